Context: an optimization exercise on an open-source flow, tuned for small area. The choices shown serve that exercise and are no tape-out recipe. At most, simulation tests tie the RTL to the original design; equivalence was not proved. Order is by start time. A run may have started before the one above it ended, and the first run may already hold edits. Some runs may be left out. An edit can pass the tests and still lose a function that they never use. For runs 3 to 13 and 16, only the layout was checked, not whether the RTL still works.

`design/flow/config.mk`:
```
export PLATFORM = sky130hd
export DESIGN_NAME = StepCalculatorDataflow
export DESIGN_NICKNAME = StepCalculatorDataflow
export VERILOG_FILES = /design/flow/design.v
export SDC_FILE = /design/flow/constraint.sdc
export NUM_CORES = 4
export LEC_CHECK = 0
export CAP_MARGIN = 20
export CORE_MARGIN = 2
export CORE_UTILIZATION = 40
export SLEW_MARGIN = 20
```
`design/flow/constraint.sdc`:
```
create_clock -name core_clock -period 90.0 [get_ports {clk}]
set_input_delay 18.0000 -clock core_clock [delete_from_list [all_inputs] [get_ports {clk}]]
set_output_delay 18.0000 -clock core_clock [all_outputs]
set_load 0.01 [all_outputs]
```
`design/flow/design.v`:
```
module HeartRateComparatorDataflow (
    input [7:0] hr_input,
    output [1:0] hr_classification
);
    assign hr_classification = (hr_input <= 150) ? 2'b00 : 
                               (hr_input <= 180) ? 2'b01 : 2'b10;   
endmodule
module WorkoutIntensityComparatorDataflow (
    input [31:0] avg_heart_rate,
    output [1:0] workout_intensity
);
    assign workout_intensity = (avg_heart_rate < 120) ? 2'b00 :    
                               (avg_heart_rate <= 160) ? 2'b01 :   
                               2'b10;   
endmodule
module StepCalculatorDataflow (
    input wire clk,
    input wire rst,
    input wire [7:0] hr_input,
    input wire [2:0] steps_per_second,
    input wire [7:0] stride_length,
    input wire valid_input,
    output reg [15:0] total_steps,
    output reg [31:0] total_distance,
    output reg [31:0] distance_per_second,
    output reg [7:0] time_elapsed,
    output wire [1:0] heart_rate_classification,
    output reg [7:0] max_heart_rate,
    output reg [31:0] total_calories,
    output reg [31:0] average_heart_rate,
    output wire [1:0] workout_intensity,
    output reg [15:0] speed
);
    reg [31:0] heart_rate_sum;
    reg [7:0] heart_rate_count;
    reg [7:0] time_counter;
    wire [31:0] distance_this_second;
    wire [31:0] calories_this_second;
    assign distance_this_second = steps_per_second * stride_length;
    assign calories_this_second = (15 * time_elapsed * average_heart_rate) / 8000;   
    HeartRateComparatorDataflow hr_comparator (
        .hr_input(hr_input),
        .hr_classification(heart_rate_classification)
    );
    WorkoutIntensityComparatorDataflow workout_intensity_comparator (
        .avg_heart_rate(average_heart_rate),
        .workout_intensity(workout_intensity)
    );
    always @(posedge clk or posedge rst) begin
        if (rst) begin
            total_steps <= 0;
            total_distance <= 0;
            distance_per_second <= 0;
            time_counter <= 0;
            time_elapsed <= 0;
            max_heart_rate <= 0;
            total_calories <= 0;
            average_heart_rate <= 0;
            heart_rate_sum <= 0;
            heart_rate_count <= 0;
            speed <= 0;
        end else if (valid_input) begin
            total_steps <= total_steps + steps_per_second;   
            total_distance <= total_distance + distance_this_second;   
            total_calories <= calories_this_second;   
            if (hr_input > max_heart_rate)
                max_heart_rate <= hr_input;
            heart_rate_sum <= heart_rate_sum + hr_input;
            heart_rate_count <= heart_rate_count + 1;
            average_heart_rate <= (heart_rate_count == 0) ? 32'd0 : heart_rate_sum / heart_rate_count;
            time_counter <= time_counter + 1;
            time_elapsed <= time_counter;
            if (time_elapsed > 0)
                speed <= total_distance / time_elapsed;
            else
                speed <= 0;
        end
    end
endmodule
```
`design/flow/run.sh`:
```
#!/bin/bash
# synth_recipe.tcl (not shown) runs the flow's synth.tcl, then flattens the netlist and writes it again
# the make line also repeats each setting of config.mk as NAME=value (left out here)
make -C /OpenROAD-flow-scripts/flow DESIGN_CONFIG=/design/flow/config.mk WORK_HOME=/design/flow/orfs CLKGATE_MAP_FILE= SYNTH_SCRIPT=/design/flow/synth_recipe.tcl finish
```
==> results.sh, run 1 <==
export IMPL_result_of_the_run="complete, no violations"
export IMPL_tritoncts="yes"
export IMPL_detail_route_first_pass_iterations=6
export IMPL_slowest_delay_ns=0.67
export IMPL_syn2layout_area_growth_pct=9.74
export IMPL_report_final_slew_viol_count=0
export IMPL_hold_violations=0
export IMPL_floorplan_die_area_um2=156000
export IMPL_yosys_area_share_simple_pct=28.0
export IMPL_multiInputGateArea_um2=54400
export IMPL_final_common_cell="nand2_1"
export IMPL_cts_sink_count=180
export IMPL_synth_seq_cells=180
export IMPL_first_global_vias=60500
export IMPL_fp_row_count=143
export IMPL_critPathRequiredTime_ns=90.43
export IMPL_synth_xor_xnor_area_share_pct=6.78
export IMPL_post_drt_wl_per_cell_um=20.0
export IMPL_drive_gt1_share_pct=10.6
export IMPL_grt_pass1_wl_um=330000
export IMPL_design_area_um2=67200
export IMPL_final_setup_skew_ns=0.0208
export IMPL_dominant_combinational_cell_family_by_area_after_synthesis="compound AO/OA/AOI/OAI gates"
export IMPL_clock_tree_root_cell="clkbuf_16"
export IMPL_cts_made_buffers=17
export IMPL_synthArstFlopShare_pct=100
export IMPL_die_width_um=395
export IMPL_bufs_and_invs_on_worst_path=17
export IMPL_critical_path_endpoint_category="flip-flop"
export IMPL_die_h_um=395
export IMPL_share_of_the_clock_period_used_by_the_worst_path_after_layout_pct=93.7
export IMPL_clk_transition_reported_paths_ns=0.08
export IMPL_synth_cell_types=160
export IMPL_worstMarginPinSlew_ns=1.25
export IMPL_top_level_ports=202
export IMPL_synth_area_um2=61300
export IMPL_yosys_warnings=1
export IMPL_most_frequent_cells_in_the_layout="nand2_1, nor2_1, ha_1"
export IMPL_synth_largest_type_area_fraction_pct=11.6
export IMPL_critPathLaunchType="flip-flop"
export IMPL_total_wirelength_of_the_detailed_routed_design_um=208000
export IMPL_grt_max_degree=67
export IMPL_post_dp_cell_area_um2=65400
export IMPL_cp_data_arrival_time_ns=84.73
export IMPL_synth_top_flop_cell="dfrtp_1"
export IMPL_critPathKind="flip-flop to flip-flop"
export IMPL_post_synth_fa_ha_maj_area_fraction_pct=20.5
export IMPL_achievable_frequency_ghz=0.0119
export IMPL_total_of_fill_cells_in_the_finished_design=15500
export IMPL_critPathSlowestCell="or4_4"
export IMPL_net_count_of_the_finished_layout=9214
export IMPL_placeable_core_region_um2=152000
export IMPL_syn_inst=8215
export IMPL_crit_family="compound AO/OA/AOI/OAI gates"
export IMPL_setup_viol=0
export IMPL_routabilityCongestion=0.932
export IMPL_synth_area_per_cell_um2=7.46
export IMPL_viasPerCell=6.11
export IMPL_grt_use_total_pct=25.7
export IMPL_post_route_drc_count=0
export IMPL_insertion_delay_ns=0.56
export IMPL_cts_hold_repair_buffers=0
export IMPL_slew_headroom_pct=16.1
export IMPL_grt_antenna_before_repair=5
export IMPL_critPathMostFrequentCell="o21a_1"
export IMPL_ys_seq_area_share_pct=7.35
export IMPL_htreeDepth=4
export IMPL_dp_final_hpwl_um=167000
export IMPL_cts_max_path_buffers=2
export IMPL_io_buffers=157
export IMPL_drt_iter0_drc=4945
export IMPL_maxCapViolations=0
export IMPL_synthMuxAreaShare_pct=3.90
export IMPL_timing_critical_path_fanout_max=19
export IMPL_setup_slack_reg_to_reg_ns=5.70
export IMPL_grt_overflow_total=0
export IMPL_final_period_minus_worst_setup_slack_ns=84.30
export IMPL_synth_area_leader_cell="ha_1"
export IMPL_edff_count_synth=0
export IMPL_start_util_pct=40.3
export IMPL_synth_compound_area_share_pct=28.2
export IMPL_seqCellArea_um2=4510
export IMPL_holdCritPathClass="flip-flop to flip-flop"
export IMPL_num_vias=63600
export IMPL_postRouteAntennaNets=0
export IMPL_synth_top_cells_by_area="ha_1, fa_1, dfrtp_1"
area by class of cell:
cell class | instances | area share (%)
Inverter | 394 | 2.21
Sequential cell | 180 | 6.70
Tap cell | 2030 | 3.78
Clock buffer | 21 | 0.700
Multi-Input combinational cell | 7327 | 80.9
Clock inverter | 11 | 0.277
Timing Repair Buffer | 437 | 5.47
Antenna cell | 1 | 0.00372
kinds of logic after synthesis:
family | after synthesis
multiplexers | 220
AO/OA/AOI/OAI | 2415
XOR/XNOR | 467
buffers and inverters | 751
other | 1
flip-flops | 180
adder cells (fa/ha/maj) | 846
AND/OR/NAND/NOR | 3335
per-stage QoR:
stage	worst slack, ns	instances	TNS [ns]	utilization (%)	hold slack [ns]
2_1_floorplan	5.80	8258	0	-	0.446
3_3_place_gp	0.973	10300	0	43.0	0.460
3_5_place_dp	-2.08	10300	-2.08	43.0	0.463
4_1_cts	0.00382	10300	0	43.5	0.478
5_1_grt	-0.231	10400	-0.329	44.2	0.484
6_report	5.70	10400	0	44.2	0.469
sequential cells by signal (all words and copies together), names as in the netlist:
register / cells
average_heart_rate: 32
heart_rate_count: 8
heart_rate_sum: 32
max_heart_rate: 8
speed: 16
time_counter: 8
time_elapsed: 8
total_calories: 20
total_distance: 32
total_steps: 16
final timing paths:
check                                              startpoint                           endpoint  cells after the start
min in group asynchronous                                 rst  average_heart_rate[0]$_DFFE_PP0P_                      2
worst max register to register  total_distance[1]$_DFFE_PP0P_               speed[0]$_DFFE_PP0P_                    394
worst max-delay path            total_distance[1]$_DFFE_PP0P_               speed[0]$_DFFE_PP0P_                    394
worst min-delay path              total_steps[15]$_DFFE_PP0P_        total_steps[15]$_DFFE_PP0P_                      1
worst min register to register    total_steps[15]$_DFFE_PP0P_        total_steps[15]$_DFFE_PP0P_                      1
max in group asynchronous                                 rst     total_calories[13]$_DFFE_PP0P_                      3
Yosys cell counts, types with 37 or more instances:
| cell type | instances |
|---|---|
| nor4_1 | 95 |
| or4_1 | 44 |
| a211o_1 | 37 |
| or2_2 | 102 |
| o31ai_1 | 172 |
| o21ai_1 | 37 |
| and2_1 | 175 |
| nor3_1 | 467 |
| a211oi_1 | 82 |
| dfrtp_1 | 180 |
| and3_1 | 84 |
| a22o_1 | 50 |
| a21oi_1 | 457 |
| nand4_1 | 113 |
| mux2_2 | 125 |
| or3_1 | 80 |
| xnor2_1 | 329 |
| inv_1 | 394 |
| nand2_1 | 879 |
| o211ai_1 | 78 |
| clkbuf_1 | 222 |
| o22ai_1 | 50 |
| o21a_1 | 350 |
| o21bai_1 | 49 |
| buf_4 | 89 |
| nand2b_1 | 74 |
| and4_1 | 37 |
| o21ai_0 | 310 |
| xor2_1 | 129 |
| fa_1 | 269 |
| nor2b_1 | 62 |
| a31oi_1 | 89 |
| mux2i_1 | 83 |
| o31a_1 | 41 |
| nor2_1 | 672 |
| ha_1 | 566 |
| a21o_1 | 137 |
| nand3_1 | 198 |
layer usage:
metal | up-vias | part of all wire [%] | global-route usage (%)
li1 | 30700 | - | -
met1 | 30700 | 45 | 35.1
met2 | 1824 | 46 | 42.6
met3 | 291 | 5.6 | 2.57
met4 | 2 | 3.1 | 7.98
met5 | - | 0.0063 | 0
what timing repair did:
action                     CTS  global route
gates resized for setup     13           153
setup endpoints to repair    1             6
buffers inserted             1            68
pin swaps                    1            28
Power of run 1 is not shown: default switching activity piles up to over one toggle a cycle in this logic, so the estimate is an artifact.
==> inputs of run 2 (changes only) <==
==> design/flow/design.v (replaced) <==
module StepCalculatorDataflow (
    input wire clk,
    input wire rst,
    input wire [7:0] hr_input,
    input wire [2:0] steps_per_second,
    input wire [7:0] stride_length,
    input wire valid_input,
    output wire [15:0] total_steps,
    output wire [31:0] total_distance,
    output wire [31:0] distance_per_second,
    output wire [7:0] time_elapsed,
    output wire [1:0] heart_rate_classification,
    output wire [7:0] max_heart_rate,
    output wire [31:0] total_calories,
    output wire [31:0] average_heart_rate,
    output wire [1:0] workout_intensity,
    output wire [15:0] speed
);
    reg [6:0] k;         
    reg z;               
    reg flag;            
    reg clr;             
    wire start = valid_input | z;
    always @(posedge clk or posedge rst) begin
        if (rst) begin
            k <= 7'd0;
            z <= 1'b1;
            flag <= 1'b0;
        end else begin
            if (start) begin
                k <= 7'd1;
                z <= 1'b0;
            end else if (k != 7'd0) begin
                k <= (k == 7'd122) ? 7'd0 : k + 7'd1;
                if (k == 7'd122 && !clr)
                    flag <= 1'b1;
            end
        end
    end
    always @(posedge clk)
        if (start) clr <= ~valid_input;
    wire ph_a  = (k >= 7'd1)  && (k <= 7'd32);
    wire ph_ts = (k >= 7'd1)  && (k <= 7'd16);
    wire ph_b  = (k >= 7'd33) && (k <= 7'd64);
    wire ph_b6 = (k >= 7'd33) && (k <= 7'd58);
    wire ph_c  = (k >= 7'd59) && (k <= 7'd90);
    wire ph_d  = (k >= 7'd91) && (k <= 7'd122);
    wire ph_te = (k >= 7'd91) && (k <= 7'd98);
    wire [6:0] ka = k - 7'd1;     
    wire [6:0] kb = k - 7'd33;    
    wire [6:0] kc = k - 7'd59;    
    wire [6:0] kd = k - 7'd91;    
    reg [7:0] h;         
    reg [7:0] w;         
    reg [2:0] s;         
    always @(posedge clk) begin
        if (valid_input) begin
            h <= hr_input;
            w <= stride_length;
        end else begin
            h <= {h[0], h[7:1]};
            w <= {w[0], w[7:1]};
        end
        if (valid_input) s <= steps_per_second;
    end
    wire [2:0] s_e = clr ? 3'd0 : s;
    reg [7:0] mx;
    always @(posedge clk or posedge rst) begin
        if (rst) mx <= 8'd0;
        else if (valid_input && hr_input > mx) mx <= hr_input;
    end
    reg [15:0] ts;
    reg [31:0] td;
    reg [31:0] sum;
    reg [31:0] avg;
    reg [19:0] cal;
    reg [15:0] spd;
    reg [7:0] te;
    reg [7:0] r;
    wire div_first = (k == 7'd1) || (k == 7'd33) || (k == 7'd59);
    wire td_rd  = td[{~ka[3:0], 1'b1}];
    wire sum_rd = sum[{~kc[3:0], 1'b1}];
    wire n_in = ph_a ? td_rd : (ph_c ? sum_rd : avg[31]);
    wire [7:0] dv = ph_b6 ? 8'd125 : te;
    wire [8:0] x9 = {(div_first ? 8'd0 : r), n_in};
    wire [9:0] df = {1'b0, x9} - {2'b0, dv} - {9'd0, ph_c};
    wire q = ~df[9];
    always @(posedge clk)
        r <= q ? df[7:0] : x9[7:0];
    wire spd_ok = flag & (te != 8'd0);
    wire avg_ok = flag & (te != 8'd255);
    reg [7:0] acc;
    reg [3:0] xd;
    reg pb;
    wire a_in = avg[0] & flag;
    wire [8:0] msum = {1'b0, (ka == 7'd0) ? 8'd0 : acc} + {1'b0, a_in ? te : 8'd0};
    wire x_t = msum[0];
    wire x_d = (ka >= 7'd4) ? xd[3] : 1'b0;
    wire b_e = (ka == 7'd0) ? 1'b0 : pb;
    wire p_t = x_d ^ x_t ^ b_e;
    wire b_n = (~x_d & (x_t | b_e)) | (x_t & b_e);
    always @(posedge clk) begin
        if (ph_a) begin
            acc <= msum[8:1];
            xd <= {xd[2:0], x_t};
            pb <= b_n;
        end
    end
    reg cts;
    wire s_bit = (ka == 7'd0) ? s_e[0] : (ka == 7'd1) ? s_e[1] : (ka == 7'd2) ? s_e[2] : 1'b0;
    wire cts_e = (ka == 7'd0) ? 1'b0 : cts;
    wire [1:0] ts_add = (ts[0] & flag) + s_bit + cts_e;
    always @(posedge clk) begin
        if (ph_ts) begin
            ts <= {ts_add[0], ts[15:1]};
            cts <= ts_add[1];
        end
    end
    reg [1:0] ctd;
    wire a0 = s_e[0] & w[0] & (kb < 7'd8);
    wire a1 = s_e[1] & w[7] & (kb >= 7'd1) & (kb <= 7'd8);
    wire a2 = s_e[2] & w[6] & (kb >= 7'd2) & (kb <= 7'd9);
    wire [1:0] ctd_e = (kb == 7'd0) ? 2'd0 : ctd;
    wire [2:0] td_add = (td[0] & flag) + a0 + a1 + a2 + ctd_e;
    always @(posedge clk) begin
        if (ph_a)
            td <= {td[0], td[31:1]};
        else if (ph_b)
            td <= {td_add[0], td[31:1]};
        if (ph_b) ctd <= td_add[2:1];
    end
    always @(posedge clk)
        if (ph_a) spd <= {spd[14:0], q & spd_ok};
    always @(posedge clk) begin
        if (ph_a)
            avg <= {p_t, avg[31:1]};
        else if (ph_b6 || ph_c)
            avg <= {avg[30:0], q & avg_ok};
    end
    always @(posedge clk)
        if (ph_b6) cal <= {cal[18:0], q};
    reg csum;
    wire h_bit = h[6] & (kd < 7'd8) & ~clr;
    wire csum_e = (kd == 7'd0) ? 1'b0 : csum;
    wire [1:0] sum_add = (sum[0] & flag) + h_bit + csum_e;
    always @(posedge clk) begin
        if (ph_c)
            sum <= {sum[0], sum[31:1]};
        else if (ph_d)
            sum <= {sum_add[0], sum[31:1]};
        if (ph_d) csum <= sum_add[1];
    end
    reg cte;
    wire cte_e = (kd == 7'd0) ? 1'b1 : cte;
    always @(posedge clk) begin
        if (ph_te) begin
            te <= {flag & (te[0] ^ cte_e), te[7:1]};
            cte <= te[0] & cte_e;
        end
    end
    assign total_steps = ts;
    assign total_distance = td;
    assign distance_per_second = 32'd0;
    assign time_elapsed = te;
    assign max_heart_rate = mx;
    assign total_calories = {12'd0, cal};
    assign average_heart_rate = avg;
    assign speed = spd;
    assign heart_rate_classification = (hr_input <= 8'd150) ? 2'b00 :
                                       (hr_input <= 8'd180) ? 2'b01 : 2'b10;
    assign workout_intensity = (avg < 32'd120) ? 2'b00 :
                               (avg <= 32'd160) ? 2'b01 : 2'b10;
endmodule
==> run 2 against run 1 <==
  * First-iteration DRC count down 93%
  * Fmax up 120%
  * Worst setup slack better by 46 ns
  * Still clean
  * Critical path depth down 388
  * Synthesized area down 84%
==> results.sh, run 2 <==
export IMPL_synth_largest_type_area_fraction_pct=53.5
export IMPL_finalSetupTns_ns=0
export IMPL_cts_hold_repair_buffers=0
export IMPL_clock_tree_root_cell="clkbuf_16"
export IMPL_n_antenna_cell=0
export IMPL_synthArstFlopShare_pct=7.76
export IMPL_bufs_and_invs_on_worst_path=2
export IMPL_fp_row_count=57
export IMPL_synth_cell_types=68
export IMPL_critPathLaunchType="input port"
export IMPL_syn_inst=704
export IMPL_worstMarginPinSlew_ns=0.824
export IMPL_total_wirelength_of_the_detailed_routed_design_um=19800
export IMPL_routabilityCongestion=0.758
export IMPL_cp_cell_sequence="clkdlybuf4s50_1 -> nor4bb_1 -> nand4_1 -> a21oi_1 -> o21a_1 -> clkdlybuf4s50_1"
export IMPL_grt_pass1_wl_um=31600
export IMPL_floorplan_die_area_um2=26300
export IMPL_die_width_um=162
export IMPL_grt_overflow_total=0
export IMPL_detail_route_first_pass_iterations=4
export IMPL_net_count_of_the_finished_layout=940
export IMPL_syn2layout_area_growth_pct=25.4
export IMPL_cp_data_arrival_time_ns=19.97
export IMPL_synth_top_cells_by_area="edfxtp_1, mux2_2, dfxtp_1"
export IMPL_slew_headroom_pct=45.1
export IMPL_design_area_um2=12500
export IMPL_slowest_delay_ns=0.56
export IMPL_cts_made_buffers=25
export IMPL_htreeDepth=1
export IMPL_post_drt_wl_per_cell_um=16.3
export IMPL_layout_top_registers="avg (32), sum (32), td (32)"
export IMPL_final_setup_skew_ns=0.0173
export IMPL_drt_iter0_drc=365
export IMPL_drive_gt1_share_pct=13.3
export IMPL_hold_worst_slack_ns=0.419
export IMPL_post_route_drc_count=0
export IMPL_ys_seq_area_share_pct=62.5
export IMPL_critPathMostFrequentCell="clkdlybuf4s50_1"
export IMPL_cts_max_path_buffers=3
export IMPL_top_level_ports=202
export IMPL_cts_sink_count=219
export IMPL_critPathRequiredTime_ns=72.00
export IMPL_final_common_cell="edfxtp_1"
export IMPL_placeable_core_region_um2=24500
export IMPL_grt_max_degree=38
export IMPL_hold_violations=0
export IMPL_num_vias=6017
export IMPL_critPathKind="input port to output port"
export IMPL_synth_area_leader_cell="edfxtp_1"
export IMPL_tritoncts="yes"
export IMPL_cts_resized=0
export IMPL_grt_antenna_before_repair=1
export IMPL_dp_final_hpwl_um=13500
export IMPL_achievable_frequency_ghz=0.0263
export IMPL_share_of_the_clock_period_used_by_the_worst_path_after_layout_pct=42.2
export IMPL_viasPerCell=4.95
export IMPL_critPathSlowestCell="clkdlybuf4s50_1"
export IMPL_edff_count_synth=178
export IMPL_start_util_pct=40.9
export IMPL_grt_setup_unrepaired="no"
export IMPL_maxCapViolations=0
export IMPL_io_buffers=157
export IMPL_holdCritPathClass="flip-flop to flip-flop"
export IMPL_die_h_um=162
export IMPL_most_frequent_cells_in_the_layout="edfxtp_1, clkdlybuf4s50_1, mux2_2"
export IMPL_cts_post_setup_buffers_inserted=0
export IMPL_insertion_delay_ns=0.51
export IMPL_clk_transition_reported_paths_ns=0.06
export IMPL_yosys_top_cells_count="edfxtp_1, mux2_2, buf_4, ha_1"
export IMPL_result_of_the_run="complete, no violations"
export IMPL_timing_critical_path_fanout_max=6
export IMPL_synth_area_um2=10000
export IMPL_first_global_vias=5735
export IMPL_crit_family="buffers and inverters"
export IMPL_synth_top_flop_cell="edfxtp_1"
export IMPL_final_cell_count_no_fill=1216
export IMPL_critical_path_endpoint_category="output port"
export IMPL_setup_viol=0
export IMPL_final_period_minus_worst_setup_slack_ns=37.97
export IMPL_report_final_slew_viol_count=0
export IMPL_postRouteAntennaNets=0
export IMPL_yosys_warnings=1
export IMPL_place_inst=1170
export IMPL_synth_area_per_cell_um2=14.2
export IMPL_grt_use_total_pct=15.0
export IMPL_synth_most_common_cell="edfxtp_1"
export IMPL_post_dp_cell_area_um2=11800
export IMPL_synth_seq_cells=219
## run 2: logic make-up after synthesis
kind of cell,synth area share [%]
flip-flops,62.5
AND/OR/NAND/NOR,9.07
buffers and inverters,5.69
AO/OA/AOI/OAI,5.88
multiplexers,8.80
adder cells (fa/ha/maj),6.31
XOR/XNOR,1.66
other,0.0375
## run 2: worst paths after layout
kind                                   start                            to  slack, ns  cells after the start
hold / removal             sum[28]$_DFFE_PP_             sum[27]$_DFFE_PP_       0.42                      0
hold reg to reg            sum[28]$_DFFE_PP_             sum[27]$_DFFE_PP_       0.42                      0
setup reg to reg            k[0]$_DFFE_PP0P_              avg[0]$_DFFE_PP_      85.00                     14
min in group asynchronous                rst             mx[5]$_DFFE_PP0P_      17.92                      2
setup / recovery                 hr_input[7]  heart_rate_classification[0]      52.03                      6
max in group asynchronous                rst             mx[7]$_DFFE_PP0P_      71.59                      2
## run 2: through the flow
step	utilization, %	worst slack (ns)
final	51.2	52.03
after global routing	51.2	51.87
after CTS	51.2	52.01
after detailed placement	48.1	52.03
after global placement	48.1	52.13
after floorplan	-	53.21
## run 2: layout make-up
| class | count | area [µm²] |
|---|---|---|
| clock inverters | 11 | 103 |
| flip-flops and latches | 219 | 6250 |
| fillers | 2124 | 11900 |
| inverters | 35 | 131 |
| well taps | 324 | 405 |
| clock buffers | 35 | 663 |
| repair buffers | 165 | 1630 |
| multi-input cells | 427 | 3350 |
## run 2: metal layers
metal / vias up / share of wire (%) / wire (µm) / track usage, %
met3: 31 / 5.5 / 1100 / 2.86
met1: 2962 / 45 / 8910 / 20.7
met5: - / 0.081 / 16 / 0
li1: 2846 / - / - / -
met4: 2 / 2.1 / 408 / 4.75
met2: 176 / 47 / 9380 / 24.2
Power of run 2 is not shown: the default activity estimate is doubtful for this run.
==> inputs of run 3 (changes only) <==
==> design/flow/design.v (replaced) <==
module StepCalculatorDataflow (
    input wire clk,
    input wire rst,
    input wire [7:0] hr_input,
    input wire [2:0] steps_per_second,
    input wire [7:0] stride_length,
    input wire valid_input,
    output wire [15:0] total_steps,
    output wire [31:0] total_distance,
    output wire [31:0] distance_per_second,
    output wire [7:0] time_elapsed,
    output wire [1:0] heart_rate_classification,
    output wire [7:0] max_heart_rate,
    output wire [31:0] total_calories,
    output wire [31:0] average_heart_rate,
    output wire [1:0] workout_intensity,
    output wire [15:0] speed
);
    reg [6:0] k;         
    reg z;               
    reg flag;            
    reg clr;             
    wire start = valid_input | z;
    always @(posedge clk or posedge rst) begin
        if (rst) begin
            k <= 7'd127;
            z <= 1'b1;
            flag <= 1'b0;
        end else begin
            if (start) begin
                k <= 7'd0;
                z <= 1'b0;
            end else if (k != 7'd127) begin
                k <= k + 7'd1;
            end
            if (k == 7'd122 && !clr)
                flag <= 1'b1;
        end
    end
    always @(posedge clk)
        if (start) clr <= ~valid_input;
    localparam [127:0] M_A  = 128'h000000000000000000000000ffffffff;
    localparam [127:0] M_TS = 128'h0000000000000000000000000000ffff;
    localparam [127:0] M_B  = 128'h0000000000000000ffffffff00000000;
    localparam [127:0] M_B6 = 128'h000000000000000003ffffff00000000;
    localparam [127:0] M_C  = 128'h0000000003fffffffc00000000000000;
    localparam [127:0] M_D  = 128'h03fffffffc0000000000000000000000;
    localparam [127:0] M_TE = 128'h00000003fc0000000000000000000000;
    localparam [127:0] M_W0 = 128'h0000000000000000000000ff00000000;
    localparam [127:0] M_W1 = 128'h0000000000000000000001fe00000000;
    localparam [127:0] M_W2 = 128'h0000000000000000000003fc00000000;
    wire ph_a  = M_A[k];
    wire ph_ts = M_TS[k];
    wire ph_b  = M_B[k];
    wire ph_b6 = M_B6[k];
    wire ph_c  = M_C[k];
    wire ph_d  = M_D[k];
    wire ph_te = M_TE[k];
    wire k0  = (k == 7'd0);
    wire k32 = (k == 7'd32);
    wire k58 = (k == 7'd58);
    wire k90 = (k == 7'd90);
    reg [7:0] h;         
    reg [7:0] w;         
    reg [2:0] s;         
    always @(posedge clk) begin
        if (valid_input) begin
            h <= hr_input;
            w <= stride_length;
        end else begin
            h <= {h[0], h[7:1]};
            w <= {w[0], w[7:1]};
        end
        if (valid_input) s <= steps_per_second;
    end
    wire [2:0] s_e = clr ? 3'd0 : s;
    reg [7:0] mx;
    reg hr_gt;
    integer gi;
    always @(*) begin
        hr_gt = 1'b0;
        for (gi = 0; gi < 8; gi = gi + 1)
            hr_gt = (hr_input[gi] & ~mx[gi]) | (~(hr_input[gi] ^ mx[gi]) & hr_gt);
    end
    always @(posedge clk or posedge rst) begin
        if (rst) mx <= 8'd0;
        else if (valid_input && hr_gt) mx <= hr_input;
    end
    reg [15:0] ts;
    reg [31:0] td;
    reg [31:0] sum;
    reg [31:0] avg;
    reg [19:0] cal;
    reg [15:0] spd;
    reg [7:0] te;
    reg [7:0] r;
    wire div_first = k0 | k32 | k58;
    wire td_rd = td[{~k[3:0], 1'b1}];
    reg sum_rd;
    always @(*) begin
        case (k[3:0])
            4'd0: sum_rd = sum[19];
            4'd1: sum_rd = sum[17];
            4'd2: sum_rd = sum[15];
            4'd3: sum_rd = sum[13];
            4'd4: sum_rd = sum[11];
            4'd5: sum_rd = sum[9];
            4'd6: sum_rd = sum[7];
            4'd7: sum_rd = sum[5];
            4'd8: sum_rd = sum[3];
            4'd9: sum_rd = sum[1];
            4'd10: sum_rd = sum[31];
            4'd11: sum_rd = sum[29];
            4'd12: sum_rd = sum[27];
            4'd13: sum_rd = sum[25];
            4'd14: sum_rd = sum[23];
            4'd15: sum_rd = sum[21];
        endcase
    end
    wire n_in = ph_a ? td_rd : (ph_c ? sum_rd : avg[31]);
    wire [7:0] dv = ph_b6 ? 8'd125 : te;
    wire [8:0] x9 = {(div_first ? 8'd0 : r), n_in};
    wire [10:0] df = {1'b0, x9, 1'b1} + {1'b0, 1'b1, ~dv, ~ph_c};
    wire q = df[10];
    always @(posedge clk)
        r <= q ? df[8:1] : x9[7:0];
    wire spd_ok = flag & (te != 8'd0);
    wire avg_ok = flag & (te != 8'd255);
    reg [7:0] acc;
    reg [3:0] xd;
    reg pb;
    wire a_in = avg[0] & flag;
    wire [8:0] msum = {1'b0, k0 ? 8'd0 : acc} + {1'b0, a_in ? te : 8'd0};
    wire x_t = msum[0];
    wire x_d = (k[6:2] != 5'd0) & xd[3];
    wire b_e = ~k0 & pb;
    wire p_t = x_d ^ x_t ^ b_e;
    wire b_n = (~x_d & (x_t | b_e)) | (x_t & b_e);
    always @(posedge clk) begin
        acc <= msum[8:1];
        xd <= {xd[2:0], x_t};
        pb <= b_n;
    end
    reg cts;
    wire s_bit = (k == 7'd0) ? s_e[0] : (k == 7'd1) ? s_e[1] : (k == 7'd2) ? s_e[2] : 1'b0;
    wire [1:0] ts_add = (ts[0] & flag) + s_bit + (~k0 & cts);
    always @(posedge clk) begin
        if (ph_ts) ts <= {ts_add[0], ts[15:1]};
        cts <= ts_add[1];
    end
    reg [1:0] ctd;
    wire a0 = s_e[0] & w[0] & M_W0[k];
    wire a1 = s_e[1] & w[7] & M_W1[k];
    wire a2 = s_e[2] & w[6] & M_W2[k];
    wire [2:0] td_add = (td[0] & flag) + a0 + a1 + a2 + (k32 ? 2'd0 : ctd);
    always @(posedge clk) begin
        if (ph_a)
            td <= {td[0], td[31:1]};
        else if (ph_b)
            td <= {td_add[0], td[31:1]};
        ctd <= td_add[2:1];
    end
    always @(posedge clk)
        if (ph_a) spd <= {spd[14:0], q & spd_ok};
    always @(posedge clk) begin
        if (ph_a)
            avg <= {p_t, avg[31:1]};
        else if (ph_b6 || ph_c)
            avg <= {avg[30:0], q & avg_ok};
    end
    always @(posedge clk)
        if (ph_b6) cal <= {cal[18:0], q};
    reg csum;
    wire h_bit = h[6] & ph_te & ~clr;
    wire [1:0] sum_add = (sum[0] & flag) + h_bit + (~k90 & csum);
    always @(posedge clk) begin
        if (ph_c)
            sum <= {sum[0], sum[31:1]};
        else if (ph_d)
            sum <= {sum_add[0], sum[31:1]};
        csum <= sum_add[1];
    end
    reg cte;
    wire cte_e = k90 | cte;
    always @(posedge clk) begin
        if (ph_te) te <= {flag & (te[0] ^ cte_e), te[7:1]};
        cte <= te[0] & cte_e;
    end
    assign total_steps = ts;
    assign total_distance = td;
    assign distance_per_second = 32'd0;
    assign time_elapsed = te;
    assign max_heart_rate = mx;
    assign total_calories = {12'd0, cal};
    assign average_heart_rate = avg;
    assign speed = spd;
    localparam [255:0] M_HR1 = 256'hffffffffffffffffffffffffff80000000000000000000000000000000000000;    
    localparam [255:0] M_HR2 = 256'hffffffffffffffffffe000000000000000000000000000000000000000000000;    
    localparam [255:0] M_AV1 = 256'hffffffffffffffffffffffffffffffffff000000000000000000000000000000;    
    localparam [255:0] M_AV2 = 256'hfffffffffffffffffffffffe0000000000000000000000000000000000000000;    
    wire hr1 = M_HR1[hr_input];
    wire hr2 = M_HR2[hr_input];
    assign heart_rate_classification = {hr2, hr1 & ~hr2};
    wire av_hi = |avg[31:8];
    wire av1 = av_hi | M_AV1[avg[7:0]];
    wire av2 = av_hi | M_AV2[avg[7:0]];
    assign workout_intensity = {av2, av1 & ~av2};
endmodule
==> design/flow/flow/run.sh (new file) <==
#!/bin/bash
# Standard layout; keep copies of the inputs for inspection.
cp standard.sh standard_copy.sh.txt
cp config.mk config_copy.mk.txt
bash standard.sh > standard.log 2>&1
==> design/flow/standard.sh (new file) <==
#!/bin/bash
# synth_recipe.tcl (not shown) runs the flow's synth.tcl, then flattens the netlist and writes it again
# the make line also repeats each setting of config.mk as NAME=value (left out here)
make -C /OpenROAD-flow-scripts/flow DESIGN_CONFIG=/design/flow/config.mk WORK_HOME=/design/flow/orfs CLKGATE_MAP_FILE= SYNTH_SCRIPT=/design/flow/synth_recipe.tcl "${@:-finish}"
removed: design/flow/run.sh
==> run 3 against run 2 <==
  * Die area decreased by 6.7%
  * Synthesized area decreased by 6.9%
  * Still clean on timing, DRC and antenna
  * Worst setup slack improved by 0.32 ns
  * Sequential share of layout area increased by 1.3 points
==> results.sh, run 3 <==
export IMPL_synth_largest_type_area_fraction_pct=51.6
export IMPL_tritoncts="yes"
export IMPL_slew_headroom_pct=42.9
export IMPL_grt_overflow_total=0
export IMPL_multiInputGateArea_um2=2870
export IMPL_grt_max_degree=34
export IMPL_first_global_vias=5597
export IMPL_grt_pass1_wl_um=30400
export IMPL_setup_viol=0
export IMPL_result_of_the_run="complete, no violations"
export IMPL_synth_top_flop_cell="edfxtp_1"
export IMPL_synthArstFlopShare_pct=7.76
export IMPL_num_vias=5662
export IMPL_drt_iter0_drc=303
export IMPL_synth_most_common_cell="edfxtp_1"
export IMPL_critical_path_endpoint_category="output port"
export IMPL_net_count_of_the_finished_layout=871
export IMPL_synth_area_per_cell_um2=14.3
export IMPL_bufs_and_invs_on_worst_path=2
export IMPL_detail_route_first_pass_iterations=5
export IMPL_syn_inst=649
export IMPL_htreeDepth=1
export IMPL_hold_violations=0
export IMPL_fp_row_count=55
export IMPL_synth_area_leader_cell="edfxtp_1"
export IMPL_cts_resized=0
export IMPL_critPathSlowestCell="clkdlybuf4s50_1"
export IMPL_crit_family="buffers and inverters"
export IMPL_holdCritPathClass="flip-flop to flip-flop"
export IMPL_die_width_um=157
export IMPL_post_drt_wl_per_cell_um=17.4
export IMPL_share_of_the_clock_period_used_by_the_worst_path_after_layout_pct=41.8
export IMPL_seqCellArea_um2=6080
export IMPL_synth_seq_cells=219
export IMPL_worstMarginPinSlew_ns=0.853
export IMPL_cp_data_arrival_time_ns=19.66
export IMPL_cts_max_path_buffers=3
export IMPL_top_level_ports=202
export IMPL_final_setup_skew_ns=0.00979
export IMPL_io_buffers=157
export IMPL_critPathRequiredTime_ns=72.00
export IMPL_edff_count_synth=160
export IMPL_die_h_um=157
export IMPL_cts_post_setup_buffers_inserted=0
export IMPL_yosys_warnings=1
export IMPL_achievable_frequency_ghz=0.0266
export IMPL_most_frequent_cells_in_the_layout="edfxtp_1, clkdlybuf4s50_1, mux2_2"
export IMPL_clk_transition_reported_paths_ns=0.06
export IMPL_slowest_delay_ns=0.53
export IMPL_report_final_slew_viol_count=0
export IMPL_synth_area_um2=9310
export IMPL_yosys_top_cells_count="edfxtp_1, mux2_2, buf_4, dfxtp_1, nor2_1"
export IMPL_timing_critical_path_fanout_max=5
export IMPL_routabilityCongestion=0.825
export IMPL_synth_cell_types=60
export IMPL_floorplan_die_area_um2=24500
export IMPL_critPathLaunchType="input port"
export IMPL_cts_hold_repair_buffers=0
export IMPL_insertion_delay_ns=0.51
export IMPL_ys_seq_area_share_pct=65.3
export IMPL_final_period_minus_worst_setup_slack_ns=37.66
export IMPL_grt_antenna_before_repair=0
export IMPL_synth_top_cells_by_area="edfxtp_1, dfxtp_1, mux2_2"
export IMPL_cts_sink_count=219
export IMPL_finalSetupTns_ns=0
export IMPL_drive_gt1_share_pct=15.3
export IMPL_viasPerCell=5.07
export IMPL_critPathMostFrequentCell="clkdlybuf4s50_1"
export IMPL_start_util_pct=41.0
export IMPL_design_area_um2=11900
export IMPL_cp_cell_sequence="clkdlybuf4s50_1 -> o21ai_0 -> nand2b_1 -> a31oi_1 -> and3b_1 -> clkdlybuf4s50_1"
export IMPL_total_of_fill_cells_in_the_finished_design=1852
export IMPL_total_wirelength_of_the_detailed_routed_design_um=19400
export IMPL_maxCapViolations=0
export IMPL_postRouteAntennaNets=0
export IMPL_placeable_core_region_um2=22700
export IMPL_cts_made_buffers=24
export IMPL_syn2layout_area_growth_pct=27.6
export IMPL_n_antenna_cell=0
export IMPL_final_common_cell="edfxtp_1"
export IMPL_critPathKind="input port to output port"
export IMPL_dp_final_hpwl_um=13400
export IMPL_setup_slack_reg_to_reg_ns=85.45
export IMPL_grt_use_total_pct=15.5
export IMPL_post_route_drc_count=0
export IMPL_post_dp_cell_area_um2=11000
export IMPL_clock_tree_root_cell="clkbuf_16"
export IMPL_layout_top_registers="avg (32), sum (32), td (32)"
export IMPL_grt_setup_unrepaired="no"
-- run 3: cell count changes in the layout (fill, tap and decap cells not counted), sizes merged, moves of 5 or more --
| cell | delta |
|---|---|
| ha | -8 |
| dfrtp | -7 |
| nand2 | -9 |
| o21a | -6 |
| edfxtp | -18 |
| dfstp | +7 |
| clkbuf | -8 |
| nor2 | +13 |
| inv | -10 |
| nand2b | -14 |
| nor3b | -5 |
| dfxtp | +18 |
| mux2i | -6 |
| a21o | -5 |
-- run 3: per-stage QoR --
| step | hold WS (ns) | setup WS [ns] | util, % | std cells |
|---|---|---|---|---|
| after CTS | 0.329 | 52.33 | 52.3 | 1116 |
| after floorplan | 0.310 | 53.41 | - | 693 |
| final | 0.327 | 52.34 | 52.3 | 1116 |
| after detailed placement | 0.315 | 52.35 | 48.5 | 1072 |
| after global routing | 0.342 | 52.21 | 52.3 | 1116 |
| after global placement | 0.314 | 52.37 | 48.5 | 1072 |
-- run 3: final timing paths --
check	cells after the start	endpoint	start
worst min-delay path	0	xd[3]$_DFF_P_	xd[2]$_DFF_P_
min in group asynchronous	2	mx[5]$_DFFE_PP0P_	rst
max in group asynchronous	2	mx[0]$_DFFE_PP0P_	rst
worst max register to register	14	avg[0]$_DFFE_PP_	k[1]$_DFFE_PP1P_
worst min register to register	0	xd[3]$_DFF_P_	xd[2]$_DFF_P_
worst max-delay path	6	heart_rate_classification[0]	hr_input[1]
-- run 3: metal layers --
layer	GRT usage [%]	vias to the layer above	wire [µm]
met3	4.46	42	1490
met1	21.2	2754	8550
met2	24.1	224	8850
met4	4.76	0	489
li1	-	2642	-
met5	0	-	0
-- run 3: cell type report --
| cell class | count | share of cell area (%) |
|---|---|---|
| inverters | 27 | 0.853 |
| multi-input cells | 379 | 24.2 |
| repair buffers | 162 | 13.5 |
| well taps | 285 | 3.00 |
| flip-flops and latches | 219 | 51.2 |
| clock inverters | 17 | 1.82 |
| clock buffers | 27 | 5.41 |
-- run 3: logic make-up after synthesis --
| logic type | Yosys count | share of synthesized area, % |
|---|---|---|
| AO/OA/AOI/OAI | 80 | 5.73 |
| XOR/XNOR | 17 | 1.60 |
| adder cells (fa/ha/maj) | 36 | 5.48 |
| buffers and inverters | 95 | 5.77 |
| flip-flops | 219 | 65.3 |
| multiplexers | 66 | 8.56 |
| other | 1 | 0.0403 |
| AND/OR/NAND/NOR | 135 | 7.49 |
Power of run 3 is not shown: the default activity estimate is doubtful for this run.
==> inputs of run 4 (changes only) <==
==> design/flow/flow/run.sh (replaced) <==
#!/bin/bash
# Standard ORFS layout (standard.sh) with a few extra ORFS settings
# from flow/extra.mk: smaller port buffers, no CTS dummy loads.
set -euo pipefail
HERE=$(pwd)
{ echo "include $HERE/config.mk"; cat "$HERE/flow/extra.mk"; } > "$HERE/my_config.mk"
sed "s#DESIGN_CONFIG=[^ ]*#DESIGN_CONFIG=$HERE/my_config.mk#" standard.sh > my_standard.sh
bash my_standard.sh > standard.log 2>&1
==> design/flow/flow/extra.mk (new file) <==
export BUFFER_PORTS_ARGS = -buffer_cell sky130_fd_sc_hd__buf_1
export CTS_ARGS = -sink_clustering_enable -repair_clock_nets -dont_use_dummy_load -buf_list sky130_fd_sc_hd__clkbuf_4
==> run 4 against run 3 <==
  * Cell count grew 1.4%
  * Count of clock-buffer cells in the layout grew 31
  * Die area is the same
  * Core utilization shrank 6.2 points
  * Worst setup slack gained 0.75 ns
  * Critical endpoint unchanged
  * Highest routed layer unchanged
==> results.sh, run 4 <==
export IMPL_slowest_delay_ns=0.21
export IMPL_synth_cell_types=60
export IMPL_post_dp_cell_area_um2=10000
export IMPL_grt_use_total_pct=14.9
export IMPL_post_route_drc_count=0
export IMPL_num_vias=5678
export IMPL_dp_final_hpwl_um=12600
export IMPL_placeable_core_region_um2=22700
export IMPL_drt_iter0_drc=291
export IMPL_grt_pass1_wl_um=29000
export IMPL_hold_violations=0
export IMPL_routabilityCongestion=0.789
export IMPL_design_area_um2=10500
export IMPL_ys_seq_area_share_pct=65.3
export IMPL_tritoncts="yes"
export IMPL_setup_viol=0
export IMPL_insertion_delay_ns=0.66
export IMPL_final_common_cell="edfxtp_1"
export IMPL_syn2layout_area_growth_pct=12.6
export IMPL_edff_count_synth=160
export IMPL_critPathLaunchType="input port"
export IMPL_grt_setup_unrepaired="no"
export IMPL_synth_top_cells_by_area="edfxtp_1, dfxtp_1, mux2_2"
export IMPL_die_h_um=157
export IMPL_fp_row_count=55
export IMPL_io_buffers=157
export IMPL_cts_max_path_buffers=3
export IMPL_synth_area_leader_cell="edfxtp_1"
export IMPL_synth_area_um2=9310
export IMPL_start_util_pct=41.0
export IMPL_result_of_the_run="complete, no violations"
export IMPL_grt_max_degree=34
export IMPL_floorplan_die_area_um2=24500
export IMPL_place_inst=1073
export IMPL_htreeDepth=2
export IMPL_syn_inst=649
export IMPL_postRouteAntennaNets=0
export IMPL_grt_antenna_before_repair=1
export IMPL_share_of_the_clock_period_used_by_the_worst_path_after_layout_pct=41.0
export IMPL_final_period_minus_worst_setup_slack_ns=36.91
export IMPL_report_final_slew_viol_count=0
export IMPL_worstMarginPinSlew_ns=0.805
export IMPL_synth_largest_type_area_fraction_pct=51.6
export IMPL_synth_most_common_cell="edfxtp_1"
export IMPL_cts_made_buffers=58
export IMPL_layout_top_registers="avg (32), sum (32), td (32)"
export IMPL_total_wirelength_of_the_detailed_routed_design_um=18500
export IMPL_cts_hold_repair_buffers=0
export IMPL_synth_area_per_cell_um2=14.3
export IMPL_timing_critical_path_fanout_max=5
export IMPL_critPathKind="input port to output port"
export IMPL_cts_sink_count=219
export IMPL_top_level_ports=202
export IMPL_maxCapViolations=0
export IMPL_synth_seq_cells=219
export IMPL_viasPerCell=5.02
export IMPL_critPathSlowestCell="a31oi_1"
export IMPL_drive_gt1_share_pct=17.1
export IMPL_clock_tree_root_cell="clkbuf_4"
export IMPL_achievable_frequency_ghz=0.0271
export IMPL_synthArstFlopShare_pct=7.76
export IMPL_synth_top_flop_cell="edfxtp_1"
export IMPL_cts_post_setup_buffers_inserted=0
export IMPL_hold_worst_slack_ns=0.310
export IMPL_clk_transition_reported_paths_ns=0.06
export IMPL_cp_data_arrival_time_ns=18.91
export IMPL_post_drt_wl_per_cell_um=16.3
export IMPL_detail_route_first_pass_iterations=4
export IMPL_yosys_warnings=1
export IMPL_finalSetupTns_ns=0
export IMPL_net_count_of_the_finished_layout=906
export IMPL_cts_resized=0
export IMPL_most_frequent_cells_in_the_layout="edfxtp_1, buf_1, mux2_2, clkbuf_4, conb_1"
export IMPL_first_global_vias=5529
export IMPL_grt_overflow_total=0
export IMPL_slew_headroom_pct=46.2
export IMPL_critPathRequiredTime_ns=72.00
export IMPL_final_setup_skew_ns=0.101
export IMPL_holdCritPathClass="flip-flop to flip-flop"
export IMPL_critical_path_endpoint_category="output port"
export IMPL_critPathMostFrequentCell="buf_1"
export IMPL_yosys_top_cells_count="edfxtp_1, mux2_2, buf_4, dfxtp_1, nor2_1"
export IMPL_total_of_fill_cells_in_the_finished_design=2094
export IMPL_cp_cell_sequence="buf_1 -> o21ai_0 -> nand2b_1 -> a31oi_1 -> and3b_1 -> buf_1"
export IMPL_die_width_um=157
export IMPL_final_cell_count_no_fill=1132
run 4: changes by cell type in the layout (fill, tap and decap cells not counted), moves of 2 or more:
cell	change
buf_1	+157
clkbuf_16	-25
clkbuf_4	+58
bufinv_16	-5
clkinv_2	-7
clkinv_1	-2
clkinvlp_4	-2
clkdlybuf4s50_1	-157
run 4: worst paths after layout:
check / start / to / slack [ns] / depth (start not counted)
setup / recovery: hr_input[1] / heart_rate_classification[0] / 53.09 / 6
hold / removal: xd[2]$_DFF_P_ / xd[3]$_DFF_P_ / 0.31 / 0
setup reg to reg: k[1]$_DFFE_PP1P_ / avg[0]$_DFFE_PP_ / 85.53 / 14
hold reg to reg: xd[2]$_DFF_P_ / xd[3]$_DFF_P_ / 0.31 / 0
max in group asynchronous: rst / mx[6]$_DFFE_PP0P_ / 72.01 / 2
min in group asynchronous: rst / mx[0]$_DFFE_PP0P_ / 17.43 / 2
run 4: layer usage:
layer  vias up  GRT usage, %  wire, µm
met1      2760          20.5      8570
met4         0          5.33       362
li1       2701             -         -
met3        32          5.07      1370
met2       185          22.1      8150
met5         -             0         0
run 4: through the flow:
step | setup WS (ns) | utilization [%]
finish | 53.09 | 46.1
global route | 52.96 | 46.1
CTS | 53.09 | 46.1
detailed placement | 53.10 | 44.2
global placement | 53.13 | 44.2
floorplan | 53.41 | -
run 4: final cells by class:
| cell class | instances | area [µm²] | area share [%] |
|---|---|---|---|
| Timing Repair Buffer | 163 | 634 | 6.06 |
| Antenna cell | 1 | 2.50 | 0.0239 |
| Tap cell | 285 | 357 | 3.40 |
| Inverter | 27 | 101 | 0.967 |
| Multi-Input combinational cell | 379 | 2870 | 27.3 |
| Sequential cell | 219 | 6080 | 58.0 |
| Clock buffer | 58 | 435 | 4.16 |
run 4: cell families (layout without fill, tap and decap cells):
family                   count (synthesis)  in the layout  synth area share (%)
other                                    1             46                0.0403
adder cells (fa/ha/maj)                 36             36                  5.48
multiplexers                            66             66                  8.56
XOR/XNOR                                17             17                  1.60
buffers and inverters                   95            248                  5.77
AND/OR/NAND/NOR                        135            135                  7.49
AO/OA/AOI/OAI                           80             80                  5.73
flip-flops                             219            219                  65.3
run 4: critical path: cells and delay by family:
family	cells	cell delay, ns
AOI/OAI and AO/OA	2	0.37
buffers and inverters	2	0.28
and+or+nand+nor	2	0.25
Power of run 4 is not shown: the default activity estimate is doubtful for this run.
==> inputs of run 5 (changes only) <==
==> design/flow/flow/extra.mk (replaced) <==
export BUFFER_PORTS_ARGS = -buffer_cell sky130_fd_sc_hd__buf_1
export CTS_ARGS = -sink_clustering_enable -repair_clock_nets -dont_use_dummy_load -buf_list sky130_fd_sc_hd__clkbuf_4
export SKIP_REPAIR_TIE_FANOUT = 1
==> run 5 against run 4 <==
  * Core utilization decreased by 0.72 points
  * Fmax decreased by 0.10%
  * Global-route usage increased by 0.26 points
  * Synthesized area did not move
  * Worst hold slack improved by 0.018 ns
  * Register-to-register slack improved by 0.08 ns
  * Worst setup slack worse by 0.037 ns
  * Synthesized cell count unchanged
  * Critical path type unchanged
==> results.sh, run 5 <==
export IMPL_floorplan_die_area_um2=24500
export IMPL_synth_area_leader_cell="edfxtp_1"
export IMPL_tritoncts="yes"
export IMPL_insertion_delay_ns=0.67
export IMPL_cts_hold_repair_buffers=0
export IMPL_grt_max_degree=46
export IMPL_start_util_pct=41.0
export IMPL_critical_path_endpoint_category="output port"
export IMPL_cts_sink_count=219
export IMPL_final_common_cell="edfxtp_1"
export IMPL_cts_made_buffers=58
export IMPL_synth_seq_cells=219
export IMPL_post_route_drc_count=0
export IMPL_report_final_slew_viol_count=0
export IMPL_synth_area_um2=9310
export IMPL_maxCapViolations=0
export IMPL_synthArstFlopShare_pct=7.76
export IMPL_total_of_fill_cells_in_the_finished_design=2105
export IMPL_io_buffers=157
export IMPL_clock_tree_root_cell="clkbuf_4"
export IMPL_slew_headroom_pct=39.1
export IMPL_critPathRequiredTime_ns=72.00
export IMPL_detail_route_first_pass_iterations=4
export IMPL_yosys_warnings=1
export IMPL_final_setup_skew_ns=0.0724
export IMPL_grt_use_total_pct=15.2
export IMPL_yosys_top_cells_count="edfxtp_1, mux2_2, buf_4, dfxtp_1, nor2_1"
export IMPL_num_vias=5587
export IMPL_finalSetupTns_ns=0
export IMPL_synth_area_per_cell_um2=14.3
export IMPL_setup_viol=0
export IMPL_final_period_minus_worst_setup_slack_ns=36.94
export IMPL_dp_final_hpwl_um=12500
export IMPL_routabilityCongestion=0.769
export IMPL_hold_worst_slack_ns=0.328
export IMPL_cts_resized=0
export IMPL_holdCritPathClass="flip-flop to flip-flop"
export IMPL_achievable_frequency_ghz=0.0271
export IMPL_synth_cell_types=60
export IMPL_placeable_core_region_um2=22700
export IMPL_edff_count_synth=160
export IMPL_die_h_um=157
export IMPL_cp_cell_sequence="buf_1 -> o21ai_0 -> nand2b_1 -> a31oi_1 -> and3b_1 -> buf_1"
export IMPL_die_width_um=157
export IMPL_post_drt_wl_per_cell_um=17.0
export IMPL_share_of_the_clock_period_used_by_the_worst_path_after_layout_pct=41.0
export IMPL_hold_violations=0
export IMPL_postRouteAntennaNets=0
export IMPL_synth_top_cells_by_area="edfxtp_1, dfxtp_1, mux2_2"
export IMPL_fp_row_count=55
export IMPL_grt_setup_unrepaired="no"
export IMPL_cts_post_setup_buffers_inserted=0
export IMPL_syn2layout_area_growth_pct=10.8
export IMPL_ys_seq_area_share_pct=65.3
export IMPL_synth_largest_type_area_fraction_pct=51.6
export IMPL_synth_top_flop_cell="edfxtp_1"
export IMPL_slowest_delay_ns=0.22
export IMPL_grt_antenna_before_repair=1
export IMPL_synth_most_common_cell="edfxtp_1"
export IMPL_grt_overflow_total=0
export IMPL_viasPerCell=5.13
export IMPL_top_level_ports=202
export IMPL_first_global_vias=5622
export IMPL_critPathLaunchType="input port"
export IMPL_net_count_of_the_finished_layout=862
export IMPL_clk_transition_reported_paths_ns=0.06
export IMPL_drive_gt1_share_pct=18.1
export IMPL_timing_critical_path_fanout_max=5
export IMPL_most_frequent_cells_in_the_layout="edfxtp_1, buf_1, mux2_2, clkbuf_4, dfxtp_1"
export IMPL_cp_data_arrival_time_ns=18.94
export IMPL_critPathMostFrequentCell="buf_1"
export IMPL_cts_max_path_buffers=3
export IMPL_critPathSlowestCell="a31oi_1"
export IMPL_htreeDepth=2
export IMPL_syn_inst=649
export IMPL_grt_pass1_wl_um=29500
export IMPL_worstMarginPinSlew_ns=0.910
export IMPL_drt_iter0_drc=306
export IMPL_layout_top_registers="avg (32), sum (32), td (32)"
export IMPL_result_of_the_run="complete, no violations"
export IMPL_critPathKind="input port to output port"
export IMPL_total_wirelength_of_the_detailed_routed_design_um=18500
run 5: cells by family after synthesis:
logic type      share of synthesized area (%)
compound gates                           5.73
xor+xnor                                 1.60
fa+ha+maj                                5.48
buf+inv                                  5.77
flops                                    65.3
mux                                      8.56
other cells                            0.0403
simple gates                             7.49
run 5: layout make-up:
cell class	instances	area [µm²]	share of cell area, %
diodes	2	5.00	0.0485
clock buffers	58	435	4.22
inverters	27	101	0.983
multi-input cells	335	2700	26.2
flip-flops and latches	219	6080	59.0
well taps	285	357	3.46
repair buffers	163	634	6.15
run 5: through the flow:
stage	cell area (µm²)	utilization, %	worst slack, ns	cells
4_1_cts	10300	45.4	53.03	1087
3_3_place_gp	9870	43.5	53.06	1029
3_5_place_dp	9870	43.5	53.04	1029
6_report	10300	45.4	53.06	1089
5_1_grt	10300	45.4	52.95	1088
2_1_floorplan	9310	-	53.41	649
run 5: path summary, 6_finish.rpt:
path                             startpoint                           end  slack, ns  cells after the start
hold reg to reg               xd[0]$_DFF_P_                 xd[1]$_DFF_P_       0.33                      0
setup reg to reg           k[1]$_DFFE_PP1P_                  r[5]$_DFF_P_      85.61                     13
min in group asynchronous               rst             mx[0]$_DFFE_PP0P_      17.45                      2
hold / removal                xd[0]$_DFF_P_                 xd[1]$_DFF_P_       0.33                      0
setup / recovery                hr_input[1]  heart_rate_classification[0]      53.06                      6
max in group asynchronous               rst             mx[6]$_DFFE_PP0P_      72.08                      2
run 5: metal layers:
layer	track usage (%)	vias to the layer above	share of wire (%)
li1	-	2654	-
met2	23.5	226	44
met1	20.5	2666	46
met3	3.93	41	7.7
met4	5.94	0	2.3
met5	0	-	0
run 5: worst max-delay path: cells and delay by family:
family | cells | cell delay [ns]
compound gates | 2 | 0.40
buf+inv | 2 | 0.28
simple gates | 2 | 0.25
Power of run 5 is not shown: the default activity estimate is doubtful for this run.
==> inputs of run 6 (changes only) <==
==> design/flow/flow/extra.mk (replaced) <==
export BUFFER_PORTS_ARGS = -buffer_cell sky130_fd_sc_hd__buf_1
export CTS_ARGS = -sink_clustering_enable -repair_clock_nets -dont_use_dummy_load -buf_list sky130_fd_sc_hd__clkbuf_16 -sink_clustering_size 20 -sink_clustering_max_diameter 60
export SKIP_REPAIR_TIE_FANOUT = 1
==> run 6 against run 5 <==
  * Clock skew fell by 0.024 ns
  * Die area did not move
  * Sequential share of layout area fell by 0.50 points
  * Global-route usage fell by 0.48 points
  * Critical path type unchanged
  * Via count fell by 3.5%
  * Critical path depth did not move
  * Synthesized area did not move
  * Synthesized cell count did not move
  * First-iteration DRC count rose by 12%
  * Core utilization rose by 0.39 points
  * Largest cell class unchanged
  * Register-to-register slack got worse by 0.02 ns
  * Fmax barely moved
==> results.sh, run 6 <==
export IMPL_result_of_the_run="complete, no violations"
export IMPL_met2_demand_to_capacity_share_in_global_routing_pct=23.1
export IMPL_synth_seq_cells=219
export IMPL_insertion_delay_ns=0.51
export IMPL_final_period_minus_worst_setup_slack_ns=36.94
export IMPL_first_global_vias=5283
export IMPL_timing_critical_path_fanout_max=5
export IMPL_achievable_frequency_ghz=0.0271
export IMPL_die_width_um=157
export IMPL_clk_transition_reported_paths_ns=0.06
export IMPL_cts_max_path_buffers=3
export IMPL_io_buffers=157
export IMPL_grt_overflow_total=0
export IMPL_timing_hold_worst_path_depth=0
export IMPL_num_vias=5391
export IMPL_top_level_ports=202
export IMPL_clock_tree_root_cell="clkbuf_16"
export IMPL_grt_util_met3_pct=3.30
export IMPL_report_final_slew_viol_count=0
export IMPL_start_util_pct=41.0
export IMPL_synth_most_common_cell="edfxtp_1"
export IMPL_synth_largest_type_area_fraction_pct=51.6
export IMPL_post_drt_wl_per_cell_um=17.2
export IMPL_grt_pass1_wl_um=28600
export IMPL_htreeDepth=1
export IMPL_cts_hold_repair_buffers=0
export IMPL_dp_final_hpwl_um=12500
export IMPL_die_h_um=157
export IMPL_cts_resized=0
export IMPL_total_wirelength_of_the_detailed_routed_design_um=18100
export IMPL_post_route_drc_count=0
export IMPL_holdCritPathClass="flip-flop to flip-flop"
export IMPL_hold_violations=0
export IMPL_postRouteAntennaNets=0
export IMPL_net_count_of_the_finished_layout=825
export IMPL_detail_route_first_pass_iterations=4
export IMPL_setup_viol=0
export IMPL_syn2layout_area_growth_pct=11.7
export IMPL_share_of_the_clock_period_used_by_the_worst_path_after_layout_pct=41.0
export IMPL_slew_headroom_pct=39.6
export IMPL_final_setup_skew_ns=0.0483
export IMPL_critPathSlowestCell="a31oi_1"
export IMPL_viasPerCell=5.13
export IMPL_fp_row_count=55
export IMPL_grt_max_degree=46
export IMPL_yosys_warnings=1
export IMPL_drive_gt1_share_pct=14.1
export IMPL_crit_reg2reg_launch="k[1]$_DFFE_PP1P_"
export IMPL_r2r_cells=14
export IMPL_busiest_layer="met2"
export IMPL_cts_made_buffers=21
export IMPL_cp_cell_sequence="buf_1 -> o21ai_0 -> nand2b_1 -> a31oi_1 -> and3b_1 -> buf_1"
export IMPL_synth_area_um2=9310
export IMPL_routabilityCongestion=0.769
export IMPL_grt_setup_unrepaired="no"
export IMPL_tritoncts="yes"
export IMPL_placeable_core_region_um2=22700
export IMPL_synth_area_leader_cell="edfxtp_1"
export IMPL_synth_cell_types=60
export IMPL_cp_data_arrival_time_ns=18.94
export IMPL_most_frequent_cells_in_the_layout="edfxtp_1, buf_1, mux2_2"
export IMPL_layout_top_registers="avg (32), sum (32), td (32)"
export IMPL_groute_layer_met1_usage_pct=21.0
export IMPL_worst_setup_path_startpoint="hr_input[1]"
export IMPL_finalSetupTns_ns=0
export IMPL_min_delay_start="xd[0]$_DFF_P_"
export IMPL_critical_path_endpoint_category="output port"
export IMPL_grt_use_total_pct=14.7
export IMPL_critPathKind="input port to output port"
export IMPL_final_common_cell="edfxtp_1"
export IMPL_slowest_delay_ns=0.22
export IMPL_ys_seq_area_share_pct=65.3
export IMPL_synthArstFlopShare_pct=7.76
export IMPL_drt_iter0_drc=344
export IMPL_critPathMostFrequentCell="buf_1"
export IMPL_edff_count_synth=160
export IMPL_syn_inst=649
export IMPL_synth_area_per_cell_um2=14.3
export IMPL_worstMarginPinSlew_ns=0.903
export IMPL_critPathLaunchType="input port"
export IMPL_synth_top_flop_cell="edfxtp_1"
export IMPL_synth_top_cells_by_area="edfxtp_1, dfxtp_1, mux2_2"
export IMPL_yosys_top_cells_count="edfxtp_1, mux2_2, buf_4, dfxtp_1, nor2_1"
export IMPL_cts_sink_count=219
export IMPL_maxCapViolations=0
export IMPL_floorplan_die_area_um2=24500
export IMPL_critPathRequiredTime_ns=72.00
export IMPL_cts_post_setup_buffers_inserted=0
export IMPL_grt_antenna_before_repair=0
[run 6: cell counts after synthesis]
Identical to the previous run, type by type.
[run 6: critical path: cells and delay by family]
family / cells / cell delay [ns]
simple gates: 2 / 0.25
buf+inv: 2 / 0.28
compound gates: 2 / 0.40
[run 6: final cells by class]
cell class	count	area, µm²
fill	2075	12300
sequential	219	6080
multi-input combinational	335	2700
timing repair buffer	163	634
clock buffer	21	526
tap	285	357
inverter	27	101
antenna	1	2.50
[run 6: kinds of logic (layout without fill, tap and decap cells)]
| group | after synthesis | count (layout) | share of synthesized area, % |
|---|---|---|---|
| buffers and inverters | 95 | 211 | 5.77 |
| adder cells (fa/ha/maj) | 36 | 36 | 5.48 |
| multiplexers | 66 | 66 | 8.56 |
| AO/OA/AOI/OAI | 80 | 80 | 5.73 |
| flip-flops | 219 | 219 | 65.3 |
| AND/OR/NAND/NOR | 135 | 135 | 7.49 |
| XOR/XNOR | 17 | 17 | 1.60 |
| other | 1 | 2 | 0.0403 |
[run 6: path summary, 6_finish.rpt]
| kind | slack (ns) | to |
|---|---|---|
| min in group asynchronous | 17.60 | mx[0]$_DFFE_PP0P_ |
| setup / recovery | 53.06 | heart_rate_classification[0] |
| hold / removal | 0.33 | xd[1]$_DFF_P_ |
| max in group asynchronous | 71.92 | mx[4]$_DFFE_PP0P_ |
| hold reg to reg | 0.33 | xd[1]$_DFF_P_ |
| setup reg to reg | 85.59 | avg[0]$_DFFE_PP_ |
[run 6: stage by stage]
step	utilization [%]	std cells	area (µm²)	setup slack (ns)	hold slack, ns
2_1_floorplan	-	649	9310	53.41	0.310
3_3_place_gp	43.5	1029	9870	53.06	0.312
3_5_place_dp	43.5	1029	9870	53.04	0.315
4_1_cts	45.8	1050	10400	53.03	0.330
5_1_grt	45.8	1050	10400	52.95	0.334
6_report	45.8	1051	10400	53.06	0.327
[run 6: metal layers]
metal  vias up  wire length [µm]
li1       2562                 -
met1      2620              8560
met2       192              8060
met3        17              1250
met4         0               210
met5         -                 0
Power of run 6 is not shown: the default activity estimate is doubtful for this run.
==> inputs of run 7 (changes only) <==
==> design/flow/flow/extra.mk (replaced) <==
export BUFFER_PORTS_ARGS = -buffer_cell sky130_fd_sc_hd__buf_1
export CTS_ARGS = -sink_clustering_enable -repair_clock_nets -dont_use_dummy_load -buf_list sky130_fd_sc_hd__clkbuf_8 -sink_clustering_size 10 -sink_clustering_max_diameter 50
export SKIP_REPAIR_TIE_FANOUT = 1
==> run 7 against run 6 <==
  * Non-clock buffer count stayed put
  * Critical path type unchanged
  * Routed wire length up 1.1%
  * Synthesized cell count stayed put
  * Worst hold slack is essentially flat
  * Count of clock-buffer cells in the layout rose by 9
  * Global-route usage is essentially flat
  * Clock skew decreased by 0.016 ns
  * Cell count rose by 0.86%
  * Register-to-register slack gained 0.05 ns
  * Critical endpoint unchanged
  * Critical path depth unchanged
  * Still clean on timing, DRC and antenna
==> results.sh, run 7 <==
export IMPL_slew_headroom_pct=39.0
export IMPL_synth_largest_type_area_fraction_pct=51.6
export IMPL_synth_cell_types=60
export IMPL_routabilityCongestion=0.769
export IMPL_critical_path_endpoint_category="output port"
export IMPL_grt_setup_unrepaired="no"
export IMPL_die_width_um=157
export IMPL_edff_count_synth=160
export IMPL_worstMarginPinSlew_ns=0.912
export IMPL_post_route_drc_count=0
export IMPL_layout_top_registers="avg (32), sum (32), td (32)"
export IMPL_final_period_minus_worst_setup_slack_ns=36.94
export IMPL_cts_sink_count=219
export IMPL_cp_cell_sequence="buf_1 -> o21ai_0 -> nand2b_1 -> a31oi_1 -> and3b_1 -> buf_1"
export IMPL_dp_final_hpwl_um=12500
export IMPL_timing_critical_path_fanout_max=5
export IMPL_critPathSlowestCell="a31oi_1"
export IMPL_report_final_slew_viol_count=0
export IMPL_final_common_cell="edfxtp_1"
export IMPL_num_vias=5460
export IMPL_min_delay_start="xd[2]$_DFF_P_"
export IMPL_post_drt_wl_per_cell_um=17.3
export IMPL_maxCapViolations=0
export IMPL_htreeDepth=1
export IMPL_setup_viol=0
export IMPL_cts_hold_repair_buffers=0
export IMPL_met3WireLength_um=1060
export IMPL_r2r_cells=14
export IMPL_top_level_ports=202
export IMPL_synth_seq_cells=219
export IMPL_synth_most_common_cell="edfxtp_1"
export IMPL_grt_antenna_before_repair=0
export IMPL_final_cell_count_no_fill=1060
export IMPL_timing_hold_worst_path_depth=0
export IMPL_dp_slack_ns=53.04
export IMPL_drt_iter0_drc=307
export IMPL_synth_area_um2=9310
export IMPL_critPathRequiredTime_ns=72.00
export IMPL_net_count_of_the_finished_layout=834
export IMPL_cts_max_path_buffers=3
export IMPL_r2r_end="avg[0]$_DFFE_PP_"
export IMPL_setup_slack_reg_to_reg_ns=85.64
export IMPL_timing_critical_path_depth=6
export IMPL_start_util_pct=41.0
export IMPL_critPathLaunchType="input port"
export IMPL_fp_row_count=55
export IMPL_grt_use_total_pct=14.7
export IMPL_grt_pass1_wl_um=28800
export IMPL_post_route_worst_setup_slack_ns=53.06
export IMPL_bufs_and_invs_on_worst_path=2
export IMPL_syn_inst=649
export IMPL_met2_length_um=8040
export IMPL_die_h_um=157
export IMPL_synthArstFlopShare_pct=7.76
export IMPL_slowest_delay_ns=0.22
export IMPL_insertion_delay_ns=0.56
export IMPL_final_core_util_pct=45.3
export IMPL_critPathKind="input port to output port"
export IMPL_synth_top_flop_cell="edfxtp_1"
export IMPL_syn2layout_area_growth_pct=10.5
export IMPL_placeable_core_region_um2=22700
export IMPL_place_inst=1029
export IMPL_io_buffers=157
export IMPL_viasPerCell=5.15
export IMPL_finalSetupTns_ns=0
export IMPL_yosys_warnings=1
export IMPL_floorplan_die_area_um2=24500
export IMPL_yosys_top_cells_count="edfxtp_1, mux2_2, buf_4, dfxtp_1, nor2_1"
export IMPL_final_setup_skew_ns=0.0326
export IMPL_grt_max_degree=46
export IMPL_share_of_the_clock_period_used_by_the_worst_path_after_layout_pct=41.0
export IMPL_holdCritPathClass="flip-flop to flip-flop"
export IMPL_grt_overflow_total=0
export IMPL_drive_gt1_share_pct=15.1
export IMPL_most_frequent_cells_in_the_layout="edfxtp_1, buf_1, mux2_2"
export IMPL_result_of_the_run="complete, no violations"
export IMPL_synth_top_cells_by_area="edfxtp_1, dfxtp_1, mux2_2"
export IMPL_cp_data_arrival_time_ns=18.94
export IMPL_synth_area_leader_cell="edfxtp_1"
export IMPL_tritoncts="yes"
export IMPL_hold_end="xd[3]$_DFF_P_"
export IMPL_clk_transition_reported_paths_ns=0.06
export IMPL_cts_post_setup_buffers_inserted=0
export IMPL_postRouteAntennaNets=0
export IMPL_highest_signal_layer="met4"
export IMPL_critPathMostFrequentCell="buf_1"
export IMPL_clock_tree_root_cell="clkbuf_8"
export IMPL_ys_seq_area_share_pct=65.3
export IMPL_first_global_vias=5373
export IMPL_crit_family="compound AO/OA/AOI/OAI gates"
export IMPL_synth_area_per_cell_um2=14.3
export IMPL_achievable_frequency_ghz=0.0271
export IMPL_detail_route_first_pass_iterations=4
export IMPL_crit_reg2reg_launch="k[1]$_DFFE_PP1P_"
export IMPL_total_wirelength_of_the_detailed_routed_design_um=18300
export IMPL_cts_resized=0
export IMPL_wirelength_met1_um=8690
export IMPL_hold_violations=0
export IMPL_cts_made_buffers=30
[run 7: cell counts after synthesis]
No cell type changed its count.
[run 7: area by class of cell]
type,instances,area (µm²)
Fill cell,2084,12400
Tap cell,285,357
Multi-Input combinational cell,335,2700
Antenna cell,1,2.50
Timing Repair Buffer,163,634
Clock buffer,30,413
Sequential cell,219,6080
Inverter,27,101
[run 7: worst max-delay path by stage]
stage | start | endpoint | slack (ns)
after floorplan | hr_input[0] | heart_rate_classification[0] | 53.41
after global placement | hr_input[1] | heart_rate_classification[0] | 53.06
after detailed placement | hr_input[0] | heart_rate_classification[0] | 53.04
after CTS | hr_input[1] | heart_rate_classification[0] | 53.03
after global routing | hr_input[1] | heart_rate_classification[0] | 52.95
final | hr_input[1] | heart_rate_classification[0] | 53.06
[run 7: stage by stage]
step                      area, µm²  hold WS (ns)
after floorplan                9310         0.310
after global placement         9870         0.312
after detailed placement       9870         0.315
after CTS                     10300         0.328
after global routing          10300         0.330
final                         10300         0.327
[run 7: kinds of logic after synthesis]
| group | count (synthesis) | share of synthesized area [%] |
|---|---|---|
| adder cells (fa/ha/maj) | 36 | 5.48 |
| AO/OA/AOI/OAI | 80 | 5.73 |
| flip-flops | 219 | 65.3 |
| buffers and inverters | 95 | 5.77 |
| XOR/XNOR | 17 | 1.60 |
| multiplexers | 66 | 8.56 |
| other | 1 | 0.0403 |
| AND/OR/NAND/NOR | 135 | 7.49 |
[run 7: routing by layer]
layer  vias up  track usage [%]
li1       2580                -
met1      2648             21.0
met2       197             22.9
met3        35             2.88
met4         0             4.41
met5         -                0
Power of run 7 is not shown: the default activity estimate is doubtful for this run.
==> inputs of run 8 (changes only) <==
==> design/flow/design.v (replaced) <==
module StepCalculatorDataflow (
    input wire clk,
    input wire rst,
    input wire [7:0] hr_input,
    input wire [2:0] steps_per_second,
    input wire [7:0] stride_length,
    input wire valid_input,
    output wire [15:0] total_steps,
    output wire [31:0] total_distance,
    output wire [31:0] distance_per_second,
    output wire [7:0] time_elapsed,
    output wire [1:0] heart_rate_classification,
    output wire [7:0] max_heart_rate,
    output wire [31:0] total_calories,
    output wire [31:0] average_heart_rate,
    output wire [1:0] workout_intensity,
    output wire [15:0] speed
);
    reg [6:0] k;         
    reg z;               
    reg flag;            
    reg clr;             
    wire start = valid_input | z;    
    wire busy = (k != 7'd0);
    always @(posedge clk or posedge rst) begin
        if (rst) begin
            k <= 7'd0;
            z <= 1'b1;
            flag <= 1'b0;
        end else begin
            if (start) begin
                k <= 7'd1;
                z <= 1'b0;
            end else if (busy) begin
                k <= k + 7'd1;
            end
            if (k == 7'd127 && !clr)
                flag <= 1'b1;
        end
    end
    always @(posedge clk)
        if (start) clr <= ~valid_input;
    wire ph_a  = start | (busy && k[6:5] == 2'd0);
    wire ph_b  = (k[6:5] == 2'd1);
    wire ph_b6 = ph_b && !(k[4:3] == 2'b11 && k[2:1] != 2'b00);    
    wire ph_c  = (k[6:5] == 2'd2);
    wire ph_ts = ph_c && !k[4];
    wire ph_d  = (k[6:5] == 2'd3);
    wire ph_te = ph_d && (k[4:3] == 2'd0);
    wire [4:0] ki = k[4:0];                  
    wire ix0 = (ki == 5'd0);
    reg [7:0] h;         
    reg [2:0] s;         
    always @(posedge clk) begin
        if (valid_input)
            h <= hr_input;
        else
            h <= {h[0], h[7:1]};
        if (valid_input) s <= steps_per_second;
    end
    wire [2:0] s_e = clr ? 3'd0 : s;
    reg [7:0] mx;
    reg hr_gt;
    integer gi;
    always @(*) begin
        hr_gt = 1'b0;
        for (gi = 0; gi < 8; gi = gi + 1)
            hr_gt = (hr_input[gi] & ~mx[gi]) | (~(hr_input[gi] ^ mx[gi]) & hr_gt);
    end
    always @(posedge clk or posedge rst) begin
        if (rst) mx <= 8'd0;
        else if (valid_input && hr_gt) mx <= hr_input;
    end
    reg [15:0] ts;
    reg [31:0] td;
    reg [31:0] sum;
    reg [31:0] avg;
    reg [19:0] cal;
    reg [15:0] spd;
    reg [7:0] te;
    reg [7:0] r;
    wire div_first = start | (ph_b & ix0) | (ph_c & ix0);
    wire td_rd  = start ? td[31] : td[{~k[3:0], 1'b1}];
    wire sum_rd = sum[{~k[3:0], 1'b1}];
    wire n_in = ph_a ? td_rd : (ph_c ? sum_rd : avg[31]);
    wire [7:0] dv = ph_b ? 8'd125 : te;
    wire [8:0] x9 = {(div_first ? 8'd0 : r), n_in};
    wire [10:0] df = {1'b0, x9, 1'b1} + {1'b0, 1'b1, ~dv, ~ph_c};
    wire q = df[10];
    always @(posedge clk)
        r <= q ? df[8:1] : x9[7:0];
    wire spd_ok = flag & (te != 8'd0);
    wire avg_ok = flag & (te != 8'd255);
    reg [7:0] acc;
    reg [3:0] xd;
    reg pb;
    wire a_in = avg[0] & flag;
    wire [8:0] msum = {1'b0, start ? 8'd0 : acc} + {1'b0, a_in ? te : 8'd0};
    wire x_t = msum[0];
    wire x_d = ~start & (k[4:2] != 3'd0) & xd[3];
    wire b_e = ~start & pb;
    wire p_t = x_d ^ x_t ^ b_e;
    wire b_n = (~x_d & (x_t | b_e)) | (x_t & b_e);
    always @(posedge clk) begin
        acc <= msum[8:1];
        xd <= {xd[2:0], x_t};
        pb <= b_n;
    end
    reg cts;
    wire s_bit = (ki == 5'd0) ? s_e[0] : (ki == 5'd1) ? s_e[1] : (ki == 5'd2) ? s_e[2] : 1'b0;
    wire [1:0] ts_add = (ts[0] & flag) + s_bit + (~ix0 & cts);
    always @(posedge clk) begin
        if (ph_ts) ts <= {ts_add[0], ts[15:1]};
        cts <= ts_add[1];
    end
    reg w1, w2;
    always @(posedge clk) begin
        w1 <= cal[19];
        w2 <= w1;
    end
    wire a0 = s_e[0] & cal[19] & (ki[4:3] == 2'd0);
    wire a1 = s_e[1] & w1 & (ki >= 5'd1) & (ki <= 5'd8);
    wire a2 = s_e[2] & w2 & (ki >= 5'd2) & (ki <= 5'd9);
    reg [1:0] ctd;
    wire [2:0] td_add = (td[0] & flag) + a0 + a1 + a2 + (ix0 ? 2'd0 : ctd);
    always @(posedge clk) begin
        if (ph_a)
            td <= {td[0], td[31:1]};
        else if (ph_b)
            td <= {td_add[0], td[31:1]};
        ctd <= td_add[2:1];
    end
    always @(posedge clk)
        if (ph_a) spd <= {spd[14:0], q & spd_ok};
    always @(posedge clk) begin
        if (ph_a)
            avg <= {p_t, avg[31:1]};
        else if (ph_b6 || ph_c)
            avg <= {avg[30:0], q & avg_ok};
    end
    always @(posedge clk) begin
        if (valid_input)
            cal[19:12] <= {stride_length[0], stride_length[1], stride_length[2], stride_length[3],
                           stride_length[4], stride_length[5], stride_length[6], stride_length[7]};
        else if (ph_b6)
            cal <= {cal[18:0], q};
    end
    reg csum;
    wire h_bit = h[1] & ph_te & ~clr;
    wire [1:0] sum_add = (sum[0] & flag) + h_bit + (~ix0 & csum);
    always @(posedge clk) begin
        if (ph_c)
            sum <= {sum[0], sum[31:1]};
        else if (ph_d)
            sum <= {sum_add[0], sum[31:1]};
        csum <= sum_add[1];
    end
    reg cte;
    wire cte_e = ix0 | cte;
    always @(posedge clk) begin
        if (ph_te) te <= {flag & (te[0] ^ cte_e), te[7:1]};
        cte <= te[0] & cte_e;
    end
    assign total_steps = ts;
    assign total_distance = td;
    assign distance_per_second = 32'd0;
    assign time_elapsed = te;
    assign max_heart_rate = mx;
    assign total_calories = {12'd0, cal};
    assign average_heart_rate = avg;
    assign speed = spd;
    localparam [255:0] M_HR1 = 256'hffffffffffffffffffffffffff80000000000000000000000000000000000000;    
    localparam [255:0] M_HR2 = 256'hffffffffffffffffffe000000000000000000000000000000000000000000000;    
    localparam [255:0] M_AV1 = 256'hffffffffffffffffffffffffffffffffff000000000000000000000000000000;    
    localparam [255:0] M_AV2 = 256'hfffffffffffffffffffffffe0000000000000000000000000000000000000000;    
    wire hr1 = M_HR1[hr_input];
    wire hr2 = M_HR2[hr_input];
    assign heart_rate_classification = {hr2, hr1 & ~hr2};
    wire av_hi = |avg[31:8];
    wire av1 = av_hi | M_AV1[avg[7:0]];
    wire av2 = av_hi | M_AV2[avg[7:0]];
    assign workout_intensity = {av2, av1 & ~av2};
endmodule
==> design/flow/flow/extra.mk (replaced) <==
export BUFFER_PORTS_ARGS = -buffer_cell sky130_fd_sc_hd__buf_1
export CTS_ARGS = -sink_clustering_enable -repair_clock_nets -dont_use_dummy_load -buf_list sky130_fd_sc_hd__clkbuf_16 -sink_clustering_size 24 -sink_clustering_max_diameter 80
export SKIP_REPAIR_TIE_FANOUT = 1
==> run 8 against run 7 <==
  * Highest routed layer unchanged
  * Core utilization fell by 0.53 points
  * Cell area shrank 1.2%
  * Die area is 0.39% lower
  * Non-clock buffer count up 3
  * Critical endpoint unchanged
  * Fmax grew 0.14%
  * Worst setup slack gained 0.051 ns
  * Global-route usage down 0.14 points
  * First-iteration DRC count is 6.2% lower
  * Synthesized area down 0.40%
  * Sequential share of layout area down 0.57 points
==> results.sh, run 8 <==
export IMPL_clk_transition_reported_paths_ns=0.10
export IMPL_cts_hold_repair_buffers=0
export IMPL_layout_top_registers="avg (32), sum (32), td (32)"
export IMPL_synth_seq_cells=213
export IMPL_detail_route_first_pass_iterations=6
export IMPL_critPathRequiredTime_ns=72.00
export IMPL_final_period_minus_worst_setup_slack_ns=36.89
export IMPL_grt_overflow_total=0
export IMPL_critPathLaunchType="input port"
export IMPL_ys_seq_area_share_pct=64.2
export IMPL_net_count_of_the_finished_layout=888
export IMPL_cts_sink_count=213
export IMPL_routabilityCongestion=0.789
export IMPL_postRouteAntennaNets=0
export IMPL_hold_worst_slack_ns=0.329
export IMPL_top_level_ports=202
export IMPL_synth_area_leader_cell="edfxtp_1"
export IMPL_cts_post_setup_buffers_inserted=0
export IMPL_clock_tree_root_cell="clkbuf_16"
export IMPL_drive_gt1_share_pct=7.48
export IMPL_cts_max_path_buffers=3
export IMPL_holdCritPathClass="flip-flop to flip-flop"
export IMPL_crit_path_end="heart_rate_classification[0]"
export IMPL_grt_util_met3_pct=3.74
export IMPL_synth_area_um2=9270
export IMPL_floorplan_die_area_um2=24400
export IMPL_edff_count_synth=160
export IMPL_total_wirelength_of_the_detailed_routed_design_um=18100
export IMPL_yosys_warnings=1
export IMPL_worstMarginPinSlew_ns=0.923
export IMPL_most_frequent_cells_in_the_layout="edfxtp_1, buf_1, nand2_1"
export IMPL_synth_top_flop_cell="edfxtp_1"
export IMPL_post_drt_wl_per_cell_um=16.2
export IMPL_syn2layout_area_growth_pct=9.69
export IMPL_finalSetupTns_ns=0
export IMPL_grt_antenna_before_repair=0
export IMPL_critPathKind="input port to output port"
export IMPL_placeable_core_region_um2=22700
export IMPL_busiest_layer="met2"
export IMPL_post_route_drc_count=0
export IMPL_maxCapViolations=0
export IMPL_met2_demand_to_capacity_share_in_global_routing_pct=21.8
export IMPL_critPathMostFrequentCell="buf_1"
export IMPL_synth_cell_types=55
export IMPL_share_of_the_clock_period_used_by_the_worst_path_after_layout_pct=41.0
export IMPL_achievable_frequency_ghz=0.0271
export IMPL_slowest_delay_ns=0.19
export IMPL_r2r_end="avg[0]$_DFFE_PP_"
export IMPL_grt_use_total_pct=14.6
export IMPL_groute_layer_met1_usage_pct=21.6
export IMPL_setup_slack_reg_to_reg_ns=85.36
export IMPL_yosys_top_cells_count="edfxtp_1, nand2_1, buf_4, dfxtp_1, inv_1"
export IMPL_design_area_um2=10200
export IMPL_cp_data_arrival_time_ns=18.89
export IMPL_grt_pass1_wl_um=28400
export IMPL_report_final_slew_viol_count=0
export IMPL_fp_row_count=55
export IMPL_io_buffers=157
export IMPL_start_util_pct=40.8
export IMPL_grt_max_degree=52
export IMPL_cts_made_buffers=14
export IMPL_synth_largest_type_area_fraction_pct=51.8
export IMPL_setup_viol=0
export IMPL_grt_setup_unrepaired="no"
export IMPL_timing_critical_path_fanout_max=5
export IMPL_r2r_cells=14
export IMPL_tritoncts="yes"
export IMPL_result_of_the_run="complete, no violations"
export IMPL_worst_setup_path_startpoint="hr_input[1]"
export IMPL_synthArstFlopShare_pct=7.98
export IMPL_critPathSlowestCell="a31oi_1"
export IMPL_slew_headroom_pct=38.2
export IMPL_htreeDepth=1
export IMPL_post_dp_cell_area_um2=9820
export IMPL_num_vias=5567
export IMPL_cts_resized=0
export IMPL_dp_final_hpwl_um=12500
export IMPL_viasPerCell=4.99
export IMPL_die_width_um=156
export IMPL_syn_inst=719
export IMPL_critical_path_endpoint_category="output port"
export IMPL_insertion_delay_ns=0.49
export IMPL_hold_violations=0
export IMPL_final_common_cell="edfxtp_1"
export IMPL_synth_top_cells_by_area="edfxtp_1, dfxtp_1, nand2_1"
export IMPL_synth_most_common_cell="edfxtp_1"
export IMPL_synth_area_per_cell_um2=12.9
export IMPL_drt_iter0_drc=288
export IMPL_final_setup_skew_ns=0.0527
export IMPL_crit_reg2reg_launch="k[0]$_DFFE_PP0P_"
export IMPL_first_global_vias=5248
export IMPL_die_h_um=156
export IMPL_cp_cell_sequence="buf_1 -> o21ai_0 -> nand2b_1 -> a31oi_1 -> and3b_1 -> buf_1"
run 8: cell types whose count changed in the layout (fill, tap and decap cells not counted), sizes merged, moves of 8 or more:
cell    change
nand2     +102
mux2       -29
mux2i      +17
clkbuf     -16
nor2        -8
run 8: area by class of cell:
cell class / count / area, µm²
multi-input cells: 403 / 2730
fillers: 2129 / 12500
diodes: 1 / 2.50
well taps: 285 / 357
flip-flops and latches: 213 / 5950
repair buffers: 166 / 657
inverters: 33 / 124
clock buffers: 14 / 350
run 8: routing by layer:
layer / vias to the layer above / share of wire [%]
li1: 2693 / -
met5: - / 0
met3: 15 / 8.1
met2: 167 / 42
met1: 2692 / 49
met4: 0 / 1.1
run 8: critical path, delay by kind of cell:
family / cells / cell delay [ns]
AOI/OAI and AO/OA: 2 / 0.36
and+or+nand+nor: 2 / 0.26
buffers and inverters: 2 / 0.26
run 8: kinds of logic after synthesis:
| logic type | share of synthesized area [%] |
|---|---|
| AOI/OAI and AO/OA | 4.40 |
| muxes | 5.90 |
| other | 0.0405 |
| DFF | 64.2 |
| buffers and inverters | 6.38 |
| xor gates and xnor gates | 1.42 |
| adders and majority gates | 5.37 |
| and+or+nand+nor | 12.3 |
run 8: how the worst min path moves through the flow:
stage                              from       endpoint  cells after the start
final                     xd[0]$_DFF_P_  xd[1]$_DFF_P_                      0
after global routing      xd[0]$_DFF_P_  xd[1]$_DFF_P_                      0
after CTS                 xd[2]$_DFF_P_  xd[3]$_DFF_P_                      0
after detailed placement  xd[1]$_DFF_P_  xd[2]$_DFF_P_                      0
after global placement    xd[0]$_DFF_P_  xd[1]$_DFF_P_                      0
after floorplan           xd[0]$_DFF_P_  xd[1]$_DFF_P_                      0
run 8: metrics by stage:
stage / worst slack [ns] / util [%] / cells
2_1_floorplan: 53.41 / - / 719
6_report: 53.11 / 44.8 / 1115
3_5_place_dp: 53.11 / 43.2 / 1100
5_1_grt: 52.99 / 44.8 / 1114
3_3_place_gp: 53.10 / 43.2 / 1100
4_1_cts: 53.10 / 44.8 / 1114
Power of run 8 is not shown: the default activity estimate is doubtful for this run.
==> inputs of run 9 (changes only) <==
==> design/flow/flow/extra.mk (replaced) <==
export BUFFER_PORTS_ARGS = -buffer_cell sky130_fd_sc_hd__buf_1
export CTS_ARGS = -sink_clustering_enable -repair_clock_nets -dont_use_dummy_load -buf_list sky130_fd_sc_hd__clkbuf_8 -sink_clustering_size 16 -sink_clustering_max_diameter 80
export SKIP_REPAIR_TIE_FANOUT = 1
==> run 9 against run 8 <==
  * Core utilization shrank 0.51 points
  * Via count grew 0.56%
  * Non-clock buffer count is the same
  * First-iteration DRC count shrank 17%
  * Largest cell class unchanged
==> results.sh, run 9 <==
export IMPL_start_util_pct=40.8
export IMPL_post_route_worst_setup_slack_ns=53.11
export IMPL_cts_post_setup_buffers_inserted=0
export IMPL_synth_area_per_cell_um2=12.9
export IMPL_synth_compound_area_share_pct=4.40
export IMPL_synth_seq_cells=213
export IMPL_edff_count_synth=160
export IMPL_ys_seq_area_share_pct=64.2
export IMPL_syn2layout_area_growth_pct=8.44
export IMPL_cts_sink_count=213
export IMPL_synth_xor_xnor_area_share_pct=1.42
export IMPL_seqCellArea_um2=5950
export IMPL_drive_gt1_share_pct=7.81
export IMPL_final_common_cell="edfxtp_1"
export IMPL_holdCritPathClass="flip-flop to flip-flop"
export IMPL_grt_use_total_pct=14.7
export IMPL_tritoncts="yes"
export IMPL_yosys_area_share_simple_pct=12.3
export IMPL_synthMuxAreaShare_pct=5.90
export IMPL_synth_area_um2=9270
export IMPL_cts_max_path_buffers=3
export IMPL_report_final_slew_viol_count=0
export IMPL_syn_inst=719
export IMPL_synth_cell_types=55
export IMPL_yosys_warnings=1
export IMPL_drt_iter0_drc=239
export IMPL_bufs_and_invs_on_worst_path=2
export IMPL_htreeDepth=1
export IMPL_critPathMostFrequentCell="buf_1"
export IMPL_timing_critical_path_fanout_max=5
export IMPL_dp_final_hpwl_um=12500
export IMPL_die_h_um=156
export IMPL_post_synth_fa_ha_maj_area_fraction_pct=5.37
export IMPL_insertion_delay_ns=0.52
export IMPL_share_of_the_clock_period_used_by_the_worst_path_after_layout_pct=41.0
export IMPL_cts_hold_repair_buffers=0
export IMPL_place_inst=1100
export IMPL_total_of_fill_cells_in_the_finished_design=2148
export IMPL_die_width_um=156
export IMPL_fp_row_count=55
export IMPL_critPathRequiredTime_ns=72.00
export IMPL_cp_cell_sequence="buf_1 -> o21ai_0 -> nand2b_1 -> a31oi_1 -> and3b_1 -> buf_1"
export IMPL_detail_route_first_pass_iterations=5
export IMPL_viasPerCell=5.01
export IMPL_routabilityCongestion=0.789
export IMPL_post_drt_wl_per_cell_um=16.3
export IMPL_critical_path_endpoint_category="output port"
export IMPL_hold_violations=0
export IMPL_grt_setup_unrepaired="no"
export IMPL_crit_reg2reg_launch="k[0]$_DFFE_PP0P_"
export IMPL_synth_area_leader_cell="edfxtp_1"
export IMPL_worstMarginPinSlew_ns=0.926
export IMPL_slew_headroom_pct=38.0
export IMPL_synth_top_cells_by_area="edfxtp_1, dfxtp_1, nand2_1"
export IMPL_grt_overflow_total=0
export IMPL_dominant_combinational_cell_family_by_area_after_synthesis="simple AND/OR/NAND/NOR gates"
export IMPL_critPathSlowestCell="a31oi_1"
export IMPL_result_of_the_run="complete, no violations"
export IMPL_floorplan_die_area_um2=24400
export IMPL_final_cell_count_no_fill=1118
export IMPL_hold_worst_slack_ns=0.336
export IMPL_synth_most_common_cell="edfxtp_1"
export IMPL_cts_made_buffers=17
export IMPL_placeable_core_region_um2=22700
export IMPL_post_route_drc_count=0
export IMPL_layout_top_registers="avg (32), sum (32), td (32)"
export IMPL_num_vias=5598
export IMPL_io_buffers=157
export IMPL_multiInputGateArea_um2=2730
export IMPL_worst_setup_path_startpoint="hr_input[1]"
export IMPL_critPathLaunchType="input port"
export IMPL_postRouteAntennaNets=0
export IMPL_dp_slack_ns=53.11
export IMPL_net_count_of_the_finished_layout=891
export IMPL_top_level_ports=202
export IMPL_final_period_minus_worst_setup_slack_ns=36.89
export IMPL_achievable_frequency_ghz=0.0271
export IMPL_synth_largest_type_area_fraction_pct=51.8
export IMPL_cts_resized=0
export IMPL_grt_max_degree=52
export IMPL_first_global_vias=5272
export IMPL_crit_family="compound AO/OA/AOI/OAI gates"
export IMPL_final_setup_skew_ns=0.0291
export IMPL_most_frequent_cells_in_the_layout="edfxtp_1, buf_1, nand2_1"
export IMPL_clock_tree_root_cell="clkbuf_8"
export IMPL_cp_data_arrival_time_ns=18.89
export IMPL_critPathKind="input port to output port"
export IMPL_synthArstFlopShare_pct=7.98
export IMPL_total_wirelength_of_the_detailed_routed_design_um=18200
export IMPL_synth_top_flop_cell="edfxtp_1"
export IMPL_grt_pass1_wl_um=28600
export IMPL_maxCapViolations=0
export IMPL_clk_transition_reported_paths_ns=0.10
export IMPL_finalSetupTns_ns=0
export IMPL_setup_viol=0
export IMPL_slowest_delay_ns=0.19
export IMPL_min_delay_start="xd[2]$_DFF_P_"
export IMPL_yosys_top_cells_count="edfxtp_1, nand2_1, buf_4, dfxtp_1, inv_1"
export IMPL_grt_antenna_before_repair=0
## run 9: cell families after synthesis
family | after synthesis
XOR/XNOR | 15
AND/OR/NAND/NOR | 243
buffers and inverters | 103
other | 1
flip-flops | 213
AO/OA/AOI/OAI | 60
adder cells (fa/ha/maj) | 35
multiplexers | 49
## run 9: cell type report
type	count	area share [%]
multi-input combinational	403	27.1
sequential	213	59.2
inverter	33	1.23
clock buffer	17	2.33
timing repair buffer	166	6.53
tap	285	3.55
antenna	1	0.0249
## run 9: path summary, 6_finish.rpt
kind	endpoint	slack, ns	depth (start not counted)
worst max register to register	avg[0]$_DFFE_PP_	85.36	14
max in group asynchronous	mx[3]$_DFFE_PP0P_	72.02	2
worst max-delay path	heart_rate_classification[0]	53.11	6
worst min register to register	xd[3]$_DFF_P_	0.34	0
min in group asynchronous	k[0]$_DFFE_PP0P_	17.54	2
worst min-delay path	xd[3]$_DFF_P_	0.34	0
## run 9: per-stage QoR
stage	util [%]	instance area, µm²
after floorplan	-	9270
after global placement	43.2	9820
after detailed placement	43.2	9820
after CTS	44.3	10000
after global routing	44.3	10000
final	44.3	10100
## run 9: layer usage
metal | routed length, µm | share of wire [%] | vias up | global-route usage (%)
met5 | 0 | 0 | - | 0
met4 | 361 | 2.0 | 0 | 3.41
met3 | 1390 | 7.7 | 20 | 3.68
met2 | 7690 | 42 | 176 | 22.0
met1 | 8730 | 48 | 2697 | 21.7
li1 | - | - | 2705 | -
Power of run 9 is not shown: the default activity estimate is doubtful for this run.
==> inputs of run 10 (changes only) <==
--- a/design/flow/design.v
+++ b/design/flow/design.v
@@ -20,42 +20,54 @@
     reg z;               
     reg flag;            
     reg clr;             
-    wire start = valid_input | z;    
-    wire busy = (k != 7'd0);
+    wire start = valid_input | z;
     always @(posedge clk or posedge rst) begin
         if (rst) begin
-            k <= 7'd0;
+            k <= 7'd127;
             z <= 1'b1;
             flag <= 1'b0;
         end else begin
             if (start) begin
-                k <= 7'd1;
+                k <= 7'd0;
                 z <= 1'b0;
-            end else if (busy) begin
+            end else if (k != 7'd127) begin
                 k <= k + 7'd1;
             end
-            if (k == 7'd127 && !clr)
+            if (k == 7'd122 && !clr)
                 flag <= 1'b1;
         end
     end
     always @(posedge clk)
         if (start) clr <= ~valid_input;
-    wire ph_a  = start | (busy && k[6:5] == 2'd0);
-    wire ph_b  = (k[6:5] == 2'd1);
-    wire ph_b6 = ph_b && !(k[4:3] == 2'b11 && k[2:1] != 2'b00);    
-    wire ph_c  = (k[6:5] == 2'd2);
-    wire ph_ts = ph_c && !k[4];
-    wire ph_d  = (k[6:5] == 2'd3);
-    wire ph_te = ph_d && (k[4:3] == 2'd0);
-    wire [4:0] ki = k[4:0];                  
-    wire ix0 = (ki == 5'd0);
+    localparam [127:0] M_A  = 128'h000000000000000000000000ffffffff;
+    localparam [127:0] M_TS = 128'h0000000000000000000000000000ffff;
+    localparam [127:0] M_B  = 128'h0000000000000000ffffffff00000000;
+    localparam [127:0] M_B6 = 128'h000000000000000003ffffff00000000;
+    localparam [127:0] M_C  = 128'h0000000003fffffffc00000000000000;
+    localparam [127:0] M_D  = 128'h03fffffffc0000000000000000000000;
+    localparam [127:0] M_TE = 128'h00000003fc0000000000000000000000;
+    localparam [127:0] M_W0 = 128'h0000000000000000000000ff00000000;
+    localparam [127:0] M_W1 = 128'h0000000000000000000001fe00000000;
+    localparam [127:0] M_W2 = 128'h0000000000000000000003fc00000000;
+    wire ph_a  = M_A[k];
+    wire ph_ts = M_TS[k];
+    wire ph_b  = M_B[k];
+    wire ph_b6 = M_B6[k];
+    wire ph_c  = M_C[k];
+    wire ph_d  = M_D[k];
+    wire ph_te = M_TE[k];
+    wire k0  = (k == 7'd0);
+    wire k32 = (k == 7'd32);
+    wire k58 = (k == 7'd58);
+    wire k90 = (k == 7'd90);
     reg [7:0] h;         
     reg [2:0] s;         
     always @(posedge clk) begin
-        if (valid_input)
+        if (valid_input) begin
             h <= hr_input;
-        else
+        end else begin
             h <= {h[0], h[7:1]};
+        end
         if (valid_input) s <= steps_per_second;
     end
     wire [2:0] s_e = clr ? 3'd0 : s;
@@ -79,11 +91,31 @@
     reg [15:0] spd;
     reg [7:0] te;
     reg [7:0] r;
-    wire div_first = start | (ph_b & ix0) | (ph_c & ix0);
-    wire td_rd  = start ? td[31] : td[{~k[3:0], 1'b1}];
-    wire sum_rd = sum[{~k[3:0], 1'b1}];
+    wire div_first = k0 | k32 | k58;
+    wire td_rd = td[{~k[3:0], 1'b1}];
+    reg sum_rd;
+    always @(*) begin
+        case (k[3:0])
+            4'd0: sum_rd = sum[19];
+            4'd1: sum_rd = sum[17];
+            4'd2: sum_rd = sum[15];
+            4'd3: sum_rd = sum[13];
+            4'd4: sum_rd = sum[11];
+            4'd5: sum_rd = sum[9];
+            4'd6: sum_rd = sum[7];
+            4'd7: sum_rd = sum[5];
+            4'd8: sum_rd = sum[3];
+            4'd9: sum_rd = sum[1];
+            4'd10: sum_rd = sum[31];
+            4'd11: sum_rd = sum[29];
+            4'd12: sum_rd = sum[27];
+            4'd13: sum_rd = sum[25];
+            4'd14: sum_rd = sum[23];
+            4'd15: sum_rd = sum[21];
+        endcase
+    end
     wire n_in = ph_a ? td_rd : (ph_c ? sum_rd : avg[31]);
-    wire [7:0] dv = ph_b ? 8'd125 : te;
+    wire [7:0] dv = ph_b6 ? 8'd125 : te;
     wire [8:0] x9 = {(div_first ? 8'd0 : r), n_in};
     wire [10:0] df = {1'b0, x9, 1'b1} + {1'b0, 1'b1, ~dv, ~ph_c};
     wire q = df[10];
@@ -95,10 +127,10 @@
     reg [3:0] xd;
     reg pb;
     wire a_in = avg[0] & flag;
-    wire [8:0] msum = {1'b0, start ? 8'd0 : acc} + {1'b0, a_in ? te : 8'd0};
+    wire [8:0] msum = {1'b0, k0 ? 8'd0 : acc} + {1'b0, a_in ? te : 8'd0};
     wire x_t = msum[0];
-    wire x_d = ~start & (k[4:2] != 3'd0) & xd[3];
-    wire b_e = ~start & pb;
+    wire x_d = (k[6:2] != 5'd0) & xd[3];
+    wire b_e = ~k0 & pb;
     wire p_t = x_d ^ x_t ^ b_e;
     wire b_n = (~x_d & (x_t | b_e)) | (x_t & b_e);
     always @(posedge clk) begin
@@ -107,22 +139,22 @@
         pb <= b_n;
     end
     reg cts;
-    wire s_bit = (ki == 5'd0) ? s_e[0] : (ki == 5'd1) ? s_e[1] : (ki == 5'd2) ? s_e[2] : 1'b0;
-    wire [1:0] ts_add = (ts[0] & flag) + s_bit + (~ix0 & cts);
+    wire s_bit = (k == 7'd0) ? s_e[0] : (k == 7'd1) ? s_e[1] : (k == 7'd2) ? s_e[2] : 1'b0;
+    wire [1:0] ts_add = (ts[0] & flag) + s_bit + (~k0 & cts);
     always @(posedge clk) begin
         if (ph_ts) ts <= {ts_add[0], ts[15:1]};
         cts <= ts_add[1];
     end
+    reg [1:0] ctd;
     reg w1, w2;
     always @(posedge clk) begin
         w1 <= cal[19];
         w2 <= w1;
     end
-    wire a0 = s_e[0] & cal[19] & (ki[4:3] == 2'd0);
-    wire a1 = s_e[1] & w1 & (ki >= 5'd1) & (ki <= 5'd8);
-    wire a2 = s_e[2] & w2 & (ki >= 5'd2) & (ki <= 5'd9);
-    reg [1:0] ctd;
-    wire [2:0] td_add = (td[0] & flag) + a0 + a1 + a2 + (ix0 ? 2'd0 : ctd);
+    wire a0 = s_e[0] & cal[19] & M_W0[k];
+    wire a1 = s_e[1] & w1 & M_W1[k];
+    wire a2 = s_e[2] & w2 & M_W2[k];
+    wire [2:0] td_add = (td[0] & flag) + a0 + a1 + a2 + (k32 ? 2'd0 : ctd);
     always @(posedge clk) begin
         if (ph_a)
             td <= {td[0], td[31:1]};
@@ -138,16 +170,15 @@
         else if (ph_b6 || ph_c)
             avg <= {avg[30:0], q & avg_ok};
     end
-    always @(posedge clk) begin
+    always @(posedge clk)
         if (valid_input)
             cal[19:12] <= {stride_length[0], stride_length[1], stride_length[2], stride_length[3],
                            stride_length[4], stride_length[5], stride_length[6], stride_length[7]};
         else if (ph_b6)
             cal <= {cal[18:0], q};
-    end
     reg csum;
-    wire h_bit = h[1] & ph_te & ~clr;
-    wire [1:0] sum_add = (sum[0] & flag) + h_bit + (~ix0 & csum);
+    wire h_bit = h[6] & ph_te & ~clr;
+    wire [1:0] sum_add = (sum[0] & flag) + h_bit + (~k90 & csum);
     always @(posedge clk) begin
         if (ph_c)
             sum <= {sum[0], sum[31:1]};
@@ -156,7 +187,7 @@
         csum <= sum_add[1];
     end
     reg cte;
-    wire cte_e = ix0 | cte;
+    wire cte_e = k90 | cte;
     always @(posedge clk) begin
         if (ph_te) te <= {flag & (te[0] ^ cte_e), te[7:1]};
         cte <= te[0] & cte_e;
==> run 10 against run 9 <==
  * Still clean
  * Register-to-register slack better by 0.31 ns
  * Count of clock-buffer cells in the layout stayed put
  * Worst setup slack better by 0.017 ns
  * Cell area is 0.12% lower
  * Core utilization is 0.055 points lower
  * Synthesized cell count is 10% lower
  * Die area hardly changed
  * Clock skew is 0.021 ns higher
  * Routed wire length is 0.68% lower
  * Synthesized area hardly changed
==> results.sh, run 10 <==
export IMPL_routabilityCongestion=0.784
export IMPL_grt_overflow_total=0
export IMPL_num_vias=5332
export IMPL_holdCritPathClass="flip-flop to flip-flop"
export IMPL_dp_final_hpwl_um=12500
export IMPL_critPathLaunchType="input port"
export IMPL_insertion_delay_ns=0.52
export IMPL_top_level_ports=202
export IMPL_final_cell_count_no_fill=1046
export IMPL_setup_viol=0
export IMPL_die_width_um=156
export IMPL_most_frequent_cells_in_the_layout="edfxtp_1, buf_1, mux2_1"
export IMPL_yosys_warnings=1
export IMPL_io_buffers=157
export IMPL_r2r_cells=13
export IMPL_edff_count_synth=160
export IMPL_share_of_the_clock_period_used_by_the_worst_path_after_layout_pct=41.0
export IMPL_clk_transition_reported_paths_ns=0.10
export IMPL_seqCellArea_um2=5960
export IMPL_worstMarginPinSlew_ns=0.909
export IMPL_tritoncts="yes"
export IMPL_die_h_um=156
export IMPL_grt_antenna_before_repair=1
export IMPL_critPathRequiredTime_ns=72.00
export IMPL_total_wirelength_of_the_detailed_routed_design_um=18000
export IMPL_busiest_layer="met2"
export IMPL_layout_top_registers="avg (32), sum (32), td (32)"
export IMPL_cts_max_path_buffers=3
export IMPL_floorplan_die_area_um2=24400
export IMPL_synth_largest_type_area_fraction_pct=51.9
export IMPL_grt_pass1_wl_um=28500
export IMPL_drt_iter0_drc=316
export IMPL_fp_row_count=55
export IMPL_viasPerCell=5.10
export IMPL_finalSetupTns_ns=0
export IMPL_syn2layout_area_growth_pct=8.37
export IMPL_placeable_core_region_um2=22700
export IMPL_start_util_pct=40.8
export IMPL_final_setup_skew_ns=0.0503
export IMPL_critical_path_endpoint_category="output port"
export IMPL_slew_headroom_pct=39.2
export IMPL_timing_hold_worst_path_depth=0
export IMPL_final_common_cell="edfxtp_1"
export IMPL_post_drt_wl_per_cell_um=17.3
export IMPL_multiInputGateArea_um2=2770
export IMPL_synth_cell_types=66
export IMPL_clock_tree_root_cell="clkbuf_8"
export IMPL_place_inst=1028
export IMPL_first_global_vias=5221
export IMPL_cts_hold_repair_buffers=0
export IMPL_maxCapViolations=0
export IMPL_cts_made_buffers=17
export IMPL_synth_top_cells_by_area="edfxtp_1, dfxtp_1, mux2_1"
export IMPL_synth_area_per_cell_um2=14.3
export IMPL_postRouteAntennaNets=0
export IMPL_result_of_the_run="complete, no violations"
export IMPL_achievable_frequency_ghz=0.0271
export IMPL_post_route_drc_count=0
export IMPL_grt_use_total_pct=14.7
export IMPL_cts_resized=0
export IMPL_synthArstFlopShare_pct=7.98
export IMPL_synth_most_common_cell="edfxtp_1"
export IMPL_cp_data_arrival_time_ns=18.87
export IMPL_synth_area_um2=9260
export IMPL_net_count_of_the_finished_layout=820
export IMPL_met2_demand_to_capacity_share_in_global_routing_pct=23.2
export IMPL_synth_seq_cells=213
export IMPL_grt_setup_unrepaired="no"
export IMPL_cts_sink_count=213
export IMPL_groute_layer_met1_usage_pct=21.0
export IMPL_final_period_minus_worst_setup_slack_ns=36.87
export IMPL_htreeDepth=1
export IMPL_total_of_fill_cells_in_the_finished_design=2107
export IMPL_hold_violations=0
export IMPL_cts_post_setup_buffers_inserted=0
export IMPL_timing_critical_path_fanout_max=5
export IMPL_critPathKind="input port to output port"
export IMPL_detail_route_first_pass_iterations=4
export IMPL_syn_inst=647
export IMPL_synth_top_flop_cell="edfxtp_1"
export IMPL_grt_util_met3_pct=3.28
export IMPL_synth_area_leader_cell="edfxtp_1"
export IMPL_drive_gt1_share_pct=7.24
export IMPL_grt_max_degree=46
export IMPL_ys_seq_area_share_pct=64.3
export IMPL_report_final_slew_viol_count=0
export IMPL_yosys_top_cells_count="edfxtp_1, mux2_1, buf_4, nor2_1, dfxtp_1"
[run 10: cell types whose count changed in the layout (fill, tap and decap cells not counted), moves of 7 or more]
cell     previous run  this run
nand2_1           127        24
mux2_1              0        49
nor2_1             26        42
mux2_2             25        10
mux2i_1            19         4
o21ai_0            13         3
inv_1              32        23
dfrtp_1            16         9
dfstp_2             1         8
[run 10: area by class of cell]
class / count / area share [%]
sequential: 213 / 59.4
antenna: 1 / 0.0249
inverter: 25 / 0.935
tap: 285 / 3.55
clock buffer: 17 / 2.33
multi-input combinational: 344 / 27.6
timing repair buffer: 161 / 6.17
[run 10: through the flow]
step                      utilization (%)  cell area (µm²)  hold WS [ns]  setup WS (ns)
after floorplan                         -             9260         0.310          53.44
after global placement               43.2             9800         0.312          53.15
after detailed placement             43.2             9800         0.316          53.13
after CTS                            44.2            10000         0.323          53.12
after global routing                 44.2            10000         0.347          52.96
final                                44.2            10000         0.324          53.13
[run 10: layer usage]
layer	part of all wire, %	routed length, µm
met1	46	8370
met2	44	7900
met3	8.3	1490
met4	1.6	287
met5	0	0
[run 10: cell families (layout without fill, tap and decap cells)]
kind of cell	after synthesis	in the layout	share of synthesized area, %
multiplexers	68	68	8.74
flip-flops	213	213	64.3
AO/OA/AOI/OAI	71	71	5.39
adder cells (fa/ha/maj)	36	36	5.51
XOR/XNOR	16	16	1.51
AND/OR/NAND/NOR	152	152	8.63
buffers and inverters	90	203	5.83
other	1	2	0.0405
[run 10: final timing paths]
path / from / to / slack [ns]
min: xd[1]$_DFF_P_ / xd[2]$_DFF_P_ / 0.32
max: hr_input[1] / heart_rate_classification[0] / 53.13
min in group asynchronous: rst / flag$_DFFE_PP0P_ / 17.60
min reg2reg: xd[1]$_DFF_P_ / xd[2]$_DFF_P_ / 0.32
max reg2reg: k[0]$_DFFE_PP1P_ / avg[0]$_DFFE_PP_ / 85.67
max in group asynchronous: rst / mx[3]$_DFFE_PP0P_ / 71.86
[run 10: worst max-delay path: stages]
cell and delay, ns:
buf_1 0.13, o21ai_1 0.14, nand2b_1 0.07, a31oi_1 0.20, and3b_1 0.18, buf_1 0.14
Power of run 10 is not shown: the default activity estimate is doubtful for this run.
==> inputs of run 11 (changes only) <==
==> design/flow/design.v (replaced) <==
module StepCalculatorDataflow (
    input wire clk,
    input wire rst,
    input wire [7:0] hr_input,
    input wire [2:0] steps_per_second,
    input wire [7:0] stride_length,
    input wire valid_input,
    output wire [15:0] total_steps,
    output wire [31:0] total_distance,
    output wire [31:0] distance_per_second,
    output wire [7:0] time_elapsed,
    output wire [1:0] heart_rate_classification,
    output wire [7:0] max_heart_rate,
    output wire [31:0] total_calories,
    output wire [31:0] average_heart_rate,
    output wire [1:0] workout_intensity,
    output wire [15:0] speed
);
    reg [6:0] k;         
    reg z;               
    reg flag;            
    reg clr;             
    wire start = valid_input | z;    
    wire busy = (k != 7'd0);
    always @(posedge clk or posedge rst) begin
        if (rst) begin
            k <= 7'd0;
            z <= 1'b1;
            flag <= 1'b0;
        end else begin
            if (start) begin
                k <= 7'd1;
                z <= 1'b0;
            end else if (busy) begin
                k <= k + 7'd1;
            end
            if (k == 7'd127 && !clr)
                flag <= 1'b1;
        end
    end
    always @(posedge clk)
        if (start) clr <= ~valid_input;
    wire ph_a  = start | (busy && k[6:5] == 2'd0);
    wire ph_b  = (k[6:5] == 2'd1);
    wire ph_b6 = ph_b && !(k[4:3] == 2'b11 && k[2:1] != 2'b00);    
    wire ph_c  = (k[6:5] == 2'd2);
    wire ph_ts = ph_c && !k[4];
    wire ph_d  = (k[6:5] == 2'd3);
    wire ph_te = ph_d && (k[4:3] == 2'd0);
    wire [4:0] ki = k[4:0];                  
    wire ix0 = (ki == 5'd0);
    reg [7:0] h;         
    reg [2:0] s;         
    always @(posedge clk) begin
        if (valid_input)
            h <= hr_input;
        else
            h <= {h[0], h[7:1]};
        if (valid_input) s <= steps_per_second;
    end
    wire [2:0] s_e = clr ? 3'd0 : s;
    reg [7:0] mx;
    reg gt;
    wire ph_mx  = (k[6:4] == 3'b100);
    wire ph_cmp = (k[6:3] == 4'b1000);
    wire m_b = mx[0] & flag;
    wire h_b = h[1] & ~clr;
    always @(posedge clk) begin
        if (ph_cmp)
            gt <= (h_b & ~m_b) | (~(h_b ^ m_b) & ~ix0 & gt);
        if (ph_mx)
            mx <= {ph_cmp ? mx[0] : (gt ? h_b : m_b), mx[7:1]};
    end
    reg [15:0] ts;
    reg [31:0] td;
    reg [31:0] sum;
    reg [31:0] avg;
    reg [19:0] cal;
    reg [15:0] spd;
    reg [7:0] te;
    reg [7:0] r;
    wire div_first = start | (ph_b & ix0) | (ph_c & ix0);
    wire td_rd  = start ? td[31] : td[{~k[3:0], 1'b1}];
    wire sum_rd = sum[{~k[3:0], 1'b1}];
    wire n_in = ph_a ? td_rd : (ph_c ? sum_rd : avg[31]);
    wire [7:0] dv = ph_b ? 8'd125 : te;
    wire [8:0] x9 = {(div_first ? 8'd0 : r), n_in};
    wire [10:0] df = {1'b0, x9, 1'b1} + {1'b0, 1'b1, ~dv, ~ph_c};
    wire q = df[10];
    always @(posedge clk)
        r <= q ? df[8:1] : x9[7:0];
    wire spd_ok = flag & (te != 8'd0);
    wire avg_ok = flag & (te != 8'd255);
    reg [7:0] acc;
    reg [3:0] xd;
    reg pb;
    wire a_in = avg[0] & flag;
    wire [8:0] msum = {1'b0, start ? 8'd0 : acc} + {1'b0, a_in ? te : 8'd0};
    wire x_t = msum[0];
    wire x_d = ~start & (k[4:2] != 3'd0) & xd[3];
    wire b_e = ~start & pb;
    wire p_t = x_d ^ x_t ^ b_e;
    wire b_n = (~x_d & (x_t | b_e)) | (x_t & b_e);
    always @(posedge clk) begin
        acc <= msum[8:1];
        xd <= {xd[2:0], x_t};
        pb <= b_n;
    end
    reg cts;
    wire s_bit = (ki == 5'd0) ? s_e[0] : (ki == 5'd1) ? s_e[1] : (ki == 5'd2) ? s_e[2] : 1'b0;
    wire [1:0] ts_add = (ts[0] & flag) + s_bit + (~ix0 & cts);
    always @(posedge clk) begin
        if (ph_ts) ts <= {ts_add[0], ts[15:1]};
        cts <= ts_add[1];
    end
    reg w1, w2;
    always @(posedge clk) begin
        w1 <= cal[19];
        w2 <= w1;
    end
    wire a0 = s_e[0] & cal[19] & (ki[4:3] == 2'd0);
    wire a1 = s_e[1] & w1 & (ki >= 5'd1) & (ki <= 5'd8);
    wire a2 = s_e[2] & w2 & (ki >= 5'd2) & (ki <= 5'd9);
    reg [1:0] ctd;
    wire [2:0] td_add = (td[0] & flag) + a0 + a1 + a2 + (ix0 ? 2'd0 : ctd);
    always @(posedge clk) begin
        if (ph_a)
            td <= {td[0], td[31:1]};
        else if (ph_b)
            td <= {td_add[0], td[31:1]};
        ctd <= td_add[2:1];
    end
    always @(posedge clk)
        if (ph_a) spd <= {spd[14:0], q & spd_ok};
    always @(posedge clk) begin
        if (ph_a)
            avg <= {p_t, avg[31:1]};
        else if (ph_b6 || ph_c)
            avg <= {avg[30:0], q & avg_ok};
    end
    always @(posedge clk) begin
        if (valid_input)
            cal[19:12] <= {stride_length[0], stride_length[1], stride_length[2], stride_length[3],
                           stride_length[4], stride_length[5], stride_length[6], stride_length[7]};
        else if (ph_b6)
            cal <= {cal[18:0], q};
    end
    reg csum;
    wire h_bit = h_b & ph_te;
    wire [1:0] sum_add = (sum[0] & flag) + h_bit + (~ix0 & csum);
    always @(posedge clk) begin
        if (ph_c)
            sum <= {sum[0], sum[31:1]};
        else if (ph_d)
            sum <= {sum_add[0], sum[31:1]};
        csum <= sum_add[1];
    end
    reg cte;
    wire cte_e = ix0 | cte;
    always @(posedge clk) begin
        if (ph_te) te <= {flag & (te[0] ^ cte_e), te[7:1]};
        cte <= te[0] & cte_e;
    end
    assign total_steps = ts;
    assign total_distance = td;
    assign distance_per_second = 32'd0;
    assign time_elapsed = te;
    assign max_heart_rate = mx;
    assign total_calories = {12'd0, cal};
    assign average_heart_rate = avg;
    assign speed = spd;
    localparam [255:0] M_HR1 = 256'hffffffffffffffffffffffffff80000000000000000000000000000000000000;    
    localparam [255:0] M_HR2 = 256'hffffffffffffffffffe000000000000000000000000000000000000000000000;    
    localparam [255:0] M_AV1 = 256'hffffffffffffffffffffffffffffffffff000000000000000000000000000000;    
    localparam [255:0] M_AV2 = 256'hfffffffffffffffffffffffe0000000000000000000000000000000000000000;    
    wire hr1 = M_HR1[hr_input];
    wire hr2 = M_HR2[hr_input];
    assign heart_rate_classification = {hr2, hr1 & ~hr2};
    wire av_hi = |avg[31:8];
    wire av1 = av_hi | M_AV1[avg[7:0]];
    wire av2 = av_hi | M_AV2[avg[7:0]];
    assign workout_intensity = {av2, av1 & ~av2};
endmodule
==> run 11 against run 10 <==
  * Critical path type unchanged
  * Still clean on timing, DRC and antenna
  * Fmax is 0.12% lower
  * Critical endpoint unchanged
  * First-iteration DRC count increased by 9.8%
  * Count of clock-buffer cells in the layout unchanged
  * Core utilization shrank 0.18 points
  * Cell count decreased by 3.1%
  * Synthesized cell count is 5.4% lower
  * Critical path depth is the same
==> results.sh, run 11 <==
export IMPL_result_of_the_run="complete, no violations"
export IMPL_critPathRequiredTime_ns=72.00
export IMPL_most_frequent_cells_in_the_layout="edfxtp_1, buf_1, mux2_1"
export IMPL_io_buffers=157
export IMPL_setup_slack_reg_to_reg_ns=85.67
export IMPL_cts_max_path_buffers=3
export IMPL_syn_inst=612
export IMPL_start_util_pct=40.5
export IMPL_cp_cell_sequence="buf_1 -> o21ai_1 -> nand2b_1 -> a31oi_1 -> and3b_1 -> buf_1"
export IMPL_post_drt_wl_per_cell_um=17.9
export IMPL_yosys_warnings=1
export IMPL_die_h_um=155
export IMPL_crit_reg2reg_launch="k[0]$_DFFE_PP0P_"
export IMPL_hold_end="xd[1]$_DFF_P_"
export IMPL_post_route_drc_count=0
export IMPL_synth_largest_type_area_fraction_pct=55.7
export IMPL_hold_violations=0
export IMPL_dp_final_hpwl_um=12700
export IMPL_r2r_cells=12
export IMPL_final_common_cell="edfxtp_1"
export IMPL_slowest_delay_ns=0.22
export IMPL_synth_cell_types=64
export IMPL_critPathKind="input port to output port"
export IMPL_ys_seq_area_share_pct=66.1
export IMPL_synth_area_um2=9100
export IMPL_grt_use_total_pct=15.0
export IMPL_layout_top_registers="avg (32), sum (32), td (32)"
export IMPL_critPathLaunchType="input port"
export IMPL_report_final_slew_viol_count=0
export IMPL_num_vias=5249
export IMPL_routabilityCongestion=0.790
export IMPL_detail_route_first_pass_iterations=4
export IMPL_tritoncts="yes"
export IMPL_r2r_end="avg[0]$_DFFE_PP_"
export IMPL_cts_resized=0
export IMPL_floorplan_die_area_um2=24000
export IMPL_min_delay_start="xd[0]$_DFF_P_"
export IMPL_placeable_core_region_um2=22500
export IMPL_yosys_top_cells_count="edfxtp_1, buf_4, mux2_1, dfxtp_1, nor2_1"
export IMPL_synth_top_cells_by_area="edfxtp_1, dfxtp_1, mux2_1"
export IMPL_grt_antenna_before_repair=0
export IMPL_synth_area_leader_cell="edfxtp_1"
export IMPL_net_count_of_the_finished_layout=781
export IMPL_clk_transition_reported_paths_ns=0.10
export IMPL_timing_hold_worst_path_depth=0
export IMPL_achievable_frequency_ghz=0.0271
export IMPL_worst_setup_path_startpoint="hr_input[1]"
export IMPL_synth_top_flop_cell="edfxtp_1"
export IMPL_setup_viol=0
export IMPL_finalSetupTns_ns=0
export IMPL_worstMarginPinSlew_ns=0.900
export IMPL_clock_tree_root_cell="clkbuf_8"
export IMPL_die_width_um=155
export IMPL_grt_overflow_total=0
export IMPL_postRouteAntennaNets=0
export IMPL_cts_post_setup_buffers_inserted=0
export IMPL_grt_pass1_wl_um=28900
export IMPL_cts_made_buffers=17
export IMPL_critPathSlowestCell="a31oi_1"
export IMPL_maxCapViolations=0
export IMPL_cp_data_arrival_time_ns=18.91
export IMPL_synth_area_per_cell_um2=14.9
export IMPL_timing_critical_path_fanout_max=3
export IMPL_cts_sink_count=214
export IMPL_edff_count_synth=169
export IMPL_grt_setup_unrepaired="no"
export IMPL_first_global_vias=5407
export IMPL_share_of_the_clock_period_used_by_the_worst_path_after_layout_pct=41.0
export IMPL_critPathMostFrequentCell="buf_1"
export IMPL_htreeDepth=1
export IMPL_grt_max_degree=46
export IMPL_final_period_minus_worst_setup_slack_ns=36.91
export IMPL_total_wirelength_of_the_detailed_routed_design_um=18200
export IMPL_insertion_delay_ns=0.52
export IMPL_slew_headroom_pct=39.8
export IMPL_top_level_ports=202
export IMPL_fp_row_count=55
export IMPL_syn2layout_area_growth_pct=8.82
export IMPL_drive_gt1_share_pct=7.55
export IMPL_drt_iter0_drc=347
export IMPL_synth_seq_cells=214
export IMPL_synth_most_common_cell="edfxtp_1"
export IMPL_synthArstFlopShare_pct=4.21
export IMPL_cts_hold_repair_buffers=0
export IMPL_critical_path_endpoint_category="output port"
export IMPL_holdCritPathClass="flip-flop to flip-flop"
export IMPL_final_setup_skew_ns=0.0461
export IMPL_viasPerCell=5.18
-- run 11: changes by cell type in the layout (fill, tap and decap cells not counted), sizes merged, moves of 6 or more --
cell,change
edfxtp,+9
o21ai,+7
mux2,-7
a211oi,-6
nor2,-16
ha,-7
dfstp,-7
and3,+7
-- run 11: worst max-delay path, delay by kind of cell --
family	cells	cell delay (ns)
AOI/OAI and AO/OA	2	0.36
buffers and inverters	2	0.27
and+or+nand+nor	2	0.28
-- run 11: how the worst max path moves through the flow --
stage / depth (start not counted) / endpoint
6_report: 6 / heart_rate_classification[0]
5_1_grt: 6 / heart_rate_classification[0]
4_1_cts: 6 / heart_rate_classification[0]
3_5_place_dp: 6 / heart_rate_classification[0]
3_3_place_gp: 6 / heart_rate_classification[0]
2_1_floorplan: 4 / heart_rate_classification[0]
-- run 11: cells by family (layout without fill, tap and decap cells) --
logic type	after synthesis	after routing	share of synthesized area [%]
buffers and inverters	91	207	5.87
DFF	214	214	66.1
AOI/OAI and AO/OA	63	63	4.92
adders and majority gates	29	29	4.65
xor gates and xnor gates	14	14	1.35
and+or+nand+nor	136	136	8.00
muxes	64	64	9.03
other	1	2	0.0412
-- run 11: per-layer routing --
layer	vias to the layer above	track usage, %	part of all wire, %
li1	2435	-	-
met1	2640	20.3	45
met2	149	24.9	48
met3	25	2.95	5.0
met4	0	3.75	2.1
met5	-	0	0
-- run 11: layout make-up --
cell class	instances	area, µm²
multi-input combinational	307	2550
clock buffer	17	234
antenna	1	2.50
tap	285	357
sequential	214	6020
fill	2035	12600
inverter	27	103
timing repair buffer	163	634
-- run 11: per-stage QoR --
stage	util [%]	cells	hold slack, ns	cell area [µm²]	setup slack [ns]
2_1_floorplan	-	612	0.310	9100	53.44
3_3_place_gp	42.9	996	0.319	9660	53.21
3_5_place_dp	43.0	996	0.313	9670	53.09
4_1_cts	44.0	1013	0.343	9900	53.09
5_1_grt	44.0	1013	0.353	9900	53.01
6_report	44.0	1014	0.342	9910	53.09
Power of run 11 is not shown: the default activity estimate is doubtful for this run.
==> inputs of run 12 (changes only) <==
--- a/design/flow/design.v
+++ b/design/flow/design.v
@@ -21,6 +21,12 @@
     reg flag;            
     reg clr;             
     wire start = valid_input | z;    
+    wire [6:0] k_inc;
+    assign k_inc[0] = ~k[0];
+    genvar gk;
+    generate for (gk = 1; gk < 7; gk = gk + 1) begin : g_inc
+        assign k_inc[gk] = k[gk] ^ (&k[gk-1:0]);
+    end endgenerate
     wire busy = (k != 7'd0);
     always @(posedge clk or posedge rst) begin
         if (rst) begin
@@ -32,7 +38,7 @@
                 k <= 7'd1;
                 z <= 1'b0;
             end else if (busy) begin
-                k <= k + 7'd1;
+                k <= k_inc;
             end
             if (k == 7'd127 && !clr)
                 flag <= 1'b1;
@@ -85,17 +91,35 @@
     wire n_in = ph_a ? td_rd : (ph_c ? sum_rd : avg[31]);
     wire [7:0] dv = ph_b ? 8'd125 : te;
     wire [8:0] x9 = {(div_first ? 8'd0 : r), n_in};
-    wire [10:0] df = {1'b0, x9, 1'b1} + {1'b0, 1'b1, ~dv, ~ph_c};
-    wire q = df[10];
+    wire [8:0] b9 = {1'b1, ~dv};
+    wire [9:0] dc;
+    wire [8:0] df;
+    assign dc[0] = ~ph_c;
+    genvar gd;
+    generate for (gd = 0; gd < 9; gd = gd + 1) begin : g_div
+        assign df[gd] = x9[gd] ^ b9[gd] ^ dc[gd];
+        assign dc[gd+1] = (x9[gd] & b9[gd]) | (x9[gd] & dc[gd]) | (b9[gd] & dc[gd]);
+    end endgenerate
+    wire q = dc[9];
     always @(posedge clk)
-        r <= q ? df[8:1] : x9[7:0];
+        r <= q ? df[7:0] : x9[7:0];
     wire spd_ok = flag & (te != 8'd0);
     wire avg_ok = flag & (te != 8'd255);
     reg [7:0] acc;
     reg [3:0] xd;
     reg pb;
     wire a_in = avg[0] & flag;
-    wire [8:0] msum = {1'b0, start ? 8'd0 : acc} + {1'b0, a_in ? te : 8'd0};
+    wire [7:0] m_pp = te & {8{a_in}};
+    wire [7:0] m_ac = acc & {8{~start}};
+    wire [8:0] mc;
+    wire [7:0] ms;
+    assign mc[0] = 1'b0;
+    genvar gm;
+    generate for (gm = 0; gm < 8; gm = gm + 1) begin : g_mul
+        assign ms[gm] = m_ac[gm] ^ m_pp[gm] ^ mc[gm];
+        assign mc[gm+1] = (m_ac[gm] & m_pp[gm]) | (m_ac[gm] & mc[gm]) | (m_pp[gm] & mc[gm]);
+    end endgenerate
+    wire [8:0] msum = {mc[8], ms};
     wire x_t = msum[0];
     wire x_d = ~start & (k[4:2] != 3'd0) & xd[3];
     wire b_e = ~start & pb;
@@ -108,7 +132,9 @@
     end
     reg cts;
     wire s_bit = (ki == 5'd0) ? s_e[0] : (ki == 5'd1) ? s_e[1] : (ki == 5'd2) ? s_e[2] : 1'b0;
-    wire [1:0] ts_add = (ts[0] & flag) + s_bit + (~ix0 & cts);
+    wire ts_i = ts[0] & flag;
+    wire cts_e = ~ix0 & cts;
+    wire [1:0] ts_add = {(ts_i & s_bit) | (ts_i & cts_e) | (s_bit & cts_e), ts_i ^ s_bit ^ cts_e};
     always @(posedge clk) begin
         if (ph_ts) ts <= {ts_add[0], ts[15:1]};
         cts <= ts_add[1];
@@ -122,7 +148,12 @@
     wire a1 = s_e[1] & w1 & (ki >= 5'd1) & (ki <= 5'd8);
     wire a2 = s_e[2] & w2 & (ki >= 5'd2) & (ki <= 5'd9);
     reg [1:0] ctd;
-    wire [2:0] td_add = (td[0] & flag) + a0 + a1 + a2 + (ix0 ? 2'd0 : ctd);
+    wire td_i = td[0] & flag;
+    wire [1:0] ctd_e = ix0 ? 2'd0 : ctd;
+    wire sA = td_i ^ a0 ^ a1;
+    wire cA = (td_i & a0) | (td_i & a1) | (a0 & a1);
+    wire cB = (sA & a2) | (sA & ctd_e[0]) | (a2 & ctd_e[0]);
+    wire [2:0] td_add = {(cA & cB) | (cA & ctd_e[1]) | (cB & ctd_e[1]), cA ^ cB ^ ctd_e[1], sA ^ a2 ^ ctd_e[0]};
     always @(posedge clk) begin
         if (ph_a)
             td <= {td[0], td[31:1]};
@@ -147,7 +178,9 @@
     end
     reg csum;
     wire h_bit = h_b & ph_te;
-    wire [1:0] sum_add = (sum[0] & flag) + h_bit + (~ix0 & csum);
+    wire sm_i = sum[0] & flag;
+    wire csum_e = ~ix0 & csum;
+    wire [1:0] sum_add = {(sm_i & h_bit) | (sm_i & csum_e) | (h_bit & csum_e), sm_i ^ h_bit ^ csum_e};
     always @(posedge clk) begin
         if (ph_c)
             sum <= {sum[0], sum[31:1]};
==> run 12 against run 11 <==
  * Global-route usage fell by 0.72 points
  * Fmax about the same
  * Register-to-register slack got worse by 2.2 ns
  * Non-clock buffer count grew 3
  * Synthesized cell count grew 3.8%
  * Flip-flop and latch count unchanged
  * Highest routed layer unchanged
  * Sequential share of layout area grew 1.4 points
==> results.sh, run 12 <==
export IMPL_result_of_the_run="complete, no violations"
export IMPL_htreeDepth=1
export IMPL_maxCapViolations=0
export IMPL_cts_sink_count=214
export IMPL_final_common_cell="edfxtp_1"
export IMPL_drive_gt1_share_pct=9.13
export IMPL_critPathKind="input port to output port"
export IMPL_timing_critical_path_fanout_max=3
export IMPL_detail_route_first_pass_iterations=4
export IMPL_share_of_the_clock_period_used_by_the_worst_path_after_layout_pct=41.0
export IMPL_synth_largest_type_area_fraction_pct=56.9
export IMPL_timing_hold_worst_path_depth=0
export IMPL_syn_inst=635
export IMPL_floorplan_die_area_um2=23500
export IMPL_synth_area_um2=8910
export IMPL_cp_data_arrival_time_ns=18.92
export IMPL_num_vias=5058
export IMPL_finalSetupTns_ns=0
export IMPL_synth_most_common_cell="edfxtp_1"
export IMPL_achievable_frequency_ghz=0.0271
export IMPL_grt_use_total_pct=14.2
export IMPL_final_period_minus_worst_setup_slack_ns=36.92
export IMPL_insertion_delay_ns=0.50
export IMPL_total_wirelength_of_the_detailed_routed_design_um=17100
export IMPL_grt_overflow_total=0
export IMPL_dp_final_hpwl_um=11500
export IMPL_critPathRequiredTime_ns=72.00
export IMPL_drt_iter0_drc=292
export IMPL_grt_pass1_wl_um=27200
export IMPL_post_drt_wl_per_cell_um=16.7
export IMPL_postRouteAntennaNets=0
export IMPL_die_width_um=153
export IMPL_worstMarginPinSlew_ns=0.991
export IMPL_ys_seq_area_share_pct=67.6
export IMPL_clk_transition_reported_paths_ns=0.11
export IMPL_synth_area_leader_cell="edfxtp_1"
export IMPL_most_frequent_cells_in_the_layout="edfxtp_1, buf_1, nand2_1"
export IMPL_viasPerCell=4.93
export IMPL_holdCritPathClass="flip-flop to flip-flop"
export IMPL_top_level_ports=202
export IMPL_post_route_drc_count=0
export IMPL_cts_made_buffers=17
export IMPL_synthArstFlopShare_pct=4.21
export IMPL_io_buffers=157
export IMPL_report_final_slew_viol_count=0
export IMPL_final_setup_skew_ns=0.0348
export IMPL_first_global_vias=4937
export IMPL_cts_hold_repair_buffers=0
export IMPL_edff_count_synth=169
export IMPL_synth_top_flop_cell="edfxtp_1"
export IMPL_critPathLaunchType="input port"
export IMPL_clock_tree_root_cell="clkbuf_8"
export IMPL_total_of_fill_cells_in_the_finished_design=2023
export IMPL_setup_slack_reg_to_reg_ns=83.51
export IMPL_synth_seq_cells=214
export IMPL_min_delay_start="w1$_DFF_P_"
export IMPL_crit_reg2reg_launch="k[1]$_DFFE_PP0P_"
export IMPL_start_util_pct=40.8
export IMPL_critical_path_endpoint_category="output port"
export IMPL_hold_violations=0
export IMPL_slew_headroom_pct=33.7
export IMPL_grt_max_degree=46
export IMPL_grt_setup_unrepaired="no"
export IMPL_yosys_warnings=1
export IMPL_net_count_of_the_finished_layout=798
export IMPL_yosys_top_cells_count="edfxtp_1, nand2_1, buf_4, dfxtp_1"
export IMPL_synth_top_cells_by_area="edfxtp_1, dfxtp_1, nand2_1"
export IMPL_synth_cell_types=57
export IMPL_synth_area_per_cell_um2=14.0
export IMPL_syn2layout_area_growth_pct=8.59
export IMPL_setup_viol=0
export IMPL_r2r_cells=22
export IMPL_tritoncts="yes"
export IMPL_hold_end="w2$_DFF_P_"
export IMPL_cts_resized=0
export IMPL_routabilityCongestion=0.751
export IMPL_cts_max_path_buffers=3
export IMPL_grt_antenna_before_repair=0
export IMPL_cts_post_setup_buffers_inserted=0
export IMPL_fp_row_count=54
export IMPL_placeable_core_region_um2=21800
export IMPL_r2r_end="avg[0]$_DFFE_PP_"
export IMPL_layout_top_registers="avg (32), sum (32), td (32)"
export IMPL_die_h_um=153
==> run 12: kinds of logic (layout without fill, tap and decap cells) <==
| group | Yosys count | count (layout) | synth area share, % |
|---|---|---|---|
| other cells | 1 | 2 | 0.0421 |
| xor+xnor | 3 | 3 | 0.295 |
| flops | 214 | 214 | 67.6 |
| mux | 35 | 35 | 5.05 |
| simple gates | 216 | 216 | 11.4 |
| buf+inv | 96 | 206 | 6.33 |
| compound gates | 41 | 41 | 3.47 |
| fa+ha+maj | 29 | 29 | 5.84 |
==> run 12: worst max-delay path by stage <==
stage,from,endpoint,cells past startpoint
final,hr_input[1],heart_rate_classification[0],6
after floorplan,hr_input[1],heart_rate_classification[0],4
after CTS,hr_input[1],heart_rate_classification[0],6
after detailed placement,hr_input[1],heart_rate_classification[0],6
after global routing,hr_input[1],heart_rate_classification[0],6
after global placement,hr_input[1],heart_rate_classification[0],6
==> run 12: metal layers <==
| layer | GRT usage [%] | vias up | part of all wire, % |
|---|---|---|---|
| met5 | 0 | - | 0 |
| met4 | 3.35 | 0 | 1.8 |
| met3 | 3.52 | 20 | 7.6 |
| met2 | 21.2 | 171 | 43 |
| met1 | 21.1 | 2474 | 47 |
| li1 | - | 2393 | - |
==> run 12: per-stage QoR <==
stage               hold slack, ns  cell area (µm²)  std cells  util (%)  worst slack, ns
detailed placement           0.318             9440       1008      43.3            53.08
finish                       0.317             9680       1026      44.4            53.08
global placement             0.312             9440       1008      43.3            53.08
CTS                          0.312             9680       1025      44.3            53.08
floorplan                    0.310             8910        635         -            53.41
global route                 0.329             9680       1025      44.3            52.93
==> run 12: layout make-up <==
class	count	area [µm²]	share of cell area, %
multi-input combinational	325	2330	24.0
clock buffer	17	234	2.42
tap	280	350	3.62
inverter	23	86.3	0.892
sequential	214	6020	62.2
timing repair buffer	166	657	6.79
antenna	1	2.50	0.0259
==> run 12: critical path, cell delays in order <==
cell	delay (ns)
buf_1	0.10
o21ai_0	0.16
nand2b_1	0.07
a31oi_1	0.19
and3b_1	0.23
buf_1	0.17
Power of run 12 is not shown: the default activity estimate is doubtful for this run.
==> inputs of run 13 (changes only) <==
==> design/flow/flow/extra.mk (replaced) <==
export BUFFER_PORTS_ARGS = -buffer_cell sky130_fd_sc_hd__buf_1
export CTS_ARGS = -sink_clustering_enable -repair_clock_nets -dont_use_dummy_load -buf_list sky130_fd_sc_hd__clkbuf_8 -sink_clustering_size 20 -sink_clustering_max_diameter 70
export SKIP_REPAIR_TIE_FANOUT = 1
--- a/design/flow/config.mk
+++ b/design/flow/config.mk
@@ -7,5 +7,5 @@
 export LEC_CHECK = 0
 export CAP_MARGIN = 20
 export CORE_MARGIN = 2
-export CORE_UTILIZATION = 40
+export CORE_UTILIZATION = 60
 export SLEW_MARGIN = 20
==> run 13 against run 12 <==
  * Clock skew down 0.0019 ns
  * Sequential share of layout area up 1.2 points
  * Synthesized area unchanged
  * Worst setup slack worse by 0.00080 ns
  * Non-clock buffer count down 4
  * Critical endpoint unchanged
  * Register-to-register slack worse by 0.48 ns
  * Global-route usage up 5.6 points
  * Count of clock-buffer cells in the layout down 3
  * Largest cell class unchanged
  * Flip-flop and latch count unchanged
  * Still clean
  * Via count down 0.22%
==> results.sh, run 13 <==
export IMPL_final_period_minus_worst_setup_slack_ns=36.92
export IMPL_share_of_the_clock_period_used_by_the_worst_path_after_layout_pct=41.0
export IMPL_finalSetupTns_ns=0
export IMPL_achievable_frequency_ghz=0.0271
export IMPL_drt_iter0_drc=379
export IMPL_critPathMostFrequentCell="buf_1"
export IMPL_final_common_cell="edfxtp_1"
export IMPL_yosys_top_cells_count="edfxtp_1, nand2_1, buf_4, dfxtp_1"
export IMPL_total_of_fill_cells_in_the_finished_design=1137
export IMPL_first_global_vias=4882
export IMPL_synth_top_flop_cell="edfxtp_1"
export IMPL_yosys_warnings=1
export IMPL_critPathKind="input port to output port"
export IMPL_most_frequent_cells_in_the_layout="edfxtp_1, buf_1, nand2_1"
export IMPL_crit_family="compound AO/OA/AOI/OAI gates"
export IMPL_worstMarginPinSlew_ns=1.07
export IMPL_ys_seq_area_share_pct=67.6
export IMPL_hold_violations=0
export IMPL_maxCapViolations=0
export IMPL_dp_final_hpwl_um=11000
export IMPL_setup_viol=0
export IMPL_timing_critical_path_fanout_max=3
export IMPL_placeable_core_region_um2=14500
export IMPL_critPathRequiredTime_ns=72.00
export IMPL_cts_made_buffers=14
export IMPL_die_h_um=126
export IMPL_grt_use_total_pct=19.8
export IMPL_hold_worst_slack_ns=0.340
export IMPL_cts_hold_repair_buffers=0
export IMPL_cts_resized=0
export IMPL_total_wirelength_of_the_detailed_routed_design_um=16100
export IMPL_layout_top_registers="avg (32), sum (32), td (32)"
export IMPL_synth_seq_cells=214
export IMPL_cp_data_arrival_time_ns=18.92
export IMPL_cts_post_setup_buffers_inserted=0
export IMPL_n_antenna_cell=0
export IMPL_synth_area_leader_cell="edfxtp_1"
export IMPL_holdCritPathClass="flip-flop to flip-flop"
export IMPL_post_drt_wl_per_cell_um=17.5
export IMPL_net_count_of_the_finished_layout=791
export IMPL_synth_area_per_cell_um2=14.0
export IMPL_routabilityCongestion=0.843
export IMPL_result_of_the_run="complete, no violations"
export IMPL_slowest_delay_ns=0.22
export IMPL_final_cell_count_no_fill=922
export IMPL_floorplan_die_area_um2=15800
export IMPL_final_core_util_pct=65.3
export IMPL_synth_largest_type_area_fraction_pct=56.9
export IMPL_bufs_and_invs_on_worst_path=2
export IMPL_syn_inst=635
export IMPL_synth_area_um2=8910
export IMPL_insertion_delay_ns=0.50
export IMPL_detail_route_first_pass_iterations=6
export IMPL_clk_transition_reported_paths_ns=0.11
export IMPL_grt_setup_unrepaired="no"
export IMPL_htreeDepth=1
export IMPL_clock_tree_root_cell="clkbuf_8"
export IMPL_grt_overflow_total=0
export IMPL_synth_most_common_cell="edfxtp_1"
export IMPL_syn2layout_area_growth_pct=6.50
export IMPL_top_level_ports=202
export IMPL_critPathLaunchType="input port"
export IMPL_cts_max_path_buffers=3
export IMPL_start_util_pct=61.3
export IMPL_viasPerCell=5.47
export IMPL_slew_headroom_pct=28.8
export IMPL_grt_antenna_before_repair=0
export IMPL_grt_max_degree=48
export IMPL_cts_sink_count=214
export IMPL_edff_count_synth=169
export IMPL_critPathSlowestCell="o21ai_0"
export IMPL_die_width_um=126
export IMPL_num_vias=5047
export IMPL_synth_top_cells_by_area="edfxtp_1, dfxtp_1, nand2_1"
export IMPL_critical_path_endpoint_category="output port"
export IMPL_cp_cell_sequence="buf_1 -> o21ai_0 -> nand2b_1 -> a31oi_1 -> and3b_1 -> buf_1"
export IMPL_fp_row_count=44
export IMPL_place_inst=908
export IMPL_synth_cell_types=57
export IMPL_final_setup_skew_ns=0.0330
export IMPL_postRouteAntennaNets=0
export IMPL_tritoncts="yes"
export IMPL_synthArstFlopShare_pct=4.21
export IMPL_grt_pass1_wl_um=25600
export IMPL_post_route_drc_count=0
export IMPL_io_buffers=157
export IMPL_report_final_slew_viol_count=0
export IMPL_drive_gt1_share_pct=8.54
-- run 13: cell counts after synthesis --
Identical to the previous run, type by type.
-- run 13: cell families after synthesis --
family          synth area share, %
simple gates                   11.4
flops                          67.6
buf+inv                        6.33
compound gates                 3.47
mux                            5.05
fa+ha+maj                      5.84
xor+xnor                      0.295
other cells                  0.0421
-- run 13: stage by stage --
step | setup WS (ns) | cell area, µm²
6_report | 53.08 | 9490
5_1_grt | 52.96 | 9490
4_1_cts | 53.08 | 9490
3_5_place_dp | 53.09 | 9300
3_3_place_gp | 53.17 | 9290
2_1_floorplan | 53.41 | 8910
-- run 13: worst paths after layout --
check                      cells past startpoint        startpoint  slack (ns)                            to
min in group asynchronous                      2               rst       17.44              k[0]$_DFFE_PP0P_
max in group asynchronous                      2               rst       72.22                 z$_DFFE_PP1P_
hold / removal                                 0     xd[1]$_DFF_P_        0.34                 xd[2]$_DFF_P_
setup / recovery                               6       hr_input[1]       53.08  heart_rate_classification[0]
setup reg to reg                              21  k[1]$_DFFE_PP0P_       83.03              avg[0]$_DFFE_PP_
hold reg to reg                                0     xd[1]$_DFF_P_        0.34                 xd[2]$_DFF_P_
-- run 13: cell type report --
cell class	count	area [µm²]	share of cell area, %
clock buffer	14	193	2.03
inverter	23	86.3	0.909
multi-input combinational	325	2330	24.6
sequential	214	6020	63.4
tap	184	230	2.43
timing repair buffer	162	627	6.60
-- run 13: metal layers --
metal | track usage (%) | wire length (µm) | vias up
met5 | 0 | 0 | -
li1 | - | - | 2377
met4 | 3.30 | 170 | 0
met1 | 30.2 | 7540 | 2487
met2 | 29.9 | 7240 | 171
met3 | 5.14 | 1140 | 12
Power of run 13 is not shown: the default activity estimate is doubtful for this run.
==> inputs of run 14 (changes only) <==
--- a/design/flow/design.v
+++ b/design/flow/design.v
@@ -139,14 +139,11 @@
         if (ph_ts) ts <= {ts_add[0], ts[15:1]};
         cts <= ts_add[1];
     end
-    reg w1, w2;
-    always @(posedge clk) begin
-        w1 <= cal[19];
-        w2 <= w1;
-    end
-    wire a0 = s_e[0] & cal[19] & (ki[4:3] == 2'd0);
-    wire a1 = s_e[1] & w1 & (ki >= 5'd1) & (ki <= 5'd8);
-    wire a2 = s_e[2] & w2 & (ki >= 5'd2) & (ki <= 5'd9);
+    localparam [31:0] W1_MASK = 32'h000001fe;    
+    localparam [31:0] W2_MASK = 32'h000003fc;    
+    wire a0 = s_e[0] & cal[17] & (ki[4:3] == 2'd0);
+    wire a1 = s_e[1] & cal[18] & W1_MASK[ki];
+    wire a2 = s_e[2] & cal[19] & W2_MASK[ki];
     reg [1:0] ctd;
     wire td_i = td[0] & flag;
     wire [1:0] ctd_e = ix0 ? 2'd0 : ctd;
@@ -171,7 +168,7 @@
     end
     always @(posedge clk) begin
         if (valid_input)
-            cal[19:12] <= {stride_length[0], stride_length[1], stride_length[2], stride_length[3],
+            cal[17:10] <= {stride_length[0], stride_length[1], stride_length[2], stride_length[3],
                            stride_length[4], stride_length[5], stride_length[6], stride_length[7]};
         else if (ph_b6)
             cal <= {cal[18:0], q};
==> design/flow/flow/extra.mk (replaced) <==
export BUFFER_PORTS_ARGS = -buffer_cell sky130_fd_sc_hd__buf_1
export CTS_ARGS = -sink_clustering_enable -repair_clock_nets -dont_use_dummy_load -buf_list sky130_fd_sc_hd__clkbuf_8 -sink_clustering_size 16 -sink_clustering_max_diameter 80
export SKIP_REPAIR_TIE_FANOUT = 1
==> run 14 against run 13 <==
  * Non-clock buffer count increased by 3
  * Still clean
  * Clock skew is 0.048 ns higher
  * Critical endpoint unchanged
  * Routed wire length down 3.7%
  * Largest cell class unchanged
==> results.sh, run 14 <==
export IMPL_timing_critical_path_fanout_max=3
export IMPL_grt_max_degree=48
export IMPL_yosys_warnings=1
export IMPL_die_h_um=125
export IMPL_synthArstFlopShare_pct=4.25
export IMPL_critPathKind="input port to output port"
export IMPL_start_util_pct=61.0
export IMPL_final_core_util_pct=65.6
export IMPL_post_drt_wl_per_cell_um=17.9
export IMPL_placeable_core_region_um2=14400
export IMPL_cp_data_arrival_time_ns=18.89
export IMPL_post_dp_cell_area_um2=9220
export IMPL_total_wirelength_of_the_detailed_routed_design_um=15500
export IMPL_maxCapViolations=0
export IMPL_holdCritPathClass="flip-flop to flip-flop"
export IMPL_result_of_the_run="complete, no violations"
export IMPL_synth_area_leader_cell="edfxtp_1"
export IMPL_yosys_top_cells_count="edfxtp_1, mux2_2, buf_4, dfxtp_1"
export IMPL_grt_overflow_total=0
export IMPL_layout_top_registers="avg (32), sum (32), td (32)"
export IMPL_floorplan_die_area_um2=15700
export IMPL_syn2layout_area_growth_pct=7.48
export IMPL_report_final_slew_viol_count=0
export IMPL_synth_area_per_cell_um2=15.6
export IMPL_achievable_frequency_ghz=0.0271
export IMPL_post_route_drc_count=0
export IMPL_drt_iter0_drc=282
export IMPL_die_width_um=125
export IMPL_clock_tree_root_cell="clkbuf_8"
export IMPL_grt_setup_unrepaired="no"
export IMPL_grt_pass1_wl_um=24700
export IMPL_critical_path_endpoint_category="output port"
export IMPL_fp_row_count=44
export IMPL_synth_top_cells_by_area="edfxtp_1, dfxtp_1, mux2_2"
export IMPL_synth_area_um2=8800
export IMPL_dp_final_hpwl_um=10700
export IMPL_worstMarginPinSlew_ns=0.990
export IMPL_tritoncts="yes"
export IMPL_critPathRequiredTime_ns=72.00
export IMPL_synth_seq_cells=212
export IMPL_cts_hold_repair_buffers=0
export IMPL_io_buffers=157
export IMPL_groute_layer_met1_usage_pct=29.4
export IMPL_grt_antenna_before_repair=0
export IMPL_detail_route_first_pass_iterations=4
export IMPL_ys_seq_area_share_pct=68.0
export IMPL_net_count_of_the_finished_layout=733
export IMPL_routabilityCongestion=0.791
export IMPL_cts_sink_count=212
export IMPL_postRouteAntennaNets=0
export IMPL_edff_count_synth=169
export IMPL_final_setup_skew_ns=0.0813
export IMPL_synth_most_common_cell="edfxtp_1"
export IMPL_setup_viol=0
export IMPL_met2_demand_to_capacity_share_in_global_routing_pct=30.0
export IMPL_grt_use_total_pct=19.5
export IMPL_design_area_um2=9460
export IMPL_synth_largest_type_area_fraction_pct=57.7
export IMPL_drive_gt1_share_pct=13.1
export IMPL_cts_max_path_buffers=3
export IMPL_syn_inst=565
export IMPL_viasPerCell=5.47
export IMPL_most_frequent_cells_in_the_layout="edfxtp_1, buf_1, mux2_2"
export IMPL_htreeDepth=1
export IMPL_final_common_cell="edfxtp_1"
export IMPL_grt_util_met3_pct=3.77
export IMPL_finalSetupTns_ns=0
export IMPL_insertion_delay_ns=0.51
export IMPL_synth_cell_types=52
export IMPL_critPathLaunchType="input port"
export IMPL_share_of_the_clock_period_used_by_the_worst_path_after_layout_pct=41.0
export IMPL_final_period_minus_worst_setup_slack_ns=36.89
export IMPL_synth_top_flop_cell="edfxtp_1"
export IMPL_cts_post_setup_buffers_inserted=0
export IMPL_first_global_vias=4659
export IMPL_num_vias=4729
export IMPL_cts_made_buffers=17
export IMPL_clk_transition_reported_paths_ns=0.09
export IMPL_hold_violations=0
export IMPL_slew_headroom_pct=33.7
export IMPL_busiest_layer="met2"
export IMPL_top_level_ports=202
export IMPL_cts_resized=0
-- run 14: worst paths after layout --
path / from / endpoint / slack, ns / cells past startpoint
worst max-delay path: hr_input[1] / heart_rate_classification[0] / 53.11 / 6
max in group asynchronous: rst / z$_DFFE_PP1P_ / 72.28 / 2
worst max register to register: k[1]$_DFFE_PP0P_ / spd[0]$_DFFE_PP_ / 83.98 / 20
min in group asynchronous: rst / k[1]$_DFFE_PP0P_ / 17.41 / 2
worst min-delay path: xd[1]$_DFF_P_ / xd[2]$_DFF_P_ / 0.33 / 0
worst min register to register: xd[1]$_DFF_P_ / xd[2]$_DFF_P_ / 0.33 / 0
-- run 14: logic make-up (layout without fill, tap and decap cells) --
group	count (synthesis)	count (layout)	share of synthesized area [%]
buffers and inverters	88	202	6.06
XOR/XNOR	6	6	0.597
other	1	2	0.0426
AND/OR/NAND/NOR	128	128	7.79
multiplexers	64	64	8.76
flip-flops	212	212	68.0
AO/OA/AOI/OAI	36	36	2.74
adder cells (fa/ha/maj)	30	30	6.06
-- run 14: worst max-delay path, stage by stage --
cell      delay [ns]
buf_1           0.10
o21ai_0         0.17
nand2b_1        0.08
a31oi_1         0.21
and3b_1         0.19
buf_1           0.15
-- run 14: metal layers --
| layer | vias to the layer above | wire [µm] |
|---|---|---|
| met3 | 22 | 1030 |
| met5 | - | 0 |
| met1 | 2336 | 7240 |
| met2 | 157 | 6960 |
| met4 | 0 | 262 |
| li1 | 2214 | - |
-- run 14: through the flow --
| stage | hold WS, ns | setup WS, ns | std cells |
|---|---|---|---|
| 2_1_floorplan | 0.310 | 53.41 | 565 |
| 5_1_grt | 0.348 | 52.99 | 863 |
| 4_1_cts | 0.336 | 53.10 | 863 |
| 3_3_place_gp | 0.313 | 53.15 | 846 |
| 6_report | 0.335 | 53.11 | 864 |
| 3_5_place_dp | 0.312 | 53.10 | 846 |
-- run 14: final cells by class --
type,count,area (µm²)
Fill cell,1093,4960
Clock buffer,17,234
Antenna cell,1,2.50
Inverter,20,75.1
Sequential cell,212,5980
Timing Repair Buffer,165,649
Multi-Input combinational cell,265,2290
Tap cell,184,230
Power of run 14 is not shown: the default activity estimate is doubtful for this run.
==> inputs of run 15 (changes only) <==
==> design/flow/flow/extra.mk (replaced) <==
export BUFFER_PORTS_ARGS = -buffer_cell sky130_fd_sc_hd__buf_1
export CTS_ARGS = -sink_clustering_enable -repair_clock_nets -dont_use_dummy_load -buf_list sky130_fd_sc_hd__clkbuf_16 -sink_clustering_size 32 -sink_clustering_max_diameter 60
export SKIP_REPAIR_TIE_FANOUT = 1
--- a/design/flow/config.mk
+++ b/design/flow/config.mk
@@ -7,5 +7,5 @@
 export LEC_CHECK = 0
 export CAP_MARGIN = 20
 export CORE_MARGIN = 2
-export CORE_UTILIZATION = 60
+export CORE_UTILIZATION = 75
 export SLEW_MARGIN = 20
==> run 15 against run 14 <==
  * Count of clock-buffer cells in the layout is 4 lower
  * Routed wire length up 8.6%
  * Synthesized area unchanged
  * Cell area increased by 0.33%
==> results.sh, run 15 <==
export IMPL_multiInputGateArea_um2=2290
export IMPL_floorplan_die_area_um2=12600
export IMPL_syn_inst=565
export IMPL_htreeDepth=1
export IMPL_grt_util_met3_pct=4.37
export IMPL_timing_critical_path_fanout_max=3
export IMPL_finalSetupTns_ns=0
export IMPL_num_vias=4901
export IMPL_placeable_core_region_um2=11400
export IMPL_final_common_cell="edfxtp_1"
export IMPL_edff_count_synth=169
export IMPL_timing_critical_path_depth=6
export IMPL_total_wirelength_of_the_detailed_routed_design_um=16800
export IMPL_critical_path_endpoint_category="output port"
export IMPL_synth_area_um2=8800
export IMPL_synth_area_leader_cell="edfxtp_1"
export IMPL_net_count_of_the_finished_layout=728
export IMPL_die_h_um=112
export IMPL_cts_resized=0
export IMPL_synthArstFlopShare_pct=4.25
export IMPL_critPathMostFrequentCell="buf_1"
export IMPL_viasPerCell=5.99
export IMPL_layout_top_registers="avg (32), sum (32), td (32)"
export IMPL_share_of_the_clock_period_used_by_the_worst_path_after_layout_pct=41.1
export IMPL_synth_most_common_cell="edfxtp_1"
export IMPL_hold_violations=0
export IMPL_synth_top_flop_cell="edfxtp_1"
export IMPL_cp_cell_sequence="buf_1 -> o21ai_0 -> nand2b_1 -> a31oi_1 -> and3b_1 -> buf_1"
export IMPL_clock_tree_root_cell="clkbuf_16"
export IMPL_detail_route_first_pass_iterations=5
export IMPL_hold_worst_slack_ns=0.337
export IMPL_synth_area_per_cell_um2=15.6
export IMPL_synth_seq_cells=212
export IMPL_crit_family="compound AO/OA/AOI/OAI gates"
export IMPL_groute_layer_met1_usage_pct=37.8
export IMPL_grt_max_degree=48
export IMPL_bufs_and_invs_on_worst_path=2
export IMPL_top_level_ports=202
export IMPL_syn2layout_area_growth_pct=7.83
export IMPL_insertion_delay_ns=0.46
export IMPL_synth_top_cells_by_area="edfxtp_1, dfxtp_1, mux2_2"
export IMPL_start_util_pct=77.1
export IMPL_cts_max_path_buffers=3
export IMPL_cp_data_arrival_time_ns=18.95
export IMPL_ys_seq_area_share_pct=68.0
export IMPL_first_global_vias=4909
export IMPL_result_of_the_run="complete, no violations"
export IMPL_cts_post_setup_buffers_inserted=0
export IMPL_cts_hold_repair_buffers=0
export IMPL_seqCellArea_um2=5980
export IMPL_routabilityCongestion=0.851
export IMPL_fp_row_count=39
export IMPL_final_period_minus_worst_setup_slack_ns=36.95
export IMPL_worstMarginPinSlew_ns=1.03
export IMPL_postRouteAntennaNets=0
export IMPL_critPathKind="input port to output port"
export IMPL_cts_made_buffers=13
export IMPL_synth_largest_type_area_fraction_pct=57.7
export IMPL_timing_hold_worst_path_depth=0
export IMPL_busiest_layer="met2"
export IMPL_grt_pass1_wl_um=26300
export IMPL_most_frequent_cells_in_the_layout="edfxtp_1, buf_1, mux2_2"
export IMPL_holdCritPathClass="flip-flop to flip-flop"
export IMPL_yosys_warnings=1
export IMPL_critPathSlowestCell="o21ai_0"
export IMPL_achievable_frequency_ghz=0.0271
export IMPL_post_drt_wl_per_cell_um=20.6
export IMPL_total_of_fill_cells_in_the_finished_design=629
export IMPL_slew_headroom_pct=30.8
export IMPL_synth_cell_types=52
export IMPL_post_route_drc_count=0
export IMPL_met2_demand_to_capacity_share_in_global_routing_pct=44.7
export IMPL_grt_overflow_total=0
export IMPL_cts_sink_count=212
export IMPL_drt_iter0_drc=477
export IMPL_final_setup_skew_ns=0.0330
export IMPL_slowest_delay_ns=0.20
export IMPL_grt_setup_unrepaired="no"
export IMPL_r2r_cells=20
export IMPL_tritoncts="yes"
export IMPL_dp_final_hpwl_um=11800
export IMPL_report_final_slew_viol_count=0
export IMPL_clk_transition_reported_paths_ns=0.10
export IMPL_drive_gt1_share_pct=12.6
export IMPL_grt_use_total_pct=26.7
export IMPL_die_width_um=112
export IMPL_maxCapViolations=0
export IMPL_yosys_top_cells_count="edfxtp_1, mux2_2, buf_4, dfxtp_1"
export IMPL_setup_viol=0
export IMPL_io_buffers=157
export IMPL_critPathLaunchType="input port"
export IMPL_grt_antenna_before_repair=0
export IMPL_critPathRequiredTime_ns=72.00
run 15: cell counts after synthesis:
No cell type changed its count.
run 15: worst reg2reg max path, delay by kind of cell, from the launching register on:
family / cells / cell delay (ns)
buf+inv: 3 / 0.34
simple gates: 6 / 1.36
compound gates: 2 / 0.38
flops: 1 / 0.57
fa+ha+maj: 9 / 3.10
run 15: cells by family after synthesis:
kind of cell	after synthesis	share of synthesized area, %
DFF	212	68.0
and+or+nand+nor	128	7.79
buffers and inverters	88	6.06
muxes	64	8.76
AOI/OAI and AO/OA	36	2.74
adders and majority gates	30	6.06
xor gates and xnor gates	6	0.597
other	1	0.0426
run 15: routing by layer:
layer | part of all wire, % | up-vias
li1 | - | 2213
met1 | 40 | 2426
met2 | 50 | 236
met3 | 6.9 | 26
met4 | 2.3 | 0
met5 | 0 | -
run 15: cell type report:
| cell class | count | share of cell area [%] |
|---|---|---|
| diodes | 1 | 0.0264 |
| repair buffers | 164 | 6.75 |
| well taps | 143 | 1.89 |
| clock buffers | 13 | 3.43 |
| flip-flops and latches | 212 | 63.0 |
| multi-input cells | 265 | 24.1 |
| inverters | 20 | 0.791 |
run 15: worst paths after layout:
kind	endpoint	slack (ns)	startpoint
max reg2reg	avg[0]$_DFFE_PP_	84.03	k[1]$_DFFE_PP0P_
min	xd[3]$_DFF_P_	0.34	xd[2]$_DFF_P_
max in group asynchronous	k[1]$_DFFE_PP0P_	72.18	rst
max	heart_rate_classification[0]	53.05	hr_input[1]
min in group asynchronous	k[6]$_DFFE_PP0P_	17.48	rst
min reg2reg	xd[3]$_DFF_P_	0.34	xd[2]$_DFF_P_
run 15: stage by stage:
stage	util, %	worst slack (ns)	area [µm²]	std cells
finish	83.1	53.05	9490	818
global route	83.1	52.99	9490	817
detailed placement	80.2	53.06	9160	804
CTS	83.1	53.05	9490	817
global placement	80.2	53.14	9160	803
floorplan	-	53.41	8800	565
Power of run 15 is not shown: the default activity estimate is doubtful for this run.
==> inputs of run 16 (changes only) <==
--- a/design/flow/design.v
+++ b/design/flow/design.v
@@ -28,18 +28,15 @@
         assign k_inc[gk] = k[gk] ^ (&k[gk-1:0]);
     end endgenerate
     wire busy = (k != 7'd0);
+    always @(posedge clk)
+        k <= start ? 7'd1 : (k_inc & {7{busy}});
     always @(posedge clk or posedge rst) begin
         if (rst) begin
-            k <= 7'd0;
             z <= 1'b1;
             flag <= 1'b0;
         end else begin
-            if (start) begin
-                k <= 7'd1;
+            if (start)
                 z <= 1'b0;
-            end else if (busy) begin
-                k <= k_inc;
-            end
             if (k == 7'd127 && !clr)
                 flag <= 1'b1;
         end
==> design/flow/flow/extra.mk (replaced) <==
export BUFFER_PORTS_ARGS = -buffer_cell sky130_fd_sc_hd__buf_1
export CTS_ARGS = -sink_clustering_enable -repair_clock_nets -dont_use_dummy_load -buf_list sky130_fd_sc_hd__clkbuf_8 -sink_clustering_size 16 -sink_clustering_max_diameter 80
export SKIP_REPAIR_TIE_FANOUT = 1
--- a/design/flow/config.mk
+++ b/design/flow/config.mk
@@ -7,5 +7,5 @@
 export LEC_CHECK = 0
 export CAP_MARGIN = 20
 export CORE_MARGIN = 2
-export CORE_UTILIZATION = 75
+export CORE_UTILIZATION = 60
 export SLEW_MARGIN = 20
==> run 16 against run 15 <==
  * Critical path type unchanged
  * Die area up 23%
  * Fmax up 0.19%
  * Critical path depth unchanged
  * Largest cell class unchanged
  * Via count is 3.3% lower
==> results.sh, run 16 <==
export IMPL_num_vias=4737
export IMPL_post_route_drc_count=0
export IMPL_die_width_um=125
export IMPL_synth_most_common_cell="edfxtp_1"
export IMPL_detail_route_first_pass_iterations=5
export IMPL_drt_iter0_drc=303
export IMPL_grt_overflow_total=0
export IMPL_final_common_cell="edfxtp_1"
export IMPL_synth_area_per_cell_um2=15.6
export IMPL_critPathMostFrequentCell="buf_1"
export IMPL_post_drt_wl_per_cell_um=17.9
export IMPL_placeable_core_region_um2=14400
export IMPL_cts_sink_count=212
export IMPL_critical_path_endpoint_category="output port"
export IMPL_cp_cell_sequence="buf_1 -> o21ai_0 -> nand2b_1 -> a31oi_1 -> and3b_1 -> buf_1"
export IMPL_cp_data_arrival_time_ns=18.88
export IMPL_total_wirelength_of_the_detailed_routed_design_um=15300
export IMPL_timing_critical_path_fanout_max=3
export IMPL_final_core_util_pct=65.3
export IMPL_slowest_delay_ns=0.20
export IMPL_most_frequent_cells_in_the_layout="edfxtp_1, buf_1, mux2_2"
export IMPL_grt_pass1_wl_um=24800
export IMPL_maxCapViolations=0
export IMPL_io_buffers=157
export IMPL_clk_transition_reported_paths_ns=0.10
export IMPL_hold_violations=0
export IMPL_finalSetupTns_ns=0
export IMPL_postRouteAntennaNets=0
export IMPL_cts_resized=0
export IMPL_synth_cell_types=50
export IMPL_top_level_ports=202
export IMPL_drive_gt1_share_pct=14.1
export IMPL_final_setup_skew_ns=0.0475
export IMPL_critPathKind="input port to output port"
export IMPL_cts_max_path_buffers=3
export IMPL_crit_family="compound AO/OA/AOI/OAI gates"
export IMPL_routabilityCongestion=0.772
export IMPL_critPathRequiredTime_ns=72.00
export IMPL_grt_use_total_pct=19.6
export IMPL_edff_count_synth=169
export IMPL_critPathSlowestCell="a31oi_1"
export IMPL_ys_seq_area_share_pct=68.2
export IMPL_insertion_delay_ns=0.50
export IMPL_net_count_of_the_finished_layout=726
export IMPL_holdCritPathClass="flip-flop to flip-flop"
export IMPL_final_period_minus_worst_setup_slack_ns=36.88
export IMPL_synth_largest_type_area_fraction_pct=58.2
export IMPL_synth_top_cells_by_area="edfxtp_1, dfxtp_1, mux2_2"
export IMPL_critPathLaunchType="input port"
export IMPL_cts_post_setup_buffers_inserted=0
export IMPL_synth_area_um2=8720
export IMPL_floorplan_die_area_um2=15500
export IMPL_synth_top_flop_cell="edfxtp_1"
export IMPL_yosys_warnings=1
export IMPL_grt_antenna_before_repair=0
export IMPL_cts_hold_repair_buffers=0
export IMPL_grt_setup_unrepaired="no"
export IMPL_synthArstFlopShare_pct=0.943
export IMPL_yosys_top_cells_count="edfxtp_1, mux2_2, buf_4, dfxtp_1, nor2_1"
export IMPL_syn2layout_area_growth_pct=7.65
export IMPL_report_final_slew_viol_count=0
export IMPL_fp_row_count=44
export IMPL_hold_worst_slack_ns=0.336
export IMPL_die_h_um=125
export IMPL_synth_area_leader_cell="edfxtp_1"
export IMPL_clock_tree_root_cell="clkbuf_8"
export IMPL_total_of_fill_cells_in_the_finished_design=1054
export IMPL_slew_headroom_pct=35.1
export IMPL_synth_seq_cells=212
export IMPL_result_of_the_run="complete, no violations"
export IMPL_share_of_the_clock_period_used_by_the_worst_path_after_layout_pct=41.0
export IMPL_dp_final_hpwl_um=10300
export IMPL_htreeDepth=1
export IMPL_grt_max_degree=46
export IMPL_tritoncts="yes"
export IMPL_achievable_frequency_ghz=0.0271
export IMPL_first_global_vias=4704
export IMPL_syn_inst=558
export IMPL_bufs_and_invs_on_worst_path=2
export IMPL_worstMarginPinSlew_ns=0.970
export IMPL_start_util_pct=60.7
export IMPL_layout_top_registers="avg (32), sum (32), td (32)"
export IMPL_setup_viol=0
export IMPL_viasPerCell=5.53
export IMPL_cts_made_buffers=17
[run 16: final cells by class]
| type | count | area, µm² | area share (%) |
|---|---|---|---|
| Antenna cell | 1 | 2.50 | 0.0267 |
| Clock buffer | 17 | 234 | 2.49 |
| Inverter | 21 | 78.8 | 0.840 |
| Multi-Input combinational cell | 258 | 2250 | 24.0 |
| Sequential cell | 212 | 5950 | 63.3 |
| Tap cell | 184 | 230 | 2.45 |
| Timing Repair Buffer | 164 | 642 | 6.84 |
[run 16: worst paths after layout]
check	endpoint	cells after the start	slack [ns]	startpoint
worst min register to register	xd[3]$_DFF_P_	0	0.34	xd[2]$_DFF_P_
min in group asynchronous	flag$_DFFE_PP0P_	2	17.30	rst
worst min-delay path	xd[3]$_DFF_P_	0	0.34	xd[2]$_DFF_P_
worst max-delay path	heart_rate_classification[0]	6	53.12	hr_input[0]
max in group asynchronous	z$_DFFE_PP1P_	2	72.49	rst
worst max register to register	avg[0]$_DFFE_PP_	18	84.11	k[0]$_SDFF_PP1_
[run 16: logic make-up (layout without fill, tap and decap cells)]
family                     Yosys count  after routing  share of synthesized area, %
xor gates and xnor gates             6              6                         0.603
buffers and inverters               88            202                          6.13
and+or+nand+nor                    115            115                          6.93
other                                1              2                        0.0430
DFF                                212            212                          68.2
AOI/OAI and AO/OA                   43             43                          3.34
adders and majority gates           30             30                          6.11
muxes                               63             63                          8.65
[run 16: routing by layer]
metal | GRT usage [%] | vias up | part of all wire [%]
met2 | 30.4 | 166 | 46
met4 | 4.43 | 0 | 1.7
met3 | 4.12 | 22 | 6.2
li1 | - | 2193 | -
met1 | 29.2 | 2356 | 46
met5 | 0 | - | 0
[run 16: worst reg2reg max path, delay by kind of cell, from the launching register on]
| family | cells | cell delay, ns |
|---|---|---|
| fa+ha+maj | 8 | 2.83 |
| compound gates | 6 | 0.98 |
| flops | 1 | 0.88 |
| mux | 1 | 0.62 |
| simple gates | 1 | 0.21 |
| buf+inv | 2 | 0.15 |
[run 16: through the flow]
step / setup slack (ns) / std cells / area, µm²
final: 53.12 / 857 / 9390
after CTS: 53.13 / 856 / 9380
after floorplan: 53.41 / 558 / 8720
after global routing: 53.00 / 856 / 9390
after global placement: 53.18 / 839 / 9150
after detailed placement: 53.13 / 839 / 9150
Power of run 16 is not shown: the default activity estimate is doubtful for this run.
==> inputs of run 17 (changes only) <==
--- a/design/flow/design.v
+++ b/design/flow/design.v
@@ -105,9 +105,9 @@
     reg [7:0] acc;
     reg [3:0] xd;
     reg pb;
-    wire a_in = avg[0] & flag;
+    wire a_in = avg[0] & flag & ph_a;
     wire [7:0] m_pp = te & {8{a_in}};
-    wire [7:0] m_ac = acc & {8{~start}};
+    wire [7:0] m_ac = acc;
     wire [8:0] mc;
     wire [7:0] ms;
     assign mc[0] = 1'b0;
@@ -118,8 +118,8 @@
     end endgenerate
     wire [8:0] msum = {mc[8], ms};
     wire x_t = msum[0];
-    wire x_d = ~start & (k[4:2] != 3'd0) & xd[3];
-    wire b_e = ~start & pb;
+    wire x_d = xd[3];
+    wire b_e = ~start & pb;      
     wire p_t = x_d ^ x_t ^ b_e;
     wire b_n = (~x_d & (x_t | b_e)) | (x_t & b_e);
     always @(posedge clk) begin
@@ -168,7 +168,7 @@
             cal[17:10] <= {stride_length[0], stride_length[1], stride_length[2], stride_length[3],
                            stride_length[4], stride_length[5], stride_length[6], stride_length[7]};
         else if (ph_b6)
-            cal <= {cal[18:0], q};
+            cal <= {cal[18:0], q & flag};
     end
     reg csum;
     wire h_bit = h_b & ph_te;
==> design/flow/flow/extra.mk (replaced) <==
export BUFFER_PORTS_ARGS = -buffer_cell sky130_fd_sc_hd__buf_1
export CTS_ARGS = -sink_clustering_enable -repair_clock_nets -dont_use_dummy_load -buf_list sky130_fd_sc_hd__clkbuf_8 -sink_clustering_size 20 -sink_clustering_max_diameter 60
export SKIP_REPAIR_TIE_FANOUT = 1
--- a/design/flow/config.mk
+++ b/design/flow/config.mk
@@ -7,5 +7,5 @@
 export LEC_CHECK = 0
 export CAP_MARGIN = 20
 export CORE_MARGIN = 2
-export CORE_UTILIZATION = 60
+export CORE_UTILIZATION = 75
 export SLEW_MARGIN = 20
==> run 17 against run 16 <==
  * Global-route usage is 5.9 points higher
  * Synthesized area fell by 0.39%
  * Sequential share of layout area increased by 0.96 points
  * Fmax is essentially flat
  * Largest cell class unchanged
  * Highest routed layer unchanged
==> results.sh, run 17 <==
export IMPL_result_of_the_run="complete, no violations"
export IMPL_worstMarginPinSlew_ns=1.01
export IMPL_synth_seq_cells=212
export IMPL_cp_cell_sequence="buf_1 -> o21ai_0 -> nand2b_1 -> a31oi_1 -> and3b_1 -> buf_1"
export IMPL_final_period_minus_worst_setup_slack_ns=36.88
export IMPL_syn2layout_area_growth_pct=6.45
export IMPL_finalSetupTns_ns=0
export IMPL_setup_viol=0
export IMPL_drive_gt1_share_pct=6.89
export IMPL_total_wirelength_of_the_detailed_routed_design_um=16300
export IMPL_yosys_top_cells_count="edfxtp_1, nand2_1, buf_4, dfxtp_1, nor2_1"
export IMPL_r2r_cells=21
export IMPL_post_dp_cell_area_um2=9050
export IMPL_critPathRequiredTime_ns=72.00
export IMPL_synth_cell_types=53
export IMPL_tritoncts="yes"
export IMPL_viasPerCell=5.91
export IMPL_report_final_slew_viol_count=0
export IMPL_insertion_delay_ns=0.49
export IMPL_critical_path_endpoint_category="output port"
export IMPL_grt_max_degree=53
export IMPL_grt_antenna_before_repair=0
export IMPL_num_vias=5140
export IMPL_clk_transition_reported_paths_ns=0.11
export IMPL_floorplan_die_area_um2=12500
export IMPL_die_width_um=112
export IMPL_critPathKind="input port to output port"
export IMPL_cts_made_buffers=14
export IMPL_cp_data_arrival_time_ns=18.88
export IMPL_start_util_pct=76.4
export IMPL_synth_top_cells_by_area="edfxtp_1, dfxtp_1, nand2_1"
export IMPL_cts_sink_count=212
export IMPL_cts_post_setup_buffers_inserted=0
export IMPL_timing_critical_path_fanout_max=3
export IMPL_synth_most_common_cell="edfxtp_1"
export IMPL_fp_row_count=39
export IMPL_layout_top_registers="avg (32), sum (32), td (32)"
export IMPL_setup_slack_reg_to_reg_ns=82.69
export IMPL_edff_count_synth=169
export IMPL_yosys_warnings=1
export IMPL_design_area_um2=9250
export IMPL_first_global_vias=4837
export IMPL_synthArstFlopShare_pct=0.943
export IMPL_cts_max_path_buffers=3
export IMPL_hold_worst_slack_ns=0.330
export IMPL_synth_area_um2=8690
export IMPL_critPathLaunchType="input port"
export IMPL_holdCritPathClass="flip-flop to flip-flop"
export IMPL_die_h_um=112
export IMPL_worst_setup_path_startpoint="hr_input[0]"
export IMPL_grt_pass1_wl_um=25500
export IMPL_final_common_cell="edfxtp_1"
export IMPL_synth_area_per_cell_um2=14.0
export IMPL_total_of_fill_cells_in_the_finished_design=641
export IMPL_post_drt_wl_per_cell_um=18.8
export IMPL_grt_use_total_pct=25.5
export IMPL_drt_iter0_drc=623
export IMPL_detail_route_first_pass_iterations=7
export IMPL_clock_tree_root_cell="clkbuf_8"
export IMPL_dp_final_hpwl_um=11500
export IMPL_slowest_delay_ns=0.21
export IMPL_syn_inst=619
export IMPL_maxCapViolations=0
export IMPL_top_level_ports=202
export IMPL_grt_setup_unrepaired="no"
export IMPL_synth_top_flop_cell="edfxtp_1"
export IMPL_crit_family="compound AO/OA/AOI/OAI gates"
export IMPL_timing_hold_worst_path_depth=0
export IMPL_critPathMostFrequentCell="buf_1"
export IMPL_hold_violations=0
export IMPL_net_count_of_the_finished_layout=780
export IMPL_share_of_the_clock_period_used_by_the_worst_path_after_layout_pct=41.0
export IMPL_grt_overflow_total=0
export IMPL_post_route_drc_count=0
export IMPL_ys_seq_area_share_pct=68.5
export IMPL_critPathSlowestCell="a31oi_1"
export IMPL_slew_headroom_pct=32.6
export IMPL_crit_reg2reg_launch="k[0]$_SDFF_PP1_"
export IMPL_cts_hold_repair_buffers=0
export IMPL_final_setup_skew_ns=0.0509
export IMPL_hold_end="xd[3]$_DFF_P_"
export IMPL_achievable_frequency_ghz=0.0271
export IMPL_htreeDepth=1
export IMPL_min_delay_start="xd[2]$_DFF_P_"
export IMPL_io_buffers=157
export IMPL_cts_resized=0
export IMPL_placeable_core_region_um2=11400
export IMPL_routabilityCongestion=0.800
export IMPL_postRouteAntennaNets=0
export IMPL_r2r_end="spd[0]$_DFFE_PP_"
export IMPL_most_frequent_cells_in_the_layout="edfxtp_1, buf_1, nand2_1"
export IMPL_synth_largest_type_area_fraction_pct=58.4
export IMPL_bufs_and_invs_on_worst_path=2
export IMPL_synth_area_leader_cell="edfxtp_1"
[run 17: cells by family (layout without fill, tap and decap cells)]
logic type	Yosys count	in the layout	share of synthesized area (%)
xor gates and xnor gates	6	6	0.605
AOI/OAI and AO/OA	40	40	3.30
buffers and inverters	91	198	6.02
adders and majority gates	30	30	6.14
other	1	2	0.0432
muxes	30	30	4.16
and+or+nand+nor	209	209	11.3
DFF	212	212	68.5
[run 17: area by class of cell]
class | instances | area [µm²] | area share [%]
Antenna cell | 1 | 2.50 | 0.0271
Clock buffer | 14 | 193 | 2.08
Inverter | 22 | 82.6 | 0.893
Multi-Input combinational cell | 316 | 2220 | 24.0
Sequential cell | 212 | 5950 | 64.3
Tap cell | 143 | 179 | 1.93
Timing Repair Buffer | 162 | 627 | 6.78
[run 17: how the worst max path moves through the flow]
stage          cells after the start                            to  slack (ns)
3_5_place_dp                       6  heart_rate_classification[0]       53.13
6_report                           6  heart_rate_classification[0]       53.12
3_3_place_gp                       6  heart_rate_classification[0]       53.16
4_1_cts                            6  heart_rate_classification[0]       53.12
2_1_floorplan                      4  heart_rate_classification[0]       53.41
5_1_grt                            6  heart_rate_classification[0]       53.05
[run 17: worst reg2reg max path, delay by kind of cell (launching register included)]
family | cells | cell delay (ns)
AND/OR/NAND/NOR | 5 | 1.76
adder cells (fa/ha/maj) | 9 | 2.57
buffers and inverters | 4 | 0.97
AO/OA/AOI/OAI | 3 | 1.31
flip-flops | 1 | 0.54
[run 17: through the flow]
step                      setup slack [ns]  cells  util [%]
final                                53.12    870      81.3
after global routing                 53.05    869      81.3
after CTS                            53.12    869      81.3
after detailed placement             53.13    855      79.6
after global placement               53.16    855      79.6
after floorplan                      53.41    619         -
[run 17: per-layer routing]
layer | wire length (µm) | GRT usage [%] | up-vias
met3 | 1300 | 3.16 | 22
met4 | 221 | 5.19 | 0
met1 | 6690 | 37.5 | 2517
met2 | 8130 | 42.6 | 275
met5 | 0 | 0 | -
li1 | - | - | 2326
Power of run 17 is not shown: the default activity estimate is doubtful for this run.
==> inputs of run 18 (changes only) <==
==> design/flow/flow/extra.mk (replaced) <==
export BUFFER_PORTS_ARGS = -buffer_cell sky130_fd_sc_hd__buf_1
export CTS_ARGS = -sink_clustering_enable -repair_clock_nets -dont_use_dummy_load -buf_list sky130_fd_sc_hd__clkbuf_16 -sink_clustering_size 28 -sink_clustering_max_diameter 70
export SKIP_REPAIR_TIE_FANOUT = 1
==> run 18 against run 17 <==
  * Still clean on timing, DRC and antenna
  * Worst setup slack improved by 0.013 ns
  * Register-to-register slack barely moved
  * Worst hold slack improved by 0.0080 ns
  * Fmax barely moved
  * Cell area rose by 1.2%
==> results.sh, run 18 <==
export IMPL_result_of_the_run="complete, no violations"
export IMPL_grt_max_degree=53
export IMPL_yosys_warnings=1
export IMPL_edff_count_synth=169
export IMPL_clk_transition_reported_paths_ns=0.10
export IMPL_cts_hold_repair_buffers=0
export IMPL_synthArstFlopShare_pct=0.943
export IMPL_maxCapViolations=0
export IMPL_critical_path_endpoint_category="output port"
export IMPL_timing_critical_path_depth=6
export IMPL_crit_reg2reg_launch="k[0]$_SDFF_PP1_"
export IMPL_worstMarginPinSlew_ns=1.01
export IMPL_cts_sink_count=212
export IMPL_min_delay_start="xd[2]$_DFF_P_"
export IMPL_cp_cell_sequence="buf_1 -> o21ai_0 -> nand2b_1 -> a31oi_1 -> and3b_1 -> buf_1"
export IMPL_die_width_um=112
export IMPL_critPathRequiredTime_ns=72.00
export IMPL_num_vias=5183
export IMPL_grt_use_total_pct=26.4
export IMPL_achievable_frequency_ghz=0.0271
export IMPL_bufs_and_invs_on_worst_path=2
export IMPL_synth_seq_cells=212
export IMPL_synth_area_per_cell_um2=14.0
export IMPL_insertion_delay_ns=0.46
export IMPL_setup_viol=0
export IMPL_cts_post_setup_buffers_inserted=0
export IMPL_cts_made_buffers=12
export IMPL_cp_data_arrival_time_ns=18.86
export IMPL_floorplan_die_area_um2=12500
export IMPL_most_frequent_cells_in_the_layout="edfxtp_1, buf_1, nand2_1"
export IMPL_critPathLaunchType="input port"
export IMPL_synth_area_um2=8690
export IMPL_routabilityCongestion=0.800
export IMPL_slew_headroom_pct=32.4
export IMPL_grt_setup_unrepaired="no"
export IMPL_critPathKind="input port to output port"
export IMPL_post_route_drc_count=0
export IMPL_crit_family="compound AO/OA/AOI/OAI gates"
export IMPL_share_of_the_clock_period_used_by_the_worst_path_after_layout_pct=41.0
export IMPL_detail_route_first_pass_iterations=5
export IMPL_synth_top_cells_by_area="edfxtp_1, dfxtp_1, nand2_1"
export IMPL_yosys_top_cells_count="edfxtp_1, nand2_1, buf_4, dfxtp_1, nor2_1"
export IMPL_htreeDepth=1
export IMPL_setup_slack_reg_to_reg_ns=82.70
export IMPL_layout_top_registers="avg (32), sum (32), td (32)"
export IMPL_final_setup_skew_ns=0.0408
export IMPL_final_period_minus_worst_setup_slack_ns=36.86
export IMPL_viasPerCell=5.97
export IMPL_syn_inst=619
export IMPL_placeable_core_region_um2=11400
export IMPL_start_util_pct=76.4
export IMPL_top_level_ports=202
export IMPL_timing_critical_path_fanout_max=3
export IMPL_hold_violations=0
export IMPL_drive_gt1_share_pct=6.63
export IMPL_syn2layout_area_growth_pct=7.69
export IMPL_critPathSlowestCell="a31oi_1"
export IMPL_timing_hold_worst_path_depth=0
export IMPL_final_common_cell="edfxtp_1"
export IMPL_r2r_cells=21
export IMPL_first_global_vias=4912
export IMPL_synth_area_leader_cell="edfxtp_1"
export IMPL_critPathMostFrequentCell="buf_1"
export IMPL_finalSetupTns_ns=0
export IMPL_tritoncts="yes"
export IMPL_r2r_end="spd[0]$_DFFE_PP_"
export IMPL_grt_pass1_wl_um=26200
export IMPL_post_drt_wl_per_cell_um=19.5
export IMPL_total_wirelength_of_the_detailed_routed_design_um=16900
export IMPL_report_final_slew_viol_count=0
export IMPL_net_count_of_the_finished_layout=778
export IMPL_synth_largest_type_area_fraction_pct=58.4
export IMPL_dp_final_hpwl_um=11500
export IMPL_synth_cell_types=53
export IMPL_total_of_fill_cells_in_the_finished_design=619
export IMPL_io_buffers=157
export IMPL_synth_top_flop_cell="edfxtp_1"
export IMPL_postRouteAntennaNets=0
export IMPL_drt_iter0_drc=678
export IMPL_clock_tree_root_cell="clkbuf_16"
export IMPL_grt_antenna_before_repair=0
export IMPL_die_h_um=112
export IMPL_holdCritPathClass="flip-flop to flip-flop"
export IMPL_hold_end="xd[3]$_DFF_P_"
export IMPL_cts_resized=0
export IMPL_synth_most_common_cell="edfxtp_1"
export IMPL_slowest_delay_ns=0.20
export IMPL_cts_max_path_buffers=3
export IMPL_grt_overflow_total=0
export IMPL_ys_seq_area_share_pct=68.5
export IMPL_fp_row_count=39
==> run 18: changes by cell type in the layout (fill, tap and decap cells not counted), sizes merged <==
| cell | delta |
|---|---|
| clkbuf | -2 |
==> run 18: worst reg2reg max path: cells and delay by family (launching register included) <==
kind,cells,cell delay [ns]
buf+inv,4,1.01
flops,1,0.54
simple gates,5,1.71
compound gates,3,1.32
fa+ha+maj,9,2.57
==> run 18: worst max-delay path by stage <==
stage / endpoint / slack, ns / startpoint
6_report: heart_rate_classification[0] / 53.14 / hr_input[0]
5_1_grt: heart_rate_classification[0] / 53.05 / hr_input[0]
4_1_cts: heart_rate_classification[0] / 53.12 / hr_input[0]
3_5_place_dp: heart_rate_classification[0] / 53.13 / hr_input[0]
3_3_place_gp: heart_rate_classification[0] / 53.16 / hr_input[0]
2_1_floorplan: heart_rate_classification[0] / 53.41 / hr_input[0]
==> run 18: metrics by stage <==
stage	hold slack, ns	utilization, %	area [µm²]	cells	setup slack, ns
finish	0.338	82.3	9360	868	53.14
global route	0.348	82.3	9350	867	53.05
CTS	0.340	82.3	9350	867	53.12
detailed placement	0.316	79.6	9050	855	53.13
global placement	0.313	79.6	9050	855	53.16
floorplan	0.310	-	8690	619	53.41
==> run 18: logic make-up (layout without fill, tap and decap cells) <==
kind of cell	after synthesis	in the layout	share of synthesized area [%]
buffers and inverters	91	196	6.02
other	1	2	0.0432
xor gates and xnor gates	6	6	0.605
adders and majority gates	30	30	6.14
AOI/OAI and AO/OA	40	40	3.30
and+or+nand+nor	209	209	11.3
DFF	212	212	68.5
muxes	30	30	4.16
==> run 18: cell type report <==
type                            instances  area, µm²  area share, %
Sequential cell                       212       5950           63.6
Multi-Input combinational cell        316       2220           23.7
Clock buffer                           12        300           3.21
Timing Repair Buffer                  162        627           6.70
Inverter                               22       82.6          0.883
Tap cell                              143        179           1.91
Antenna cell                            1       2.50         0.0267
==> run 18: routing by layer <==
metal  vias up  share of wire [%]  global-route usage (%)
li1       2325                  -                       -
met1      2554                 41                    38.0
met2       279                 50                    44.8
met3        25                7.3                    3.21
met4         0                1.6                    5.19
met5         -                  0                       0
Power of run 18 is not shown: the default activity estimate is doubtful for this run.
==> inputs of run 19 (changes only) <==
==> design/flow/flow/extra.mk (replaced) <==
export BUFFER_PORTS_ARGS = -buffer_cell sky130_fd_sc_hd__buf_1
export CTS_ARGS = -sink_clustering_enable -repair_clock_nets -dont_use_dummy_load -buf_list {sky130_fd_sc_hd__clkbuf_4 sky130_fd_sc_hd__clkbuf_8 sky130_fd_sc_hd__clkbuf_16} -sink_clustering_size 20 -sink_clustering_max_diameter 60
export SKIP_REPAIR_TIE_FANOUT = 1
==> run 19 against run 18 <==
  * Still clean
  * Worst setup slack got worse by 0.0016 ns
  * Synthesized area unchanged
  * Synthesized cell count did not move
  * Fmax hardly changed
  * Via count hardly changed
  * Register-to-register slack worse by 0.03 ns
  * Core utilization rose by 0.44 points
  * Sequential share of layout area shrank 0.34 points
==> results.sh, run 19 <==
export IMPL_start_util_pct=76.4
export IMPL_final_common_cell="edfxtp_1"
export IMPL_total_wirelength_of_the_detailed_routed_design_um=17000
export IMPL_viasPerCell=5.96
export IMPL_clock_tree_root_cell="clkbuf_16"
export IMPL_syn2layout_area_growth_pct=8.27
export IMPL_edff_count_synth=169
export IMPL_drt_iter0_drc=668
export IMPL_grt_overflow_total=0
export IMPL_grt_antenna_before_repair=0
export IMPL_holdCritPathClass="flip-flop to flip-flop"
export IMPL_postRouteAntennaNets=0
export IMPL_hold_violations=0
export IMPL_synth_area_leader_cell="edfxtp_1"
export IMPL_synthArstFlopShare_pct=0.943
export IMPL_post_synth_fa_ha_maj_area_fraction_pct=6.14
export IMPL_synth_largest_type_area_fraction_pct=58.4
export IMPL_timing_critical_path_fanout_max=3
export IMPL_cp_data_arrival_time_ns=18.87
export IMPL_finalSetupTns_ns=0
export IMPL_post_route_drc_count=0
export IMPL_critPathRequiredTime_ns=72.00
export IMPL_grt_max_degree=53
export IMPL_cts_resized=0
export IMPL_critPathKind="input port to output port"
export IMPL_cts_post_setup_buffers_inserted=0
export IMPL_tritoncts="yes"
export IMPL_grt_pass1_wl_um=26300
export IMPL_ys_seq_area_share_pct=68.5
export IMPL_top_level_ports=202
export IMPL_critical_path_endpoint_category="output port"
export IMPL_htreeDepth=1
export IMPL_synth_top_flop_cell="edfxtp_1"
export IMPL_synth_seq_cells=212
export IMPL_insertion_delay_ns=0.46
export IMPL_synth_top_cells_by_area="edfxtp_1, dfxtp_1, nand2_1"
export IMPL_cts_sink_count=212
export IMPL_detail_route_first_pass_iterations=5
export IMPL_dominant_combinational_cell_family_by_area_after_synthesis="simple AND/OR/NAND/NOR gates"
export IMPL_syn_inst=619
export IMPL_first_global_vias=4995
export IMPL_yosys_area_share_simple_pct=11.3
export IMPL_yosys_top_cells_count="edfxtp_1, nand2_1, buf_4, dfxtp_1, nor2_1"
export IMPL_synth_xor_xnor_area_share_pct=0.605
export IMPL_clk_transition_reported_paths_ns=0.08
export IMPL_synth_most_common_cell="edfxtp_1"
export IMPL_dp_final_hpwl_um=11500
export IMPL_yosys_warnings=1
export IMPL_cts_max_path_buffers=3
export IMPL_synth_cell_types=53
export IMPL_result_of_the_run="complete, no violations"
export IMPL_slew_headroom_pct=31.6
export IMPL_maxCapViolations=0
export IMPL_placeable_core_region_um2=11400
export IMPL_final_setup_skew_ns=0.0370
export IMPL_synth_area_um2=8690
export IMPL_most_frequent_cells_in_the_layout="edfxtp_1, buf_1, nand2_1"
export IMPL_io_buffers=157
export IMPL_layout_top_registers="avg (32), sum (32), td (32)"
export IMPL_drive_gt1_share_pct=6.89
export IMPL_net_count_of_the_finished_layout=780
export IMPL_routabilityCongestion=0.800
export IMPL_synth_area_per_cell_um2=14.0
export IMPL_achievable_frequency_ghz=0.0271
export IMPL_report_final_slew_viol_count=0
export IMPL_die_width_um=112
export IMPL_worstMarginPinSlew_ns=1.02
export IMPL_post_drt_wl_per_cell_um=19.5
export IMPL_synthMuxAreaShare_pct=4.16
export IMPL_setup_viol=0
export IMPL_fp_row_count=39
export IMPL_total_of_fill_cells_in_the_finished_design=599
export IMPL_floorplan_die_area_um2=12500
export IMPL_critPathLaunchType="input port"
export IMPL_synth_compound_area_share_pct=3.30
export IMPL_final_period_minus_worst_setup_slack_ns=36.87
export IMPL_die_h_um=112
export IMPL_cts_made_buffers=14
export IMPL_hold_worst_slack_ns=0.328
export IMPL_grt_setup_unrepaired="no"
export IMPL_grt_use_total_pct=26.6
export IMPL_share_of_the_clock_period_used_by_the_worst_path_after_layout_pct=41.0
export IMPL_num_vias=5184
export IMPL_cts_hold_repair_buffers=0
[run 19: cell counts after synthesis]
Identical to the previous run, type by type.
[run 19: worst paths after layout]
path	from	to	slack [ns]	cells past startpoint
max reg2reg	k[0]$_SDFF_PP1_	spd[0]$_DFFE_PP_	82.67	21
min in group asynchronous	rst	flag$_DFFE_PP0P_	17.34	2
min reg2reg	xd[2]$_DFF_P_	xd[3]$_DFF_P_	0.33	0
min	xd[2]$_DFF_P_	xd[3]$_DFF_P_	0.33	0
max in group asynchronous	rst	z$_DFFE_PP1P_	72.46	2
max	hr_input[0]	heart_rate_classification[0]	53.13	6
[run 19: cell families after synthesis]
group                    after synthesis
adder cells (fa/ha/maj)               30
flip-flops                           212
XOR/XNOR                               6
other                                  1
buffers and inverters                 91
AO/OA/AOI/OAI                         40
multiplexers                          30
AND/OR/NAND/NOR                      209
[run 19: stage by stage]
step	utilization, %	cell area [µm²]	cells	worst slack [ns]
finish	82.7	9410	870	53.13
CTS	82.7	9400	869	53.12
global placement	79.6	9050	855	53.16
global route	82.7	9400	869	53.05
floorplan	-	8690	619	53.41
detailed placement	79.6	9050	855	53.13
[run 19: layout make-up]
cell class                 instances  area (µm²)  area share [%]
sequential                       212        5950            63.2
multi-input combinational        316        2220            23.6
timing repair buffer             162         627            6.66
clock buffer                      14         350            3.72
tap                              143         179            1.90
inverter                          22        82.6           0.878
antenna                            1        2.50          0.0266
[run 19: per-layer routing]
layer  share of wire (%)  vias to the layer above  global-route usage (%)
met2                  51                      273                    45.9
met5                   0                        -                       0
met1                  41                     2555                    38.0
met4                 1.1                        0                    4.12
li1                    -                     2335                       -
met3                 7.5                       21                    3.81
[run 19: critical path, cell delays in order]
cell and delay [ns]:
buf_1 0.10, o21ai_0 0.16, nand2b_1 0.07, a31oi_1 0.21
and3b_1 0.18, buf_1 0.15
Power of run 19 is not shown: the default activity estimate is doubtful for this run.
==> inputs of run 20 (changes only) <==
==> design/flow/flow/extra.mk (replaced) <==
export BUFFER_PORTS_ARGS = -buffer_cell sky130_fd_sc_hd__buf_1
export CTS_ARGS = -sink_clustering_enable -repair_clock_nets -dont_use_dummy_load -buf_list sky130_fd_sc_hd__clkbuf_8 -sink_clustering_size 18 -sink_clustering_max_diameter 55
export SKIP_REPAIR_TIE_FANOUT = 1
==> run 20 against run 19 <==
  * Worst setup slack about the same
  * Die area unchanged
  * Core utilization decreased by 1.3 points
  * Fmax about the same
  * Via count decreased by 0.21%
  * Global-route usage decreased by 0.31 points
  * Clock skew increased by 0.00064 ns
  * Synthesized cell count unchanged
  * Cell count increased by 0.11%
  * Worst hold slack improved by 0.013 ns
  * Largest cell class unchanged
  * Flip-flop and latch count unchanged
  * Cell area decreased by 1.5%
==> results.sh, run 20 <==
export IMPL_postRouteAntennaNets=0
export IMPL_cts_post_setup_buffers_inserted=0
export IMPL_synth_area_per_cell_um2=14.0
export IMPL_insertion_delay_ns=0.49
export IMPL_slew_headroom_pct=32.3
export IMPL_groute_layer_met1_usage_pct=37.6
export IMPL_viasPerCell=5.94
export IMPL_grt_pass1_wl_um=26000
export IMPL_die_width_um=112
export IMPL_synth_top_flop_cell="edfxtp_1"
export IMPL_ys_seq_area_share_pct=68.5
export IMPL_num_vias=5173
export IMPL_grt_overflow_total=0
export IMPL_start_util_pct=76.4
export IMPL_final_setup_skew_ns=0.0376
export IMPL_die_h_um=112
export IMPL_post_drt_wl_per_cell_um=19.2
export IMPL_top_level_ports=202
export IMPL_synth_cell_types=53
export IMPL_busiest_layer="met2"
export IMPL_worstMarginPinSlew_ns=1.01
export IMPL_met2_demand_to_capacity_share_in_global_routing_pct=44.3
export IMPL_final_period_minus_worst_setup_slack_ns=36.87
export IMPL_synthArstFlopShare_pct=0.943
export IMPL_drive_gt1_share_pct=7.02
export IMPL_dp_final_hpwl_um=11500
export IMPL_achievable_frequency_ghz=0.0271
export IMPL_finalSetupTns_ns=0
export IMPL_crit_reg2reg_launch="k[0]$_SDFF_PP1_"
export IMPL_critical_path_endpoint_category="output port"
export IMPL_grt_antenna_before_repair=0
export IMPL_synth_seq_cells=212
export IMPL_report_final_slew_viol_count=0
export IMPL_syn_inst=619
export IMPL_final_core_util_pct=81.5
export IMPL_syn2layout_area_growth_pct=6.61
export IMPL_cts_hold_repair_buffers=0
export IMPL_cts_made_buffers=15
export IMPL_hold_violations=0
export IMPL_r2r_end="spd[0]$_DFFE_PP_"
export IMPL_synth_area_leader_cell="edfxtp_1"
export IMPL_timing_critical_path_fanout_max=3
export IMPL_synth_top_cells_by_area="edfxtp_1, dfxtp_1, nand2_1"
export IMPL_critPathLaunchType="input port"
export IMPL_hold_end="xd[3]$_DFF_P_"
export IMPL_clock_tree_root_cell="clkbuf_8"
export IMPL_synth_most_common_cell="edfxtp_1"
export IMPL_post_route_drc_count=0
export IMPL_share_of_the_clock_period_used_by_the_worst_path_after_layout_pct=41.0
export IMPL_cts_resized=0
export IMPL_clk_transition_reported_paths_ns=0.10
export IMPL_synth_area_um2=8690
export IMPL_maxCapViolations=0
export IMPL_net_count_of_the_finished_layout=781
export IMPL_layout_top_registers="avg (32), sum (32), td (32)"
export IMPL_htreeDepth=1
export IMPL_routabilityCongestion=0.800
export IMPL_yosys_top_cells_count="edfxtp_1, nand2_1, buf_4, dfxtp_1, nor2_1"
export IMPL_grt_use_total_pct=26.3
export IMPL_cts_sink_count=212
export IMPL_grt_util_met3_pct=4.35
export IMPL_critPathRequiredTime_ns=72.00
export IMPL_floorplan_die_area_um2=12500
export IMPL_grt_max_degree=53
export IMPL_total_wirelength_of_the_detailed_routed_design_um=16700
export IMPL_most_frequent_cells_in_the_layout="edfxtp_1, buf_1, nand2_1"
export IMPL_edff_count_synth=169
export IMPL_min_delay_start="xd[2]$_DFF_P_"
export IMPL_final_common_cell="edfxtp_1"
export IMPL_fp_row_count=39
export IMPL_timing_hold_worst_path_depth=0
export IMPL_r2r_cells=21
export IMPL_io_buffers=157
export IMPL_cts_max_path_buffers=3
export IMPL_setup_slack_reg_to_reg_ns=82.77
export IMPL_placeable_core_region_um2=11400
export IMPL_critPathKind="input port to output port"
export IMPL_detail_route_first_pass_iterations=5
export IMPL_grt_setup_unrepaired="no"
export IMPL_result_of_the_run="complete, no violations"
export IMPL_synth_largest_type_area_fraction_pct=58.4
export IMPL_drt_iter0_drc=663
export IMPL_holdCritPathClass="flip-flop to flip-flop"
export IMPL_tritoncts="yes"
export IMPL_worst_setup_path_startpoint="hr_input[0]"
export IMPL_first_global_vias=4900
export IMPL_cp_data_arrival_time_ns=18.87
export IMPL_yosys_warnings=1
export IMPL_setup_viol=0
run 20: per-stage QoR:
step	cells	hold slack (ns)	setup WS, ns	area (µm²)
after floorplan	619	0.310	53.41	8690
after global placement	855	0.313	53.16	9050
after detailed placement	855	0.316	53.13	9050
after CTS	870	0.340	53.12	9260
after global routing	870	0.350	53.05	9260
final	871	0.341	53.13	9260
run 20: worst max-delay path by stage:
stage | to | cells past startpoint
final | heart_rate_classification[0] | 6
after global routing | heart_rate_classification[0] | 6
after CTS | heart_rate_classification[0] | 6
after detailed placement | heart_rate_classification[0] | 6
after global placement | heart_rate_classification[0] | 6
after floorplan | heart_rate_classification[0] | 4
run 20: cell families after synthesis:
| logic type | Yosys count | synth area share (%) |
|---|---|---|
| flops | 212 | 68.5 |
| compound gates | 40 | 3.30 |
| fa+ha+maj | 30 | 6.14 |
| mux | 30 | 4.16 |
| simple gates | 209 | 11.3 |
| other cells | 1 | 0.0432 |
| xor+xnor | 6 | 0.605 |
| buf+inv | 91 | 6.02 |
run 20: worst max-delay path, stage by stage:
cell and delay (ns):
buf_1 0.09, o21ai_0 0.16, nand2b_1 0.07, a31oi_1 0.21, and3b_1 0.18, buf_1 0.15
run 20: layout make-up:
type	instances	area, µm²
antenna	1	2.50
clock buffer	15	206
fill	625	2110
inverter	22	82.6
multi-input combinational	316	2220
sequential	212	5950
tap	143	179
timing repair buffer	162	627
run 20: routing by layer:
layer  part of all wire, %  wire [µm]
met5                     0          0
met3                   7.6       1260
met2                    50       8400
met1                    41       6820
met4                   1.4        232
Power of run 20 is not shown: the default activity estimate is doubtful for this run.
==> inputs of run 21 (changes only) <==
--- a/design/flow/design.v
+++ b/design/flow/design.v
@@ -52,13 +52,15 @@
     wire ph_te = ph_d && (k[4:3] == 2'd0);
     wire [4:0] ki = k[4:0];                  
     wire ix0 = (ki == 5'd0);
-    reg [7:0] h;         
+    localparam [7:0] H_POL = 8'haa;
+    reg [7:0] h_q;
+    wire [7:0] h = h_q ^ H_POL;
     reg [2:0] s;         
     always @(posedge clk) begin
         if (valid_input)
-            h <= hr_input;
+            h_q <= hr_input ^ H_POL;
         else
-            h <= {h[0], h[7:1]};
+            h_q <= ~{h_q[0], h_q[7:1]};
         if (valid_input) s <= steps_per_second;
     end
     wire [2:0] s_e = clr ? 3'd0 : s;
@@ -77,7 +79,9 @@
     reg [15:0] ts;
     reg [31:0] td;
     reg [31:0] sum;
-    reg [31:0] avg;
+    localparam [31:0] AVG_POL = 32'haaaaaaaa;
+    reg [31:0] avg_q;
+    wire [31:0] avg = avg_q ^ AVG_POL;
     reg [19:0] cal;
     reg [15:0] spd;
     reg [7:0] te;
@@ -159,9 +163,9 @@
         if (ph_a) spd <= {spd[14:0], q & spd_ok};
     always @(posedge clk) begin
         if (ph_a)
-            avg <= {p_t, avg[31:1]};
+            avg_q <= ~{p_t, avg_q[31:1]};
         else if (ph_b6 || ph_c)
-            avg <= {avg[30:0], q & avg_ok};
+            avg_q <= ~{avg_q[30:0], ~(q & avg_ok)};
     end
     always @(posedge clk) begin
         if (valid_input)
==> run 21 against run 20 <==
  * Count of clock-buffer cells in the layout increased by 1
  * Critical path depth unchanged
  * Critical endpoint unchanged
  * Core utilization decreased by 0.42 points
  * Highest routed layer unchanged
  * First-iteration DRC count decreased by 21%
  * Worst setup slack got worse by 0.040 ns
  * Die area increased by 0.84%
  * Synthesized cell count decreased by 7.8%
  * Synthesized area increased by 0.88%
  * Register-to-register slack improved by 0.65 ns
  * Worst hold slack improved by 0.00065 ns
==> results.sh, run 21 <==
export IMPL_cts_hold_repair_buffers=0
export IMPL_final_period_minus_worst_setup_slack_ns=36.91
export IMPL_cts_made_buffers=16
export IMPL_htreeDepth=1
export IMPL_routabilityCongestion=0.820
export IMPL_critPathLaunchType="input port"
export IMPL_yosys_warnings=1
export IMPL_grt_overflow_total=0
export IMPL_final_common_cell="edfxtp_1"
export IMPL_die_width_um=112
export IMPL_syn_inst=571
export IMPL_finalSetupTns_ns=0
export IMPL_first_global_vias=4816
export IMPL_synth_most_common_cell="edfxtp_1"
export IMPL_synth_largest_type_area_fraction_pct=57.9
export IMPL_achievable_frequency_ghz=0.0271
export IMPL_detail_route_first_pass_iterations=5
export IMPL_wirelength_met1_um=6580
export IMPL_maxCapViolations=0
export IMPL_start_util_pct=76.7
export IMPL_syn2layout_area_growth_pct=5.58
export IMPL_synth_cell_types=55
export IMPL_synth_seq_cells=212
export IMPL_num_vias=4882
export IMPL_top_level_ports=202
export IMPL_setup_viol=0
export IMPL_clk_transition_reported_paths_ns=0.11
export IMPL_tritoncts="yes"
export IMPL_dp_final_hpwl_um=11100
export IMPL_cts_sink_count=212
export IMPL_report_final_slew_viol_count=0
export IMPL_most_frequent_cells_in_the_layout="edfxtp_1, buf_1, dfxtp_1"
export IMPL_postRouteAntennaNets=0
export IMPL_dp_slack_ns=53.09
export IMPL_met2_length_um=7510
export IMPL_synth_area_per_cell_um2=15.3
export IMPL_synth_area_um2=8760
export IMPL_viasPerCell=5.98
export IMPL_critical_path_endpoint_category="output port"
export IMPL_met3WireLength_um=1490
export IMPL_synth_top_cells_by_area="edfxtp_1, dfxtp_1, buf_4"
export IMPL_edff_count_synth=169
export IMPL_ys_seq_area_share_pct=67.9
export IMPL_highest_signal_layer="met4"
export IMPL_layout_top_registers="avg_q (32), sum (32), td (32)"
export IMPL_cts_max_path_buffers=3
export IMPL_net_count_of_the_finished_layout=726
export IMPL_synth_top_flop_cell="edfxtp_1"
export IMPL_final_setup_skew_ns=0.0481
export IMPL_total_of_fill_cells_in_the_finished_design=656
export IMPL_critPathRequiredTime_ns=72.00
export IMPL_insertion_delay_ns=0.50
export IMPL_io_buffers=157
export IMPL_synthArstFlopShare_pct=0.943
export IMPL_cp_data_arrival_time_ns=18.91
export IMPL_slew_headroom_pct=35.9
export IMPL_fp_row_count=39
export IMPL_post_route_drc_count=0
export IMPL_cts_resized=0
export IMPL_drt_iter0_drc=524
export IMPL_setup_slack_reg_to_reg_ns=83.42
export IMPL_share_of_the_clock_period_used_by_the_worst_path_after_layout_pct=41.0
export IMPL_final_cell_count_no_fill=816
export IMPL_synth_area_leader_cell="edfxtp_1"
export IMPL_critPathKind="input port to output port"
export IMPL_floorplan_die_area_um2=12600
export IMPL_holdCritPathClass="flip-flop to flip-flop"
export IMPL_place_inst=799
export IMPL_grt_setup_unrepaired="no"
export IMPL_placeable_core_region_um2=11400
export IMPL_die_h_um=112
export IMPL_post_route_worst_setup_slack_ns=53.10
export IMPL_yosys_top_cells_count="edfxtp_1, buf_4, dfxtp_1, mux2i_1, inv_1"
export IMPL_grt_pass1_wl_um=25100
export IMPL_cts_post_setup_buffers_inserted=0
export IMPL_grt_max_degree=46
export IMPL_result_of_the_run="complete, no violations"
export IMPL_drive_gt1_share_pct=7.59
export IMPL_hold_violations=0
export IMPL_clock_tree_root_cell="clkbuf_8"
export IMPL_total_wirelength_of_the_detailed_routed_design_um=15900
export IMPL_post_drt_wl_per_cell_um=19.4
export IMPL_grt_antenna_before_repair=0
export IMPL_worstMarginPinSlew_ns=0.958
export IMPL_grt_use_total_pct=25.1
export IMPL_timing_critical_path_fanout_max=3
run 21: stage by stage:
step	util [%]	instance area, µm²	hold slack, ns
finish	81.0	9250	0.342
global route	81.0	9250	0.355
CTS	81.0	9250	0.350
detailed placement	79.1	9030	0.321
global placement	79.1	9030	0.315
floorplan	-	8760	0.310
run 21: kinds of logic (layout without fill, tap and decap cells):
group                    after synthesis  after routing  share of synthesized area, %
other                                  1              2                        0.0428
flip-flops                           212            212                          67.9
AND/OR/NAND/NOR                      110            110                          6.84
buffers and inverters                113            214                          7.80
multiplexers                          56             56                          7.40
adder cells (fa/ha/maj)               30             30                          6.08
XOR/XNOR                               5              5                         0.500
AO/OA/AOI/OAI                         44             44                          3.48
run 21: layer usage:
layer  up-vias  global-route usage [%]
met5         -                       0
met4         0                    5.61
met3        34                    5.56
met2       254                    40.6
met1      2422                    36.1
li1       2172                       -
run 21: critical path, cell delays in order:
cell      delay [ns]
buf_1           0.10
o21ai_0         0.20
nand2b_1        0.08
a31oi_1         0.20
and3b_1         0.18
buf_1           0.14
run 21: cell type report:
| class | instances | area [µm²] | share of cell area [%] |
|---|---|---|---|
| inverters | 36 | 138 | 1.49 |
| multi-input cells | 246 | 2140 | 23.1 |
| repair buffers | 162 | 627 | 6.77 |
| flip-flops and latches | 212 | 5950 | 64.3 |
| well taps | 143 | 179 | 1.93 |
| clock buffers | 16 | 220 | 2.38 |
| diodes | 1 | 2.50 | 0.0270 |
run 21: final timing paths:
check                           startpoint                      endpoint  cells after the start
hold / removal               xd[1]$_DFF_P_                 xd[2]$_DFF_P_                      0
hold reg to reg              xd[1]$_DFF_P_                 xd[2]$_DFF_P_                      0
max in group asynchronous              rst                 z$_DFFE_PP1P_                      2
min in group asynchronous              rst              flag$_DFFE_PP0P_                      2
setup / recovery               hr_input[0]  heart_rate_classification[0]                      6
setup reg to reg           k[0]$_SDFF_PP1_              spd[0]$_DFFE_PP_                     17
Power of run 21 is not shown: the default activity estimate is doubtful for this run.
==> inputs of run 22 (changes only) <==
--- a/design/flow/config.mk
+++ b/design/flow/config.mk
@@ -7,5 +7,6 @@
 export LEC_CHECK = 0
 export CAP_MARGIN = 20
 export CORE_MARGIN = 2
-export CORE_UTILIZATION = 75
+export CORE_UTILIZATION = 90
+export PLACE_DENSITY = 0.9
 export SLEW_MARGIN = 20
==> run 22 against run 21 <==
  * Clock skew is 0.014 ns lower
  * Cell area down 0.31%
  * Synthesized cell count unchanged
  * Worst hold slack lost 0.0037 ns
  * Die area shrank 16%
  * Global-route usage increased by 20 points
  * Critical path depth unchanged
  * Cell count fell by 1.5%
  * Via count up 18%
  * Routed wire length up 46%
  * Critical endpoint unchanged
==> results.sh, run 22 <==
export IMPL_final_common_cell="edfxtp_1"
export IMPL_critPathMostFrequentCell="buf_1"
export IMPL_fp_row_count=36
export IMPL_grt_pass1_wl_um=33700
export IMPL_clock_tree_root_cell="clkbuf_8"
export IMPL_worstMarginPinSlew_ns=1.06
export IMPL_postRouteAntennaNets=0
export IMPL_report_final_slew_viol_count=0
export IMPL_die_h_um=103
export IMPL_cts_made_buffers=15
export IMPL_yosys_top_cells_count="edfxtp_1, buf_4, dfxtp_1, mux2i_1, inv_1"
export IMPL_grt_setup_unrepaired="no"
export IMPL_min_delay_start="xd[2]$_DFF_P_"
export IMPL_layout_top_registers="avg_q (32), sum (32), td (32)"
export IMPL_setup_viol=0
export IMPL_result_of_the_run="complete, no violations"
export IMPL_yosys_warnings=1
export IMPL_achievable_frequency_ghz=0.0270
export IMPL_worst_setup_path_startpoint="hr_input[1]"
export IMPL_timing_critical_path_fanout_max=3
export IMPL_slowest_delay_ns=0.24
export IMPL_routabilityCongestion=0.827
export IMPL_final_setup_skew_ns=0.0340
export IMPL_share_of_the_clock_period_used_by_the_worst_path_after_layout_pct=41.2
export IMPL_hold_violations=0
export IMPL_synth_area_leader_cell="edfxtp_1"
export IMPL_critPathRequiredTime_ns=72.00
export IMPL_grt_use_total_pct=45.1
export IMPL_syn2layout_area_growth_pct=5.25
export IMPL_synth_area_um2=8760
export IMPL_crit_reg2reg_launch="k[0]$_SDFF_PP1_"
export IMPL_critPathKind="input port to output port"
export IMPL_synth_most_common_cell="edfxtp_1"
export IMPL_viasPerCell=7.15
export IMPL_num_vias=5748
export IMPL_total_wirelength_of_the_detailed_routed_design_um=23100
export IMPL_synth_top_cells_by_area="edfxtp_1, dfxtp_1, buf_4"
export IMPL_net_count_of_the_finished_layout=725
export IMPL_cp_cell_sequence="buf_1 -> o21ai_0 -> nand2b_1 -> a31oi_1 -> and3b_1 -> buf_1"
export IMPL_grt_antenna_before_repair=0
export IMPL_syn_inst=571
export IMPL_detail_route_first_pass_iterations=6
export IMPL_n_antenna_cell=0
export IMPL_post_route_drc_count=0
export IMPL_final_period_minus_worst_setup_slack_ns=37.07
export IMPL_synth_cell_types=55
export IMPL_post_dp_cell_area_um2=9010
export IMPL_grt_max_degree=46
export IMPL_synth_top_flop_cell="edfxtp_1"
export IMPL_cts_post_setup_buffers_inserted=0
export IMPL_critPathLaunchType="input port"
export IMPL_slew_headroom_pct=29.3
export IMPL_post_drt_wl_per_cell_um=28.8
export IMPL_placeable_core_region_um2=9590
export IMPL_finalSetupTns_ns=0
export IMPL_tritoncts="yes"
export IMPL_final_core_util_pct=96.1
export IMPL_ys_seq_area_share_pct=67.9
export IMPL_drt_iter0_drc=910
export IMPL_cts_hold_repair_buffers=0
export IMPL_maxCapViolations=0
export IMPL_edff_count_synth=169
export IMPL_synth_largest_type_area_fraction_pct=57.9
export IMPL_insertion_delay_ns=0.50
export IMPL_htreeDepth=1
export IMPL_design_area_um2=9220
export IMPL_critical_path_endpoint_category="output port"
export IMPL_cts_resized=0
export IMPL_top_level_ports=202
export IMPL_cts_sink_count=212
export IMPL_io_buffers=157
export IMPL_holdCritPathClass="flip-flop to flip-flop"
export IMPL_die_width_um=103
export IMPL_cts_max_path_buffers=3
export IMPL_crit_family="compound AO/OA/AOI/OAI gates"
export IMPL_grt_overflow_total=0
export IMPL_dp_final_hpwl_um=13700
export IMPL_drive_gt1_share_pct=7.45
export IMPL_start_util_pct=91.3
export IMPL_synthArstFlopShare_pct=0.943
export IMPL_synth_area_per_cell_um2=15.3
export IMPL_floorplan_die_area_um2=10500
export IMPL_critPathSlowestCell="a31oi_1"
export IMPL_synth_seq_cells=212
export IMPL_most_frequent_cells_in_the_layout="edfxtp_1, buf_1, dfxtp_1"
export IMPL_first_global_vias=5525
export IMPL_clk_transition_reported_paths_ns=0.11
export IMPL_bufs_and_invs_on_worst_path=2
export IMPL_cp_data_arrival_time_ns=19.07
-- run 22: logic make-up (layout without fill, tap and decap cells) --
logic type,count (synthesis),in the layout,synth area share (%)
DFF,212,212,67.9
buffers and inverters,113,213,7.80
and+or+nand+nor,110,110,6.84
muxes,56,56,7.40
AOI/OAI and AO/OA,44,44,3.48
adders and majority gates,30,30,6.08
xor gates and xnor gates,5,5,0.500
other,1,1,0.0428
-- run 22: worst register-to-register path: stages, from the launching register on --
cell and delay (ns):
dfxtp_1 0.96, mux4_2 0.63, mux2_2 0.29, a2111oi_0 0.66
o22a_2 0.34, fa_1 0.21, fa_1 0.18, inv_1 0.06
fa_1 0.45, fa_1 0.47, fa_1 0.48, fa_1 0.50
fa_1 0.46, inv_1 0.14, fa_1 0.25, a21bo_2 0.31
and2_1 0.21, a21boi_1 0.14
-- run 22: routing by layer --
metal | up-vias | global-route usage, % | wire (µm)
li1 | 2179 | - | -
met1 | 2661 | 55.4 | 6960
met2 | 752 | 76.2 | 11500
met3 | 156 | 9.49 | 3040
met4 | 0 | 24.7 | 1660
met5 | - | 0 | 0
-- run 22: stage by stage --
step           hold slack (ns)  instances  setup slack (ns)
6_report                 0.338        804             52.93
5_1_grt                  0.344        804             52.91
4_1_cts                  0.339        804             52.93
3_5_place_dp             0.312        789             53.02
3_3_place_gp             0.314        789             53.12
2_1_floorplan            0.310        571             53.41
-- run 22: path summary, 6_finish.rpt --
path                                                      to  depth (start not counted)  slack, ns
worst max-delay path            heart_rate_classification[0]                          6      52.93
worst min-delay path                           xd[3]$_DFF_P_                          0       0.34
worst max register to register              spd[0]$_DFFE_PP_                         17      83.01
worst min register to register                 xd[3]$_DFF_P_                          0       0.34
max in group asynchronous                      z$_DFFE_PP1P_                          2      72.48
min in group asynchronous                   flag$_DFFE_PP0P_                          2      17.32
-- run 22: area by class of cell --
type / instances / area [µm²]
Tap cell: 133 / 166
Sequential cell: 212 / 5950
Fill cell: 179 / 370
Inverter: 36 / 138
Multi-Input combinational cell: 246 / 2140
Timing Repair Buffer: 162 / 627
Clock buffer: 15 / 206
Power of run 22 is not shown: the default activity estimate is doubtful for this run.
==> inputs of run 23 (changes only) <==
--- a/design/flow/config.mk
+++ b/design/flow/config.mk
@@ -7,6 +7,5 @@
 export LEC_CHECK = 0
 export CAP_MARGIN = 20
 export CORE_MARGIN = 2
-export CORE_UTILIZATION = 90
-export PLACE_DENSITY = 0.9
+export CORE_UTILIZATION = 85
 export SLEW_MARGIN = 20
==> run 23 against run 22 <==
  * Worst hold slack about the same
  * Non-clock buffer count unchanged
  * Synthesized area unchanged
  * Clock skew increased by 0.0040 ns
  * Worst setup slack improved by 0.12 ns
  * Highest routed layer unchanged
==> results.sh, run 23 <==
export IMPL_synth_area_leader_cell="edfxtp_1"
export IMPL_busiest_layer="met2"
export IMPL_placeable_core_region_um2=10200
export IMPL_ys_seq_area_share_pct=67.9
export IMPL_grt_setup_unrepaired="no"
export IMPL_cts_hold_repair_buffers=0
export IMPL_setup_viol=0
export IMPL_cp_data_arrival_time_ns=18.96
export IMPL_share_of_the_clock_period_used_by_the_worst_path_after_layout_pct=41.1
export IMPL_drive_gt1_share_pct=7.45
export IMPL_synth_area_per_cell_um2=15.3
export IMPL_grt_util_met3_pct=6.25
export IMPL_total_of_fill_cells_in_the_finished_design=385
export IMPL_insertion_delay_ns=0.50
export IMPL_synth_cell_types=55
export IMPL_post_route_drc_count=0
export IMPL_final_period_minus_worst_setup_slack_ns=36.96
export IMPL_grt_antenna_before_repair=1
export IMPL_worstMarginPinSlew_ns=0.948
export IMPL_maxCapViolations=0
export IMPL_met2_demand_to_capacity_share_in_global_routing_pct=55.7
export IMPL_synth_seq_cells=212
export IMPL_postRouteAntennaNets=0
export IMPL_edff_count_synth=169
export IMPL_net_count_of_the_finished_layout=725
export IMPL_io_buffers=157
export IMPL_achievable_frequency_ghz=0.0271
export IMPL_critPathKind="input port to output port"
export IMPL_start_util_pct=86.0
export IMPL_grt_use_total_pct=33.3
export IMPL_grt_overflow_total=0
export IMPL_grt_pass1_wl_um=28200
export IMPL_htreeDepth=1
export IMPL_yosys_top_cells_count="edfxtp_1, buf_4, dfxtp_1, mux2i_1, inv_1"
export IMPL_yosys_warnings=1
export IMPL_synth_top_flop_cell="edfxtp_1"
export IMPL_finalSetupTns_ns=0
export IMPL_layout_top_registers="avg_q (32), sum (32), td (32)"
export IMPL_total_wirelength_of_the_detailed_routed_design_um=18000
export IMPL_critical_path_endpoint_category="output port"
export IMPL_tritoncts="yes"
export IMPL_detail_route_first_pass_iterations=5
export IMPL_final_common_cell="edfxtp_1"
export IMPL_result_of_the_run="complete, no violations"
export IMPL_num_vias=5188
export IMPL_critPathRequiredTime_ns=72.00
export IMPL_cts_resized=0
export IMPL_drt_iter0_drc=601
export IMPL_cts_sink_count=212
export IMPL_final_setup_skew_ns=0.0380
export IMPL_holdCritPathClass="flip-flop to flip-flop"
export IMPL_die_h_um=106
export IMPL_most_frequent_cells_in_the_layout="edfxtp_1, buf_1, dfxtp_1"
export IMPL_groute_layer_met1_usage_pct=46.4
export IMPL_floorplan_die_area_um2=11100
export IMPL_cts_max_path_buffers=3
export IMPL_syn2layout_area_growth_pct=5.33
export IMPL_viasPerCell=6.42
export IMPL_clk_transition_reported_paths_ns=0.10
export IMPL_routabilityCongestion=0.882
export IMPL_grt_max_degree=46
export IMPL_critPathLaunchType="input port"
export IMPL_top_level_ports=202
export IMPL_slew_headroom_pct=36.5
export IMPL_synth_most_common_cell="edfxtp_1"
export IMPL_cts_made_buffers=15
export IMPL_syn_inst=571
export IMPL_die_width_um=106
export IMPL_first_global_vias=5170
export IMPL_synthArstFlopShare_pct=0.943
export IMPL_synth_top_cells_by_area="edfxtp_1, dfxtp_1, buf_4"
export IMPL_fp_row_count=37
export IMPL_post_drt_wl_per_cell_um=22.3
export IMPL_dp_final_hpwl_um=12600
export IMPL_cts_post_setup_buffers_inserted=0
export IMPL_report_final_slew_viol_count=0
export IMPL_synth_area_um2=8760
export IMPL_synth_largest_type_area_fraction_pct=57.9
export IMPL_hold_violations=0
export IMPL_timing_critical_path_fanout_max=3
export IMPL_clock_tree_root_cell="clkbuf_8"
==> run 23: cell counts after synthesis <==
Identical to the previous run, type by type.
==> run 23: worst max-delay path, cell delays in order <==
cell      delay, ns
buf_1          0.11
o21ai_0        0.17
nand2b_1       0.08
a31oi_1        0.21
and3b_1        0.22
buf_1          0.16
==> run 23: path summary, 6_finish.rpt <==
kind	start	endpoint	slack, ns	depth (start not counted)
worst max register to register	k[0]$_SDFF_PP1_	spd[0]$_DFFE_PP_	83.21	17
max in group asynchronous	rst	z$_DFFE_PP1P_	72.49	2
worst min-delay path	xd[2]$_DFF_P_	xd[3]$_DFF_P_	0.34	0
worst min register to register	xd[2]$_DFF_P_	xd[3]$_DFF_P_	0.34	0
worst max-delay path	hr_input[0]	heart_rate_classification[0]	53.04	6
min in group asynchronous	rst	flag$_DFFE_PP0P_	17.31	2
==> run 23: layout make-up <==
type | instances | area [µm²] | area share, %
Inverter | 36 | 138 | 1.49
Sequential cell | 212 | 5950 | 64.4
Antenna cell | 1 | 2.50 | 0.0271
Tap cell | 136 | 170 | 1.84
Clock buffer | 15 | 206 | 2.24
Timing Repair Buffer | 162 | 627 | 6.79
Multi-Input combinational cell | 246 | 2140 | 23.2
==> run 23: stage by stage <==
step	hold WS (ns)	cells	cell area (µm²)	setup slack [ns]	utilization, %
3_3_place_gp	0.315	792	9020	53.11	88.6
4_1_cts	0.338	807	9230	53.07	90.6
6_report	0.338	808	9230	53.04	90.6
2_1_floorplan	0.310	571	8760	53.41	-
3_5_place_dp	0.315	792	9020	53.08	88.6
5_1_grt	0.352	808	9230	52.97	90.6
==> run 23: kinds of logic (layout without fill, tap and decap cells) <==
logic type | after synthesis | after routing | synth area share [%]
AO/OA/AOI/OAI | 44 | 44 | 3.48
XOR/XNOR | 5 | 5 | 0.500
adder cells (fa/ha/maj) | 30 | 30 | 6.08
buffers and inverters | 113 | 213 | 7.80
flip-flops | 212 | 212 | 67.9
multiplexers | 56 | 56 | 7.40
other | 1 | 2 | 0.0428
AND/OR/NAND/NOR | 110 | 110 | 6.84
==> run 23: per-layer routing <==
metal  share of wire, %  wire, µm
met5                  0         0
met1                 36      6550
met2                 51      9130
met4                2.2       390
met3                 11      1980
Power of run 23 is not shown: the default activity estimate is doubtful for this run.
==> inputs of run 24 (changes only) <==
==> design/flow/flow/extra.mk (replaced) <==
export BUFFER_PORTS_ARGS = -buffer_cell sky130_fd_sc_hd__buf_1
export CTS_ARGS = -sink_clustering_enable -repair_clock_nets -dont_use_dummy_load -buf_list sky130_fd_sc_hd__clkbuf_8 -sink_clustering_size 18 -sink_clustering_max_diameter 55 -distance_between_buffers 300
export SKIP_REPAIR_TIE_FANOUT = 1
==> run 24 against run 23 <==
  * Non-clock buffer count did not move
  * Cell count did not move
  * Worst setup slack did not move
  * Sequential share of layout area did not move
  * Synthesized cell count did not move
  * Fmax did not move
  * Critical path depth did not move
  * Clock skew did not move
  * Critical path type unchanged
  * Critical endpoint unchanged
==> results.sh, run 24 <==
export IMPL_result_of_the_run="complete, no violations"
export IMPL_seqCellArea_um2=5950
export IMPL_slowest_delay_ns=0.22
export IMPL_critPathMostFrequentCell="buf_1"
export IMPL_placeable_core_region_um2=10200
export IMPL_fp_row_count=37
export IMPL_top_level_ports=202
export IMPL_crit_family="compound AO/OA/AOI/OAI gates"
export IMPL_grt_overflow_total=0
export IMPL_crit_path_end="heart_rate_classification[0]"
export IMPL_cp_cell_sequence="buf_1 -> o21ai_0 -> nand2b_1 -> a31oi_1 -> and3b_1 -> buf_1"
export IMPL_synth_xor_xnor_area_share_pct=0.500
export IMPL_post_route_drc_count=0
export IMPL_critPathLaunchType="input port"
export IMPL_syn_inst=571
export IMPL_postRouteAntennaNets=0
export IMPL_setup_viol=0
export IMPL_clk_transition_reported_paths_ns=0.10
export IMPL_synthMuxAreaShare_pct=7.40
export IMPL_synth_compound_area_share_pct=3.48
export IMPL_cp_data_arrival_time_ns=18.96
export IMPL_die_width_um=106
export IMPL_num_vias=5188
export IMPL_synth_area_um2=8760
export IMPL_dp_final_hpwl_um=12600
export IMPL_start_util_pct=86.0
export IMPL_post_synth_fa_ha_maj_area_fraction_pct=6.08
export IMPL_cts_max_path_buffers=3
export IMPL_final_setup_skew_ns=0.0380
export IMPL_synth_area_per_cell_um2=15.3
export IMPL_cts_hold_repair_buffers=0
export IMPL_cts_made_buffers=15
export IMPL_grt_pass1_wl_um=28200
export IMPL_yosys_top_cells_count="edfxtp_1, buf_4, dfxtp_1, mux2i_1, inv_1"
export IMPL_ys_seq_area_share_pct=67.9
export IMPL_drive_gt1_share_pct=7.45
export IMPL_timing_critical_path_fanout_max=3
export IMPL_timing_critical_path_depth=6
export IMPL_yosys_area_share_simple_pct=6.84
export IMPL_dominant_combinational_cell_family_by_area_after_synthesis="buffers and inverters"
export IMPL_holdCritPathClass="flip-flop to flip-flop"
export IMPL_cts_post_setup_buffers_inserted=0
export IMPL_grt_use_total_pct=33.3
export IMPL_synth_largest_type_area_fraction_pct=57.9
export IMPL_worstMarginPinSlew_ns=0.948
export IMPL_critPathKind="input port to output port"
export IMPL_grt_setup_unrepaired="no"
export IMPL_clock_tree_root_cell="clkbuf_8"
export IMPL_finalSetupTns_ns=0
export IMPL_edff_count_synth=169
export IMPL_grt_max_degree=46
export IMPL_synthArstFlopShare_pct=0.943
export IMPL_total_wirelength_of_the_detailed_routed_design_um=18000
export IMPL_most_frequent_cells_in_the_layout="edfxtp_1, buf_1, dfxtp_1"
export IMPL_synth_most_common_cell="edfxtp_1"
export IMPL_synth_cell_types=55
export IMPL_insertion_delay_ns=0.50
export IMPL_layout_top_registers="avg_q (32), sum (32), td (32)"
export IMPL_htreeDepth=1
export IMPL_synth_area_leader_cell="edfxtp_1"
export IMPL_bufs_and_invs_on_worst_path=2
export IMPL_r2r_cells=17
export IMPL_hold_violations=0
export IMPL_net_count_of_the_finished_layout=725
export IMPL_share_of_the_clock_period_used_by_the_worst_path_after_layout_pct=41.1
export IMPL_maxCapViolations=0
export IMPL_drt_iter0_drc=601
export IMPL_cts_resized=0
export IMPL_multiInputGateArea_um2=2140
export IMPL_critPathRequiredTime_ns=72.00
export IMPL_post_drt_wl_per_cell_um=22.3
export IMPL_viasPerCell=6.42
export IMPL_synth_seq_cells=212
export IMPL_detail_route_first_pass_iterations=5
export IMPL_setup_slack_reg_to_reg_ns=83.21
export IMPL_synth_top_cells_by_area="edfxtp_1, dfxtp_1, buf_4"
export IMPL_synth_top_flop_cell="edfxtp_1"
export IMPL_die_h_um=106
export IMPL_final_common_cell="edfxtp_1"
export IMPL_floorplan_die_area_um2=11100
export IMPL_slew_headroom_pct=36.5
export IMPL_first_global_vias=5170
export IMPL_critPathSlowestCell="and3b_1"
export IMPL_critical_path_endpoint_category="output port"
export IMPL_total_of_fill_cells_in_the_finished_design=385
export IMPL_routabilityCongestion=0.882
export IMPL_syn2layout_area_growth_pct=5.33
export IMPL_report_final_slew_viol_count=0
export IMPL_cts_sink_count=212
export IMPL_final_period_minus_worst_setup_slack_ns=36.96
export IMPL_achievable_frequency_ghz=0.0271
export IMPL_yosys_warnings=1
export IMPL_grt_antenna_before_repair=1
export IMPL_crit_reg2reg_launch="k[0]$_SDFF_PP1_"
export IMPL_io_buffers=157
export IMPL_r2r_end="spd[0]$_DFFE_PP_"
export IMPL_worst_setup_path_startpoint="hr_input[0]"
export IMPL_tritoncts="yes"
## run 24: cell counts after synthesis
Identical to the previous run, type by type.
## run 24: through the flow
| step | hold WS, ns | setup slack (ns) | cell area [µm²] | utilization [%] | instances |
|---|---|---|---|---|---|
| 5_1_grt | 0.352 | 52.97 | 9230 | 90.6 | 808 |
| 6_report | 0.338 | 53.04 | 9230 | 90.6 | 808 |
| 4_1_cts | 0.338 | 53.07 | 9230 | 90.6 | 807 |
| 2_1_floorplan | 0.310 | 53.41 | 8760 | - | 571 |
| 3_5_place_dp | 0.315 | 53.08 | 9020 | 88.6 | 792 |
| 3_3_place_gp | 0.315 | 53.11 | 9020 | 88.6 | 792 |
## run 24: worst reg2reg max path, stage by stage, from the launching register on
cell and delay, ns:
dfxtp_1 0.93, mux4_2 0.62, mux2_2 0.28, a2111oi_0 0.64
o22a_2 0.31, fa_1 0.22, fa_1 0.18, inv_1 0.06
fa_1 0.45, fa_1 0.48, fa_1 0.47, fa_1 0.46
fa_1 0.43, inv_1 0.10, fa_1 0.22, a21bo_2 0.29
and2_1 0.22, a21boi_1 0.15
## run 24: cell families after synthesis
family | count (synthesis)
adders and majority gates | 30
DFF | 212
xor gates and xnor gates | 5
other | 1
AOI/OAI and AO/OA | 44
muxes | 56
and+or+nand+nor | 110
buffers and inverters | 113
## run 24: worst min path at each step
stage                    end  depth (start not counted)           from  slack [ns]
6_report       xd[3]$_DFF_P_                          0  xd[2]$_DFF_P_        0.34
3_5_place_dp   xd[3]$_DFF_P_                          0  xd[2]$_DFF_P_        0.31
5_1_grt        xd[2]$_DFF_P_                          0  xd[1]$_DFF_P_        0.35
3_3_place_gp   xd[1]$_DFF_P_                          0  xd[0]$_DFF_P_        0.31
2_1_floorplan  xd[1]$_DFF_P_                          0  xd[0]$_DFF_P_        0.31
4_1_cts        xd[3]$_DFF_P_                          0  xd[2]$_DFF_P_        0.34
## run 24: final cells by class
| class | instances | area share, % |
|---|---|---|
| antenna | 1 | 0.0271 |
| inverter | 36 | 1.49 |
| timing repair buffer | 162 | 6.79 |
| sequential | 212 | 64.4 |
| clock buffer | 15 | 2.24 |
| tap | 136 | 1.84 |
| multi-input combinational | 246 | 23.2 |
## run 24: per-layer routing
metal	share of wire [%]	GRT usage (%)
met5	0	0
met4	2.2	8.93
met3	11	6.25
met2	51	55.7
met1	36	46.4
Power of run 24 is not shown: the default activity estimate is doubtful for this run.
==> inputs of run 25 (changes only) <==
==> design/flow/flow/extra.mk (replaced) <==
export BUFFER_PORTS_ARGS = -buffer_cell sky130_fd_sc_hd__buf_1
export CTS_ARGS = -sink_clustering_enable -repair_clock_nets -dont_use_dummy_load -buf_list sky130_fd_sc_hd__clkbuf_8 -root_buf sky130_fd_sc_hd__clkbuf_4 -tree_buf sky130_fd_sc_hd__clkbuf_4 -sink_clustering_size 18 -sink_clustering_max_diameter 55
export SKIP_REPAIR_TIE_FANOUT = 1
==> run 25 against run 24 <==
  * Largest cell class unchanged
  * Sequential share of layout area is 0.13 points higher
  * Non-clock buffer count unchanged
  * Count of clock-buffer cells in the layout did not move
  * Cell area down 0.20%
  * Still clean
  * Fmax hardly changed
  * Global-route usage grew 0.33 points
  * Routed wire length grew 1.6%
  * Synthesized cell count unchanged
  * First-iteration DRC count fell by 12%
  * Flip-flop and latch count did not move
  * Register-to-register slack better by 0.06 ns
==> results.sh, run 25 <==
export IMPL_drive_gt1_share_pct=7.45
export IMPL_first_global_vias=5176
export IMPL_synth_area_um2=8760
export IMPL_critPathLaunchType="input port"
export IMPL_cts_max_path_buffers=3
export IMPL_top_level_ports=202
export IMPL_holdCritPathClass="flip-flop to flip-flop"
export IMPL_critical_path_endpoint_category="output port"
export IMPL_seqCellArea_um2=5950
export IMPL_yosys_top_cells_count="edfxtp_1, buf_4, dfxtp_1, mux2i_1, inv_1"
export IMPL_crit_family="compound AO/OA/AOI/OAI gates"
export IMPL_synth_largest_type_area_fraction_pct=57.9
export IMPL_critPathRequiredTime_ns=72.00
export IMPL_min_delay_start="xd[2]$_DFF_P_"
export IMPL_synth_top_flop_cell="edfxtp_1"
export IMPL_synthArstFlopShare_pct=0.943
export IMPL_syn_inst=571
export IMPL_synth_area_leader_cell="edfxtp_1"
export IMPL_yosys_warnings=1
export IMPL_start_util_pct=86.0
export IMPL_floorplan_die_area_um2=11100
export IMPL_postRouteAntennaNets=0
export IMPL_post_route_drc_count=0
export IMPL_cts_post_setup_buffers_inserted=0
export IMPL_drt_iter0_drc=526
export IMPL_io_buffers=157
export IMPL_placeable_core_region_um2=10200
export IMPL_syn2layout_area_growth_pct=5.11
export IMPL_hold_end="xd[3]$_DFF_P_"
export IMPL_report_final_slew_viol_count=0
export IMPL_bufs_and_invs_on_worst_path=2
export IMPL_finalSetupTns_ns=0
export IMPL_most_frequent_cells_in_the_layout="edfxtp_1, buf_1, dfxtp_1"
export IMPL_multiInputGateArea_um2=2140
export IMPL_synth_cell_types=55
export IMPL_setup_viol=0
export IMPL_setup_slack_reg_to_reg_ns=83.27
export IMPL_dp_final_hpwl_um=12600
export IMPL_net_count_of_the_finished_layout=725
export IMPL_grt_max_degree=46
export IMPL_clock_tree_root_cell="clkbuf_4"
export IMPL_cts_resized=0
export IMPL_cts_made_buffers=15
export IMPL_total_of_fill_cells_in_the_finished_design=381
export IMPL_worstMarginPinSlew_ns=0.943
export IMPL_met2_length_um=9400
export IMPL_layout_top_registers="avg_q (32), sum (32), td (32)"
export IMPL_insertion_delay_ns=0.59
export IMPL_synth_top_cells_by_area="edfxtp_1, dfxtp_1, buf_4"
export IMPL_die_width_um=106
export IMPL_cp_cell_sequence="buf_1 -> o21ai_0 -> nand2b_1 -> a31oi_1 -> and3b_1 -> buf_1"
export IMPL_htreeDepth=1
export IMPL_detail_route_first_pass_iterations=5
export IMPL_routabilityCongestion=0.882
export IMPL_cts_sink_count=212
export IMPL_total_wirelength_of_the_detailed_routed_design_um=18300
export IMPL_synth_seq_cells=212
export IMPL_crit_reg2reg_launch="k[0]$_SDFF_PP1_"
export IMPL_met3WireLength_um=1670
export IMPL_slew_headroom_pct=36.9
export IMPL_grt_pass1_wl_um=28500
export IMPL_post_drt_wl_per_cell_um=22.7
export IMPL_worst_setup_path_startpoint="hr_input[0]"
export IMPL_viasPerCell=6.36
export IMPL_critPathKind="input port to output port"
export IMPL_tritoncts="yes"
export IMPL_highest_signal_layer="met4"
export IMPL_synth_area_per_cell_um2=15.3
export IMPL_clk_transition_reported_paths_ns=0.10
export IMPL_timing_hold_worst_path_depth=0
export IMPL_hold_violations=0
export IMPL_achievable_frequency_ghz=0.0271
export IMPL_final_common_cell="edfxtp_1"
export IMPL_wirelength_met1_um=6780
export IMPL_ys_seq_area_share_pct=67.9
export IMPL_share_of_the_clock_period_used_by_the_worst_path_after_layout_pct=41.0
export IMPL_die_h_um=106
export IMPL_edff_count_synth=169
export IMPL_cts_hold_repair_buffers=0
export IMPL_final_setup_skew_ns=0.0533
export IMPL_maxCapViolations=0
export IMPL_slowest_delay_ns=0.22
export IMPL_r2r_cells=17
export IMPL_timing_critical_path_fanout_max=3
export IMPL_critPathMostFrequentCell="buf_1"
export IMPL_num_vias=5137
export IMPL_result_of_the_run="complete, no violations"
export IMPL_cp_data_arrival_time_ns=18.93
export IMPL_critPathSlowestCell="and3b_1"
export IMPL_grt_overflow_total=0
export IMPL_grt_use_total_pct=33.6
export IMPL_grt_setup_unrepaired="no"
export IMPL_final_period_minus_worst_setup_slack_ns=36.93
export IMPL_grt_antenna_before_repair=1
export IMPL_synth_most_common_cell="edfxtp_1"
export IMPL_fp_row_count=37
export IMPL_r2r_end="spd[0]$_DFFE_PP_"
-- run 25: cell count changes in the layout (fill, tap and decap cells not counted) --
cell	before	now
clkbuf_4	0	3
clkbuf_8	15	12
-- run 25: stage by stage --
step           setup WS, ns  hold WS [ns]  instances  cell area (µm²)  utilization [%]
3_3_place_gp          53.11         0.315        792             9020             88.6
2_1_floorplan         53.41         0.310        571             8760                -
5_1_grt               52.97         0.353        808             9210             90.4
6_report              53.07         0.341        808             9210             90.4
3_5_place_dp          53.08         0.315        792             9020             88.6
4_1_cts               53.07         0.341        807             9210             90.4
-- run 25: area by class of cell --
class	instances	share of cell area, %
clock buffer	15	2.04
multi-input combinational	246	23.2
antenna	1	0.0272
timing repair buffer	162	6.81
inverter	36	1.49
sequential	212	64.6
tap	136	1.85
-- run 25: kinds of logic after synthesis --
family                     count (synthesis)  synth area share, %
AOI/OAI and AO/OA                         44                 3.48
xor gates and xnor gates                   5                0.500
adders and majority gates                 30                 6.08
buffers and inverters                    113                 7.80
DFF                                      212                 67.9
muxes                                     56                 7.40
other                                      1               0.0428
and+or+nand+nor                          110                 6.84
-- run 25: worst max path at each step --
stage / to / slack, ns / cells after the start
after CTS: heart_rate_classification[0] / 53.07 / 6
after floorplan: heart_rate_classification[0] / 53.41 / 4
final: heart_rate_classification[0] / 53.07 / 6
after global routing: heart_rate_classification[0] / 52.97 / 6
after detailed placement: heart_rate_classification[0] / 53.08 / 6
after global placement: heart_rate_classification[0] / 53.11 / 6
-- run 25: routing by layer --
layer / GRT usage, % / up-vias
li1: - / 2172
met1: 46.1 / 2551
met2: 56.9 / 363
met3: 6.12 / 51
met4: 9.49 / 0
met5: 0 / -
Power of run 25 is not shown: the default activity estimate is doubtful for this run.
==> inputs of run 26 (changes only) <==
--- a/design/flow/design.v
+++ b/design/flow/design.v
@@ -131,14 +131,16 @@
         xd <= {xd[2:0], x_t};
         pb <= b_n;
     end
-    reg cts;
+    reg cser;
     wire s_bit = (ki == 5'd0) ? s_e[0] : (ki == 5'd1) ? s_e[1] : (ki == 5'd2) ? s_e[2] : 1'b0;
-    wire ts_i = ts[0] & flag;
-    wire cts_e = ~ix0 & cts;
-    wire [1:0] ts_add = {(ts_i & s_bit) | (ts_i & cts_e) | (s_bit & cts_e), ts_i ^ s_bit ^ cts_e};
-    always @(posedge clk) begin
-        if (ph_ts) ts <= {ts_add[0], ts[15:1]};
-        cts <= ts_add[1];
+    wire h_bit = h_b & ph_te;
+    wire ser_a = ((ts[0] & ph_c) | (sum[0] & ph_d)) & flag;
+    wire ser_b = (s_bit & ph_c) | h_bit;
+    wire ser_c = ~ix0 & cser;
+    wire [1:0] ser_add = {(ser_a & ser_b) | (ser_a & ser_c) | (ser_b & ser_c), ser_a ^ ser_b ^ ser_c};
+    always @(posedge clk) begin
+        if (ph_ts) ts <= {ser_add[0], ts[15:1]};
+        cser <= ser_add[1];
     end
     localparam [31:0] W1_MASK = 32'h000001fe;    
     localparam [31:0] W2_MASK = 32'h000003fc;    
@@ -174,17 +176,11 @@
         else if (ph_b6)
             cal <= {cal[18:0], q & flag};
     end
-    reg csum;
-    wire h_bit = h_b & ph_te;
-    wire sm_i = sum[0] & flag;
-    wire csum_e = ~ix0 & csum;
-    wire [1:0] sum_add = {(sm_i & h_bit) | (sm_i & csum_e) | (h_bit & csum_e), sm_i ^ h_bit ^ csum_e};
     always @(posedge clk) begin
         if (ph_c)
             sum <= {sum[0], sum[31:1]};
         else if (ph_d)
-            sum <= {sum_add[0], sum[31:1]};
-        csum <= sum_add[1];
+            sum <= {ser_add[0], sum[31:1]};
     end
     reg cte;
     wire cte_e = ix0 | cte;
==> run 26 against run 25 <==
  * Still clean on timing, DRC and antenna
  * Non-clock buffer count is 1 higher
  * Worst hold slack better by 0.0053 ns
  * Synthesized cell count is 3.3% higher
  * Synthesized area fell by 0.73%
  * Global-route usage up 7.5 points
  * Cell area decreased by 0.56%
  * Routed wire length increased by 21%
  * Die area down 0.70%
  * Fmax about the same
  * Count of clock-buffer cells in the layout is the same
  * Critical endpoint unchanged
==> results.sh, run 26 <==
export IMPL_result_of_the_run="complete, no violations"
export IMPL_crit_family="compound AO/OA/AOI/OAI gates"
export IMPL_edff_count_synth=169
export IMPL_cts_sink_count=211
export IMPL_drive_gt1_share_pct=6.38
export IMPL_worst_setup_path_startpoint="hr_input[0]"
export IMPL_die_h_um=105
export IMPL_cts_post_setup_buffers_inserted=0
export IMPL_critPathRequiredTime_ns=72.00
export IMPL_synth_compound_area_share_pct=4.67
export IMPL_hold_worst_slack_ns=0.346
export IMPL_cts_made_buffers=15
export IMPL_placeable_core_region_um2=9860
export IMPL_synth_area_per_cell_um2=14.7
export IMPL_layout_top_registers="avg_q (32), sum (32), td (32)"
export IMPL_synth_cell_types=53
export IMPL_share_of_the_clock_period_used_by_the_worst_path_after_layout_pct=41.1
export IMPL_drt_iter0_drc=845
export IMPL_synth_top_cells_by_area="edfxtp_1, dfxtp_1, buf_4"
export IMPL_grt_pass1_wl_um=33600
export IMPL_crit_path_end="heart_rate_classification[0]"
export IMPL_net_count_of_the_finished_layout=743
export IMPL_maxCapViolations=0
export IMPL_syn2layout_area_growth_pct=5.29
export IMPL_viasPerCell=6.90
export IMPL_synth_seq_cells=211
export IMPL_final_period_minus_worst_setup_slack_ns=36.97
export IMPL_synthMuxAreaShare_pct=5.45
export IMPL_crit_reg2reg_launch="k[0]$_SDFF_PP1_"
export IMPL_slowest_delay_ns=0.22
export IMPL_top_level_ports=202
export IMPL_syn_inst=590
export IMPL_grt_use_total_pct=41.1
export IMPL_timing_critical_path_depth=6
export IMPL_timing_critical_path_fanout_max=3
export IMPL_critPathSlowestCell="a31oi_1"
export IMPL_bufs_and_invs_on_worst_path=2
export IMPL_routabilityCongestion=0.889
export IMPL_start_util_pct=88.2
export IMPL_cp_data_arrival_time_ns=18.97
export IMPL_synth_area_um2=8700
export IMPL_worstMarginPinSlew_ns=1.12
export IMPL_htreeDepth=1
export IMPL_report_final_slew_viol_count=0
export IMPL_cts_max_path_buffers=3
export IMPL_cp_cell_sequence="buf_1 -> o21ai_0 -> nand2b_1 -> a31oi_1 -> and3b_1 -> buf_1"
export IMPL_final_setup_skew_ns=0.0189
export IMPL_hold_violations=0
export IMPL_ys_seq_area_share_pct=68.1
export IMPL_total_wirelength_of_the_detailed_routed_design_um=22200
export IMPL_cts_hold_repair_buffers=0
export IMPL_setup_slack_reg_to_reg_ns=82.72
export IMPL_r2r_cells=17
export IMPL_yosys_top_cells_count="edfxtp_1, buf_4, nor2_1, dfxtp_1, inv_1"
export IMPL_dp_final_hpwl_um=14300
export IMPL_timing_hold_worst_path_depth=0
export IMPL_grt_max_degree=52
export IMPL_critPathKind="input port to output port"
export IMPL_fp_row_count=36
export IMPL_synthArstFlopShare_pct=0.948
export IMPL_slew_headroom_pct=23.1
export IMPL_design_area_um2=9160
export IMPL_floorplan_die_area_um2=11100
export IMPL_grt_setup_unrepaired="no"
export IMPL_post_route_drc_count=0
export IMPL_final_common_cell="edfxtp_1"
export IMPL_yosys_area_share_simple_pct=7.39
export IMPL_postRouteAntennaNets=0
export IMPL_num_vias=5682
export IMPL_grt_antenna_before_repair=0
export IMPL_dominant_combinational_cell_family_by_area_after_synthesis="buffers and inverters"
export IMPL_grt_overflow_total=0
export IMPL_io_buffers=157
export IMPL_achievable_frequency_ghz=0.0271
export IMPL_first_global_vias=5641
export IMPL_most_frequent_cells_in_the_layout="edfxtp_1, buf_1, nor2_1"
export IMPL_cts_resized=0
export IMPL_synth_area_leader_cell="edfxtp_1"
export IMPL_critical_path_endpoint_category="output port"
export IMPL_synth_largest_type_area_fraction_pct=58.3
export IMPL_post_drt_wl_per_cell_um=26.9
export IMPL_finalSetupTns_ns=0
export IMPL_r2r_end="r[0]$_DFF_P_"
export IMPL_clock_tree_root_cell="clkbuf_4"
export IMPL_critPathLaunchType="input port"
export IMPL_synth_xor_xnor_area_share_pct=0.604
export IMPL_die_width_um=105
export IMPL_tritoncts="yes"
export IMPL_yosys_warnings=1
export IMPL_synth_top_flop_cell="edfxtp_1"
export IMPL_critPathMostFrequentCell="buf_1"
export IMPL_holdCritPathClass="flip-flop to flip-flop"
export IMPL_final_core_util_pct=92.9
export IMPL_clk_transition_reported_paths_ns=0.11
export IMPL_post_synth_fa_ha_maj_area_fraction_pct=5.90
export IMPL_insertion_delay_ns=0.59
export IMPL_setup_viol=0
export IMPL_post_dp_cell_area_um2=8960
export IMPL_detail_route_first_pass_iterations=5
export IMPL_synth_most_common_cell="edfxtp_1"
## run 26: cell types whose count changed after synthesis, moves of 3 or more
cell | previous run | this run
buf_2 | 7 | 3
nor2_1 | 25 | 45
clkbuf_1 | 5 | 10
nand3b_1 | 0 | 3
a21oi_1 | 7 | 24
o21ai_1 | 5 | 0
mux2i_1 | 40 | 26
## run 26: metal layers
metal | share of wire, % | vias up | GRT usage (%)
li1 | - | 2236 | -
met1 | 32 | 2726 | 51.4
met2 | 52 | 606 | 71.1
met3 | 12 | 114 | 7.17
met4 | 5.0 | 0 | 18.4
met5 | 0 | - | 0
## run 26: cells by family after synthesis
family / count (synthesis)
flip-flops: 211
AND/OR/NAND/NOR: 128
buffers and inverters: 114
AO/OA/AOI/OAI: 61
multiplexers: 40
adder cells (fa/ha/maj): 29
XOR/XNOR: 6
other: 1
## run 26: final cells by class
class | instances | area, µm²
Antenna cell | 1 | 2.50
Clock buffer | 15 | 188
Fill cell | 279 | 704
Inverter | 36 | 135
Multi-Input combinational cell | 265 | 2110
Sequential cell | 211 | 5930
Tap cell | 133 | 166
Timing Repair Buffer | 163 | 634
## run 26: worst min-delay path by stage
| stage | startpoint | to | slack (ns) |
|---|---|---|---|
| after floorplan | xd[0]$_DFF_P_ | xd[1]$_DFF_P_ | 0.31 |
| after global placement | xd[0]$_DFF_P_ | xd[1]$_DFF_P_ | 0.31 |
| after detailed placement | xd[2]$_DFF_P_ | xd[3]$_DFF_P_ | 0.31 |
| after CTS | xd[2]$_DFF_P_ | xd[3]$_DFF_P_ | 0.34 |
| after global routing | xd[2]$_DFF_P_ | xd[3]$_DFF_P_ | 0.35 |
| final | xd[2]$_DFF_P_ | xd[3]$_DFF_P_ | 0.35 |
## run 26: worst reg2reg max path, stage by stage (launching register included)
cell and delay [ns]:
dfxtp_1 0.93, mux4_2 0.62, mux2_2 0.28, a2111oi_0 0.99
o22a_1 0.32, fa_1 0.21, fa_1 0.22, inv_1 0.07
fa_1 0.44, fa_1 0.46, fa_1 0.47, fa_1 0.46
fa_1 0.45, inv_1 0.10, fa_1 0.26, a21bo_1 0.36
or3_1 0.44, o311ai_1 0.11
## run 26: through the flow
step	std cells	setup slack, ns
6_report	824	53.03
5_1_grt	823	52.97
4_1_cts	822	53.07
3_5_place_dp	807	53.09
3_3_place_gp	807	53.19
2_1_floorplan	590	53.41
Power of run 26 is not shown: the default activity estimate is doubtful for this run.
==> inputs of run 27 (changes only) <==
==> design/flow/flow/extra.mk (replaced) <==
export BUFFER_PORTS_ARGS = -buffer_cell sky130_fd_sc_hd__buf_1
export CTS_ARGS = -sink_clustering_enable -repair_clock_nets -dont_use_dummy_load -buf_list sky130_fd_sc_hd__clkbuf_8 -root_buf sky130_fd_sc_hd__clkbuf_4 -tree_buf sky130_fd_sc_hd__clkbuf_4 -sink_clustering_size 17 -sink_clustering_max_diameter 45
export SKIP_REPAIR_TIE_FANOUT = 1
==> run 27 against run 26 <==
  * Routed wire length grew 4.6%
  * Cell area grew 0.22%
  * Clock skew grew 0.027 ns
  * Global-route usage grew 1.4 points
  * Via count grew 3.3%
  * Non-clock buffer count shrank 1
  * Register-to-register slack lost 0.10 ns
  * Critical path type unchanged
==> results.sh, run 27 <==
export IMPL_syn_inst=590
export IMPL_result_of_the_run="complete, no violations"
export IMPL_worstMarginPinSlew_ns=1.08
export IMPL_final_setup_skew_ns=0.0455
export IMPL_grt_antenna_before_repair=0
export IMPL_share_of_the_clock_period_used_by_the_worst_path_after_layout_pct=41.2
export IMPL_total_of_fill_cells_in_the_finished_design=264
export IMPL_die_width_um=105
export IMPL_first_global_vias=5703
export IMPL_worst_setup_path_startpoint="hr_input[1]"
export IMPL_final_common_cell="edfxtp_1"
export IMPL_r2r_cells=17
export IMPL_design_area_um2=9180
export IMPL_floorplan_die_area_um2=11100
export IMPL_critPathKind="input port to output port"
export IMPL_post_synth_fa_ha_maj_area_fraction_pct=5.90
export IMPL_min_delay_start="xd[2]$_DFF_P_"
export IMPL_grt_use_total_pct=42.5
export IMPL_grt_max_degree=52
export IMPL_timing_hold_worst_path_depth=0
export IMPL_total_wirelength_of_the_detailed_routed_design_um=23200
export IMPL_synthArstFlopShare_pct=0.948
export IMPL_critical_path_endpoint_category="output port"
export IMPL_post_route_drc_count=0
export IMPL_crit_reg2reg_launch="k[0]$_SDFF_PP1_"
export IMPL_synth_area_um2=8700
export IMPL_ys_seq_area_share_pct=68.1
export IMPL_top_level_ports=202
export IMPL_cts_post_setup_buffers_inserted=0
export IMPL_layout_top_registers="avg_q (32), sum (32), td (32)"
export IMPL_drive_gt1_share_pct=6.51
export IMPL_num_vias=5870
export IMPL_synth_most_common_cell="edfxtp_1"
export IMPL_cp_cell_sequence="buf_1 -> o21ai_0 -> nand2b_1 -> a31oi_1 -> and3b_1 -> buf_1"
export IMPL_dp_final_hpwl_um=14300
export IMPL_synthMuxAreaShare_pct=5.45
export IMPL_grt_overflow_total=0
export IMPL_maxCapViolations=0
export IMPL_cts_sink_count=211
export IMPL_postRouteAntennaNets=0
export IMPL_placeable_core_region_um2=9860
export IMPL_syn2layout_area_growth_pct=5.52
export IMPL_die_h_um=105
export IMPL_cts_resized=0
export IMPL_cp_data_arrival_time_ns=19.11
export IMPL_htreeDepth=1
export IMPL_critPathRequiredTime_ns=72.00
export IMPL_synth_largest_type_area_fraction_pct=58.3
export IMPL_io_buffers=157
export IMPL_yosys_top_cells_count="edfxtp_1, buf_4, nor2_1, dfxtp_1, inv_1"
export IMPL_fp_row_count=36
export IMPL_critPathLaunchType="input port"
export IMPL_critPathMostFrequentCell="buf_1"
export IMPL_critPathSlowestCell="a31oi_1"
export IMPL_viasPerCell=7.12
export IMPL_synth_xor_xnor_area_share_pct=0.604
export IMPL_tritoncts="yes"
export IMPL_cts_max_path_buffers=3
export IMPL_synth_area_per_cell_um2=14.7
export IMPL_report_final_slew_viol_count=0
export IMPL_achievable_frequency_ghz=0.0269
export IMPL_post_dp_cell_area_um2=8960
export IMPL_grt_pass1_wl_um=34700
export IMPL_finalSetupTns_ns=0
export IMPL_most_frequent_cells_in_the_layout="edfxtp_1, buf_1, nor2_1"
export IMPL_yosys_area_share_simple_pct=7.39
export IMPL_hold_violations=0
export IMPL_cts_hold_repair_buffers=0
export IMPL_drt_iter0_drc=927
export IMPL_synth_top_cells_by_area="edfxtp_1, dfxtp_1, buf_4"
export IMPL_clk_transition_reported_paths_ns=0.10
export IMPL_yosys_warnings=1
export IMPL_synth_cell_types=53
export IMPL_cts_made_buffers=17
export IMPL_grt_setup_unrepaired="no"
export IMPL_detail_route_first_pass_iterations=10
export IMPL_dominant_combinational_cell_family_by_area_after_synthesis="buffers and inverters"
export IMPL_holdCritPathClass="flip-flop to flip-flop"
export IMPL_final_period_minus_worst_setup_slack_ns=37.11
export IMPL_net_count_of_the_finished_layout=744
export IMPL_synth_seq_cells=211
export IMPL_timing_critical_path_fanout_max=3
export IMPL_slowest_delay_ns=0.27
export IMPL_synth_top_flop_cell="edfxtp_1"
export IMPL_start_util_pct=88.2
export IMPL_edff_count_synth=169
export IMPL_synth_area_leader_cell="edfxtp_1"
export IMPL_post_drt_wl_per_cell_um=28.1
export IMPL_routabilityCongestion=0.889
export IMPL_synth_compound_area_share_pct=4.67
export IMPL_clock_tree_root_cell="clkbuf_4"
export IMPL_setup_viol=0
export IMPL_slew_headroom_pct=26.0
export IMPL_insertion_delay_ns=0.60
-- run 27: cells by family (layout without fill, tap and decap cells) --
group	after synthesis	in the layout
other	1	2
XOR/XNOR	6	6
adder cells (fa/ha/maj)	29	29
multiplexers	40	40
AND/OR/NAND/NOR	128	128
AO/OA/AOI/OAI	61	61
buffers and inverters	114	215
flip-flops	211	211
-- run 27: worst paths after layout --
check	endpoint	slack [ns]
max reg2reg	r[0]$_DFF_P_	82.62
max in group asynchronous	z$_DFFE_PP1P_	72.56
min	xd[3]$_DFF_P_	0.36
max	heart_rate_classification[0]	52.89
min reg2reg	xd[3]$_DFF_P_	0.36
min in group asynchronous	flag$_DFFE_PP0P_	17.25
-- run 27: through the flow --
step,cells,util (%),setup WS [ns],hold WS (ns)
after floorplan,590,-,53.41,0.310
after global placement,807,90.8,53.19,0.311
after detailed placement,807,90.8,53.09,0.314
after CTS,824,93.0,52.96,0.350
after global routing,824,93.0,52.84,0.358
final,825,93.1,52.89,0.357
-- run 27: area by class of cell --
class                   count  area, µm²  share of cell area, %
multi-input cells         265       2110                   23.0
diodes                      1       2.50                 0.0273
inverters                  36        135                   1.47
repair buffers            162        627                   6.83
well taps                 133        166                   1.81
clock buffers              17        215                   2.34
flip-flops and latches    211       5930                   64.6
-- run 27: worst max-delay path, delay by kind of cell --
family          cells  cell delay (ns)
compound gates      2             0.45
buf+inv             2             0.32
simple gates        2             0.33
-- run 27: per-layer routing --
metal,routed length (µm),GRT usage (%)
met1,7070,53.5
met2,11400,71.7
met3,2980,7.42
met4,1810,21.9
met5,0,0
Power of run 27 is not shown: the default activity estimate is doubtful for this run.
==> inputs of run 28 (changes only) <==
==> design/flow/flow/extra.mk (replaced) <==
export BUFFER_PORTS_ARGS = -buffer_cell sky130_fd_sc_hd__buf_1
export CTS_ARGS = -sink_clustering_enable -repair_clock_nets -dont_use_dummy_load -buf_list sky130_fd_sc_hd__clkbuf_8 -root_buf sky130_fd_sc_hd__clkbuf_4 -tree_buf sky130_fd_sc_hd__clkbuf_4 -sink_clustering_size 16 -sink_clustering_max_diameter 50
export SKIP_REPAIR_TIE_FANOUT = 1
==> run 28 against run 27 <==
  * First-iteration DRC count decreased by 7.7%
  * Cell count unchanged
  * Flip-flop and latch count unchanged
  * Routed wire length decreased by 2.7%
  * Global-route usage decreased by 0.50 points
  * Via count decreased by 2.2%
  * Worst hold slack got worse by 0.010 ns
  * Register-to-register slack improved by 0.18 ns
  * Largest cell class unchanged
  * Core utilization about the same
  * Cell area about the same
==> results.sh, run 28 <==
export IMPL_postRouteAntennaNets=0
export IMPL_slew_headroom_pct=26.9
export IMPL_share_of_the_clock_period_used_by_the_worst_path_after_layout_pct=41.3
export IMPL_clock_tree_root_cell="clkbuf_4"
export IMPL_post_drt_wl_per_cell_um=27.4
export IMPL_num_vias=5739
export IMPL_tritoncts="yes"
export IMPL_grt_max_degree=52
export IMPL_total_wirelength_of_the_detailed_routed_design_um=22600
export IMPL_syn2layout_area_growth_pct=5.54
export IMPL_cts_sink_count=211
export IMPL_fp_row_count=36
export IMPL_synth_top_flop_cell="edfxtp_1"
export IMPL_dp_final_hpwl_um=14300
export IMPL_cts_post_setup_buffers_inserted=0
export IMPL_most_frequent_cells_in_the_layout="edfxtp_1, buf_1, nor2_1"
export IMPL_detail_route_first_pass_iterations=6
export IMPL_final_cell_count_no_fill=825
export IMPL_first_global_vias=5678
export IMPL_synth_seq_cells=211
export IMPL_cts_hold_repair_buffers=0
export IMPL_synth_largest_type_area_fraction_pct=58.3
export IMPL_achievable_frequency_ghz=0.0269
export IMPL_final_common_cell="edfxtp_1"
export IMPL_seqCellArea_um2=5930
export IMPL_die_width_um=105
export IMPL_post_route_drc_count=0
export IMPL_final_period_minus_worst_setup_slack_ns=37.16
export IMPL_layout_top_registers="avg_q (32), sum (32), td (32)"
export IMPL_placeable_core_region_um2=9860
export IMPL_maxCapViolations=0
export IMPL_worstMarginPinSlew_ns=1.09
export IMPL_setup_viol=0
export IMPL_synth_most_common_cell="edfxtp_1"
export IMPL_net_count_of_the_finished_layout=744
export IMPL_cp_data_arrival_time_ns=19.16
export IMPL_syn_inst=590
export IMPL_critPathKind="input port to output port"
export IMPL_grt_setup_unrepaired="no"
export IMPL_routabilityCongestion=0.889
export IMPL_synthArstFlopShare_pct=0.948
export IMPL_io_buffers=157
export IMPL_htreeDepth=1
export IMPL_place_inst=807
export IMPL_viasPerCell=6.96
export IMPL_drive_gt1_share_pct=6.51
export IMPL_top_level_ports=202
export IMPL_insertion_delay_ns=0.61
export IMPL_critPathLaunchType="input port"
export IMPL_cts_made_buffers=17
export IMPL_hold_violations=0
export IMPL_cts_resized=0
export IMPL_critPathRequiredTime_ns=72.00
export IMPL_multiInputGateArea_um2=2110
export IMPL_start_util_pct=88.2
export IMPL_total_of_fill_cells_in_the_finished_design=275
export IMPL_die_h_um=105
export IMPL_synth_area_um2=8700
export IMPL_floorplan_die_area_um2=11100
export IMPL_finalSetupTns_ns=0
export IMPL_synth_cell_types=53
export IMPL_grt_pass1_wl_um=34200
export IMPL_edff_count_synth=169
export IMPL_report_final_slew_viol_count=0
export IMPL_grt_use_total_pct=42.0
export IMPL_synth_area_leader_cell="edfxtp_1"
export IMPL_cts_max_path_buffers=3
export IMPL_synth_top_cells_by_area="edfxtp_1, dfxtp_1, buf_4"
export IMPL_yosys_top_cells_count="edfxtp_1, buf_4, nor2_1, dfxtp_1, inv_1"
export IMPL_timing_critical_path_fanout_max=3
export IMPL_yosys_warnings=1
export IMPL_clk_transition_reported_paths_ns=0.11
export IMPL_synth_area_per_cell_um2=14.7
export IMPL_grt_antenna_before_repair=0
export IMPL_critical_path_endpoint_category="output port"
export IMPL_holdCritPathClass="flip-flop to flip-flop"
export IMPL_grt_overflow_total=0
export IMPL_final_core_util_pct=93.1
export IMPL_final_setup_skew_ns=0.0275
export IMPL_result_of_the_run="complete, no violations"
export IMPL_drt_iter0_drc=856
export IMPL_ys_seq_area_share_pct=68.1
## run 28: cell counts after synthesis
No cell type changed its count.
## run 28: layout make-up
class | instances | area share, %
diodes | 1 | 0.0273
clock buffers | 17 | 2.34
inverters | 36 | 1.47
multi-input cells | 265 | 23.0
flip-flops and latches | 211 | 64.6
well taps | 133 | 1.81
repair buffers | 162 | 6.83
## run 28: final timing paths
check | startpoint | to | slack, ns | cells past startpoint
setup / recovery | hr_input[0] | heart_rate_classification[0] | 52.84 | 6
max in group asynchronous | rst | z$_DFFE_PP1P_ | 72.57 | 2
setup reg to reg | k[0]$_SDFF_PP1_ | r[0]$_DFF_P_ | 82.80 | 17
hold / removal | xd[2]$_DFF_P_ | xd[3]$_DFF_P_ | 0.35 | 0
min in group asynchronous | rst | flag$_DFFE_PP0P_ | 17.22 | 2
hold reg to reg | xd[2]$_DFF_P_ | xd[3]$_DFF_P_ | 0.35 | 0
## run 28: cells by family after synthesis
group,count (synthesis),share of synthesized area (%)
compound gates,61,4.67
xor+xnor,6,0.604
other cells,1,0.0431
flops,211,68.1
simple gates,128,7.39
fa+ha+maj,29,5.90
mux,40,5.45
buf+inv,114,7.81
## run 28: routing by layer
layer / wire length, µm / GRT usage (%) / part of all wire [%] / up-vias
met1: 7080 / 53.0 / 31 / 2670
met4: 1350 / 18.4 / 6.0 / 0
li1: - / - / - / 2234
met2: 11200 / 71.3 / 50 / 680
met5: 0 / 0 / 0 / -
met3: 2930 / 8.67 / 13 / 155
## run 28: worst max-delay path, stage by stage
cell	delay, ns
buf_1	0.10
o21ai_0	0.29
nand2b_1	0.10
a31oi_1	0.30
and3b_1	0.21
buf_1	0.16
## run 28: per-stage QoR
| step | hold WS (ns) | worst slack (ns) | area, µm² |
|---|---|---|---|
| floorplan | 0.310 | 53.41 | 8700 |
| global placement | 0.311 | 53.19 | 8960 |
| detailed placement | 0.314 | 53.09 | 8960 |
| CTS | 0.339 | 52.93 | 9180 |
| global route | 0.346 | 52.78 | 9180 |
| finish | 0.347 | 52.84 | 9180 |
Power of run 28 is not shown: the default activity estimate is doubtful for this run.
==> inputs of run 29 (changes only) <==
--- a/design/flow/design.v
+++ b/design/flow/design.v
@@ -37,7 +37,7 @@
         end else begin
             if (start)
                 z <= 1'b0;
-            if (k == 7'd127 && !clr)
+            if (k == 7'd127 && !clr && !z)
                 flag <= 1'b1;
         end
     end
==> run 29 against run 28 <==
  * Fmax up 0.52%
  * Critical path type unchanged
  * Worst setup slack improved by 0.19 ns
  * Flip-flop and latch count unchanged
  * Synthesized cell count grew 2.7%
  * Routed wire length down 17%
  * Non-clock buffer count is 1 higher
  * Cell count rose by 1.9%
  * First-iteration DRC count down 29%
  * Core utilization decreased by 2.5 points
  * Clock skew up 0.011 ns
  * Synthesized area is 0.78% higher
  * Global-route usage is 7.6 points lower
==> results.sh, run 29 <==
export IMPL_syn2layout_area_growth_pct=5.27
export IMPL_synth_cell_types=59
export IMPL_critPathLaunchType="input port"
export IMPL_top_level_ports=202
export IMPL_layout_top_registers="avg_q (32), sum (32), td (32)"
export IMPL_final_setup_skew_ns=0.0383
export IMPL_die_h_um=106
export IMPL_place_inst=822
export IMPL_edff_count_synth=169
export IMPL_setup_viol=0
export IMPL_min_delay_start="xd[2]$_DFF_P_"
export IMPL_detail_route_first_pass_iterations=5
export IMPL_synth_area_per_cell_um2=14.5
export IMPL_synth_area_leader_cell="edfxtp_1"
export IMPL_yosys_warnings=1
export IMPL_first_global_vias=5310
export IMPL_final_period_minus_worst_setup_slack_ns=36.97
export IMPL_finalSetupTns_ns=0
export IMPL_report_final_slew_viol_count=0
export IMPL_grt_pass1_wl_um=28800
export IMPL_crit_reg2reg_launch="k[2]$_SDFF_PP0_"
export IMPL_final_cell_count_no_fill=841
export IMPL_grt_overflow_total=0
export IMPL_post_route_drc_count=0
export IMPL_grt_antenna_before_repair=1
export IMPL_grt_setup_unrepaired="no"
export IMPL_slew_headroom_pct=28.2
export IMPL_io_buffers=157
export IMPL_hold_violations=0
export IMPL_setup_slack_reg_to_reg_ns=83.58
export IMPL_synthArstFlopShare_pct=0.948
export IMPL_final_common_cell="edfxtp_1"
export IMPL_yosys_top_cells_count="edfxtp_1, buf_4, nor2_1, dfxtp_1, inv_1"
export IMPL_cts_post_setup_buffers_inserted=0
export IMPL_cts_sink_count=211
export IMPL_holdCritPathClass="flip-flop to flip-flop"
export IMPL_net_count_of_the_finished_layout=756
export IMPL_placeable_core_region_um2=10200
export IMPL_dp_final_hpwl_um=12700
export IMPL_grt_use_total_pct=34.3
export IMPL_synth_top_flop_cell="edfxtp_1"
export IMPL_cts_hold_repair_buffers=0
export IMPL_achievable_frequency_ghz=0.0270
export IMPL_insertion_delay_ns=0.58
export IMPL_synth_top_cells_by_area="edfxtp_1, dfxtp_1, buf_4"
export IMPL_timing_hold_worst_path_depth=0
export IMPL_total_of_fill_cells_in_the_finished_design=390
export IMPL_post_dp_cell_area_um2=9010
export IMPL_critPathMostFrequentCell="buf_1"
export IMPL_result_of_the_run="complete, no violations"
export IMPL_r2r_cells=17
export IMPL_share_of_the_clock_period_used_by_the_worst_path_after_layout_pct=41.1
export IMPL_cp_data_arrival_time_ns=18.97
export IMPL_syn_inst=606
export IMPL_design_area_um2=9230
export IMPL_viasPerCell=6.35
export IMPL_most_frequent_cells_in_the_layout="edfxtp_1, buf_1, nor2_1"
export IMPL_routabilityCongestion=0.871
export IMPL_synth_largest_type_area_fraction_pct=57.9
export IMPL_cts_max_path_buffers=3
export IMPL_drt_iter0_drc=607
export IMPL_critPathRequiredTime_ns=72.00
export IMPL_slowest_delay_ns=0.25
export IMPL_total_wirelength_of_the_detailed_routed_design_um=18800
export IMPL_worstMarginPinSlew_ns=1.08
export IMPL_cts_resized=0
export IMPL_clock_tree_root_cell="clkbuf_4"
export IMPL_tritoncts="yes"
export IMPL_drive_gt1_share_pct=6.12
export IMPL_post_drt_wl_per_cell_um=22.4
export IMPL_multiInputGateArea_um2=2150
export IMPL_hold_end="xd[3]$_DFF_P_"
export IMPL_die_width_um=106
export IMPL_ys_seq_area_share_pct=67.6
export IMPL_floorplan_die_area_um2=11100
export IMPL_critical_path_endpoint_category="output port"
export IMPL_num_vias=5340
export IMPL_cts_made_buffers=17
export IMPL_postRouteAntennaNets=0
export IMPL_r2r_end="cal[0]$_DFFE_PP_"
export IMPL_critPathSlowestCell="and3b_1"
export IMPL_maxCapViolations=0
export IMPL_fp_row_count=37
export IMPL_grt_max_degree=53
export IMPL_synth_seq_cells=211
export IMPL_synth_area_um2=8770
export IMPL_synth_most_common_cell="edfxtp_1"
export IMPL_timing_critical_path_fanout_max=3
export IMPL_htreeDepth=1
export IMPL_critPathKind="input port to output port"
export IMPL_clk_transition_reported_paths_ns=0.09
export IMPL_start_util_pct=86.1
export IMPL_cp_cell_sequence="buf_1 -> o21ai_0 -> nand2b_1 -> a31oi_1 -> and3b_1 -> buf_1"
export IMPL_seqCellArea_um2=5930
[run 29: cell types whose count changed after synthesis, moves of 3 or more]
cell     previous run  this run
a21oi_1            24        21
a22oi_1             0         3
buf_2               3         7
mux2i_1            26        31
mux4_2              5         2
nand2_1            21        25
nor2b_1             3         7
o21ai_0            11        15
[run 29: cell type report]
type / instances / area share, %
tap: 136 / 1.84
timing repair buffer: 163 / 6.87
antenna: 2 / 0.0542
multi-input combinational: 277 / 23.3
clock buffer: 17 / 2.33
inverter: 35 / 1.42
sequential: 211 / 64.2
[run 29: how the worst max path moves through the flow]
stage	startpoint	end	slack, ns	cells past startpoint
after global placement	hr_input[0]	heart_rate_classification[0]	53.09	6
final	hr_input[1]	heart_rate_classification[0]	53.03	6
after detailed placement	hr_input[1]	heart_rate_classification[0]	53.05	6
after floorplan	hr_input[0]	heart_rate_classification[0]	53.41	4
after global routing	hr_input[0]	heart_rate_classification[0]	52.97	6
after CTS	hr_input[1]	heart_rate_classification[0]	53.04	6
[run 29: through the flow]
stage / util, % / setup WS [ns] / hold WS, ns
global placement: 88.4 / 53.09 / 0.313
finish: 90.6 / 53.03 / 0.335
CTS: 90.6 / 53.04 / 0.335
global route: 90.6 / 52.97 / 0.351
detailed placement: 88.5 / 53.05 / 0.318
floorplan: - / 53.41 / 0.310
[run 29: kinds of logic (layout without fill, tap and decap cells)]
| logic type | count (synthesis) | count (layout) | synth area share [%] |
|---|---|---|---|
| compound gates | 64 | 64 | 4.82 |
| simple gates | 136 | 136 | 7.93 |
| buf+inv | 118 | 215 | 8.06 |
| other cells | 1 | 3 | 0.0428 |
| mux | 41 | 41 | 5.08 |
| xor+xnor | 6 | 6 | 0.599 |
| fa+ha+maj | 29 | 29 | 5.85 |
| flops | 211 | 211 | 67.6 |
[run 29: worst max-delay path: cells and delay by family]
kind	cells	cell delay (ns)
simple gates	2	0.32
compound gates	2	0.37
buf+inv	2	0.28
[run 29: per-layer routing]
layer  vias to the layer above  global-route usage (%)  share of wire (%)
met3                        65                    5.01                 10
met1                      2580                    45.3                 35
li1                       2275                       -                  -
met2                       420                    59.3                 51
met4                         0                    12.6                3.3
met5                         -                       0                  0
Power of run 29 is not shown: the default activity estimate is doubtful for this run.
==> inputs of run 30 (changes only) <==
--- a/design/flow/design.v
+++ b/design/flow/design.v
@@ -85,6 +85,9 @@
     reg [19:0] cal;
     reg [15:0] spd;
     reg [7:0] te;
+    reg pc;              
+    reg [1:0] ctd;       
+    wire cte_e = ix0 | ctd[0];
     reg [7:0] r;
     wire div_first = start | (ph_b & ix0) | (ph_c & ix0);
     wire td_rd  = start ? td[31] : td[{~k[3:0], 1'b1}];
@@ -108,7 +111,6 @@
     wire avg_ok = flag & (te != 8'd255);
     reg [7:0] acc;
     reg [3:0] xd;
-    reg pb;
     wire a_in = avg[0] & flag & ph_a;
     wire [7:0] m_pp = te & {8{a_in}};
     wire [7:0] m_ac = acc;
@@ -123,31 +125,28 @@
     wire [8:0] msum = {mc[8], ms};
     wire x_t = msum[0];
     wire x_d = xd[3];
-    wire b_e = ~start & pb;      
+    wire b_e = ~start & pc;      
     wire p_t = x_d ^ x_t ^ b_e;
     wire b_n = (~x_d & (x_t | b_e)) | (x_t & b_e);
     always @(posedge clk) begin
         acc <= msum[8:1];
         xd <= {xd[2:0], x_t};
-        pb <= b_n;
-    end
-    reg cser;
+    end
     wire s_bit = (ki == 5'd0) ? s_e[0] : (ki == 5'd1) ? s_e[1] : (ki == 5'd2) ? s_e[2] : 1'b0;
     wire h_bit = h_b & ph_te;
     wire ser_a = ((ts[0] & ph_c) | (sum[0] & ph_d)) & flag;
     wire ser_b = (s_bit & ph_c) | h_bit;
-    wire ser_c = ~ix0 & cser;
+    wire ser_c = ~ix0 & pc;
     wire [1:0] ser_add = {(ser_a & ser_b) | (ser_a & ser_c) | (ser_b & ser_c), ser_a ^ ser_b ^ ser_c};
     always @(posedge clk) begin
         if (ph_ts) ts <= {ser_add[0], ts[15:1]};
-        cser <= ser_add[1];
+        pc <= ph_a ? b_n : ser_add[1];
     end
     localparam [31:0] W1_MASK = 32'h000001fe;    
     localparam [31:0] W2_MASK = 32'h000003fc;    
     wire a0 = s_e[0] & cal[17] & (ki[4:3] == 2'd0);
     wire a1 = s_e[1] & cal[18] & W1_MASK[ki];
     wire a2 = s_e[2] & cal[19] & W2_MASK[ki];
-    reg [1:0] ctd;
     wire td_i = td[0] & flag;
     wire [1:0] ctd_e = ix0 ? 2'd0 : ctd;
     wire sA = td_i ^ a0 ^ a1;
@@ -159,7 +158,7 @@
             td <= {td[0], td[31:1]};
         else if (ph_b)
             td <= {td_add[0], td[31:1]};
-        ctd <= td_add[2:1];
+        ctd <= {td_add[2], ph_d ? (te[0] & cte_e) : td_add[1]};
     end
     always @(posedge clk)
         if (ph_a) spd <= {spd[14:0], q & spd_ok};
@@ -182,11 +181,8 @@
         else if (ph_d)
             sum <= {ser_add[0], sum[31:1]};
     end
-    reg cte;
-    wire cte_e = ix0 | cte;
     always @(posedge clk) begin
         if (ph_te) te <= {flag & (te[0] ^ cte_e), te[7:1]};
-        cte <= te[0] & cte_e;
     end
     assign total_steps = ts;
     assign total_distance = td;
==> run 30 against run 29 <==
  * Synthesized area fell by 1.1%
  * Non-clock buffer count did not move
  * Clock skew rose by 0.023 ns
  * Cell count fell by 2.3%
  * Global-route usage rose by 0.54 points
  * Synthesized cell count fell by 3.0%
  * Die area fell by 1.1%
  * Count of clock-buffer cells in the layout did not move
  * Worst hold slack improved by 0.016 ns
  * Via count fell by 0.17%
  * Cell area fell by 0.92%
  * First-iteration DRC count rose by 6.8%
  * Critical path type unchanged
==> results.sh, run 30 <==
export IMPL_synth_area_um2=8670
export IMPL_setup_slack_reg_to_reg_ns=83.39
export IMPL_final_period_minus_worst_setup_slack_ns=36.98
export IMPL_crit_reg2reg_launch="k[0]$_SDFF_PP1_"
export IMPL_floorplan_die_area_um2=11000
export IMPL_clock_tree_root_cell="clkbuf_4"
export IMPL_grt_pass1_wl_um=29400
export IMPL_worst_setup_path_startpoint="hr_input[1]"
export IMPL_cts_sink_count=209
export IMPL_synth_area_per_cell_um2=14.7
export IMPL_layout_top_registers="avg_q (32), sum (32), td (32)"
export IMPL_clk_transition_reported_paths_ns=0.10
export IMPL_share_of_the_clock_period_used_by_the_worst_path_after_layout_pct=41.1
export IMPL_final_setup_skew_ns=0.0609
export IMPL_grt_antenna_before_repair=1
export IMPL_cts_made_buffers=17
export IMPL_total_wirelength_of_the_detailed_routed_design_um=18700
export IMPL_synth_top_flop_cell="edfxtp_1"
export IMPL_critPathRequiredTime_ns=72.00
export IMPL_final_common_cell="edfxtp_1"
export IMPL_synth_area_leader_cell="edfxtp_1"
export IMPL_holdCritPathClass="flip-flop to flip-flop"
export IMPL_top_level_ports=202
export IMPL_slew_headroom_pct=37.5
export IMPL_cts_hold_repair_buffers=0
export IMPL_r2r_cells=18
export IMPL_synth_most_common_cell="edfxtp_1"
export IMPL_start_util_pct=88.3
export IMPL_critPathKind="input port to output port"
export IMPL_post_drt_wl_per_cell_um=22.8
export IMPL_setup_viol=0
export IMPL_finalSetupTns_ns=0
export IMPL_fp_row_count=36
export IMPL_num_vias=5331
export IMPL_viasPerCell=6.49
export IMPL_grt_max_degree=53
export IMPL_tritoncts="yes"
export IMPL_io_buffers=157
export IMPL_post_route_drc_count=0
export IMPL_htreeDepth=1
export IMPL_achievable_frequency_ghz=0.0270
export IMPL_total_of_fill_cells_in_the_finished_design=315
export IMPL_insertion_delay_ns=0.59
export IMPL_dp_final_hpwl_um=12500
export IMPL_postRouteAntennaNets=0
export IMPL_grt_overflow_total=0
export IMPL_syn_inst=588
export IMPL_first_global_vias=5341
export IMPL_timing_hold_worst_path_depth=0
export IMPL_r2r_end="acc[6]$_DFF_P_"
export IMPL_cts_post_setup_buffers_inserted=0
export IMPL_cp_data_arrival_time_ns=18.98
export IMPL_report_final_slew_viol_count=0
export IMPL_most_frequent_cells_in_the_layout="edfxtp_1, buf_1, nor2_1"
export IMPL_detail_route_first_pass_iterations=6
export IMPL_synthArstFlopShare_pct=0.957
export IMPL_critPathLaunchType="input port"
export IMPL_edff_count_synth=169
export IMPL_critical_path_endpoint_category="output port"
export IMPL_routabilityCongestion=0.850
export IMPL_net_count_of_the_finished_layout=740
export IMPL_cts_resized=0
export IMPL_grt_use_total_pct=34.9
export IMPL_cts_max_path_buffers=3
export IMPL_synth_top_cells_by_area="edfxtp_1, dfxtp_1, buf_4"
export IMPL_yosys_top_cells_count="edfxtp_1, buf_4, nor2_1, dfxtp_1, inv_1"
export IMPL_hold_end="xd[2]$_DFF_P_"
export IMPL_drive_gt1_share_pct=7.71
export IMPL_syn2layout_area_growth_pct=5.45
export IMPL_result_of_the_run="complete, no violations"
export IMPL_die_h_um=105
export IMPL_die_width_um=105
export IMPL_yosys_warnings=1
export IMPL_ys_seq_area_share_pct=67.9
export IMPL_maxCapViolations=0
export IMPL_synth_seq_cells=209
export IMPL_drt_iter0_drc=648
export IMPL_min_delay_start="xd[1]$_DFF_P_"
export IMPL_placeable_core_region_um2=9820
export IMPL_grt_setup_unrepaired="no"
export IMPL_synth_cell_types=49
export IMPL_hold_violations=0
export IMPL_worstMarginPinSlew_ns=0.934
export IMPL_synth_largest_type_area_fraction_pct=58.5
export IMPL_timing_critical_path_fanout_max=3
[run 30: cell types whose count changed after synthesis, moves of 3 or more]
cell,delta
a211oi_1,-3
nor3_1,+3
nand2_1,-5
a21oi_1,+3
mux2_2,+6
clkbuf_1,+3
nor2_1,-4
mux2i_1,-11
mux4_2,+4
[run 30: kinds of logic after synthesis]
kind of cell,synth area share (%)
flip-flops,67.9
AND/OR/NAND/NOR,7.53
buffers and inverters,7.78
AO/OA/AOI/OAI,4.55
multiplexers,5.69
adder cells (fa/ha/maj),5.92
XOR/XNOR,0.606
other,0.0432
[run 30: area by class of cell]
class | instances | area, µm² | share of cell area, %
Sequential cell | 209 | 5890 | 64.4
Multi-Input combinational cell | 265 | 2110 | 23.1
Timing Repair Buffer | 163 | 634 | 6.94
Clock buffer | 17 | 215 | 2.35
Tap cell | 133 | 166 | 1.82
Inverter | 33 | 124 | 1.35
Antenna cell | 2 | 5.00 | 0.0547
[run 30: metrics by stage]
stage	area, µm²	std cells	worst slack, ns	hold WS (ns)	utilization [%]
after global routing	9140	821	52.94	0.359	93.1
final	9140	822	53.02	0.351	93.1
after global placement	8920	803	53.17	0.314	90.9
after CTS	9140	820	53.04	0.347	93.0
after detailed placement	8920	803	53.09	0.319	90.9
after floorplan	8670	588	53.41	0.310	-
[run 30: metal layers]
layer	vias to the layer above	share of wire [%]	routed length, µm	global-route usage (%)
met2	448	50	9300	59.4
met5	-	0	0	0
met4	0	4.2	782	12.3
met1	2570	35	6640	46.3
met3	79	11	1990	6.05
li1	2234	-	-	-
[run 30: worst max-delay path by stage]
| stage | end | slack [ns] | cells after the start |
|---|---|---|---|
| 2_1_floorplan | heart_rate_classification[0] | 53.41 | 4 |
| 3_3_place_gp | heart_rate_classification[0] | 53.17 | 6 |
| 3_5_place_dp | heart_rate_classification[0] | 53.09 | 6 |
| 4_1_cts | heart_rate_classification[0] | 53.04 | 6 |
| 5_1_grt | heart_rate_classification[0] | 52.94 | 6 |
| 6_report | heart_rate_classification[0] | 53.02 | 6 |
[run 30: critical path: stages]
cell	delay [ns]
buf_1	0.12
o21ai_0	0.21
nand2b_1	0.09
a31oi_1	0.22
and3b_1	0.19
buf_1	0.15
Power of run 30 is not shown: the default activity estimate is doubtful for this run.

-- port drivers added, routing unchanged --
The results above use ideal ports. As a check the final layouts listed here were re-extracted and re-timed, cells and wires unchanged. Step 1 sets driving cells, clkbuf_16 on the clock port and buf_2 on the other inputs (assumed; they add their load-dependent delay and slew). Step 2 times the ports against the registers' clock, not the clock port: input delays grow and output delays shrink by t, the midpoint of the rising clock arrivals with the driver on. Slacks: no drivers / after step 1 / after step 2; pairs: no drivers / after step 1.
| run | t (ns) | setup slack, ns | hold WS [ns] | latest minus earliest clock arrival (ns) | worst slew at a driven data input, ns |
|---|---|---|---|---|---|
| run 1 | 0.631 | 5.703 / 5.703 / 5.703 | 0.469 / 0.469 / 0.469 | 0.021 / 0.021 | 0.04 |
| run 2 | 0.556 | 52.026 / 52.002 / 52.002 | 0.419 / 0.419 / 0.419 | 0.018 / 0.017 | 0.05 |
| run 3 | 0.556 | 52.343 / 52.321 / 52.321 | 0.327 / 0.327 / 0.327 | 0.011 / 0.011 | 0.05 |
| run 4 | 0.657 | 53.093 / 53.073 / 53.073 | 0.310 / 0.310 / 0.310 | 0.104 / 0.104 | 0.05 |
| run 5 | 0.670 | 53.056 / 53.036 / 53.036 | 0.328 / 0.328 / 0.328 | 0.073 / 0.073 | 0.06 |
| run 6 | 0.528 | 53.061 / 53.041 / 53.041 | 0.327 / 0.327 / 0.327 | 0.050 / 0.049 | 0.06 |
| run 7 | 0.583 | 53.063 / 53.042 / 53.042 | 0.327 / 0.327 / 0.327 | 0.033 / 0.033 | 0.06 |
| run 8 | 0.508 | 53.114 / 53.094 / 53.094 | 0.329 / 0.329 / 0.329 | 0.053 / 0.053 | 0.05 |
| run 9 | 0.543 | 53.114 / 53.094 / 53.094 | 0.336 / 0.336 / 0.336 | 0.030 / 0.030 | 0.05 |
| run 10 | 0.536 | 53.132 / 53.112 / 53.112 | 0.324 / 0.324 / 0.324 | 0.050 / 0.050 | 0.05 |
| run 11 | 0.542 | 53.088 / 53.061 / 53.061 | 0.342 / 0.342 / 0.342 | 0.046 / 0.046 | 0.04 |
| run 12 | 0.524 | 53.079 / 53.059 / 53.059 | 0.317 / 0.317 / 0.317 | 0.034 / 0.035 | 0.04 |
| run 13 | 0.513 | 53.079 / 53.057 / 53.057 | 0.340 / 0.340 / 0.340 | 0.034 / 0.034 | 0.04 |
| run 14 | 0.511 | 53.107 / 53.088 / 53.088 | 0.335 / 0.335 / 0.335 | 0.085 / 0.084 | 0.04 |
| run 15 | 0.488 | 53.050 / 53.026 / 53.026 | 0.337 / 0.337 / 0.337 | 0.033 / 0.033 | 0.06 |
| run 16 | 0.512 | 53.119 / 53.097 / 53.097 | 0.336 / 0.336 / 0.336 | 0.051 / 0.050 | 0.05 |
| run 17 | 0.498 | 53.123 / 53.100 / 53.100 | 0.330 / 0.330 / 0.330 | 0.050 / 0.051 | 0.05 |
| run 18 | 0.482 | 53.136 / 53.113 / 53.113 | 0.338 / 0.338 / 0.338 | 0.041 / 0.041 | 0.05 |
| run 19 | 0.485 | 53.135 / 53.111 / 53.111 | 0.328 / 0.328 / 0.328 | 0.037 / 0.037 | 0.05 |
| run 20 | 0.510 | 53.135 / 53.112 / 53.112 | 0.341 / 0.341 / 0.341 | 0.038 / 0.037 | 0.05 |
| run 21 | 0.514 | 53.095 / 53.075 / 53.075 | 0.342 / 0.342 / 0.342 | 0.048 / 0.049 | 0.04 |
| run 22 | 0.526 | 52.925 / 52.890 / 52.890 | 0.338 / 0.338 / 0.338 | 0.036 / 0.035 | 0.05 |
| run 23 | 0.519 | 53.043 / 53.003 / 53.003 | 0.338 / 0.338 / 0.338 | 0.038 / 0.038 | 0.05 |
| run 24 | 0.519 | 53.043 / 53.003 / 53.003 | 0.338 / 0.338 / 0.338 | 0.038 / 0.038 | 0.05 |
| run 25 | 0.601 | 53.066 / 53.026 / 53.026 | 0.341 / 0.341 / 0.341 | 0.053 / 0.053 | 0.05 |
| run 26 | 0.613 | 53.033 / 53.005 / 53.005 | 0.346 / 0.346 / 0.346 | 0.022 / 0.022 | 0.07 |
| run 27 | 0.614 | 52.891 / 52.868 / 52.868 | 0.357 / 0.357 / 0.357 | 0.046 / 0.046 | 0.06 |
| run 28 | 0.628 | 52.835 / 52.803 / 52.803 | 0.347 / 0.347 / 0.347 | 0.028 / 0.028 | 0.06 |
| run 29 | 0.605 | 53.026 / 52.982 / 52.982 | 0.335 / 0.335 / 0.335 | 0.039 / 0.039 | 0.06 |
| run 30 | 0.601 | 53.020 / 53.000 / 53.000 | 0.351 / 0.351 / 0.351 | 0.062 / 0.063 | 0.04 |
After both steps setup and hold are still met in every run listed. The setup slack of run 29, which loses most, moves by -0.044 ns with the drivers and by -0.044 ns with both steps.
